Context: an optimization exercise on an open-source flow, tuned for small area and a short achievable clock period. The choices shown serve that exercise and are no tape-out recipe.
At most, simulation tests tie the RTL to the original design; equivalence was not proved.
Order is by start time. A run may have started before the one above it ended, and the first run may already hold edits.
The series may have gaps, and a smaller design here may also do less where the tests do not look.
For run 2, only the layout was checked, not whether the RTL still works.
No activity file was given, so power comes from the tool's default toggle rates.

==> flow/design.v <==
package typedefs;
parameter NUM_OPS  = 32;
parameter WIDTH_OP = $clog2(NUM_OPS);
typedef enum logic[WIDTH_OP-1:0] {ALU_ADD , ALU_SUB , ALU_NOT , ALU_AND , ALU_OR , ALU_XOR , ALU_SLL , ALU_SRL , ALU_SLA , ALU_SRA , EQ , GRT , GTU , GTE , LTE , GEU , LEU, ALU_BSL} alu_opcode_t;
typedef enum logic[5:0] {
    ADD   = 6'b000000,
    SUB   = 6'b000001,
    NOT   = 6'b000010,
    AND   = 6'b000011,
    OR    = 6'b000100,
    XOR   = 6'b000101,
    SLL   = 6'b000110,
    SRL   = 6'b000111,
    SRA   = 6'b001000,
    ADDI  = 6'b001001,
    LUI   = 6'b001010,
    ANDI  = 6'b001011,
    ORI   = 6'b001100,
    XORI  = 6'b001101,
    BEQ   = 6'b001110,
    BNE   = 6'b001111,
    BLT   = 6'b010000,
    BGT   = 6'b010001,
    BGE   = 6'b010010,
    BLE   = 6'b010011,
    BLTU  = 6'b010100,
    BGTU  = 6'b010101,
    BGEU  = 6'b010110,
    BLEU  = 6'b010111,
    JAL   = 6'b011000,
    LW    = 6'b011001,
    SW    = 6'b011010,
    LAD   = 6'b011011,
    LOA   = 6'b011100
} opcode_t;
endpackage
module Mux2x1
( 
  input  [15:0] a   ,
  input  [15:0] b   ,
  input  sel ,
  output [15:0] out 
);
logic [15:0] aux;
assign out = aux;
always_comb begin
        aux = (sel == 1'b1) ? b : a;
end
endmodule
module Reg
#(
    parameter WIDTH = 16
)
(
    input  [WIDTH-1:0]  in,
    input               clk,
    input               rst,
    output [WIDTH-1:0]  out
);
logic [WIDTH-1:0] aux;
assign out = aux;
always_ff @(posedge clk or negedge rst) begin
    if (!rst) begin
        aux <= '0;
    end
    else begin
        aux <= in;
    end
end
endmodule
module RegFile
#(
    parameter WIDTH = 16,
    parameter DEPTH = 32,
    parameter ADDR_SIZE = $clog2(DEPTH)
)
(
    input  [ADDR_SIZE-1:0] a1,
    input  [ADDR_SIZE-1:0] a2,
    input  [WIDTH-1:0]     wdata,
    input                  we,
    input                  clk,
    input                  rst,
    output [WIDTH-1:0]     rd1,
    output [WIDTH-1:0]     rd2
);
logic [WIDTH-1:0] file [DEPTH-1:0];  
logic [WIDTH-1:0] out1, out2;
assign rd1 = out1;
assign rd2 = out2;
always_comb begin
	out1 = file[a1];
	out2 = file[a2];
end
always_ff @(negedge clk or negedge rst) begin
    if (!rst) begin
        integer i;
        for (i = 0; i < DEPTH; i = i + 1) begin
            file[i] <= '0;
        end
    end else if (we) begin
        file[a2] <= wdata;
    end
end
endmodule
import typedefs::*;
module ALU
#(
    parameter WIDTH    = 16
)
(
    input  [WIDTH-1:0]    a     ,
    input  [WIDTH-1:0]    b     ,
    input  typedefs::alu_opcode_t       opcode,
    output [WIDTH-1:0]    out   ,
    output                comp
);
logic [WIDTH-1:0] aux_out;
logic             aux_comp;
assign out = aux_out;
assign comp = aux_comp;
always_comb begin
    case (opcode)
        ALU_ADD : begin
            aux_out = (a + b);
            aux_comp = '0;
        end
        ALU_SUB : begin
            aux_out = (a - b);
            aux_comp = '0;
        end
        ALU_NOT : begin
            aux_out = ~a;
            aux_comp = '0;
        end
        ALU_AND : begin
            aux_out = (a & b);
            aux_comp = '0;
        end
        ALU_OR  : begin
            aux_out = (a | b);
            aux_comp = '0;
        end
        ALU_XOR : begin
            aux_out = (a ^ b);
            aux_comp = '0;
        end
        ALU_SLL : begin
            aux_out = (a << b);
            aux_comp = '0;
        end
        ALU_SRL : begin
            aux_out = (a >> b);
            aux_comp = '0;
        end
        ALU_SLA : begin
            aux_out = (a <<< b);
            aux_comp = '0;
        end
        ALU_SRA : begin
            aux_out = (a >>> b);
            aux_comp = '0;
        end
        EQ  : begin
            aux_out = '0;
            aux_comp = (signed'(a) == signed'(b)) ? '1 : '0;
        end
        GRT : begin
            aux_out = '0;
            aux_comp = (signed'(a) > signed'(b)) ? '1 : '0;
        end
        GTU : begin
            aux_out = '0;
            aux_comp = (a > b) ? '1 : '0;
        end
        GTE : begin
            aux_out = '0;
            aux_comp = (signed'(a) >= signed'(b)) ? '1 : '0;
        end
        LTE : begin
            aux_out = '0;
            aux_comp = (signed'(a) <= signed'(b)) ? '1 : '0;
        end
        GEU : begin
            aux_out = '0;
            aux_comp = (a >= b) ? '1 : '0;
        end
        LEU : begin
            aux_out = '0;
            aux_comp = (a <= b) ? '1 : '0;
        end
		  ALU_BSL : begin		 
            aux_out = (b << 8);
            aux_comp = '0;
        end
        default : begin
            aux_out = '0;
            aux_comp = '0;
        end
    endcase
end
endmodule
import typedefs::*;
module Controller
(
    input  logic        clk       ,
    input  typedefs::opcode_t     op        ,
    input  logic        comp      ,
    output logic        sel_PC    ,
    output logic        sum_imm   ,
    output logic        store_pc  ,
    output logic        reg_we    ,
    output logic        alu_imm   ,
    output typedefs::alu_opcode_t alu_ctrl  ,
    output logic        alu_bypass,
	 output logic			alu_feedback_in,
    output logic        mem_we    ,
    output logic        mem_bypass
);
always_comb begin
    case(op)
        ADD  : begin
            sel_PC     = '0;
            sum_imm    = '0;
            store_pc   = '0;
            reg_we     = '0;
            alu_imm    = '0;
            alu_ctrl   = ALU_ADD;
            alu_bypass = '0;
				alu_feedback_in = '0;
            mem_we     = '0;
            mem_bypass = '0;        
        end
        SUB  : begin
            sel_PC     = '0;
            sum_imm    = '0;
            store_pc   = '0;
            reg_we     = '0;
            alu_imm    = '0;
            alu_ctrl   = ALU_SUB;
            alu_bypass = '0;
				alu_feedback_in = '0;
            mem_we     = '0;
            mem_bypass = '0;        
        end
        NOT : begin
            sel_PC     = '0;
            sum_imm    = '0;
            store_pc   = '0;
            reg_we     = '0;
            alu_imm    = '0;
            alu_ctrl   = ALU_NOT;
            alu_bypass = '0;
				alu_feedback_in = '0;
            mem_we     = '0;
            mem_bypass = '0;        
        end
        AND  : begin
            sel_PC     = '0;
            sum_imm    = '0;
            store_pc   = '0;
            reg_we     = '0;
            alu_imm    = '0;
            alu_ctrl   = ALU_AND;
            alu_bypass = '0;
				alu_feedback_in = '0;
            mem_we     = '0;
            mem_bypass = '0;        
        end
        OR   : begin
            sel_PC     = '0;
            sum_imm    = '0;
            store_pc   = '0;
            reg_we     = '0;
            alu_imm    = '0;
            alu_ctrl   = ALU_OR;
            alu_bypass = '0;
				alu_feedback_in = '0;
            mem_we     = '0;
            mem_bypass = '0;        
        end
        XOR  : begin
            sel_PC     = '0;
            sum_imm    = '0;
            store_pc   = '0;
            reg_we     = '0;
            alu_imm    = '0;
            alu_ctrl   = ALU_XOR;
            alu_bypass = '0;
				alu_feedback_in = '0;
            mem_we     = '0;
            mem_bypass = '0;        
        end
        SLL  : begin
            sel_PC     = '0;
            sum_imm    = '0;
            store_pc   = '0;
            reg_we     = '0;
            alu_imm    = '0;
            alu_ctrl   = ALU_SLL;
            alu_bypass = '0;
				alu_feedback_in = '0;
            mem_we     = '0;
            mem_bypass = '0;        
        end
        SRL  : begin
            sel_PC     = '0;
            sum_imm    = '0;
            store_pc   = '0;
            reg_we     = '0;
            alu_imm    = '0;
            alu_ctrl   = ALU_SRL;
            alu_bypass = '0;
				alu_feedback_in = '0;
            mem_we     = '0;
            mem_bypass = '0;        
        end
        SRA  : begin
            sel_PC     = '0;
            sum_imm    = '0;
            store_pc   = '0;
            reg_we     = '0;
            alu_imm    = '0;
            alu_ctrl   = ALU_SRA;
            alu_bypass = '0;
				alu_feedback_in = '0;
            mem_we     = '0;
            mem_bypass = '0;        
        end
        ADDI : begin
            sel_PC     = '0;
            sum_imm    = '0;
            store_pc   = '0;
            reg_we     = '0;
            alu_imm    = '1;
            alu_ctrl   = ALU_ADD;
            alu_bypass = '0;
				alu_feedback_in = '1;
            mem_we     = '0;
            mem_bypass = '0;        
        end
        LUI  : begin
            sel_PC     = '0;
            sum_imm    = '0;
            store_pc   = '0;
            reg_we     = '0;
            alu_imm    = '1;
            alu_ctrl   = ALU_BSL;
            alu_bypass = '0;
				alu_feedback_in = '0;
            mem_we     = '0;
            mem_bypass = '0;        
        end
        ANDI : begin
            sel_PC     = '0;
            sum_imm    = '0;
            store_pc   = '0;
            reg_we     = '0;
            alu_imm    = '1;
            alu_ctrl   = ALU_AND;
            alu_bypass = '0;
				alu_feedback_in = '1;
            mem_we     = '0;
            mem_bypass = '0;        
        end
        ORI  : begin
            sel_PC     = '0;
            sum_imm    = '0;
            store_pc   = '0;
            reg_we     = '0;
            alu_imm    = '1;
            alu_ctrl   = ALU_OR;
            alu_bypass = '0;
				alu_feedback_in = '1;
            mem_we     = '0;
            mem_bypass = '0;        
        end
        XORI : begin
            sel_PC     = '0;
            sum_imm    = '0;
            store_pc   = '0;
            reg_we     = '0;
            alu_imm    = '1;
            alu_ctrl   = ALU_XOR;
            alu_bypass = '0;
				alu_feedback_in = '1;
            mem_we     = '0;
            mem_bypass = '0;        
        end
        BEQ  : begin
            sel_PC     = '0;
            if(comp == '1) 
                sum_imm = '1;
            else
                sum_imm = '0;
            store_pc   = '0;
            reg_we     = '0;
            alu_imm    = '0;
            alu_ctrl   = EQ;
				alu_feedback_in = '0;
            alu_bypass = '0;
            mem_we     = '0;
            mem_bypass = '0;
        end
        BNE  : begin
            sel_PC     = '0;
            if(comp == '0) 
                sum_imm = '1;
            else
                sum_imm = '0;
            store_pc   = '0;
            reg_we     = '0;
            alu_imm    = '0;
            alu_ctrl   = EQ;
				alu_feedback_in = '0;
            alu_bypass = '0;
            mem_we     = '0;
            mem_bypass = '0;
        end
        BGT  : begin
            sel_PC     = '0;
            if(comp == '1) 
                sum_imm = '1;
            else
                sum_imm = '0;
            store_pc   = '0;
            reg_we     = '0;
            alu_imm    = '0;
            alu_ctrl   = GRT;
				alu_feedback_in = '0;
            alu_bypass = '0;
            mem_we     = '0;
            mem_bypass = '0;
        end
        BLT  : begin
            sel_PC     = '0;
            if(comp == '0) 
                sum_imm = '1;
            else
                sum_imm = '0;
            store_pc   = '0;
            reg_we     = '0;
            alu_imm    = '0;
            alu_ctrl   = GRT;
				alu_feedback_in = '0;
            alu_bypass = '0;
            mem_we     = '0;
            mem_bypass = '0;
        end
        BGE  : begin
            sel_PC     = '0;
            if(comp == '1) 
                sum_imm = '1;
            else
                sum_imm = '0;
            store_pc   = '0;
            reg_we     = '0;
            alu_imm    = '0;
            alu_ctrl   = GTE;
				alu_feedback_in = '0;
            alu_bypass = '0;
            mem_we     = '0;
            mem_bypass = '0;
        end
        BLE : begin
            sel_PC     = '0;
            if(comp == '1) 
                sum_imm = '1;
            else
                sum_imm = '0;
            store_pc   = '0;
            reg_we     = '0;
            alu_imm    = '0;
            alu_ctrl   = LTE;
				alu_feedback_in = '0;
            alu_bypass = '0;
            mem_we     = '0;
            mem_bypass = '0;
        end
        BGTU : begin
            sel_PC     = '0;
            if(comp == '1) 
                sum_imm = '1;
            else
                sum_imm = '0;
            store_pc   = '0;
            reg_we     = '0;
            alu_imm    = '0;
            alu_ctrl   = GTU;
				alu_feedback_in = '0;
            alu_bypass = '0;
            mem_we     = '0;
            mem_bypass = '0;
        end
        BLTU : begin
            sel_PC     = '0;
            if(comp == '0) 
                sum_imm = '1;
            else
                sum_imm = '0;
            store_pc   = '0;
            reg_we     = '0;
            alu_imm    = '0;
            alu_ctrl   = GTU;
				alu_feedback_in = '0;
            alu_bypass = '0;
            mem_we     = '0;
            mem_bypass = '0;
        end
        BGEU : begin
            sel_PC     = '0;
            if(comp == '1) 
                sum_imm = '1;
            else
                sum_imm = '0;
            store_pc   = '0;
            reg_we     = '0;
            alu_imm    = '0;
            alu_ctrl   = GEU;
				alu_feedback_in = '0;
            alu_bypass = '0;
            mem_we     = '0;
            mem_bypass = '0;
        end
        BLEU : begin
            sel_PC     = '0;
            if(comp == '1) 
                sum_imm = '1;
            else
                sum_imm = '0;
            store_pc   = '0;
            reg_we     = '0;
            alu_imm    = '0;
            alu_ctrl   = LEU;
				alu_feedback_in = '0;
            alu_bypass = '0;
            mem_we     = '0;
            mem_bypass = '0;
        end
        JAL  : begin
            sel_PC     = '1;
            sum_imm    = '0;
            store_pc   = '1;
            reg_we     = '1;
            alu_imm    = '0;
            alu_ctrl   = ALU_ADD;
            alu_bypass = '0;
				alu_feedback_in = '0;
            mem_we     = '0;
            mem_bypass = '0;
        end
        LW   : begin
            sel_PC     = '0;
            sum_imm    = '0;
            store_pc   = '0;
            reg_we     = '1;
            alu_imm    = '0;
            alu_ctrl   = ALU_ADD;
            alu_bypass = '0;
				alu_feedback_in = '0;
            mem_we     = '0;
            mem_bypass = '0;
        end
        SW   : begin
            sel_PC     = '0;
            sum_imm    = '0;
            store_pc   = '0;
            reg_we     = '0;
            alu_imm    = '0;
            alu_ctrl   = ALU_ADD;
            alu_bypass = '0;
				alu_feedback_in = '0;
            mem_we     = '1;
            mem_bypass = '0;
        end
        LAD  : begin
            sel_PC     = '0;
            sum_imm    = '0;
            store_pc   = '0;
            reg_we     = '1;
            alu_imm    = '0;
            alu_ctrl   = ALU_ADD;
            alu_bypass = '0;
				alu_feedback_in = '0;
            mem_we     = '0;
            mem_bypass = '1;
        end
        LOA  : begin
            sel_PC     = '0;
            sum_imm    = '0;
            store_pc   = '0;
            reg_we     = '0;
            alu_imm    = '0;
            alu_ctrl   = ALU_ADD;
            alu_bypass = '1;
				alu_feedback_in = '0;
            mem_we     = '0;
            mem_bypass = '0;
        end
        default : begin
            sel_PC     = '0;
            sum_imm    = '0;
            store_pc   = '0;
            reg_we     = '0;
            alu_imm    = '0;
            alu_ctrl   = ALU_ADD;
            alu_bypass = '0;
				alu_feedback_in = '0;
            mem_we     = '0;
            mem_bypass = '0;
        end
    endcase
end
endmodule
import typedefs::*;
module SingleCycle_Top
(
	input				CLK	,
	input				RST	,
	output [9:0]	IMEM_ADDR	,
	input	 [15:0]	IMEM_RDATA	,
	output [9:0]	DMEM_ADDR	,
	output [15:0]	DMEM_WDATA	,
	output			DMEM_WE		,
	input	 [15:0]	DMEM_RDATA
);
	wire [15:0] sel_pc_out;
	wire [15:0] pc_out;
	wire [15:0] im_out;
	wire [15:0] alu_in;
	wire [15:0] rd1;
	wire [15:0] rd2;
	wire [15:0] alu_imm_out;
	wire [15:0] alu_out;
	wire [15:0] alu_bypass_out;
	wire [15:0] aux_out;
	wire [15:0] mem_out;
	wire [15:0] mem_bypass_out;
	wire [15:0] store_pc_out;
	wire [15:0] sum_imm_out;
	wire               comp;
	wire               sel_pc;    
	wire               sum_imm;   
	wire               store_pc;  
	wire               reg_we;    
	wire               alu_imm;   
	typedefs::alu_opcode_t alu_ctrl;  
	wire               alu_bypass;
	wire					 alu_feedback_in;
	wire               mem_we;    
	wire               mem_bypass;
	Controller control_block(
		.clk(CLK), 
		.op(typedefs::opcode_t'(im_out[15:10])), 
		.comp(comp), 
		.sel_PC(sel_pc), 
		.sum_imm(sum_imm), 
		.store_pc(store_pc), 
		.reg_we(reg_we), 
		.alu_imm(alu_imm), 
		.alu_ctrl(alu_ctrl), 
		.alu_bypass(alu_bypass),
		.alu_feedback_in(alu_feedback_in),
		.mem_we(mem_we), 
		.mem_bypass(mem_bypass)
	);
	Mux2x1 feedback_mux(
		.a(rd1), 
		.b(aux_out), 
		.sel(alu_feedback_in), 
		.out(alu_in)
	);
	Mux2x1 pc_mux(
		.a(pc_out + sum_imm_out), 
		.b(aux_out), 
		.sel(sel_pc), 
		.out(sel_pc_out)
	);
	Mux2x1 sum_imm_mux(
		.a(16'h1), 
		.b(aux_out), 
		.sel(sum_imm), 
		.out(sum_imm_out)
	);
	Reg pc(
		.in(sel_pc_out), 
		.clk(CLK),
		.rst(RST), 
		.out(pc_out)
	);
	assign IMEM_ADDR = pc_out[9:0];
	assign im_out    = IMEM_RDATA;
	RegFile reg_file(
		.a1(im_out[9:5]), 
		.a2(im_out[4:0]), 
		.wdata(store_pc_out), 
		.we(reg_we), 
		.clk(CLK),
		.rst(RST),
		.rd1(rd1), 
		.rd2(rd2)
	);
	Mux2x1 alu_imm_mux(
		.a(rd2), 
		.b({8'h0, im_out[7:0]}), 
		.sel(alu_imm), 
		.out(alu_imm_out)
	);
	ALU my_alu(
		.a(alu_in), 
		.b(alu_imm_out), 
		.opcode(alu_ctrl), 
		.out(alu_out), 
		.comp(comp)
	);
	Mux2x1 alu_bypass_mux(
		.a(alu_out), 
		.b(alu_imm_out), 
		.sel(alu_bypass), 
		.out(alu_bypass_out)
	);
	Reg aux(
		.in(alu_bypass_out), 
		.clk(CLK), 
		.rst(RST),
		.out(aux_out)
	);
	assign DMEM_ADDR  = aux_out[9:0];
	assign DMEM_WDATA = rd2;
	assign DMEM_WE    = mem_we;
	assign mem_out    = DMEM_RDATA;
	Mux2x1 mem_bypass_mux(
		.a(mem_out), 
		.b(aux_out), 
		.sel(mem_bypass), 
		.out(mem_bypass_out)
	);
	Mux2x1 store_pc_mux(
		.a(mem_bypass_out), 
		.b(pc_out), 
		.sel(store_pc), 
		.out(store_pc_out)
	);
endmodule
==> flow/run.sh <==
#!/bin/bash
# synth_recipe.tcl (not shown) runs the flow's synth.tcl, then flattens the netlist and writes it again
# the make line also repeats each setting of config.mk as NAME=value (left out here)
make -C /OpenROAD-flow-scripts/flow DESIGN_CONFIG=/design/flow/config.mk WORK_HOME=/design/flow/orfs CLKGATE_MAP_FILE= SYNTH_SCRIPT=/design/flow/synth_recipe.tcl finish
==> flow/config.mk <==
export PLATFORM = sky130hd
export DESIGN_NAME = SingleCycle_Top
export DESIGN_NICKNAME = SingleCycle_Top
export VERILOG_FILES = /design/flow/design.v
export SDC_FILE = /design/flow/constraint.sdc
export NUM_CORES = 4
export LEC_CHECK = 0
export CAP_MARGIN = 20
export CORE_MARGIN = 2
export CORE_UTILIZATION = 40
export SLEW_MARGIN = 20
==> flow/constraint.sdc <==
create_clock -name core_clock -period 16.0 [get_ports {CLK}]
set_input_delay 3.2000 -clock core_clock [delete_from_list [all_inputs] [get_ports {CLK}]]
set_output_delay 3.2000 -clock core_clock [all_outputs]
set_load 0.01 [all_outputs]
==> impl_results.html, run 1 <==
<table>
<tr><th>Metric</th><th>Value</th></tr>
<tr><th colspan="2">Logic synthesis</th></tr>
<tr><td>Cells after Synth</td><td>4095</td></tr>
<tr><td>EDFF count, synth</td><td>0</td></tr>
<tr><td>Top cells by area, synth</td><td>dfrtn_1 38%, o21ai_0 8.8%, nand2_1 7.2%, nand3_1 6.3%, and3_1 2.9%</td></tr>
<tr><td>Mean cell area of the mapped netlist</td><td>between 8 and 9 µm²</td></tr>
<tr><td>Post-synthesis instance area</td><td>around 0.034 mm²</td></tr>
<tr><td>Synth cell types</td><td>roughly 110</td></tr>
<tr><td>Cell type contributing the most total cell area after synthesis</td><td>dfrtn_1</td></tr>
<tr><td>Synth top area share</td><td>38.0%</td></tr>
<tr><td>Sequential element share of the synthesized area</td><td>40.4%</td></tr>
<tr><td>Net count after synthesis</td><td>4195</td></tr>
<tr><td>Predominant post-synthesis flop cell</td><td>dfrtn_1</td></tr>
<tr><td>Async S/R FF share, synth</td><td>100%</td></tr>
<tr><td>Number of synthesized register bits</td><td>approximately 540</td></tr>
<tr><td>Leading cell type by number of instances after synthesis</td><td>nand2_1</td></tr>
<tr><td>List of most frequent post-synthesis cells</td><td>643 x nand2_1, 592 x o21ai_0, 512 x dfrtn_1</td></tr>
<tr><td>Number of warning messages in the yosys log</td><td>6</td></tr>
<tr><th colspan="2">Global route</th></tr>
<tr><td>Global-route total usage across every layer</td><td>41.5%</td></tr>
<tr><td>Total grt overflow</td><td>0</td></tr>
<tr><td>Vias in the first global route</td><td>34000</td></tr>
<tr><td>Pin count of the biggest net entering global routing</td><td>about 110</td></tr>
<tr><td>First-pass GRT wire length</td><td>256000 µm</td></tr>
<tr><td>Antenna violations before repair</td><td>17</td></tr>
<tr><th colspan="2">Hold path</th></tr>
<tr><td>Worst Min Path Start</td><td>reg_file.file[31][13]</td></tr>
<tr><td>Worst Hold Endpoint</td><td>reg_file.file[31][13]</td></tr>
<tr><td>HP Class</td><td>reg -&gt; reg</td></tr>
<tr><td>Cells on Worst Hold Path</td><td>2</td></tr>
<tr><th colspan="2">Setup path</th></tr>
<tr><td>Crit-path max FO</td><td>4</td></tr>
<tr><td>Signal arrival time at the worst endpoint</td><td>15.99 ns</td></tr>
<tr><td>Worst Path Class, Setup</td><td>reg -&gt; reg</td></tr>
<tr><td>End of the worst register-to-register path</td><td>pc.aux[14]</td></tr>
<tr><td>Standard cell with the maximum stage delay on the critical path</td><td>fa_1</td></tr>
<tr><td>Number of cells traversed by the worst register-to-register path</td><td>36</td></tr>
<tr><td>Required @ worst endpoint</td><td>roughly 17 ns</td></tr>
<tr><td>Critical Path Max Stage Delay</td><td>0.47 ns</td></tr>
<tr><td>Crit path top cell by count</td><td>o21ai_1</td></tr>
<tr><td>RR Startpoint</td><td>reg_file.file[24][0]</td></tr>
<tr><td>Crit path capture type</td><td>register</td></tr>
<tr><td>Register-to-Register Setup Slack</td><td>0.52 ns</td></tr>
<tr><td>Sort of element at the start of the critical path</td><td>register</td></tr>
<tr><th colspan="2">STA</th></tr>
<tr><td>Worst hold slack after final layout</td><td>0.445 ns</td></tr>
<tr><td>Max-slew violation count</td><td>0</td></tr>
<tr><td>Actual transition at the worst max-transition pin</td><td>~1.3 ns</td></tr>
<tr><td>Endpoints failing setup</td><td>0</td></tr>
<tr><td>Hold violation total from the final report</td><td>0</td></tr>
<tr><td>Relative slew slack</td><td>11.8%</td></tr>
<tr><td>Post-Route Skew</td><td>0.0329 ns</td></tr>
<tr><td>Minimum setup slack in the final design</td><td>about 0.52 ns</td></tr>
<tr><th colspan="2">Place</th></tr>
<tr><td>Hpwl dp</td><td>123000 µm</td></tr>
<tr><td>Setup Slack @ Placement</td><td>0.0766 ns</td></tr>
<tr><td>Count of buffers inserted at the top-level ports</td><td>70</td></tr>
<tr><td>Gp weighted congestion</td><td>1.04</td></tr>
<tr><td>Post-Place Cells</td><td>around 5100</td></tr>
<tr><th colspan="2">Route</th></tr>
<tr><td>Number of DRC violations after detailed routing</td><td>0</td></tr>
<tr><td>Via count</td><td>around 36000</td></tr>
<tr><td>Wire length reported by the detailed router</td><td>183000 µm</td></tr>
<tr><td>Average wire length per cell after detail routing</td><td>35.0 µm</td></tr>
<tr><td>Antenna-violating nets left</td><td>0</td></tr>
<tr><td>Pre-antenna DRT Iters</td><td>9</td></tr>
<tr><td>First DRT Iteration DRCs</td><td>6308</td></tr>
<tr><td>Vias per Instance</td><td>between 6 and 7</td></tr>
<tr><th colspan="2">Floorplanning</th></tr>
<tr><td>Number of top-level pins</td><td>71</td></tr>
<tr><td>Effective utilization at floorplan</td><td>approximately two fifths</td></tr>
<tr><td>Core footprint</td><td>0.0836 mm²</td></tr>
<tr><td>Die width</td><td>just under 300 µm</td></tr>
<tr><td>DIE AREA</td><td>slightly below 0.09 mm²</td></tr>
<tr><td>Die height</td><td>294 µm</td></tr>
<tr><td>Row cnt</td><td>106</td></tr>
<tr><th colspan="2">Clocking</th></tr>
<tr><td>Hold buffer count at cts</td><td>0</td></tr>
<tr><td>Buffers inserted during post-CTS setup optimization</td><td>0</td></tr>
<tr><td>Register clock-pin slew on the reported worst setup and hold paths</td><td>0.06 ns</td></tr>
<tr><td>CTS root buf</td><td>clkbuf_16</td></tr>
<tr><td>Number of clock sinks</td><td>544</td></tr>
<tr><td>Maximum number of buffers from clock root to sink</td><td>3</td></tr>
<tr><td>Depth of the CTS H-tree</td><td>3</td></tr>
<tr><td>CTS tree</td><td>done</td></tr>
<tr><td>TritonCTS buffer count</td><td>66</td></tr>
<tr><td>Clk Latency, worst-skew pair</td><td>around 0.62 ns</td></tr>
<tr><th colspan="2">Layout</th></tr>
<tr><td>Fraction of final layout cells sized beyond drive strength 1</td><td>12.0%</td></tr>
<tr><td>Non-filler cells in the finished layout</td><td>5211</td></tr>
<tr><td>Number of fill cells</td><td>~8300</td></tr>
<tr><td>Storage cell area</td><td>0.0136 mm²</td></tr>
<tr><td>Area of the multi-input gates</td><td>approximately 0.018 mm²</td></tr>
<tr><td>Signed area change from the synthesized netlist to the final layout</td><td>13.6%</td></tr>
<tr><td>Final Net Count</td><td>4175</td></tr>
<tr><td>Final design utilization</td><td>roughly 46%</td></tr>
<tr><th colspan="2">Flow run</th></tr>
<tr><td>Max-capacitance violation count</td><td>0</td></tr>
<tr><th colspan="2">Power</th></tr>
<tr><td>PwrDens</td><td>97.1 mW/mm²</td></tr>
<tr><td>Leakage</td><td>approximately 17 nW</td></tr>
<tr><td>Total power after layout</td><td>3.72 mW</td></tr>
<tr><td>Worst-case vdd ir drop</td><td>0.0000722 V</td></tr>
<tr><th colspan="2">Outcome</th></tr>
<tr><td>Run status</td><td>finished clean</td></tr>
</table>
-- through the flow --
stage | TNS, ns | area (µm²)
CTS | 0 | 38200
global placement | 0 | 36100
floorplan | 0 | 33700
global route | -0.0566 | 38300
detailed placement | 0 | 36100
finish | 0 | 38300
-- logic make-up after synthesis --
| logic type | count (synthesis) | share of synthesized area, % |
|---|---|---|
| flops | 544 | 40.4 |
| mux | 82 | 2.61 |
| xor+xnor | 12 | 0.312 |
| compound gates | 1176 | 22.2 |
| simple gates | 1744 | 25.6 |
| buf+inv | 471 | 6.39 |
| fa+ha+maj | 66 | 2.52 |
-- registers in the layout (all words and copies together) (netlist names) --
name,flops
aux.aux,16
pc.aux,16
reg_file.file,512
-- worst max-delay path by stage --
stage / startpoint / slack (ns) / to / depth (start not counted)
2_1_floorplan: reg_file.file[12][1] / 0.57 / pc.aux[14] / 32
3_3_place_gp: reg_file.file[24][0] / 0.11 / pc.aux[14] / 36
3_5_place_dp: reg_file.file[24][0] / 0.08 / pc.aux[14] / 36
4_1_cts: reg_file.file[24][0] / 0.09 / pc.aux[14] / 36
5_1_grt: reg_file.file[24][0] / -0.06 / pc.aux[14] / 36
6_report: reg_file.file[24][0] / 0.52 / pc.aux[14] / 36
-- report_power, final --
part           switching, mW  leakage (nW)  internal [mW]
Clock                  0.652          1.07          0.884
Sequential            0.0929          7.50           1.46
Combinational          0.427          8.13          0.199
Total                   1.17          16.7           2.54
-- area by class of cell --
type | count | share of cell area (%)
diodes | 11 | 0.0719
repair buffers | 313 | 6.82
inverters | 70 | 0.693
clock buffers | 91 | 4.98
well taps | 1080 | 3.53
flip-flops and latches | 544 | 35.6
clock inverters | 22 | 0.634
multi-input cells | 3080 | 47.7
-- layout by cell type, fill, tap and decap left out, types with 28 or more instances in the layout --
cell             netlist  final
nand2_1              643    643
o21ai_0              592    589
dfrtn_1              512    512
nand3_1              427    416
buf_4                 37    233
and3_1               156    156
nor2_1               141    133
nand4_1              124    124
a21oi_1              101     84
a22oi_1               82     82
clkbuf_16              0     67
inv_1                 66     65
mux2i_1               63     63
ha_1                  63     63
clkdlybuf4s50_1        0     60
a2111oi_0             45     43
a32oi_1               38     38
dfrtp_1               32     32
o211ai_1              31     31
and2_1                30     30
nor3_1                30     28
nor4_1                32     28
-- critical path, delay by kind of cell (launching register included) --
| kind | cells | cell delay [ns] |
|---|---|---|
| buffers and inverters | 5 | 0.52 |
| multiplexers | 1 | 0.36 |
| AND/OR/NAND/NOR | 4 | 0.70 |
| AO/OA/AOI/OAI | 22 | 4.35 |
| flip-flops | 1 | 0.43 |
| adder cells (fa/ha/maj) | 4 | 1.04 |
-- metal layers --
| layer | global-route usage [%] | routed length, µm | vias to the layer above | share of wire [%] |
|---|---|---|---|---|
| met5 | 0.567 | 130 | - | 0.071 |
| met4 | 33.5 | 17900 | 8 | 9.8 |
| met3 | 15.0 | 24600 | 1006 | 13 |
| met2 | 59.0 | 74500 | 3032 | 41 |
| met1 | 50.3 | 65400 | 17300 | 36 |
| li1 | - | - | 15000 | - |
-- repair_timing --
item / CTS / global route
gates resized for setup: 1 / 16
hold endpoints to repair: 0 / 0
endpoints found under the setup margin: 1 / 3
pin swaps: 0 / 3
==> inputs of run 2 (changes only) <==
==> flow/design.v (replaced) <==
module rf_hold (input we, input wd, input nwe, input q, output y);
	assign y = (we & wd) | (nwe & q);
endmodule
module rf_rdbit (input [31:0] sel, input [31:0] d, output y);
	assign y = |(sel & d);
endmodule
module add16 (input [15:0] a, input [15:0] b, output [15:0] y);
	wire [16:0] c;
	assign c[0] = 1'b0;
	genvar i;
	generate
		for (i = 0; i < 16; i = i + 1) begin : rc
			assign y[i]   = a[i] ^ b[i] ^ c[i];
			assign c[i+1] = (a[i] & b[i]) | (c[i] & (a[i] ^ b[i]));
		end
	endgenerate
endmodule
module inc16 (input [15:0] a, output [15:0] y);
	wire [16:0] c;
	assign c[0] = 1'b1;
	genvar i;
	generate
		for (i = 0; i < 16; i = i + 1) begin : rc
			assign y[i]   = a[i] ^ c[i];
			assign c[i+1] = a[i] & c[i];
		end
	endgenerate
endmodule
module SingleCycle_Top
(
	input				CLK	,
	input				RST	,
	output [9:0]	IMEM_ADDR	,
	input	 [15:0]	IMEM_RDATA	,
	output [9:0]	DMEM_ADDR	,
	output [15:0]	DMEM_WDATA	,
	output			DMEM_WE		,
	input	 [15:0]	DMEM_RDATA
);
	reg  [15:0] pc;
	reg  [15:0] aux;
	reg  [31:0] vld;
	wire [15:0] I  = IMEM_RDATA;
	wire [5:0]  op = I[15:10];
	wire [4:0]  fa = I[9:5];
	wire [4:0]  fb = I[4:0];
	wire is_sub  = (op == 6'd1);
	wire is_not  = (op == 6'd2);
	wire is_and  = (op == 6'd3) | (op == 6'd11);
	wire is_or   = (op == 6'd4) | (op == 6'd12);
	wire is_xor  = (op == 6'd5) | (op == 6'd13);
	wire is_sll  = (op == 6'd6);
	wire is_srl  = (op == 6'd7) | (op == 6'd8);
	wire is_imm  = (op >= 6'd9) & (op <= 6'd13);
	wire is_lui  = (op == 6'd10);
	wire is_br   = (op >= 6'd14) & (op <= 6'd23);
	wire is_jal  = (op == 6'd24);
	wire is_lw   = (op == 6'd25);
	wire is_sw   = (op == 6'd26);
	wire is_loa  = (op == 6'd28);
	wire reg_we  = (op == 6'd24) | (op == 6'd25) | (op == 6'd27);
	wire [15:0] wdata = is_jal ? pc : (is_lw ? DMEM_RDATA : aux);
	wire [31:0] sel1, sel2;
	wire [31:0] col [0:15];    
	genvar g, b;
	generate
		for (g = 0; g < 32; g = g + 1) begin : regs
			wire        we  = reg_we & (fb == g);
			wire        nwe = ~we;
			wire [15:0] d;
			reg  [15:0] r;
			for (b = 0; b < 16; b = b + 1) begin : bits
				rf_hold h (.we(we), .wd(wdata[b]), .nwe(nwe), .q(r[b]), .y(d[b]));
				assign col[b][g] = r[b];
			end
			always @(posedge CLK) r <= d;
			always @(posedge CLK or negedge RST) begin
				if (!RST) vld[g] <= 1'b0;
				else if (we) vld[g] <= 1'b1;
			end
			assign sel1[g] = (fa == g) & vld[g];
			assign sel2[g] = (fb == g) & vld[g];
		end
	endgenerate
	wire [15:0] rd1, rd2;
	generate
		for (b = 0; b < 16; b = b + 1) begin : rdp
			rf_rdbit p1 (.sel(sel1), .d(col[b]), .y(rd1[b]));
			rf_rdbit p2 (.sel(sel2), .d(col[b]), .y(rd2[b]));
		end
	endgenerate
	wire [15:0] X = is_imm ? aux : ((reg_we & (fa == fb)) ? wdata : rd1);
	wire [15:0] Y = is_imm ? {8'h00, I[7:0]} : (reg_we ? wdata : rd2);
	wire        sub  = is_sub | is_br;
	wire [15:0] Yp   = Y ^ {16{sub}};
	wire [15:0] p    = X ^ Yp;           
	wire [15:0] gn   = X & Yp;           
	wire [16:0] sum  = {1'b0, X} + {1'b0, Yp} + {16'h0, sub};
	wire        eq   = &p;               
	wire        ge_u = sum[16];
	wire        ge_s = sum[16] ^ X[15] ^ Y[15];
	wire        gt_u = ge_u & ~eq;
	wire        gt_s = ge_s & ~eq;
	reg taken;
	always @* begin
		case (op[4:0])
			5'd14:   taken = eq;
			5'd15:   taken = ~eq;
			5'd16:   taken = ~gt_s;
			5'd17:   taken = gt_s;
			5'd18:   taken = ge_s;
			5'd19:   taken = ~gt_s;
			5'd20:   taken = ~gt_u;
			5'd21:   taken = gt_u;
			5'd22:   taken = ge_u;
			default: taken = ~gt_u;
		endcase
	end
	wire [15:0] Xr, T, Tr;
	genvar j;
	generate
		for (j = 0; j < 16; j = j + 1) begin : rev
			assign Xr[j] = X[15-j];
			assign Tr[j] = T[15-j];
		end
	endgenerate
	wire [15:0] Z   = is_sll ? X : Xr;
	assign      T   = Z << Y[3:0];
	wire        big = |Y[15:4];
	wire s_sum = ~(is_not | is_and | is_or | is_xor | is_sll | is_srl | is_lui | is_br | is_loa);
	wire [15:0] aux_n =
		  ({16{s_sum}}          & sum[15:0])
		| ({16{is_not}}         & ~X)
		| ({16{is_and}}         & gn)
		| ({16{is_or}}          & (p | gn))
		| ({16{is_xor}}         & p)
		| ({16{is_sll & ~big}}  & T)
		| ({16{is_srl & ~big}}  & Tr)
		| ({16{is_lui}}         & {I[7:0], 8'h00})
		| ({16{is_loa}}         & Y);
	wire [15:0] pc_br, pc_inc;
	add16 u_pcbr (.a(pc), .b(aux), .y(pc_br));
	inc16 u_pcinc (.a(pc), .y(pc_inc));
	wire [15:0] pc_n = is_jal ? aux : ((is_br & taken) ? pc_br : pc_inc);
	always @(posedge CLK or negedge RST) begin
		if (!RST) begin
			pc  <= 16'h0;
			aux <= 16'h0;
		end else begin
			pc  <= pc_n;
			aux <= aux_n;
		end
	end
	assign IMEM_ADDR  = pc[9:0];
	assign DMEM_ADDR  = aux[9:0];
	assign DMEM_WDATA = rd2;
	assign DMEM_WE    = is_sw;
endmodule
==> flow/flow/run.sh (new file) <==
#!/bin/bash
# Layout flow: the standard synthesis unchanged, then the standard ORFS
# layout steps with these changes:
#  - ports are buffered with buf_2 cells (the default picks a slow delay cell),
#  - timing repair may resize across cell footprints and aims for extra
#    setup slack, repairing only the worst paths.
set -euo pipefail
bash standard.sh synth > synth.log 2>&1
bash standard.sh \
  "BUFFER_PORTS_ARGS=-buffer_cell sky130_fd_sc_hd__buf_2" \
  MATCH_CELL_FOOTPRINT=0 \
  SETUP_SLACK_MARGIN=${MARGIN:-7.5} \
  TNS_END_PERCENT=5 \
  finish > layout.log 2>&1
==> flow/standard.sh (new file) <==
#!/bin/bash
# synth_recipe.tcl (not shown) runs the flow's synth.tcl, then flattens the netlist and writes it again
# the make line also repeats each setting of config.mk as NAME=value (left out here)
make -C /OpenROAD-flow-scripts/flow DESIGN_CONFIG=/design/flow/config.mk WORK_HOME=/design/flow/orfs CLKGATE_MAP_FILE= SYNTH_SCRIPT=/design/flow/synth_recipe.tcl "${@:-finish}"
--- a/flow/config.mk
+++ b/flow/config.mk
@@ -11 +11,2 @@
 export SLEW_MARGIN = 20
+export SYNTH_HIERARCHICAL = 1
removed: flow/run.sh
==> impl_results.html, run 2 <==
<table>
<tr><th>Metric</th><th>Value</th></tr>
<tr><th colspan="2">STA</th></tr>
<tr><td>Worst hold slack after final layout</td><td>0.496 ns (was 0.445 ns)</td></tr>
<tr><td>Max-slew violation count</td><td>0 (unchanged)</td></tr>
<tr><td>Actual transition at the worst max-transition pin</td><td>1.15 ns (was 1.32 ns)</td></tr>
<tr><td>Post-Route Skew</td><td>0.0326 ns (was 0.0329 ns)</td></tr>
<tr><td>Minimum setup slack in the final design</td><td>7.33 ns (was 0.524 ns)</td></tr>
<tr><td>Final critical path time including I/O delays and setup</td><td>8.67 ns</td></tr>
<tr><td>Max Clk Rate</td><td>115 MHz</td></tr>
<tr><td>Relative slew slack</td><td>22.7% (was 11.8%)</td></tr>
<tr><td>Setup repair after global routing missed its margin</td><td>true</td></tr>
<tr><td>Endpoints failing setup</td><td>0 (unchanged)</td></tr>
<tr><td>Setup TNS</td><td>0 ns (unchanged)</td></tr>
<tr><td>Hold violation total from the final report</td><td>0 (unchanged)</td></tr>
<tr><td>Part of the cycle the worst path needs</td><td>54.2%</td></tr>
<tr><th colspan="2">Logic synthesis</th></tr>
<tr><td>Synth top area share</td><td>36.1% (was 38.0%)</td></tr>
<tr><td>Top cells by area, synth</td><td>dfxtp_1 36%, a22o_1 16%, a22oi_1 13%, dfrtp_1 5.6%, nand4_1 3.0% (was dfrtn_1 38%, o21ai_0 8.8%, nand2_1 7.2%, nand3_1 6.3%, and3_1 2.9%)</td></tr>
<tr><td>Post-synthesis mux area share</td><td>1.42% (was 2.61%)</td></tr>
<tr><td>List of most frequent post-synthesis cells</td><td>515 x a22o_1, 512 x dfxtp_1, 490 x a22oi_1 (was 643 x nand2_1, 592 x o21ai_0, 512 x dfrtn_1)</td></tr>
<tr><td>Synthesized-area fraction occupied by ao, oa, aoi and oai cells</td><td>37.7% (was 22.2%)</td></tr>
<tr><td>Cells after Synth</td><td>2832 (was 4095)</td></tr>
<tr><td>Fraction of synthesized cell area in xor and xnor cells</td><td>1.22% (was 0.312%)</td></tr>
<tr><td>Area fraction in and, or, nand and nor cells after synthesis</td><td>12.0% (was 25.6%)</td></tr>
<tr><td>Synthesized-area fraction occupied by adder cells</td><td>3.13% (was 2.52%)</td></tr>
<tr><td>EDFF count, synth</td><td>0 (unchanged)</td></tr>
<tr><td>Cell type contributing the most total cell area after synthesis</td><td>dfxtp_1 (was dfrtn_1)</td></tr>
<tr><td>Post-synthesis instance area</td><td>0.0284 mm² (was 0.0337 mm²)</td></tr>
<tr><td>Dominant combinational cell family by area after synthesis</td><td>compound AO/OA/AOI/OAI gates (was simple AND/OR/NAND/NOR gates)</td></tr>
<tr><td>Number of synthesized register bits</td><td>576 (was 544)</td></tr>
<tr><td>Number of warning messages in the yosys log</td><td>7 (was 6)</td></tr>
<tr><td>Leading cell type by number of instances after synthesis</td><td>a22o_1 (was nand2_1)</td></tr>
<tr><td>Mean cell area of the mapped netlist</td><td>10.0 µm² (was 8.23 µm²)</td></tr>
<tr><td>Sequential element share of the synthesized area</td><td>41.7% (was 40.4%)</td></tr>
<tr><td>Net count after synthesis</td><td>2928 (was 4195)</td></tr>
<tr><td>Async S/R FF share, synth</td><td>11.1% (was 100%)</td></tr>
<tr><td>Synth cell types</td><td>89 (was 114)</td></tr>
<tr><td>Predominant post-synthesis flop cell</td><td>dfxtp_1 (was dfrtn_1)</td></tr>
<tr><th colspan="2">Layout</th></tr>
<tr><td>Ant. Diodes</td><td>0 (was 11)</td></tr>
<tr><td>Signed area change from the synthesized netlist to the final layout</td><td>18.1% (was 13.6%)</td></tr>
<tr><td>Largest registers</td><td>regs.r (512), vld (32) (was reg_file.file (512), aux.aux (16), pc.aux (16))</td></tr>
<tr><td>Most common cell after layout, fill and taps aside</td><td>a22o_1 (was nand2_1)</td></tr>
<tr><td>Fraction of final layout cells sized beyond drive strength 1</td><td>18.8% (was 12.0%)</td></tr>
<tr><td>Largest register FFs</td><td>512 (unchanged)</td></tr>
<tr><td>Most frequent cells in the layout</td><td>515 x a22o_1, 512 x dfxtp_1, 451 x a22oi_1, 135 x nand4_1, 101 x nand2_1 (was 643 x nand2_1, 589 x o21ai_0, 512 x dfrtn_1, 416 x nand3_1, 233 x buf_4)</td></tr>
<tr><td>Number of fill cells</td><td>6623 (was 8289)</td></tr>
<tr><td>Register name with the most flops</td><td>regs.r (was reg_file.file)</td></tr>
<tr><td>Non-filler cells in the finished layout</td><td>3988 (was 5211)</td></tr>
<tr><td>Final Net Count</td><td>3096 (was 4175)</td></tr>
<tr><td>Post-layout instance area</td><td>0.0336 mm² (was 0.0383 mm²)</td></tr>
<tr><th colspan="2">Place</th></tr>
<tr><td>Hpwl dp</td><td>93200 µm (was 123000 µm)</td></tr>
<tr><td>Setup Slack @ Placement</td><td>5.55 ns (was 0.0766 ns)</td></tr>
<tr><td>Gp weighted congestion</td><td>0.998 (was 1.04)</td></tr>
<tr><td>Post-Place Cells</td><td>3811 (was 5087)</td></tr>
<tr><td>Post-placement cell area</td><td>0.0301 mm² (was 0.0361 mm²)</td></tr>
<tr><td>Count of buffers inserted at the top-level ports</td><td>70 (unchanged)</td></tr>
<tr><th colspan="2">Setup path</th></tr>
<tr><td>Sort of element at the start of the critical path</td><td>primary input (was register)</td></tr>
<tr><td>Worst Path Class, Setup</td><td>in -&gt; out (was reg -&gt; reg)</td></tr>
<tr><td>Crit path capture type</td><td>output port (was register)</td></tr>
<tr><td>Crit-path max FO</td><td>9 (was 4)</td></tr>
<tr><td>Register-to-Register Setup Slack</td><td>8.81 ns (was 0.52 ns)</td></tr>
<tr><td>Signal arrival time at the worst endpoint</td><td>5.47 ns (was 15.99 ns)</td></tr>
<tr><td>Required @ worst endpoint</td><td>12.80 ns (was 16.51 ns)</td></tr>
<tr><th colspan="2">Route</th></tr>
<tr><td>Average wire length per cell after detail routing</td><td>34.1 µm (was 35.0 µm)</td></tr>
<tr><td>First DRT Iteration DRCs</td><td>3996 (was 6308)</td></tr>
<tr><td>Antenna-violating nets left</td><td>0 (unchanged)</td></tr>
<tr><td>Vias per Instance</td><td>7.14 (was 6.96)</td></tr>
<tr><td>Number of DRC violations after detailed routing</td><td>0 (unchanged)</td></tr>
<tr><td>Pre-antenna DRT Iters</td><td>7 (was 9)</td></tr>
<tr><td>Wire length reported by the detailed router</td><td>136000 µm (was 183000 µm)</td></tr>
<tr><td>Via count</td><td>28500 (was 36300)</td></tr>
<tr><th colspan="2">Global route</th></tr>
<tr><td>Met1 GRT Util</td><td>46.2% (was 50.3%)</td></tr>
<tr><td>First-pass GRT wire length</td><td>193000 µm (was 256000 µm)</td></tr>
<tr><td>Total grt overflow</td><td>0 (unchanged)</td></tr>
<tr><td>Met2 track demand over resource</td><td>54.5% (was 59.0%)</td></tr>
<tr><td>Met3 GRT Util</td><td>7.98% (was 15.0%)</td></tr>
<tr><td>Antenna violations before repair</td><td>5 (was 17)</td></tr>
<tr><td>Pin count of the biggest net entering global routing</td><td>65 (was 111)</td></tr>
<tr><td>Vias in the first global route</td><td>26600 (was 34000)</td></tr>
<tr><td>Most utilized layer in the global route result</td><td>met2 (unchanged)</td></tr>
<tr><td>Global-route total usage across every layer</td><td>35.4% (was 41.5%)</td></tr>
<tr><th colspan="2">Clocking</th></tr>
<tr><td>CTS root buf</td><td>clkbuf_16 (unchanged)</td></tr>
<tr><td>Maximum number of buffers from clock root to sink</td><td>3 (unchanged)</td></tr>
<tr><td>Clk Latency, worst-skew pair</td><td>0.63 ns (was 0.62 ns)</td></tr>
<tr><td>Depth of the CTS H-tree</td><td>3 (unchanged)</td></tr>
<tr><td>CTS tree</td><td>done (unchanged)</td></tr>
<tr><td>Register clock-pin slew on the reported worst setup and hold paths</td><td>0.06 ns (about the same)</td></tr>
<tr><td>Hold buffer count at cts</td><td>0 (unchanged)</td></tr>
<tr><td>Number of clock sinks</td><td>576 (was 544)</td></tr>
<tr><td>TritonCTS buffer count</td><td>66 (unchanged)</td></tr>
<tr><th colspan="2">Flow run</th></tr>
<tr><td>Max-capacitance violation count</td><td>0 (unchanged)</td></tr>
<tr><th colspan="2">Floorplanning</th></tr>
<tr><td>Die height</td><td>271 µm (was 294 µm)</td></tr>
<tr><td>DIE AREA</td><td>0.0732 mm² (was 0.0866 mm²)</td></tr>
<tr><td>Effective utilization at floorplan</td><td>40.5% (was 40.3%)</td></tr>
<tr><td>Core footprint</td><td>0.0701 mm² (was 0.0836 mm²)</td></tr>
<tr><td>Die width</td><td>271 µm (was 294 µm)</td></tr>
<tr><td>Row cnt</td><td>97 (was 106)</td></tr>
<tr><td>Number of top-level pins</td><td>71 (unchanged)</td></tr>
<tr><th colspan="2">Power</th></tr>
<tr><td>PwrDens</td><td>106 mW/mm² (was 97.1 mW/mm²)</td></tr>
<tr><td>Leakage</td><td>13.1 nW (was 16.7 nW)</td></tr>
<tr><td>Worst-case vdd ir drop</td><td>0.0000718 V (was 0.0000722 V)</td></tr>
<tr><th colspan="2">Outcome</th></tr>
<tr><td>Run status</td><td>finished clean (unchanged)</td></tr>
<tr><th colspan="2">Hold path</th></tr>
<tr><td>HP Class</td><td>reg -&gt; reg (unchanged)</td></tr>
</table>
## run 2: cell types whose count changed after synthesis, moves of 76 or more
cell,before,now
clkbuf_1,236,50
and3_1,156,74
o21ai_0,592,62
nand2_1,643,102
dfrtn_1,512,0
a22o_1,19,515
nand3_1,427,26
buf_2,88,12
a22oi_1,82,490
dfxtp_1,0,512
## run 2: per-module statistics from Yosys, one instance, submodules excluded
module | times used | flops+latches | cells | cell area [µm²]
SingleCycle_Top | 1 | 576 | 1616 | 18400
add16 | 1 | 0 | 16 | 317
inc16 | 1 | 0 | 16 | 188
rf_hold | 512 | 0 | 1 | 8.76
rf_rdbit | 32 | 0 | 21 | 158
## run 2: per-layer routing
metal	up-vias	routed length [µm]
li1	12000	-
met3	374	14500
met5	-	55
met4	8	8380
met1	14200	53400
met2	1964	59700
## run 2: path summary, 6_finish.rpt
kind | from | to | depth (start not counted)
setup reg to reg | aux[0] | pc[15] | 19
max in group asynchronous | RST | vld[24] | 2
hold / removal | vld[22] | vld[22] | 1
setup / recovery | IMEM_RDATA[2] | DMEM_WDATA[6] | 8
min in group asynchronous | RST | pc[3] | 2
hold reg to reg | vld[22] | vld[22] | 1
## run 2: cell families after synthesis
| family | Yosys count |
|---|---|
| buffers and inverters | 180 |
| DFF | 576 |
| AOI/OAI and AO/OA | 1327 |
| and+or+nand+nor | 611 |
| muxes | 39 |
| xor gates and xnor gates | 37 |
| adders and majority gates | 62 |
## run 2: area by class of cell
type	instances	area (µm²)	share of cell area, %
sequential	576	11900	35.3
clock buffer	91	1900	5.65
tap	940	1180	3.50
timing repair buffer	175	1340	3.98
multi-input combinational	2091	16700	49.7
clock inverter	25	273	0.813
inverter	90	342	1.02
## run 2: power by group
part	internal [mW]	switching (mW)	total, mW
Sequential	1.50	0.0899	1.59
Combinational	0.168	0.270	0.437
Clock	0.899	0.644	1.54
Total	2.56	1.00	3.57
## run 2: worst max-delay path: stages
cell	delay [ns]
buf_16	0.13
nor2b_2	0.18
and2_4	0.19
and3_2	0.27
a22oi_1	0.34
nand4_1	0.29
or4_4	0.66
buf_2	0.20
## run 2: repair_timing
action	4_1_cts	5_1_grt
endpoints found under the setup margin	37	33
pin swaps	62	47
resized for setup	155	62
buffers inserted	32	13
cloned	14	2
## run 2: metrics by stage
stage | util, % | total power, mW
global route | 47.9 | 3.68
global placement | 43.0 | 2.01
finish | 47.9 | 3.57
detailed placement | 43.0 | 2.02
floorplan | - | 1.86
CTS | 47.3 | 3.57
==> inputs of run 3 (changes only) <==
--- a/flow/design.v
+++ b/flow/design.v
@@ -3,4 +3,24 @@
 endmodule
-module rf_rdbit (input [31:0] sel, input [31:0] d, output y);
-	assign y = |(sel & d);
+module rf_oct (input [7:0] s, input [7:0] d, output y);
+	assign y = |(s & d);
+endmodule
+module rf_nor2 (input a, input b, output y);
+	assign y = ~(a | b);
+endmodule
+module rf_nand3 (input a, input b, input c, output y);
+	assign y = ~(a & b & c);
+endmodule
+module rf_rdbit (input [31:0] sel, input [31:0] d, input nx, output y);
+	wire [3:0] h;
+	wire [1:0] m;
+	genvar i;
+	generate
+		for (i = 0; i < 4; i = i + 1) begin : l2
+			rf_oct u (.s(sel[8*i+7:8*i]), .d(d[8*i+7:8*i]), .y(h[i]));
+		end
+		for (i = 0; i < 2; i = i + 1) begin : l3
+			rf_nor2 u (.a(h[2*i]), .b(h[2*i+1]), .y(m[i]));
+		end
+	endgenerate
+	rf_nand3 u4 (.a(m[0]), .b(m[1]), .c(nx), .y(y));
 endmodule
@@ -80,15 +100,18 @@
 			end
-			assign sel1[g] = (fa == g) & vld[g];
-			assign sel2[g] = (fb == g) & vld[g];
+			assign sel1[g] = (fa == g) & vld[g] & ~killX;
+			assign sel2[g] = (fb == g) & vld[g] & ~killY;
 		end
 	endgenerate
-	wire [15:0] rd1, rd2;
+	wire        fwdA  = reg_we & (fa == fb);
+	wire        killX = is_imm | fwdA;
+	wire        killY = is_imm | reg_we;
+	wire [15:0] xsrc  = is_imm ? aux : (fwdA ? wdata : 16'h0);
+	wire [15:0] ysrc  = is_imm ? {8'h00, I[7:0]} : (reg_we ? wdata : 16'h0);
+	wire [15:0] X, Y;
 	generate
 		for (b = 0; b < 16; b = b + 1) begin : rdp
-			rf_rdbit p1 (.sel(sel1), .d(col[b]), .y(rd1[b]));
-			rf_rdbit p2 (.sel(sel2), .d(col[b]), .y(rd2[b]));
+			rf_rdbit p1 (.sel(sel1), .d(col[b]), .nx(~xsrc[b]), .y(X[b]));
+			rf_rdbit p2 (.sel(sel2), .d(col[b]), .nx(~ysrc[b]), .y(Y[b]));
 		end
 	endgenerate
-	wire [15:0] X = is_imm ? aux : ((reg_we & (fa == fb)) ? wdata : rd1);
-	wire [15:0] Y = is_imm ? {8'h00, I[7:0]} : (reg_we ? wdata : rd2);
 	wire        sub  = is_sub | is_br;
@@ -155,3 +178,3 @@
 	assign DMEM_ADDR  = aux[9:0];
-	assign DMEM_WDATA = rd2;
+	assign DMEM_WDATA = Y;    
 	assign DMEM_WE    = is_sw;
==> impl_results.html, run 3 <==
<table>
<tr><th>Metric</th><th>Value</th></tr>
<tr><th colspan="2">Outcome</th></tr>
<tr><td>Run status</td><td>finished clean (unchanged)</td></tr>
<tr><th colspan="2">Logic synthesis</th></tr>
<tr><td>Cell type contributing the most total cell area after synthesis</td><td>dfxtp_1 (unchanged)</td></tr>
<tr><td>Net count after synthesis</td><td>2804 (was 2928)</td></tr>
<tr><td>Mean cell area of the mapped netlist</td><td>10.1 µm² (was 10.0 µm²)</td></tr>
<tr><td>Number of warning messages in the yosys log</td><td>7 (unchanged)</td></tr>
<tr><td>Number of synthesized register bits</td><td>576 (unchanged)</td></tr>
<tr><td>Cells after Synth</td><td>2708 (was 2832)</td></tr>
<tr><td>Top cells by area, synth</td><td>dfxtp_1 37%, a22o_1 16%, a22oi_1 15%, dfrtp_1 5.8%, nand4_1 3.1% (was dfxtp_1 36%, a22o_1 16%, a22oi_1 13%, dfrtp_1 5.6%, nand4_1 3.0%)</td></tr>
<tr><td>Async S/R FF share, synth</td><td>11.1% (unchanged)</td></tr>
<tr><td>Sequential element share of the synthesized area</td><td>43.2% (was 41.7%)</td></tr>
<tr><td>Post-synthesis instance area</td><td>0.0274 mm² (was 0.0284 mm²)</td></tr>
<tr><td>Synth cell types</td><td>82 (was 89)</td></tr>
<tr><td>EDFF count, synth</td><td>0 (unchanged)</td></tr>
<tr><td>Leading cell type by number of instances after synthesis</td><td>a22oi_1 (was a22o_1)</td></tr>
<tr><td>Synth top area share</td><td>37.4% (was 36.1%)</td></tr>
<tr><td>List of most frequent post-synthesis cells</td><td>541 x a22oi_1, 513 x a22o_1, 512 x dfxtp_1 (was 515 x a22o_1, 512 x dfxtp_1, 490 x a22oi_1)</td></tr>
<tr><td>Predominant post-synthesis flop cell</td><td>dfxtp_1 (unchanged)</td></tr>
<tr><th colspan="2">Setup path</th></tr>
<tr><td>Register-to-Register Setup Slack</td><td>9.00 ns (was 8.81 ns)</td></tr>
<tr><td>Standard cell with the maximum stage delay on the critical path</td><td>nand4_1 (was or4_4)</td></tr>
<tr><td>Required @ worst endpoint</td><td>12.80 ns (about the same)</td></tr>
<tr><td>Signal arrival time at the worst endpoint</td><td>5.85 ns (was 5.47 ns)</td></tr>
<tr><td>Crit path capture type</td><td>output port (unchanged)</td></tr>
<tr><td>Crit path top cell by count</td><td>buf_12</td></tr>
<tr><td>CP Cell Sequence</td><td>buf_12 &gt; nand2b_4 &gt; or2_4 &gt; nor2_4 &gt; buf_12 &gt; nor3_4 &gt; buf_12 &gt; and3_4 &gt; a22oi_1 &gt; nand4_1 &gt; nor2_2 &gt; nand3_2 &gt; buf_2 (was buf_16 &gt; nor2b_2 &gt; and2_4 &gt; and3_2 &gt; a22oi_1 &gt; nand4_1 &gt; or4_4 &gt; buf_2)</td></tr>
<tr><td>Cell family with most CP delay</td><td>simple AND/OR/NAND/NOR gates (unchanged)</td></tr>
<tr><td>Number of buffers and inverters on the critical path</td><td>4 (was 2)</td></tr>
<tr><td>Crit-path max FO</td><td>8 (was 9)</td></tr>
<tr><td>Critical Path Max Stage Delay</td><td>0.35 ns (was 0.66 ns)</td></tr>
<tr><td>Sort of element at the start of the critical path</td><td>primary input (unchanged)</td></tr>
<tr><td>Worst Path Class, Setup</td><td>in -&gt; out (unchanged)</td></tr>
<tr><th colspan="2">STA</th></tr>
<tr><td>Hold violation total from the final report</td><td>0 (unchanged)</td></tr>
<tr><td>Actual transition at the worst max-transition pin</td><td>1.08 ns (was 1.15 ns)</td></tr>
<tr><td>Endpoints failing setup</td><td>0 (unchanged)</td></tr>
<tr><td>Minimum setup slack in the final design</td><td>6.95 ns (was 7.33 ns)</td></tr>
<tr><td>Worst hold slack after final layout</td><td>0.492 ns (was 0.496 ns)</td></tr>
<tr><td>Part of the cycle the worst path needs</td><td>56.6% (was 54.2%)</td></tr>
<tr><td>Max Clk Rate</td><td>110 MHz (was 115 MHz)</td></tr>
<tr><td>Final critical path time including I/O delays and setup</td><td>9.05 ns (was 8.67 ns)</td></tr>
<tr><td>Setup TNS</td><td>0 ns (unchanged)</td></tr>
<tr><td>Setup repair after global routing missed its margin</td><td>true (unchanged)</td></tr>
<tr><td>Post-Route Skew</td><td>0.0459 ns (was 0.0326 ns)</td></tr>
<tr><td>Max-slew violation count</td><td>0 (unchanged)</td></tr>
<tr><td>Relative slew slack</td><td>27.6% (was 22.7%)</td></tr>
<tr><th colspan="2">Global route</th></tr>
<tr><td>First-pass GRT wire length</td><td>181000 µm (was 193000 µm)</td></tr>
<tr><td>Vias in the first global route</td><td>25900 (was 26600)</td></tr>
<tr><td>Pin count of the biggest net entering global routing</td><td>65 (unchanged)</td></tr>
<tr><td>Global-route total usage across every layer</td><td>34.4% (was 35.4%)</td></tr>
<tr><td>Total grt overflow</td><td>0 (unchanged)</td></tr>
<tr><td>Antenna violations before repair</td><td>7 (was 5)</td></tr>
<tr><th colspan="2">Floorplanning</th></tr>
<tr><td>DIE AREA</td><td>0.0706 mm² (was 0.0732 mm²)</td></tr>
<tr><td>Number of top-level pins</td><td>71 (unchanged)</td></tr>
<tr><td>Core footprint</td><td>0.0675 mm² (was 0.0701 mm²)</td></tr>
<tr><td>Die height</td><td>266 µm (was 271 µm)</td></tr>
<tr><td>Row cnt</td><td>95 (was 97)</td></tr>
<tr><td>Effective utilization at floorplan</td><td>40.6% (was 40.5%)</td></tr>
<tr><td>Die width</td><td>266 µm (was 271 µm)</td></tr>
<tr><th colspan="2">Clocking</th></tr>
<tr><td>Depth of the CTS H-tree</td><td>2 (was 3)</td></tr>
<tr><td>Register clock-pin slew on the reported worst setup and hold paths</td><td>0.06 ns (about the same)</td></tr>
<tr><td>Hold buffer count at cts</td><td>0 (unchanged)</td></tr>
<tr><td>CTS root buf</td><td>clkbuf_16 (unchanged)</td></tr>
<tr><td>CTS tree</td><td>done (unchanged)</td></tr>
<tr><td>Clk Latency, worst-skew pair</td><td>0.66 ns (was 0.63 ns)</td></tr>
<tr><td>Maximum number of buffers from clock root to sink</td><td>3 (unchanged)</td></tr>
<tr><td>TritonCTS buffer count</td><td>60 (was 66)</td></tr>
<tr><td>Number of clock sinks</td><td>576 (unchanged)</td></tr>
<tr><th colspan="2">Route</th></tr>
<tr><td>Average wire length per cell after detail routing</td><td>32.8 µm (was 34.1 µm)</td></tr>
<tr><td>Wire length reported by the detailed router</td><td>125000 µm (was 136000 µm)</td></tr>
<tr><td>Pre-antenna DRT Iters</td><td>8 (was 7)</td></tr>
<tr><td>Number of DRC violations after detailed routing</td><td>0 (unchanged)</td></tr>
<tr><td>Met2 layer wire length in the routed design</td><td>52400 µm (was 59700 µm)</td></tr>
<tr><td>Total routed wire length on the met1 layer</td><td>49700 µm (was 53400 µm)</td></tr>
<tr><td>First DRT Iteration DRCs</td><td>3797 (was 3996)</td></tr>
<tr><td>Via count</td><td>27200 (was 28500)</td></tr>
<tr><td>Wire length on met3</td><td>13900 µm (was 14500 µm)</td></tr>
<tr><td>Vias per Instance</td><td>7.16 (was 7.14)</td></tr>
<tr><td>Highest routed layer</td><td>met5 (unchanged)</td></tr>
<tr><td>Antenna-violating nets left</td><td>0 (unchanged)</td></tr>
<tr><th colspan="2">Layout</th></tr>
<tr><td>Largest registers</td><td>regs.r (512), vld (32) (unchanged)</td></tr>
<tr><td>Final Net Count</td><td>2970 (was 3096)</td></tr>
<tr><td>Signed area change from the synthesized netlist to the final layout</td><td>21.1% (was 18.1%)</td></tr>
<tr><td>Number of fill cells</td><td>6154 (was 6623)</td></tr>
<tr><td>Largest register FFs</td><td>512 (unchanged)</td></tr>
<tr><td>Final design utilization</td><td>49.2% (was 47.9%)</td></tr>
<tr><td>Most common cell after layout, fill and taps aside</td><td>a22o_1 (unchanged)</td></tr>
<tr><td>Fraction of final layout cells sized beyond drive strength 1</td><td>18.9% (was 18.8%)</td></tr>
<tr><td>Register name with the most flops</td><td>regs.r (unchanged)</td></tr>
<tr><td>Most frequent cells in the layout</td><td>513 x a22o_1, 512 x dfxtp_1, 480 x a22oi_1, 134 x nand4_1, 118 x nand2_1 (was 515 x a22o_1, 512 x dfxtp_1, 451 x a22oi_1, 135 x nand4_1, 101 x nand2_1)</td></tr>
<tr><th colspan="2">Power</th></tr>
<tr><td>Switching fraction of total power</td><td>27.1% (was 28.1%)</td></tr>
<tr><td>Fraction of power consumed by the clock network</td><td>43.7% (was 43.3%)</td></tr>
<tr><td>Internal power</td><td>2.49 mW (was 2.56 mW)</td></tr>
<tr><td>Net switching component of the power</td><td>0.927 mW (was 1.00 mW)</td></tr>
<tr><td>Sequential cell fraction of total power</td><td>45.8% (was 44.5%)</td></tr>
<tr><td>Leakage</td><td>13.0 nW (was 13.1 nW)</td></tr>
<tr><td>PwrDens</td><td>103 mW/mm² (was 106 mW/mm²)</td></tr>
<tr><td>Logic pwr share</td><td>10.5% (was 12.3%)</td></tr>
<tr><td>Worst-case vdd ir drop</td><td>0.0000893 V (was 0.0000718 V)</td></tr>
<tr><th colspan="2">Place</th></tr>
<tr><td>Hpwl dp</td><td>82200 µm (was 93200 µm)</td></tr>
<tr><td>Count of buffers inserted at the top-level ports</td><td>70 (unchanged)</td></tr>
<tr><td>Gp weighted congestion</td><td>1.08 (was 0.998)</td></tr>
<tr><td>Setup Slack @ Placement</td><td>5.53 ns (was 5.55 ns)</td></tr>
<tr><th colspan="2">Hold path</th></tr>
<tr><td>HP Class</td><td>reg -&gt; reg (unchanged)</td></tr>
<tr><th colspan="2">Flow run</th></tr>
<tr><td>Max-capacitance violation count</td><td>0 (unchanged)</td></tr>
</table>
run 3: cell types whose count changed after synthesis, sizes merged, moves of 11 or more:
cell / delta
nand2: +16
a22oi: +19
mux4: +11
o221ai: -15
a211oi: -18
a21oi: -20
mux2i: +27
nand3: +14
or2: -21
inv: -20
a221o: -11
or4: -34
run 3: kinds of logic after synthesis:
| logic type | count (synthesis) | synth area share [%] |
|---|---|---|
| compound gates | 1233 | 35.5 |
| mux | 73 | 3.26 |
| xor+xnor | 35 | 1.17 |
| fa+ha+maj | 62 | 3.24 |
| buf+inv | 148 | 2.45 |
| simple gates | 581 | 11.1 |
| flops | 576 | 43.2 |
run 3: metrics by stage:
| stage | std cells | cell area [µm²] | power (mW) |
|---|---|---|---|
| after global placement | 3624 | 29100 | 1.91 |
| after floorplan | 2708 | 27600 | 1.78 |
| final | 3800 | 33200 | 3.42 |
| after CTS | 3794 | 32800 | 3.41 |
| after global routing | 3796 | 33200 | 3.52 |
| after detailed placement | 3624 | 29100 | 1.92 |
run 3: area by class of cell:
class | instances | area [µm²] | share of cell area (%)
timing repair buffer | 165 | 1400 | 4.22
clock inverter | 22 | 304 | 0.916
clock buffer | 89 | 1790 | 5.40
sequential | 576 | 11900 | 35.7
tap | 873 | 1090 | 3.29
inverter | 71 | 267 | 0.803
antenna | 4 | 10.0 | 0.0302
multi-input combinational | 2000 | 16500 | 49.6
run 3: timing repair:
item,CTS,global route
endpoints found under the setup margin,44,47
endpoints found under the hold margin,0,0
gates resized for setup,253,96
gates cloned,23,0
pin swaps,101,13
setup buffers,36,2
run 3: power groups by stage:
stage	clock, mW	sequential [mW]	combinational (mW)
2_1_floorplan	0	1.57	0.213
3_3_place_gp	0	1.59	0.318
3_5_place_dp	0	1.59	0.326
4_1_cts	1.50	1.56	0.348
5_1_grt	1.57	1.57	0.382
6_report	1.49	1.57	0.360
run 3: path summary, 6_finish.rpt:
| check | start | endpoint | cells after the start |
|---|---|---|---|
| worst max-delay path | IMEM_RDATA[12] | DMEM_WDATA[11] | 13 |
| worst min-delay path | vld[12] | vld[12] | 1 |
| worst max register to register | aux[0] | pc[15] | 18 |
| worst min register to register | vld[12] | vld[12] | 1 |
| max in group asynchronous | RST | vld[19] | 2 |
| min in group asynchronous | RST | pc[6] | 2 |
run 3: layer usage:
layer / global-route usage [%] / vias up
met2: 50.0 / 1760
met1: 45.2 / 13600
li1: - / 11500
met5: 0 / -
met4: 20.1 / 10
met3: 9.89 / 433
run 3: modules after synthesis (local to each module, per instance), a selection:
module	cell area [µm²]	cells	copies in the design
inc16	188	16	1
rf_hold	8.76	1	512
add16	317	16	1
SingleCycle_Top	17400	1428	1
rf_nand3	5.00	1	32
rf_nor2	3.75	1	64
rf_oct	36.3	5	128
==> inputs of run 4 (changes only) <==
--- a/flow/design.v
+++ b/flow/design.v
@@ -6,4 +6,4 @@
 endmodule
-module rf_nor2 (input a, input b, output y);
-	assign y = ~(a | b);
+module rf_oai21 (input a, input b, input c, output y);
+	assign y = ~((a | b) & c);
 endmodule
@@ -12,3 +12,3 @@
 endmodule
-module rf_rdbit (input [31:0] sel, input [31:0] d, input nx, output y);
+module rf_rdbit (input [31:0] sel, input [31:0] d, input nkill, input nx, output y);
 	wire [3:0] h;
@@ -21,3 +21,3 @@
 		for (i = 0; i < 2; i = i + 1) begin : l3
-			rf_nor2 u (.a(h[2*i]), .b(h[2*i+1]), .y(m[i]));
+			rf_oai21 u (.a(h[2*i]), .b(h[2*i+1]), .c(nkill), .y(m[i]));
 		end
@@ -100,4 +100,4 @@
 			end
-			assign sel1[g] = (fa == g) & vld[g] & ~killX;
-			assign sel2[g] = (fb == g) & vld[g] & ~killY;
+			assign sel1[g] = (fa == g) & vld[g];
+			assign sel2[g] = (fb == g) & vld[g];
 		end
@@ -112,4 +112,4 @@
 		for (b = 0; b < 16; b = b + 1) begin : rdp
-			rf_rdbit p1 (.sel(sel1), .d(col[b]), .nx(~xsrc[b]), .y(X[b]));
-			rf_rdbit p2 (.sel(sel2), .d(col[b]), .nx(~ysrc[b]), .y(Y[b]));
+			rf_rdbit p1 (.sel(sel1), .d(col[b]), .nkill(~killX), .nx(~xsrc[b]), .y(X[b]));
+			rf_rdbit p2 (.sel(sel2), .d(col[b]), .nkill(~killY), .nx(~ysrc[b]), .y(Y[b]));
 		end
--- a/flow/flow/run.sh
+++ b/flow/flow/run.sh
@@ -5,3 +5,4 @@
 #  - timing repair may resize across cell footprints and aims for extra
-#    setup slack, repairing only the worst paths.
+#    setup slack, repairing only the worst paths,
+#  - the clock tree uses larger sink clusters of clkbuf_8 cells.
 set -euo pipefail
@@ -11,4 +12,7 @@
   MATCH_CELL_FOOTPRINT=0 \
-  SETUP_SLACK_MARGIN=${MARGIN:-7.5} \
+  SETUP_SLACK_MARGIN=8 \
   TNS_END_PERCENT=5 \
+  CTS_CLUSTER_SIZE=16 \
+  CTS_CLUSTER_DIAMETER=60 \
+  CTS_BUF_LIST=sky130_fd_sc_hd__clkbuf_8 \
   finish > layout.log 2>&1
==> impl_results.html, run 4 <==
<table>
<tr><th>Metric</th><th>Value</th></tr>
<tr><th colspan="2">Outcome</th></tr>
<tr><td>Run status</td><td>finished clean (unchanged)</td></tr>
<tr><th colspan="2">Route</th></tr>
<tr><td>Vias per Instance</td><td>7.33 (was 7.16)</td></tr>
<tr><td>Average wire length per cell after detail routing</td><td>35.8 µm (was 32.8 µm)</td></tr>
<tr><td>Pre-antenna DRT Iters</td><td>7 (was 8)</td></tr>
<tr><td>Via count</td><td>28700 (was 27200)</td></tr>
<tr><td>Number of DRC violations after detailed routing</td><td>0 (unchanged)</td></tr>
<tr><td>First DRT Iteration DRCs</td><td>4243 (was 3797)</td></tr>
<tr><td>Wire length reported by the detailed router</td><td>141000 µm (was 125000 µm)</td></tr>
<tr><td>Antenna-violating nets left</td><td>0 (unchanged)</td></tr>
<tr><th colspan="2">Layout</th></tr>
<tr><td>Final design utilization</td><td>48.5% (was 49.2%)</td></tr>
<tr><td>Most common cell after layout, fill and taps aside</td><td>a22o_1 (unchanged)</td></tr>
<tr><td>Signed area change from the synthesized netlist to the final layout</td><td>20.0% (was 21.1%)</td></tr>
<tr><td>Largest register FFs</td><td>512 (unchanged)</td></tr>
<tr><td>Register name with the most flops</td><td>regs.r (unchanged)</td></tr>
<tr><td>Most frequent cells in the layout</td><td>514 x a22o_1, 512 x dfxtp_1, 488 x a22oi_1, 132 x nand4_1, 110 x nand2_1 (was 513 x a22o_1, 512 x dfxtp_1, 480 x a22oi_1, 134 x nand4_1, 118 x nand2_1)</td></tr>
<tr><td>Fraction of final layout cells sized beyond drive strength 1</td><td>18.9% (about the same)</td></tr>
<tr><td>Largest registers</td><td>regs.r (512), vld (32) (unchanged)</td></tr>
<tr><td>Final Net Count</td><td>3056 (was 2970)</td></tr>
<tr><td>Post-layout instance area</td><td>0.0333 mm² (was 0.0332 mm²)</td></tr>
<tr><th colspan="2">Logic synthesis</th></tr>
<tr><td>Dominant combinational cell family by area after synthesis</td><td>compound AO/OA/AOI/OAI gates (unchanged)</td></tr>
<tr><td>Synthesized-area fraction occupied by ao, oa, aoi and oai cells</td><td>36.5% (was 35.5%)</td></tr>
<tr><td>Cell type contributing the most total cell area after synthesis</td><td>dfxtp_1 (unchanged)</td></tr>
<tr><td>Number of warning messages in the yosys log</td><td>7 (unchanged)</td></tr>
<tr><td>Mean cell area of the mapped netlist</td><td>10.1 µm² (about the same)</td></tr>
<tr><td>Number of synthesized register bits</td><td>576 (unchanged)</td></tr>
<tr><td>Synthesized-area fraction occupied by adder cells</td><td>3.20% (was 3.24%)</td></tr>
<tr><td>Synth cell types</td><td>87 (was 82)</td></tr>
<tr><td>Net count after synthesis</td><td>2839 (was 2804)</td></tr>
<tr><td>Post-synthesis instance area</td><td>0.0278 mm² (was 0.0274 mm²)</td></tr>
<tr><td>Synth top area share</td><td>36.9% (was 37.4%)</td></tr>
<tr><td>Post-synthesis mux area share</td><td>2.47% (was 3.26%)</td></tr>
<tr><td>Predominant post-synthesis flop cell</td><td>dfxtp_1 (unchanged)</td></tr>
<tr><td>Cells after Synth</td><td>2743 (was 2708)</td></tr>
<tr><td>List of most frequent post-synthesis cells</td><td>544 x a22oi_1, 514 x a22o_1, 512 x dfxtp_1 (was 541 x a22oi_1, 513 x a22o_1, 512 x dfxtp_1)</td></tr>
<tr><td>EDFF count, synth</td><td>0 (unchanged)</td></tr>
<tr><td>Async S/R FF share, synth</td><td>11.1% (unchanged)</td></tr>
<tr><td>Sequential element share of the synthesized area</td><td>42.7% (was 43.2%)</td></tr>
<tr><td>Leading cell type by number of instances after synthesis</td><td>a22oi_1 (unchanged)</td></tr>
<tr><td>Top cells by area, synth</td><td>dfxtp_1 37%, a22o_1 16%, a22oi_1 15%, dfrtp_1 5.8%, nand4_1 3.0% (was dfxtp_1 37%, a22o_1 16%, a22oi_1 15%, dfrtp_1 5.8%, nand4_1 3.1%)</td></tr>
<tr><td>Fraction of synthesized cell area in xor and xnor cells</td><td>1.10% (was 1.17%)</td></tr>
<tr><td>Area fraction in and, or, nand and nor cells after synthesis</td><td>11.6% (was 11.1%)</td></tr>
<tr><th colspan="2">Setup path</th></tr>
<tr><td>RR Startpoint</td><td>aux[0] (unchanged)</td></tr>
<tr><td>Required @ worst endpoint</td><td>12.80 ns (about the same)</td></tr>
<tr><td>Worst Path Class, Setup</td><td>in -&gt; out (unchanged)</td></tr>
<tr><td>Number of cells traversed by the worst register-to-register path</td><td>18 (unchanged)</td></tr>
<tr><td>End of the worst register-to-register path</td><td>pc[15] (unchanged)</td></tr>
<tr><td>Sort of element at the start of the critical path</td><td>primary input (unchanged)</td></tr>
<tr><td>Crit-path max FO</td><td>9 (was 8)</td></tr>
<tr><td>Crit path capture type</td><td>output port (unchanged)</td></tr>
<tr><td>Register-to-Register Setup Slack</td><td>8.97 ns (was 9.00 ns)</td></tr>
<tr><td>Signal arrival time at the worst endpoint</td><td>5.19 ns (was 5.85 ns)</td></tr>
<tr><th colspan="2">Global route</th></tr>
<tr><td>Vias in the first global route</td><td>27100 (was 25900)</td></tr>
<tr><td>Antenna violations before repair</td><td>8 (was 7)</td></tr>
<tr><td>Global-route total usage across every layer</td><td>37.8% (was 34.4%)</td></tr>
<tr><td>Pin count of the biggest net entering global routing</td><td>65 (unchanged)</td></tr>
<tr><td>First-pass GRT wire length</td><td>196000 µm (was 181000 µm)</td></tr>
<tr><td>Total grt overflow</td><td>0 (unchanged)</td></tr>
<tr><th colspan="2">Place</th></tr>
<tr><td>Hpwl dp</td><td>82300 µm (was 82200 µm)</td></tr>
<tr><td>Post-placement cell area</td><td>0.0297 mm² (was 0.0291 mm²)</td></tr>
<tr><td>Count of buffers inserted at the top-level ports</td><td>70 (unchanged)</td></tr>
<tr><td>Gp weighted congestion</td><td>1.02 (was 1.08)</td></tr>
<tr><th colspan="2">Power</th></tr>
<tr><td>Worst-case vdd ir drop</td><td>0.0000722 V (was 0.0000893 V)</td></tr>
<tr><td>Total power after layout</td><td>2.93 mW (was 3.42 mW)</td></tr>
<tr><td>PwrDens</td><td>88.0 mW/mm² (was 103 mW/mm²)</td></tr>
<tr><td>Leakage</td><td>13.0 nW (about the same)</td></tr>
<tr><th colspan="2">STA</th></tr>
<tr><td>Actual transition at the worst max-transition pin</td><td>0.965 ns (was 1.08 ns)</td></tr>
<tr><td>Part of the cycle the worst path needs</td><td>52.4% (was 56.6%)</td></tr>
<tr><td>Hold violation total from the final report</td><td>0 (unchanged)</td></tr>
<tr><td>Post-Route Skew</td><td>0.0799 ns (was 0.0459 ns)</td></tr>
<tr><td>Relative slew slack</td><td>35.4% (was 27.6%)</td></tr>
<tr><td>Max Clk Rate</td><td>119 MHz (was 110 MHz)</td></tr>
<tr><td>Worst hold slack after final layout</td><td>0.505 ns (was 0.492 ns)</td></tr>
<tr><td>Endpoints failing setup</td><td>0 (unchanged)</td></tr>
<tr><td>Setup repair after global routing missed its margin</td><td>true (unchanged)</td></tr>
<tr><td>Setup TNS</td><td>0 ns (unchanged)</td></tr>
<tr><td>Final critical path time including I/O delays and setup</td><td>8.39 ns (was 9.05 ns)</td></tr>
<tr><td>Max-slew violation count</td><td>0 (unchanged)</td></tr>
<tr><th colspan="2">Clocking</th></tr>
<tr><td>Depth of the CTS H-tree</td><td>2 (unchanged)</td></tr>
<tr><td>CTS root buf</td><td>clkbuf_8 (was clkbuf_16)</td></tr>
<tr><td>Hold buffer count at cts</td><td>0 (unchanged)</td></tr>
<tr><td>TritonCTS buffer count</td><td>47 (was 60)</td></tr>
<tr><td>Clk Latency, worst-skew pair</td><td>0.73 ns (was 0.66 ns)</td></tr>
<tr><td>Maximum number of buffers from clock root to sink</td><td>3 (unchanged)</td></tr>
<tr><td>CTS tree</td><td>done (unchanged)</td></tr>
<tr><td>Number of clock sinks</td><td>576 (unchanged)</td></tr>
<tr><td>Register clock-pin slew on the reported worst setup and hold paths</td><td>0.11 ns (was 0.06 ns)</td></tr>
<tr><th colspan="2">Floorplanning</th></tr>
<tr><td>Effective utilization at floorplan</td><td>40.4% (was 40.6%)</td></tr>
<tr><td>Die width</td><td>267 µm (was 266 µm)</td></tr>
<tr><td>Row cnt</td><td>96 (was 95)</td></tr>
<tr><td>Core footprint</td><td>0.0687 mm² (was 0.0675 mm²)</td></tr>
<tr><td>Number of top-level pins</td><td>71 (unchanged)</td></tr>
<tr><td>DIE AREA</td><td>0.0715 mm² (was 0.0706 mm²)</td></tr>
<tr><td>Die height</td><td>267 µm (was 266 µm)</td></tr>
<tr><th colspan="2">Hold path</th></tr>
<tr><td>Worst Hold Endpoint</td><td>vld[27] (was vld[12])</td></tr>
<tr><td>Cells on Worst Hold Path</td><td>1 (unchanged)</td></tr>
<tr><td>HP Class</td><td>reg -&gt; reg (unchanged)</td></tr>
<tr><td>Worst Min Path Start</td><td>vld[27] (was vld[12])</td></tr>
<tr><th colspan="2">Flow run</th></tr>
<tr><td>Max-capacitance violation count</td><td>0 (unchanged)</td></tr>
</table>
[run 4: critical path: stages]
cell     delay [ns]
buf_6          0.13
nor2b_4        0.16
buf_6          0.13
and3_4         0.23
a22oi_2        0.26
nand4_1        0.37
o21ai_2        0.38
nand3_4        0.15
buf_6          0.16
[run 4: modules after synthesis, one instance, submodules excluded, excerpt]
module           times used  cells inside  flops+latches  area (µm²)
SingleCycle_Top           1          1463            576       17600
rf_oai21                 64             1              0        5.00
inc16                     1            16              0         188
rf_hold                 512             1              0        8.76
rf_nand3                 32             1              0        5.00
add16                     1            16              0         317
rf_oct                  128             5              0        36.3
[run 4: how the worst max path moves through the flow]
stage          slack [ns]            from              to
2_1_floorplan        7.68  IMEM_RDATA[12]   DMEM_WDATA[2]
3_3_place_gp         6.47  IMEM_RDATA[14]          pc[13]
3_5_place_dp         6.32  IMEM_RDATA[14]           pc[5]
4_1_cts              7.78   IMEM_RDATA[4]   DMEM_WDATA[4]
5_1_grt              7.66   IMEM_RDATA[0]  DMEM_WDATA[12]
6_report             7.61   IMEM_RDATA[0]   DMEM_WDATA[6]
[run 4: metal layers]
metal | part of all wire, % | up-vias | track usage (%)
met5 | 0.027 | - | 0
met4 | 7.9 | 6 | 24.5
met3 | 12 | 543 | 11.9
met2 | 42 | 2133 | 55.5
met1 | 38 | 14300 | 47.9
li1 | - | 11800 | -
[run 4: logic make-up (layout without fill, tap and decap cells)]
| kind of cell | after synthesis | count (layout) |
|---|---|---|
| DFF | 576 | 576 |
| and+or+nand+nor | 569 | 593 |
| AOI/OAI and AO/OA | 1304 | 1304 |
| xor gates and xnor gates | 33 | 33 |
| buffers and inverters | 153 | 373 |
| adders and majority gates | 62 | 62 |
| muxes | 46 | 46 |
| other | 0 | 4 |
[run 4: cell type report]
type | count | area [µm²]
Tap cell | 931 | 1160
Multi-Input combinational cell | 2038 | 16700
Antenna cell | 4 | 10.0
Sequential cell | 576 | 11900
Inverter | 72 | 270
Timing Repair Buffer | 225 | 2380
Fill cell | 6345 | 35400
Clock inverter | 26 | 251
Clock buffer | 50 | 688
[run 4: what timing repair did]
item / in CTS / in global routing
hold endpoints to repair: 0 / 0
setup endpoints to repair: 35 / 32
buffers inserted: 75 / 0
pin swaps: 127 / 12
cloned: 46 / 0
resized for setup: 337 / 23
[run 4: metrics by stage]
stage	setup slack (ns)	instances
after floorplan	7.68	2743
after global placement	6.47	3721
after detailed placement	6.32	3721
after CTS	7.78	3918
after global routing	7.66	3919
final	7.61	3922
[run 4: report_power, final]
part	total, mW	internal (mW)	switching [mW]
combinational	0.468	0.180	0.288
clock	0.890	0.348	0.541
sequential	1.57	1.49	0.0814
==> inputs of run 5 (changes only) <==
--- a/flow/flow/run.sh
+++ b/flow/flow/run.sh
@@ -12,5 +12,5 @@
   MATCH_CELL_FOOTPRINT=0 \
-  SETUP_SLACK_MARGIN=8 \
+  SETUP_SLACK_MARGIN=7.4 \
   TNS_END_PERCENT=5 \
-  CTS_CLUSTER_SIZE=16 \
+  CTS_CLUSTER_SIZE=14 \
   CTS_CLUSTER_DIAMETER=60 \
==> impl_results.html, run 5 <==
<table>
<tr><th>Metric</th><th>Value</th></tr>
<tr><th colspan="2">Outcome</th></tr>
<tr><td>Run status</td><td>finished clean (unchanged)</td></tr>
<tr><th colspan="2">Layout</th></tr>
<tr><td>Final Net Count</td><td>2979 (was 3056)</td></tr>
<tr><td>Largest register FFs</td><td>512 (unchanged)</td></tr>
<tr><td>Most frequent cells in the layout</td><td>527 x a22oi_1, 514 x a22o_1, 512 x dfxtp_1, 132 x nand4_1, 119 x nand2_1 (was 514 x a22o_1, 512 x dfxtp_1, 488 x a22oi_1, 132 x nand4_1, 110 x nand2_1)</td></tr>
<tr><td>Most common cell after layout, fill and taps aside</td><td>a22oi_1 (was a22o_1)</td></tr>
<tr><td>Number of fill cells</td><td>6565 (was 6345)</td></tr>
<tr><td>Register name with the most flops</td><td>regs.r (unchanged)</td></tr>
<tr><td>Post-layout instance area</td><td>0.0317 mm² (was 0.0333 mm²)</td></tr>
<tr><td>Signed area change from the synthesized netlist to the final layout</td><td>14.3% (was 20.0%)</td></tr>
<tr><td>Fraction of final layout cells sized beyond drive strength 1</td><td>13.8% (was 18.9%)</td></tr>
<tr><td>Largest registers</td><td>regs.r (512), vld (32) (unchanged)</td></tr>
<tr><td>Area of the multi-input gates</td><td>0.0160 mm² (was 0.0167 mm²)</td></tr>
<tr><td>Storage cell area</td><td>0.0119 mm² (unchanged)</td></tr>
<tr><th colspan="2">Logic synthesis</th></tr>
<tr><td>Async S/R FF share, synth</td><td>11.1% (unchanged)</td></tr>
<tr><td>Cells after Synth</td><td>2743 (unchanged)</td></tr>
<tr><td>List of most frequent post-synthesis cells</td><td>544 x a22oi_1, 514 x a22o_1, 512 x dfxtp_1 (unchanged)</td></tr>
<tr><td>Synth top area share</td><td>36.9% (unchanged)</td></tr>
<tr><td>Predominant post-synthesis flop cell</td><td>dfxtp_1 (unchanged)</td></tr>
<tr><td>Cell type contributing the most total cell area after synthesis</td><td>dfxtp_1 (unchanged)</td></tr>
<tr><td>Post-synthesis instance area</td><td>0.0278 mm² (unchanged)</td></tr>
<tr><td>Number of synthesized register bits</td><td>576 (unchanged)</td></tr>
<tr><td>Mean cell area of the mapped netlist</td><td>10.1 µm² (unchanged)</td></tr>
<tr><td>Sequential element share of the synthesized area</td><td>42.7% (unchanged)</td></tr>
<tr><td>Number of warning messages in the yosys log</td><td>7 (unchanged)</td></tr>
<tr><td>Synth cell types</td><td>87 (unchanged)</td></tr>
<tr><td>Net count after synthesis</td><td>2839 (unchanged)</td></tr>
<tr><td>Leading cell type by number of instances after synthesis</td><td>a22oi_1 (unchanged)</td></tr>
<tr><td>EDFF count, synth</td><td>0 (unchanged)</td></tr>
<tr><td>Top cells by area, synth</td><td>dfxtp_1 37%, a22o_1 16%, a22oi_1 15%, dfrtp_1 5.8%, nand4_1 3.0% (unchanged)</td></tr>
<tr><th colspan="2">Clocking</th></tr>
<tr><td>Register clock-pin slew on the reported worst setup and hold paths</td><td>0.09 ns (was 0.11 ns)</td></tr>
<tr><td>Hold buffer count at cts</td><td>0 (unchanged)</td></tr>
<tr><td>Clk Latency, worst-skew pair</td><td>0.72 ns (was 0.73 ns)</td></tr>
<tr><td>Number of clock sinks</td><td>576 (unchanged)</td></tr>
<tr><td>Maximum number of buffers from clock root to sink</td><td>3 (unchanged)</td></tr>
<tr><td>CTS tree</td><td>done (unchanged)</td></tr>
<tr><td>Depth of the CTS H-tree</td><td>2 (unchanged)</td></tr>
<tr><td>CTS root buf</td><td>clkbuf_8 (unchanged)</td></tr>
<tr><td>TritonCTS buffer count</td><td>53 (was 47)</td></tr>
<tr><th colspan="2">Route</th></tr>
<tr><td>Antenna-violating nets left</td><td>0 (unchanged)</td></tr>
<tr><td>Via count</td><td>27400 (was 28700)</td></tr>
<tr><td>Wire length reported by the detailed router</td><td>122000 µm (was 141000 µm)</td></tr>
<tr><td>Average wire length per cell after detail routing</td><td>31.8 µm (was 35.8 µm)</td></tr>
<tr><td>Vias per Instance</td><td>7.12 (was 7.33)</td></tr>
<tr><td>Pre-antenna DRT Iters</td><td>6 (was 7)</td></tr>
<tr><td>Number of DRC violations after detailed routing</td><td>0 (unchanged)</td></tr>
<tr><td>First DRT Iteration DRCs</td><td>3585 (was 4243)</td></tr>
<tr><th colspan="2">STA</th></tr>
<tr><td>Hold violation total from the final report</td><td>0 (unchanged)</td></tr>
<tr><td>Setup repair after global routing missed its margin</td><td>true (unchanged)</td></tr>
<tr><td>Setup TNS</td><td>0 ns (unchanged)</td></tr>
<tr><td>Max Clk Rate</td><td>115 MHz (was 119 MHz)</td></tr>
<tr><td>Endpoints failing setup</td><td>0 (unchanged)</td></tr>
<tr><td>Final critical path time including I/O delays and setup</td><td>8.72 ns (was 8.39 ns)</td></tr>
<tr><td>Actual transition at the worst max-transition pin</td><td>1.04 ns (was 0.965 ns)</td></tr>
<tr><td>Post-Route Skew</td><td>0.0360 ns (was 0.0799 ns)</td></tr>
<tr><td>Minimum setup slack in the final design</td><td>7.28 ns (was 7.61 ns)</td></tr>
<tr><td>Worst hold slack after final layout</td><td>0.490 ns (was 0.505 ns)</td></tr>
<tr><td>Relative slew slack</td><td>30.8% (was 35.4%)</td></tr>
<tr><td>Part of the cycle the worst path needs</td><td>54.5% (was 52.4%)</td></tr>
<tr><td>Max-slew violation count</td><td>0 (unchanged)</td></tr>
<tr><th colspan="2">Setup path</th></tr>
<tr><td>Signal arrival time at the worst endpoint</td><td>5.52 ns (was 5.19 ns)</td></tr>
<tr><td>CP Cell Sequence</td><td>buf_2 &gt; nor2b_2 &gt; buf_4 &gt; and3_4 &gt; a22oi_1 &gt; nand4_1 &gt; o21ai_2 &gt; nand3_2 &gt; buf_2 (was buf_6 &gt; nor2b_4 &gt; buf_6 &gt; and3_4 &gt; a22oi_2 &gt; nand4_1 &gt; o21ai_2 &gt; nand3_4 &gt; buf_6)</td></tr>
<tr><td>Worst Path Class, Setup</td><td>in -&gt; out (unchanged)</td></tr>
<tr><td>Critical Path Max Stage Delay</td><td>0.37 ns (was 0.38 ns)</td></tr>
<tr><td>Standard cell with the maximum stage delay on the critical path</td><td>nand4_1 (was o21ai_2)</td></tr>
<tr><td>Cell family with most CP delay</td><td>simple AND/OR/NAND/NOR gates (unchanged)</td></tr>
<tr><td>Crit path capture type</td><td>output port (unchanged)</td></tr>
<tr><td>Number of buffers and inverters on the critical path</td><td>3 (unchanged)</td></tr>
<tr><td>Sort of element at the start of the critical path</td><td>primary input (unchanged)</td></tr>
<tr><td>Crit path top cell by count</td><td>buf_2 (was buf_6)</td></tr>
<tr><td>Crit-path max FO</td><td>16 (was 9)</td></tr>
<tr><td>Required @ worst endpoint</td><td>12.80 ns (about the same)</td></tr>
<tr><th colspan="2">Power</th></tr>
<tr><td>Fraction of power consumed by the clock network</td><td>31.3% (was 30.3%)</td></tr>
<tr><td>Sequential cell fraction of total power</td><td>54.9% (was 53.7%)</td></tr>
<tr><td>Net switching component of the power</td><td>0.860 mW (was 0.910 mW)</td></tr>
<tr><td>Switching fraction of total power</td><td>30.2% (was 31.0%)</td></tr>
<tr><td>Internal power</td><td>1.99 mW (was 2.02 mW)</td></tr>
<tr><td>Total power after layout</td><td>2.85 mW (was 2.93 mW)</td></tr>
<tr><td>Worst-case vdd ir drop</td><td>0.0000658 V (was 0.0000722 V)</td></tr>
<tr><td>PwrDens</td><td>89.8 mW/mm² (was 88.0 mW/mm²)</td></tr>
<tr><td>Leakage</td><td>12.4 nW (was 13.0 nW)</td></tr>
<tr><td>Logic pwr share</td><td>13.8% (was 16.0%)</td></tr>
<tr><th colspan="2">Floorplanning</th></tr>
<tr><td>Row cnt</td><td>96 (unchanged)</td></tr>
<tr><td>DIE AREA</td><td>0.0715 mm² (unchanged)</td></tr>
<tr><td>Core footprint</td><td>0.0687 mm² (unchanged)</td></tr>
<tr><td>Effective utilization at floorplan</td><td>40.4% (unchanged)</td></tr>
<tr><td>Die height</td><td>267 µm (unchanged)</td></tr>
<tr><td>Die width</td><td>267 µm (unchanged)</td></tr>
<tr><td>Number of top-level pins</td><td>71 (unchanged)</td></tr>
<tr><th colspan="2">Global route</th></tr>
<tr><td>Total grt overflow</td><td>0 (unchanged)</td></tr>
<tr><td>First-pass GRT wire length</td><td>173000 µm (was 196000 µm)</td></tr>
<tr><td>Vias in the first global route</td><td>25600 (was 27100)</td></tr>
<tr><td>Global-route total usage across every layer</td><td>32.2% (was 37.8%)</td></tr>
<tr><td>Antenna violations before repair</td><td>11 (was 8)</td></tr>
<tr><td>Pin count of the biggest net entering global routing</td><td>65 (unchanged)</td></tr>
<tr><th colspan="2">Flow run</th></tr>
<tr><td>Max-capacitance violation count</td><td>0 (unchanged)</td></tr>
<tr><th colspan="2">Place</th></tr>
<tr><td>Hpwl dp</td><td>80700 µm (was 82300 µm)</td></tr>
<tr><td>Setup Slack @ Placement</td><td>5.86 ns (was 6.32 ns)</td></tr>
<tr><td>Gp weighted congestion</td><td>1.03 (was 1.02)</td></tr>
<tr><td>Count of buffers inserted at the top-level ports</td><td>70 (unchanged)</td></tr>
<tr><td>Post-placement cell area</td><td>0.0295 mm² (was 0.0297 mm²)</td></tr>
<tr><th colspan="2">Hold path</th></tr>
<tr><td>HP Class</td><td>reg -&gt; reg (unchanged)</td></tr>
</table>
==> run 5: cell counts after synthesis <==
No cell type changed its count.
==> run 5: kinds of logic after synthesis <==
group	share of synthesized area (%)
compound gates	36.5
flops	42.7
simple gates	11.6
buf+inv	2.43
fa+ha+maj	3.20
mux	2.47
xor+xnor	1.10
==> run 5: through the flow <==
step	util, %	cells
floorplan	-	2743
global placement	42.9	3717
detailed placement	42.9	3717
CTS	45.3	3817
global route	46.2	3843
finish	46.2	3845
==> run 5: cell type report <==
cell class	instances	area share (%)
Clock inverter	28	0.647
Multi-Input combinational cell	2015	50.4
Clock buffer	55	2.39
Inverter	72	0.852
Sequential cell	576	37.4
Tap cell	931	3.67
Timing Repair Buffer	165	4.65
Antenna cell	3	0.0237
==> run 5: worst register-to-register path, cell delays in order, from the launching register on <==
cell     delay, ns
dfrtp_1       0.50
ha_1          0.24
fa_1          0.39
fa_1          0.39
fa_1          0.41
fa_1          0.40
fa_1          0.42
fa_1          0.41
fa_1          0.39
fa_1          0.42
fa_1          0.40
fa_1          0.39
fa_1          0.38
fa_1          0.39
fa_1          0.39
fa_1          0.39
xor3_1        0.36
o21ai_0       0.08
nand3_1       0.09
==> run 5: path summary, 6_finish.rpt <==
kind,from,end,slack [ns],cells after the start
setup reg to reg,aux[0],pc[15],9.03,18
max in group asynchronous,RST,pc[5],12.69,1
min in group asynchronous,RST,vld[20],2.64,1
hold reg to reg,vld[16],vld[16],0.49,1
setup / recovery,IMEM_RDATA[0],DMEM_WDATA[6],7.28,9
hold / removal,vld[16],vld[16],0.49,1
==> run 5: Yosys stat by module (local to each module, per instance), excerpt <==
module	cells inside	copies in the design	flops+latches	area, µm²
SingleCycle_Top	1463	1	576	17600
rf_oai21	1	64	0	5.00
rf_oct	5	128	0	36.3
add16	16	1	0	317
rf_hold	1	512	0	8.76
inc16	16	1	0	188
rf_nand3	1	32	0	5.00
==> run 5: what timing repair did <==
| action | 4_1_cts | 5_1_grt |
|---|---|---|
| setup endpoints to repair | 32 | 32 |
| gates cloned | 4 | 5 |
| setup buffers | 13 | 20 |
| pin swaps | 8 | 18 |
| resized for setup | 140 | 71 |
==> run 5: routing by layer <==
layer	GRT usage, %	routed length [µm]	up-vias
met4	17.0	7390	16
met2	49.9	54200	1813
li1	-	-	11600
met3	8.50	13500	371
met5	0.208	165	-
met1	41.1	47000	13600
==> run 5: power by group through the flow <==
| stage | Sequential [mW] | Clock (mW) | Combinational, mW |
|---|---|---|---|
| 3_5_place_dp | 1.59 | 0 | 0.330 |
| 6_report | 1.56 | 0.891 | 0.394 |
| 2_1_floorplan | 1.57 | 0 | 0.221 |
| 4_1_cts | 1.56 | 0.899 | 0.353 |
| 3_3_place_gp | 1.59 | 0 | 0.322 |
| 5_1_grt | 1.57 | 0.952 | 0.417 |
==> inputs of run 6 (changes only) <==
--- a/flow/design.v
+++ b/flow/design.v
@@ -8,2 +8,8 @@
 	assign y = ~((a | b) & c);
+endmodule
+module rf_nor2 (input a, input b, output y);
+	assign y = ~(a | b);
+endmodule
+module rf_nand2 (input a, input b, output y);
+	assign y = ~(a & b);
 endmodule
@@ -25,2 +31,19 @@
 	rf_nand3 u4 (.a(m[0]), .b(m[1]), .c(nx), .y(y));
+endmodule
+module rf_rdbit2 (input [31:0] sel, input [31:0] d, input nkill, input nx, output r, output y);
+	wire [3:0] h;
+	wire [1:0] m;
+	wire       t;
+	genvar i;
+	generate
+		for (i = 0; i < 4; i = i + 1) begin : l2
+			rf_oct u (.s(sel[8*i+7:8*i]), .d(d[8*i+7:8*i]), .y(h[i]));
+		end
+		for (i = 0; i < 2; i = i + 1) begin : l3
+			rf_nor2 u (.a(h[2*i]), .b(h[2*i+1]), .y(m[i]));
+		end
+	endgenerate
+	rf_nand2 u4 (.a(m[0]), .b(m[1]), .y(r));
+	rf_nand2 u5 (.a(r), .b(nkill), .y(t));
+	rf_nand2 u6 (.a(t), .b(nx), .y(y));
 endmodule
@@ -109,3 +132,3 @@
 	wire [15:0] ysrc  = is_imm ? {8'h00, I[7:0]} : (reg_we ? wdata : 16'h0);
-	wire [15:0] X, Y;
+	wire [15:0] X, Y, rd2;
 	generate
@@ -113,3 +136,3 @@
 			rf_rdbit p1 (.sel(sel1), .d(col[b]), .nkill(~killX), .nx(~xsrc[b]), .y(X[b]));
-			rf_rdbit p2 (.sel(sel2), .d(col[b]), .nkill(~killY), .nx(~ysrc[b]), .y(Y[b]));
+			rf_rdbit2 p2 (.sel(sel2), .d(col[b]), .nkill(~killY), .nx(~ysrc[b]), .r(rd2[b]), .y(Y[b]));
 		end
@@ -178,3 +201,3 @@
 	assign DMEM_ADDR  = aux[9:0];
-	assign DMEM_WDATA = Y;    
+	assign DMEM_WDATA = rd2;
 	assign DMEM_WE    = is_sw;
==> impl_results.html, run 6 <==
<table>
<tr><th>Metric</th><th>Value</th></tr>
<tr><th colspan="2">Outcome</th></tr>
<tr><td>Run status</td><td>finished clean (unchanged)</td></tr>
<tr><th colspan="2">Clocking</th></tr>
<tr><td>Number of clock sinks</td><td>576 (unchanged)</td></tr>
<tr><td>Depth of the CTS H-tree</td><td>2 (unchanged)</td></tr>
<tr><td>CTS tree</td><td>done (unchanged)</td></tr>
<tr><td>TritonCTS buffer count</td><td>51 (was 53)</td></tr>
<tr><td>Register clock-pin slew on the reported worst setup and hold paths</td><td>0.08 ns (was 0.09 ns)</td></tr>
<tr><td>Clk Latency, worst-skew pair</td><td>0.74 ns (was 0.72 ns)</td></tr>
<tr><td>CTS root buf</td><td>clkbuf_8 (unchanged)</td></tr>
<tr><td>Maximum number of buffers from clock root to sink</td><td>3 (unchanged)</td></tr>
<tr><th colspan="2">STA</th></tr>
<tr><td>Max-slew violation count</td><td>0 (unchanged)</td></tr>
<tr><td>Endpoints failing setup</td><td>0 (unchanged)</td></tr>
<tr><td>Minimum setup slack in the final design</td><td>7.29 ns (was 7.28 ns)</td></tr>
<tr><td>Hold violation total from the final report</td><td>0 (unchanged)</td></tr>
<tr><td>Final critical path time including I/O delays and setup</td><td>8.71 ns (was 8.72 ns)</td></tr>
<tr><td>Part of the cycle the worst path needs</td><td>54.4% (was 54.5%)</td></tr>
<tr><td>Actual transition at the worst max-transition pin</td><td>0.999 ns (was 1.04 ns)</td></tr>
<tr><td>Post-Route Skew</td><td>0.0519 ns (was 0.0360 ns)</td></tr>
<tr><td>Worst hold slack after final layout</td><td>0.483 ns (was 0.490 ns)</td></tr>
<tr><td>Relative slew slack</td><td>33.4% (was 30.8%)</td></tr>
<tr><td>Max Clk Rate</td><td>115 MHz (about the same)</td></tr>
<tr><td>Setup TNS</td><td>0 ns (unchanged)</td></tr>
<tr><td>Setup repair after global routing missed its margin</td><td>true (unchanged)</td></tr>
<tr><th colspan="2">Layout</th></tr>
<tr><td>Final design utilization</td><td>44.8% (was 46.2%)</td></tr>
<tr><td>Most common cell after layout, fill and taps aside</td><td>a22oi_1 (unchanged)</td></tr>
<tr><td>Largest registers</td><td>regs.r (512), vld (32) (unchanged)</td></tr>
<tr><td>Number of fill cells</td><td>6537 (was 6565)</td></tr>
<tr><td>Most frequent cells in the layout</td><td>535 x a22oi_1, 514 x a22o_1, 512 x dfxtp_1, 172 x nand2_1, 132 x nand4_1 (was 527 x a22oi_1, 514 x a22o_1, 512 x dfxtp_1, 132 x nand4_1, 119 x nand2_1)</td></tr>
<tr><td>Largest register FFs</td><td>512 (unchanged)</td></tr>
<tr><td>Signed area change from the synthesized netlist to the final layout</td><td>11.1% (was 14.3%)</td></tr>
<tr><td>Fraction of final layout cells sized beyond drive strength 1</td><td>10.9% (was 13.8%)</td></tr>
<tr><td>Post-layout instance area</td><td>0.0306 mm² (was 0.0317 mm²)</td></tr>
<tr><td>Non-filler cells in the finished layout</td><td>3778 (was 3845)</td></tr>
<tr><td>Final Net Count</td><td>2965 (was 2979)</td></tr>
<tr><td>Register name with the most flops</td><td>regs.r (unchanged)</td></tr>
<tr><th colspan="2">Setup path</th></tr>
<tr><td>Sort of element at the start of the critical path</td><td>primary input (unchanged)</td></tr>
<tr><td>Crit path capture type</td><td>output port (unchanged)</td></tr>
<tr><td>Required @ worst endpoint</td><td>12.80 ns (about the same)</td></tr>
<tr><td>Worst Path Class, Setup</td><td>in -&gt; out (unchanged)</td></tr>
<tr><td>Crit-path max FO</td><td>16 (unchanged)</td></tr>
<tr><td>Signal arrival time at the worst endpoint</td><td>5.51 ns (was 5.52 ns)</td></tr>
<tr><th colspan="2">Logic synthesis</th></tr>
<tr><td>EDFF count, synth</td><td>0 (unchanged)</td></tr>
<tr><td>Cells after Synth</td><td>2754 (was 2743)</td></tr>
<tr><td>List of most frequent post-synthesis cells</td><td>543 x a22oi_1, 514 x a22o_1, 512 x dfxtp_1 (was 544 x a22oi_1, 514 x a22o_1, 512 x dfxtp_1)</td></tr>
<tr><td>Number of synthesized register bits</td><td>576 (unchanged)</td></tr>
<tr><td>Synth top area share</td><td>37.2% (was 36.9%)</td></tr>
<tr><td>Cell type contributing the most total cell area after synthesis</td><td>dfxtp_1 (unchanged)</td></tr>
<tr><td>Mean cell area of the mapped netlist</td><td>9.99 µm² (was 10.1 µm²)</td></tr>
<tr><td>Sequential element share of the synthesized area</td><td>43.1% (was 42.7%)</td></tr>
<tr><td>Post-synthesis instance area</td><td>0.0275 mm² (was 0.0278 mm²)</td></tr>
<tr><td>Number of warning messages in the yosys log</td><td>7 (unchanged)</td></tr>
<tr><td>Synth cell types</td><td>69 (was 87)</td></tr>
<tr><td>Leading cell type by number of instances after synthesis</td><td>a22oi_1 (unchanged)</td></tr>
<tr><td>Predominant post-synthesis flop cell</td><td>dfxtp_1 (unchanged)</td></tr>
<tr><td>Top cells by area, synth</td><td>dfxtp_1 37%, a22o_1 16%, a22oi_1 15%, dfrtp_1 5.8%, nand4_1 3.0% (unchanged)</td></tr>
<tr><td>Async S/R FF share, synth</td><td>11.1% (unchanged)</td></tr>
<tr><td>Net count after synthesis</td><td>2850 (was 2839)</td></tr>
<tr><th colspan="2">Power</th></tr>
<tr><td>Worst-case vdd ir drop</td><td>0.0000642 V (was 0.0000658 V)</td></tr>
<tr><td>PwrDens</td><td>89.4 mW/mm² (was 89.8 mW/mm²)</td></tr>
<tr><td>Leakage</td><td>12.1 nW (was 12.4 nW)</td></tr>
<tr><td>Total power after layout</td><td>2.73 mW (was 2.85 mW)</td></tr>
<tr><th colspan="2">Route</th></tr>
<tr><td>Average wire length per cell after detail routing</td><td>31.5 µm (was 31.8 µm)</td></tr>
<tr><td>Vias per Instance</td><td>7.10 (was 7.12)</td></tr>
<tr><td>Antenna-violating nets left</td><td>0 (unchanged)</td></tr>
<tr><td>Pre-antenna DRT Iters</td><td>6 (unchanged)</td></tr>
<tr><td>First DRT Iteration DRCs</td><td>3908 (was 3585)</td></tr>
<tr><td>Via count</td><td>26800 (was 27400)</td></tr>
<tr><td>Wire length reported by the detailed router</td><td>119000 µm (was 122000 µm)</td></tr>
<tr><td>Number of DRC violations after detailed routing</td><td>0 (unchanged)</td></tr>
<tr><th colspan="2">Place</th></tr>
<tr><td>Setup Slack @ Placement</td><td>6.54 ns (was 5.86 ns)</td></tr>
<tr><td>Count of buffers inserted at the top-level ports</td><td>70 (unchanged)</td></tr>
<tr><td>Hpwl dp</td><td>79800 µm (was 80700 µm)</td></tr>
<tr><td>Gp weighted congestion</td><td>0.994 (was 1.03)</td></tr>
<tr><td>Post-placement cell area</td><td>0.0293 mm² (was 0.0295 mm²)</td></tr>
<tr><td>Post-Place Cells</td><td>3688 (was 3717)</td></tr>
<tr><th colspan="2">Floorplanning</th></tr>
<tr><td>Die width</td><td>266 µm (was 267 µm)</td></tr>
<tr><td>Number of top-level pins</td><td>71 (unchanged)</td></tr>
<tr><td>Row cnt</td><td>96 (unchanged)</td></tr>
<tr><td>Core footprint</td><td>0.0683 mm² (was 0.0687 mm²)</td></tr>
<tr><td>Die height</td><td>266 µm (was 267 µm)</td></tr>
<tr><td>DIE AREA</td><td>0.0709 mm² (was 0.0715 mm²)</td></tr>
<tr><td>Effective utilization at floorplan</td><td>40.3% (was 40.4%)</td></tr>
<tr><th colspan="2">Global route</th></tr>
<tr><td>Vias in the first global route</td><td>25400 (was 25600)</td></tr>
<tr><td>Total grt overflow</td><td>0 (unchanged)</td></tr>
<tr><td>Pin count of the biggest net entering global routing</td><td>65 (unchanged)</td></tr>
<tr><td>First-pass GRT wire length</td><td>173000 µm (about the same)</td></tr>
<tr><td>Antenna violations before repair</td><td>9 (was 11)</td></tr>
<tr><td>Global-route total usage across every layer</td><td>32.5% (was 32.2%)</td></tr>
<tr><th colspan="2">Flow run</th></tr>
<tr><td>Max-capacitance violation count</td><td>0 (unchanged)</td></tr>
<tr><th colspan="2">Hold path</th></tr>
<tr><td>HP Class</td><td>reg -&gt; reg (unchanged)</td></tr>
</table>
run 6: changes by cell type after synthesis, moves of 15 or more:
cell      delta
and3_1      -15
nand3_1     -29
nand4b_1    -15
nor2_1      +33
o21ai_1     -37
mux2i_1     +41
nand2_1     +53
run 6: critical path: stages:
cell and delay (ns):
clkbuf_4 0.25, nand2b_1 0.24, nor2_1 0.12, and3_2 0.38
a22oi_1 0.23, nand4_1 0.31, nor2_2 0.33, nand2_1 0.23
buf_2 0.20
run 6: where the power goes:
part	internal, mW	switching (mW)	total [mW]
logic	0.120	0.209	0.329
registers	1.49	0.0655	1.56
clock network	0.313	0.535	0.848
total	1.93	0.809	2.73
run 6: final timing paths:
kind                       cells after the start  slack, ns        endpoint          start
setup / recovery                               9       7.29  DMEM_WDATA[10]  IMEM_RDATA[3]
hold / removal                                 1       0.48         vld[18]        vld[18]
setup reg to reg                              18       8.99          pc[15]          pc[0]
hold reg to reg                                1       0.48         vld[18]        vld[18]
max in group asynchronous                      2      12.62         vld[29]            RST
min in group asynchronous                      2       2.69           pc[9]            RST
run 6: area by class of cell:
| cell class | count | area [µm²] | area share (%) |
|---|---|---|---|
| clock buffer | 53 | 729 | 2.38 |
| antenna | 4 | 10.0 | 0.0327 |
| multi-input combinational | 2023 | 15500 | 50.5 |
| sequential | 576 | 11900 | 38.7 |
| inverter | 74 | 282 | 0.920 |
| clock inverter | 23 | 145 | 0.475 |
| timing repair buffer | 143 | 1010 | 3.29 |
| tap | 882 | 1100 | 3.61 |
run 6: Yosys stat by module (local to each module, per instance), excerpt:
module / cells inside / flip-flops and latches / cell area [µm²] / times used
inc16: 16 / 0 / 188 / 1
rf_hold: 1 / 0 / 8.76 / 512
rf_nand2: 1 / 0 / 3.75 / 48
SingleCycle_Top: 1442 / 576 / 17300 / 1
rf_nor2: 1 / 0 / 3.75 / 32
rf_nand3: 1 / 0 / 5.00 / 16
rf_oai21: 1 / 0 / 5.00 / 32
rf_oct: 5 / 0 / 36.3 / 128
add16: 16 / 0 / 317 / 1
run 6: repair_timing:
| action | CTS | global route |
|---|---|---|
| endpoints found under the setup margin | 32 | 37 |
| setup buffers | 2 | 6 |
| resized for setup | 50 | 38 |
| pin swaps | 4 | 8 |
| hold buffers | 0 | 0 |
| gates cloned | 0 | 0 |
run 6: kinds of logic (layout without fill, tap and decap cells):
| family | count (synthesis) | after routing | synth area share [%] |
|---|---|---|---|
| AOI/OAI and AO/OA | 1259 | 1259 | 35.9 |
| and+or+nand+nor | 592 | 592 | 11.1 |
| muxes | 75 | 75 | 3.01 |
| xor gates and xnor gates | 35 | 35 | 1.17 |
| buffers and inverters | 155 | 293 | 2.52 |
| other | 0 | 4 | 0 |
| DFF | 576 | 576 | 43.1 |
| adders and majority gates | 62 | 62 | 3.23 |
run 6: routing by layer:
metal	global-route usage (%)	vias up	share of wire, %
met5	0	-	0.035
met4	20.4	8	7.5
met3	7.07	397	11
met2	47.9	1807	42
met1	43.3	13200	39
li1	-	11400	-
==> inputs of run 7 (changes only) <==
--- a/flow/design.v
+++ b/flow/design.v
@@ -48,2 +48,9 @@
 	rf_nand2 u6 (.a(t), .b(nx), .y(y));
+endmodule
+module rf_aoi222 (input s0, input d0, input s1, input d1, input s2, input d2, output y);
+	assign y = ~((s0 & d0) | (s1 & d1) | (s2 & d2));
+endmodule
+module rf_aoi2222 (input s0, input d0, input s1, input d1, input s2, input d2,
+                   input s3, input d3, output y);
+	assign y = ~((s0 & d0) | (s1 & d1) | (s2 & d2) | (s3 & d3));
 endmodule
@@ -130,4 +137,9 @@
 	wire        killY = is_imm | reg_we;
-	wire [15:0] xsrc  = is_imm ? aux : (fwdA ? wdata : 16'h0);
-	wire [15:0] ysrc  = is_imm ? {8'h00, I[7:0]} : (reg_we ? wdata : 16'h0);
+	wire        is_lad = (op == 6'd27);
+	wire        same   = (fa == fb);
+	wire        cxa    = is_imm | (same & is_lad);
+	wire        cxp    = same & is_jal;
+	wire        cxd    = same & is_lw;
+	wire [15:0] imm16  = {8'h00, I[7:0]};
+	wire [15:0] nxsrc, nysrc;
 	wire [15:0] X, Y, rd2;
@@ -135,4 +147,12 @@
 		for (b = 0; b < 16; b = b + 1) begin : rdp
-			rf_rdbit p1 (.sel(sel1), .d(col[b]), .nkill(~killX), .nx(~xsrc[b]), .y(X[b]));
-			rf_rdbit2 p2 (.sel(sel2), .d(col[b]), .nkill(~killY), .nx(~ysrc[b]), .r(rd2[b]), .y(Y[b]));
+			rf_aoi222 sx (.s0(cxa), .d0(aux[b]), .s1(cxp), .d1(pc[b]), .s2(cxd), .d2(DMEM_RDATA[b]), .y(nxsrc[b]));
+			if (b < 8) begin : ylo
+				rf_aoi2222 sy (.s0(is_imm), .d0(imm16[b]), .s1(is_jal), .d1(pc[b]), .s2(is_lw), .d2(DMEM_RDATA[b]),
+				               .s3(is_lad), .d3(aux[b]), .y(nysrc[b]));
+			end else begin : yhi
+				rf_aoi222 sy (.s0(is_jal), .d0(pc[b]), .s1(is_lw), .d1(DMEM_RDATA[b]), .s2(is_lad), .d2(aux[b]),
+				              .y(nysrc[b]));
+			end
+			rf_rdbit p1 (.sel(sel1), .d(col[b]), .nkill(~killX), .nx(nxsrc[b]), .y(X[b]));
+			rf_rdbit2 p2 (.sel(sel2), .d(col[b]), .nkill(~killY), .nx(nysrc[b]), .r(rd2[b]), .y(Y[b]));
 		end
==> impl_results.html, run 7 <==
<table>
<tr><th>Metric</th><th>Value</th></tr>
<tr><th colspan="2">Place</th></tr>
<tr><td>Gp weighted congestion</td><td>1.03 (was 0.994)</td></tr>
<tr><td>Setup Slack @ Placement</td><td>6.07 ns (was 6.54 ns)</td></tr>
<tr><td>Count of buffers inserted at the top-level ports</td><td>70 (unchanged)</td></tr>
<tr><td>Hpwl dp</td><td>87800 µm (was 79800 µm)</td></tr>
<tr><th colspan="2">Layout</th></tr>
<tr><td>Most common cell after layout, fill and taps aside</td><td>a22o_1 (was a22oi_1)</td></tr>
<tr><td>Signed area change from the synthesized netlist to the final layout</td><td>12.0% (was 11.1%)</td></tr>
<tr><td>Storage cell area</td><td>0.0119 mm² (unchanged)</td></tr>
<tr><td>Final Net Count</td><td>2965 (unchanged)</td></tr>
<tr><td>Number of fill cells</td><td>6526 (was 6537)</td></tr>
<tr><td>Final design utilization</td><td>45.3% (was 44.8%)</td></tr>
<tr><td>Largest register FFs</td><td>512 (unchanged)</td></tr>
<tr><td>Largest registers</td><td>regs.r (512), vld (32) (unchanged)</td></tr>
<tr><td>Most frequent cells in the layout</td><td>520 x a22o_1, 512 x dfxtp_1, 501 x a22oi_1, 156 x nand2_1, 133 x nand4_1 (was 535 x a22oi_1, 514 x a22o_1, 512 x dfxtp_1, 172 x nand2_1, 132 x nand4_1)</td></tr>
<tr><td>Area of the multi-input gates</td><td>0.0158 mm² (was 0.0155 mm²)</td></tr>
<tr><td>Fraction of final layout cells sized beyond drive strength 1</td><td>12.3% (was 10.9%)</td></tr>
<tr><td>Register name with the most flops</td><td>regs.r (unchanged)</td></tr>
<tr><th colspan="2">Clocking</th></tr>
<tr><td>Hold buffer count at cts</td><td>0 (unchanged)</td></tr>
<tr><td>TritonCTS buffer count</td><td>52 (was 51)</td></tr>
<tr><td>Number of clock sinks</td><td>576 (unchanged)</td></tr>
<tr><td>Clk Latency, worst-skew pair</td><td>0.76 ns (was 0.74 ns)</td></tr>
<tr><td>CTS tree</td><td>done (unchanged)</td></tr>
<tr><td>Maximum number of buffers from clock root to sink</td><td>3 (unchanged)</td></tr>
<tr><td>Register clock-pin slew on the reported worst setup and hold paths</td><td>0.08 ns (about the same)</td></tr>
<tr><td>CTS root buf</td><td>clkbuf_8 (unchanged)</td></tr>
<tr><td>Depth of the CTS H-tree</td><td>2 (unchanged)</td></tr>
<tr><th colspan="2">Floorplanning</th></tr>
<tr><td>Row cnt</td><td>96 (unchanged)</td></tr>
<tr><td>Number of top-level pins</td><td>71 (unchanged)</td></tr>
<tr><td>Effective utilization at floorplan</td><td>40.5% (was 40.3%)</td></tr>
<tr><td>Core footprint</td><td>0.0686 mm² (was 0.0683 mm²)</td></tr>
<tr><td>Die width</td><td>267 µm (was 266 µm)</td></tr>
<tr><td>DIE AREA</td><td>0.0715 mm² (was 0.0709 mm²)</td></tr>
<tr><td>Die height</td><td>267 µm (was 266 µm)</td></tr>
<tr><th colspan="2">STA</th></tr>
<tr><td>Minimum setup slack in the final design</td><td>7.19 ns (was 7.29 ns)</td></tr>
<tr><td>Setup TNS</td><td>0 ns (unchanged)</td></tr>
<tr><td>Part of the cycle the worst path needs</td><td>55.1% (was 54.4%)</td></tr>
<tr><td>Final critical path time including I/O delays and setup</td><td>8.81 ns (was 8.71 ns)</td></tr>
<tr><td>Max Clk Rate</td><td>113 MHz (was 115 MHz)</td></tr>
<tr><td>Max-slew violation count</td><td>0 (unchanged)</td></tr>
<tr><td>Post-Route Skew</td><td>0.0763 ns (was 0.0519 ns)</td></tr>
<tr><td>Actual transition at the worst max-transition pin</td><td>1.14 ns (was 0.999 ns)</td></tr>
<tr><td>Endpoints failing setup</td><td>0 (unchanged)</td></tr>
<tr><td>Relative slew slack</td><td>24.0% (was 33.4%)</td></tr>
<tr><td>Hold violation total from the final report</td><td>0 (unchanged)</td></tr>
<tr><td>Setup repair after global routing missed its margin</td><td>true (unchanged)</td></tr>
<tr><th colspan="2">Route</th></tr>
<tr><td>Average wire length per cell after detail routing</td><td>32.6 µm (was 31.5 µm)</td></tr>
<tr><td>Pre-antenna DRT Iters</td><td>8 (was 6)</td></tr>
<tr><td>Wire length reported by the detailed router</td><td>125000 µm (was 119000 µm)</td></tr>
<tr><td>Vias per Instance</td><td>7.08 (was 7.10)</td></tr>
<tr><td>Via count</td><td>27100 (was 26800)</td></tr>
<tr><td>Antenna-violating nets left</td><td>0 (unchanged)</td></tr>
<tr><td>Number of DRC violations after detailed routing</td><td>0 (unchanged)</td></tr>
<tr><td>First DRT Iteration DRCs</td><td>4020 (was 3908)</td></tr>
<tr><th colspan="2">Power</th></tr>
<tr><td>PwrDens</td><td>91.9 mW/mm² (was 89.4 mW/mm²)</td></tr>
<tr><td>Leakage</td><td>12.2 nW (was 12.1 nW)</td></tr>
<tr><td>Worst-case vdd ir drop</td><td>0.0000686 V (was 0.0000642 V)</td></tr>
<tr><td>Total power after layout</td><td>2.86 mW (was 2.73 mW)</td></tr>
<tr><th colspan="2">Logic synthesis</th></tr>
<tr><td>Cells after Synth</td><td>2750 (was 2754)</td></tr>
<tr><td>Sequential element share of the synthesized area</td><td>42.7% (was 43.1%)</td></tr>
<tr><td>Cell type contributing the most total cell area after synthesis</td><td>dfxtp_1 (unchanged)</td></tr>
<tr><td>Synth top area share</td><td>36.9% (was 37.2%)</td></tr>
<tr><td>Leading cell type by number of instances after synthesis</td><td>a22o_1 (was a22oi_1)</td></tr>
<tr><td>Number of warning messages in the yosys log</td><td>7 (unchanged)</td></tr>
<tr><td>Top cells by area, synth</td><td>dfxtp_1 37%, a22o_1 16%, a22oi_1 14%, dfrtp_1 5.8%, nand4_1 3.0% (was dfxtp_1 37%, a22o_1 16%, a22oi_1 15%, dfrtp_1 5.8%, nand4_1 3.0%)</td></tr>
<tr><td>Number of synthesized register bits</td><td>576 (unchanged)</td></tr>
<tr><td>Net count after synthesis</td><td>2846 (was 2850)</td></tr>
<tr><td>EDFF count, synth</td><td>0 (unchanged)</td></tr>
<tr><td>Async S/R FF share, synth</td><td>11.1% (unchanged)</td></tr>
<tr><td>Mean cell area of the mapped netlist</td><td>10.1 µm² (was 9.99 µm²)</td></tr>
<tr><td>Synth cell types</td><td>71 (was 69)</td></tr>
<tr><td>Predominant post-synthesis flop cell</td><td>dfxtp_1 (unchanged)</td></tr>
<tr><td>Post-synthesis instance area</td><td>0.0277 mm² (was 0.0275 mm²)</td></tr>
<tr><td>List of most frequent post-synthesis cells</td><td>520 x a22o_1, 517 x a22oi_1, 512 x dfxtp_1 (was 543 x a22oi_1, 514 x a22o_1, 512 x dfxtp_1)</td></tr>
<tr><th colspan="2">Setup path</th></tr>
<tr><td>Sort of element at the start of the critical path</td><td>primary input (unchanged)</td></tr>
<tr><td>Signal arrival time at the worst endpoint</td><td>5.61 ns (was 5.51 ns)</td></tr>
<tr><td>Worst Path Class, Setup</td><td>in -&gt; out (unchanged)</td></tr>
<tr><td>Number of cells traversed by the worst register-to-register path</td><td>18 (unchanged)</td></tr>
<tr><td>Required @ worst endpoint</td><td>12.80 ns (about the same)</td></tr>
<tr><td>Crit path capture type</td><td>output port (unchanged)</td></tr>
<tr><td>End of the worst register-to-register path</td><td>pc[15] (unchanged)</td></tr>
<tr><td>Register-to-Register Setup Slack</td><td>8.89 ns (was 8.99 ns)</td></tr>
<tr><td>Crit-path max FO</td><td>16 (unchanged)</td></tr>
<tr><td>RR Startpoint</td><td>pc[0] (unchanged)</td></tr>
<tr><th colspan="2">Hold path</th></tr>
<tr><td>HP Class</td><td>reg -&gt; reg (unchanged)</td></tr>
<tr><td>Worst Min Path Start</td><td>vld[17] (was vld[18])</td></tr>
<tr><td>Cells on Worst Hold Path</td><td>1 (unchanged)</td></tr>
<tr><td>Worst Hold Endpoint</td><td>vld[17] (was vld[18])</td></tr>
<tr><th colspan="2">Global route</th></tr>
<tr><td>Global-route total usage across every layer</td><td>33.7% (was 32.5%)</td></tr>
<tr><td>Antenna violations before repair</td><td>5 (was 9)</td></tr>
<tr><td>Vias in the first global route</td><td>25800 (was 25400)</td></tr>
<tr><td>Pin count of the biggest net entering global routing</td><td>81 (was 65)</td></tr>
<tr><td>Total grt overflow</td><td>0 (unchanged)</td></tr>
<tr><td>First-pass GRT wire length</td><td>179000 µm (was 173000 µm)</td></tr>
<tr><th colspan="2">Flow run</th></tr>
<tr><td>Max-capacitance violation count</td><td>0 (unchanged)</td></tr>
<tr><th colspan="2">Outcome</th></tr>
<tr><td>Run status</td><td>finished clean (unchanged)</td></tr>
</table>
==> run 7: modules after synthesis, one instance, submodules excluded, a selection <==
module	cell area (µm²)	cells inside
SingleCycle_Top	17100	1398
add16	317	16
inc16	188	16
rf_aoi222	10.0	1
rf_aoi2222	23.8	2
rf_hold	8.76	1
rf_nand2	3.75	1
rf_nand3	5.00	1
rf_nor2	3.75	1
rf_oai21	5.00	1
rf_oct	36.3	5
==> run 7: per-stage QoR <==
step / cell area [µm²] / hold WS, ns / std cells
3_3_place_gp: 29500 / 0.456 / 3728
4_1_cts: 30900 / 0.485 / 3820
6_report: 31100 / 0.488 / 3829
5_1_grt: 31100 / 0.511 / 3829
3_5_place_dp: 29500 / 0.462 / 3728
2_1_floorplan: 27800 / 0.440 / 2750
==> run 7: worst max-delay path, stage by stage <==
cell and delay, ns:
clkbuf_4 0.23, nor2b_1 0.18, and2_1 0.20, and3_2 0.39, a22oi_1 0.38, nand4_1 0.29, nor2_2 0.31, nand2_1 0.22
buf_2 0.20
==> run 7: worst max path at each step <==
stage	start	end
6_report	IMEM_RDATA[3]	DMEM_WDATA[13]
5_1_grt	IMEM_RDATA[3]	DMEM_WDATA[14]
4_1_cts	IMEM_RDATA[3]	DMEM_WDATA[11]
3_5_place_dp	IMEM_RDATA[12]	aux[14]
3_3_place_gp	IMEM_RDATA[12]	aux[14]
2_1_floorplan	IMEM_RDATA[15]	pc[10]
==> run 7: area by class of cell <==
class                   count  area share [%]
diodes                      1         0.00805
clock inverters            25           0.680
inverters                  76           0.954
well taps                 931            3.75
flip-flops and latches    576            38.1
repair buffers            140            3.12
multi-input cells        2023            50.8
clock buffers              57            2.52
==> run 7: where the power goes <==
part	switching (mW)	internal (mW)	total, mW
Combinational	0.231	0.126	0.356
Sequential	0.0891	1.49	1.58
Clock	0.548	0.368	0.916
==> run 7: cell families after synthesis <==
family / count (synthesis) / synth area share (%)
buffers and inverters: 151 / 2.37
adders and majority gates: 62 / 3.20
DFF: 576 / 42.7
and+or+nand+nor: 577 / 10.9
xor gates and xnor gates: 37 / 1.22
AOI/OAI and AO/OA: 1275 / 36.6
muxes: 72 / 3.06
==> run 7: repair_timing <==
item | in CTS | in global routing
endpoints found under the setup margin | 47 | 38
buffers inserted | 10 | 8
hold endpoints to repair | 0 | 0
pin swaps | 11 | 6
resized for setup | 65 | 37
==> run 7: metal layers <==
metal | GRT usage [%] | vias to the layer above | wire, µm | share of wire, %
li1 | - | 11500 | - | -
met1 | 44.5 | 13600 | 50500 | 40
met2 | 51.4 | 1705 | 55300 | 44
met3 | 8.86 | 304 | 12900 | 10
met4 | 15.3 | 6 | 6280 | 5.0
met5 | 0 | - | 47 | 0.038
==> inputs of run 8 (changes only) <==
--- a/flow/design.v
+++ b/flow/design.v
@@ -48,9 +48,2 @@
 	rf_nand2 u6 (.a(t), .b(nx), .y(y));
-endmodule
-module rf_aoi222 (input s0, input d0, input s1, input d1, input s2, input d2, output y);
-	assign y = ~((s0 & d0) | (s1 & d1) | (s2 & d2));
-endmodule
-module rf_aoi2222 (input s0, input d0, input s1, input d1, input s2, input d2,
-                   input s3, input d3, output y);
-	assign y = ~((s0 & d0) | (s1 & d1) | (s2 & d2) | (s3 & d3));
 endmodule
@@ -137,9 +130,4 @@
 	wire        killY = is_imm | reg_we;
-	wire        is_lad = (op == 6'd27);
-	wire        same   = (fa == fb);
-	wire        cxa    = is_imm | (same & is_lad);
-	wire        cxp    = same & is_jal;
-	wire        cxd    = same & is_lw;
-	wire [15:0] imm16  = {8'h00, I[7:0]};
-	wire [15:0] nxsrc, nysrc;
+	wire [15:0] xsrc  = is_imm ? aux : (fwdA ? wdata : 16'h0);
+	wire [15:0] ysrc  = is_imm ? {8'h00, I[7:0]} : (reg_we ? wdata : 16'h0);
 	wire [15:0] X, Y, rd2;
@@ -147,12 +135,4 @@
 		for (b = 0; b < 16; b = b + 1) begin : rdp
-			rf_aoi222 sx (.s0(cxa), .d0(aux[b]), .s1(cxp), .d1(pc[b]), .s2(cxd), .d2(DMEM_RDATA[b]), .y(nxsrc[b]));
-			if (b < 8) begin : ylo
-				rf_aoi2222 sy (.s0(is_imm), .d0(imm16[b]), .s1(is_jal), .d1(pc[b]), .s2(is_lw), .d2(DMEM_RDATA[b]),
-				               .s3(is_lad), .d3(aux[b]), .y(nysrc[b]));
-			end else begin : yhi
-				rf_aoi222 sy (.s0(is_jal), .d0(pc[b]), .s1(is_lw), .d1(DMEM_RDATA[b]), .s2(is_lad), .d2(aux[b]),
-				              .y(nysrc[b]));
-			end
-			rf_rdbit p1 (.sel(sel1), .d(col[b]), .nkill(~killX), .nx(nxsrc[b]), .y(X[b]));
-			rf_rdbit2 p2 (.sel(sel2), .d(col[b]), .nkill(~killY), .nx(nysrc[b]), .r(rd2[b]), .y(Y[b]));
+			rf_rdbit p1 (.sel(sel1), .d(col[b]), .nkill(~killX), .nx(~xsrc[b]), .y(X[b]));
+			rf_rdbit2 p2 (.sel(sel2), .d(col[b]), .nkill(~killY), .nx(~ysrc[b]), .r(rd2[b]), .y(Y[b]));
 		end
--- a/flow/flow/run.sh
+++ b/flow/flow/run.sh
@@ -12,3 +12,3 @@
   MATCH_CELL_FOOTPRINT=0 \
-  SETUP_SLACK_MARGIN=7.4 \
+  SETUP_SLACK_MARGIN=7.8 \
   TNS_END_PERCENT=5 \
==> impl_results.html, run 8 <==
<table>
<tr><th>Metric</th><th>Value</th></tr>
<tr><th colspan="2">Setup path</th></tr>
<tr><td>Crit-path max FO</td><td>16 (unchanged)</td></tr>
<tr><td>CP Cell Sequence</td><td>buf_6 &gt; nand2_1 &gt; nor2_1 &gt; and3_4 &gt; a22oi_1 &gt; nand4_1 &gt; nor2_4 &gt; nand2_2 &gt; buf_2 (was clkbuf_4 &gt; nor2b_1 &gt; and2_1 &gt; and3_2 &gt; a22oi_1 &gt; nand4_1 &gt; nor2_2 &gt; nand2_1 &gt; buf_2)</td></tr>
<tr><td>Critical Path Max Stage Delay</td><td>0.45 ns (was 0.39 ns)</td></tr>
<tr><td>Standard cell with the maximum stage delay on the critical path</td><td>nand4_1 (was and3_2)</td></tr>
<tr><td>Signal arrival time at the worst endpoint</td><td>5.18 ns (was 5.61 ns)</td></tr>
<tr><td>Crit path capture type</td><td>output port (unchanged)</td></tr>
<tr><td>Cell family with most CP delay</td><td>simple AND/OR/NAND/NOR gates (unchanged)</td></tr>
<tr><td>Sort of element at the start of the critical path</td><td>primary input (unchanged)</td></tr>
<tr><td>Required @ worst endpoint</td><td>12.80 ns (about the same)</td></tr>
<tr><td>Worst Path Class, Setup</td><td>in -&gt; out (unchanged)</td></tr>
<tr><td>Number of buffers and inverters on the critical path</td><td>2 (unchanged)</td></tr>
<tr><th colspan="2">Logic synthesis</th></tr>
<tr><td>Synth cell types</td><td>69 (was 71)</td></tr>
<tr><td>EDFF count, synth</td><td>0 (unchanged)</td></tr>
<tr><td>Async S/R FF share, synth</td><td>11.1% (unchanged)</td></tr>
<tr><td>Leading cell type by number of instances after synthesis</td><td>a22oi_1 (was a22o_1)</td></tr>
<tr><td>Synth top area share</td><td>37.2% (was 36.9%)</td></tr>
<tr><td>Net count after synthesis</td><td>2850 (was 2846)</td></tr>
<tr><td>Number of synthesized register bits</td><td>576 (unchanged)</td></tr>
<tr><td>Top cells by area, synth</td><td>dfxtp_1 37%, a22o_1 16%, a22oi_1 15%, dfrtp_1 5.8%, nand4_1 3.0% (was dfxtp_1 37%, a22o_1 16%, a22oi_1 14%, dfrtp_1 5.8%, nand4_1 3.0%)</td></tr>
<tr><td>Cells after Synth</td><td>2754 (was 2750)</td></tr>
<tr><td>Number of warning messages in the yosys log</td><td>7 (unchanged)</td></tr>
<tr><td>List of most frequent post-synthesis cells</td><td>543 x a22oi_1, 514 x a22o_1, 512 x dfxtp_1 (was 520 x a22o_1, 517 x a22oi_1, 512 x dfxtp_1)</td></tr>
<tr><td>Predominant post-synthesis flop cell</td><td>dfxtp_1 (unchanged)</td></tr>
<tr><td>Sequential element share of the synthesized area</td><td>43.1% (was 42.7%)</td></tr>
<tr><td>Post-synthesis instance area</td><td>0.0275 mm² (was 0.0277 mm²)</td></tr>
<tr><td>Mean cell area of the mapped netlist</td><td>9.99 µm² (was 10.1 µm²)</td></tr>
<tr><td>Cell type contributing the most total cell area after synthesis</td><td>dfxtp_1 (unchanged)</td></tr>
<tr><th colspan="2">Power</th></tr>
<tr><td>Worst-case vdd ir drop</td><td>0.0000733 V (was 0.0000686 V)</td></tr>
<tr><td>Leakage</td><td>12.4 nW (was 12.2 nW)</td></tr>
<tr><td>PwrDens</td><td>88.9 mW/mm² (was 91.9 mW/mm²)</td></tr>
<tr><th colspan="2">STA</th></tr>
<tr><td>Part of the cycle the worst path needs</td><td>52.4% (was 55.1%)</td></tr>
<tr><td>Hold violation total from the final report</td><td>0 (unchanged)</td></tr>
<tr><td>Max-slew violation count</td><td>0 (unchanged)</td></tr>
<tr><td>Actual transition at the worst max-transition pin</td><td>1.05 ns (was 1.14 ns)</td></tr>
<tr><td>Max Clk Rate</td><td>119 MHz (was 113 MHz)</td></tr>
<tr><td>Endpoints failing setup</td><td>0 (unchanged)</td></tr>
<tr><td>Relative slew slack</td><td>29.6% (was 24.0%)</td></tr>
<tr><td>Setup TNS</td><td>0 ns (unchanged)</td></tr>
<tr><td>Setup repair after global routing missed its margin</td><td>true (unchanged)</td></tr>
<tr><td>Post-Route Skew</td><td>0.0432 ns (was 0.0763 ns)</td></tr>
<tr><td>Worst hold slack after final layout</td><td>0.490 ns (was 0.488 ns)</td></tr>
<tr><td>Final critical path time including I/O delays and setup</td><td>8.38 ns (was 8.81 ns)</td></tr>
<tr><th colspan="2">Route</th></tr>
<tr><td>First DRT Iteration DRCs</td><td>3891 (was 4020)</td></tr>
<tr><td>Antenna-violating nets left</td><td>0 (unchanged)</td></tr>
<tr><td>Average wire length per cell after detail routing</td><td>32.2 µm (was 32.6 µm)</td></tr>
<tr><td>Vias per Instance</td><td>7.17 (was 7.08)</td></tr>
<tr><td>Via count</td><td>27300 (was 27100)</td></tr>
<tr><td>Number of DRC violations after detailed routing</td><td>0 (unchanged)</td></tr>
<tr><td>Wire length reported by the detailed router</td><td>123000 µm (was 125000 µm)</td></tr>
<tr><td>Pre-antenna DRT Iters</td><td>6 (was 8)</td></tr>
<tr><th colspan="2">Clocking</th></tr>
<tr><td>CTS tree</td><td>done (unchanged)</td></tr>
<tr><td>Register clock-pin slew on the reported worst setup and hold paths</td><td>0.09 ns (was 0.08 ns)</td></tr>
<tr><td>CTS root buf</td><td>clkbuf_8 (unchanged)</td></tr>
<tr><td>Maximum number of buffers from clock root to sink</td><td>3 (unchanged)</td></tr>
<tr><td>Number of clock sinks</td><td>576 (unchanged)</td></tr>
<tr><td>Depth of the CTS H-tree</td><td>2 (unchanged)</td></tr>
<tr><td>Clk Latency, worst-skew pair</td><td>0.70 ns (was 0.76 ns)</td></tr>
<tr><td>TritonCTS buffer count</td><td>51 (was 52)</td></tr>
<tr><th colspan="2">Global route</th></tr>
<tr><td>Antenna violations before repair</td><td>7 (was 5)</td></tr>
<tr><td>Global-route total usage across every layer</td><td>32.7% (was 33.7%)</td></tr>
<tr><td>Pin count of the biggest net entering global routing</td><td>66 (was 81)</td></tr>
<tr><td>Total grt overflow</td><td>0 (unchanged)</td></tr>
<tr><td>Vias in the first global route</td><td>25300 (was 25800)</td></tr>
<tr><td>First-pass GRT wire length</td><td>174000 µm (was 179000 µm)</td></tr>
<tr><th colspan="2">Place</th></tr>
<tr><td>Gp weighted congestion</td><td>0.953 (was 1.03)</td></tr>
<tr><td>Hpwl dp</td><td>77500 µm (was 87800 µm)</td></tr>
<tr><td>Post-placement cell area</td><td>0.0293 mm² (was 0.0295 mm²)</td></tr>
<tr><td>Count of buffers inserted at the top-level ports</td><td>70 (unchanged)</td></tr>
<tr><th colspan="2">Floorplanning</th></tr>
<tr><td>Effective utilization at floorplan</td><td>40.3% (was 40.5%)</td></tr>
<tr><td>DIE AREA</td><td>0.0709 mm² (was 0.0715 mm²)</td></tr>
<tr><td>Die height</td><td>266 µm (was 267 µm)</td></tr>
<tr><td>Row cnt</td><td>96 (unchanged)</td></tr>
<tr><td>Number of top-level pins</td><td>71 (unchanged)</td></tr>
<tr><td>Core footprint</td><td>0.0683 mm² (was 0.0686 mm²)</td></tr>
<tr><td>Die width</td><td>266 µm (was 267 µm)</td></tr>
<tr><th colspan="2">Layout</th></tr>
<tr><td>Most common cell after layout, fill and taps aside</td><td>a22oi_1 (was a22o_1)</td></tr>
<tr><td>Largest registers</td><td>regs.r (512), vld (32) (unchanged)</td></tr>
<tr><td>Fraction of final layout cells sized beyond drive strength 1</td><td>13.5% (was 12.3%)</td></tr>
<tr><td>Largest register FFs</td><td>512 (unchanged)</td></tr>
<tr><td>Post-layout instance area</td><td>0.0313 mm² (was 0.0311 mm²)</td></tr>
<tr><td>Most frequent cells in the layout</td><td>534 x a22oi_1, 514 x a22o_1, 512 x dfxtp_1, 166 x nand2_1, 132 x nand4_1 (was 520 x a22o_1, 512 x dfxtp_1, 501 x a22oi_1, 156 x nand2_1, 133 x nand4_1)</td></tr>
<tr><td>Register name with the most flops</td><td>regs.r (unchanged)</td></tr>
<tr><td>Signed area change from the synthesized netlist to the final layout</td><td>13.8% (was 12.0%)</td></tr>
<tr><td>Final Net Count</td><td>2998 (was 2965)</td></tr>
<tr><th colspan="2">Hold path</th></tr>
<tr><td>HP Class</td><td>reg -&gt; reg (unchanged)</td></tr>
<tr><th colspan="2">Flow run</th></tr>
<tr><td>Max-capacitance violation count</td><td>0 (unchanged)</td></tr>
<tr><th colspan="2">Outcome</th></tr>
<tr><td>Run status</td><td>finished clean (unchanged)</td></tr>
</table>
[run 8: cell types whose count changed after synthesis, sizes merged, moves of 7 or more]
cell	before	now
or2	19	11
nand2b	31	39
a221oi	27	14
a222oi	25	0
a21oi	34	25
nand2	160	173
mux2i	60	67
a22oi	517	543
[run 8: worst paths after layout]
| kind | cells after the start | slack [ns] | startpoint | endpoint |
|---|---|---|---|---|
| setup / recovery | 9 | 7.62 | IMEM_RDATA[2] | DMEM_WDATA[7] |
| hold / removal | 1 | 0.49 | vld[0] | vld[0] |
| setup reg to reg | 18 | 9.03 | aux[0] | pc[15] |
| hold reg to reg | 1 | 0.49 | vld[0] | vld[0] |
| max in group asynchronous | 2 | 12.64 | RST | vld[16] |
| min in group asynchronous | 2 | 2.72 | RST | pc[5] |
[run 8: layout make-up]
| class | count | area, µm² |
|---|---|---|
| fill | 6422 | 37000 |
| multi-input combinational | 2032 | 15800 |
| sequential | 576 | 11900 |
| timing repair buffer | 167 | 1330 |
| tap | 882 | 1100 |
| clock buffer | 56 | 771 |
| inverter | 74 | 278 |
| clock inverter | 18 | 171 |
| antenna | 4 | 10.0 |
[run 8: logic make-up after synthesis]
| family | Yosys count | share of synthesized area, % |
|---|---|---|
| adder cells (fa/ha/maj) | 62 | 3.23 |
| XOR/XNOR | 35 | 1.17 |
| AND/OR/NAND/NOR | 592 | 11.1 |
| multiplexers | 75 | 3.01 |
| AO/OA/AOI/OAI | 1259 | 35.9 |
| flip-flops | 576 | 43.1 |
| buffers and inverters | 155 | 2.52 |
[run 8: layer usage]
layer	vias up	wire [µm]	GRT usage [%]
li1	11500	-	-
met1	13600	48800	43.8
met2	1901	51400	48.1
met3	343	14800	8.41
met4	4	7540	17.2
met5	-	23	0
[run 8: timing repair]
action	CTS	global route
resized for setup	112	62
endpoints found under the setup margin	37	37
hold buffers	0	0
pin swaps	34	25
gates cloned	4	9
buffers inserted	11	18
[run 8: through the flow]
stage                     worst slack, ns  total power, mW  util, %  std cells
final                                7.62             2.78     45.8       3809
after global routing                 7.67             2.88     45.8       3807
after CTS                            7.67             2.77     45.0       3776
after detailed placement             6.61             1.90     42.9       3687
after global placement               6.70             1.88     42.8       3685
after floorplan                      7.81             1.78        -       2754
[run 8: modules after synthesis (local to each module, per instance), a selection]
module,area [µm²],times used,flops+latches
rf_oct,36.3,128,0
rf_nand3,5.00,16,0
add16,317,1,0
rf_hold,8.76,512,0
rf_nor2,3.75,32,0
inc16,188,1,0
rf_oai21,5.00,32,0
rf_nand2,3.75,48,0
SingleCycle_Top,17300,1,576
[run 8: worst reg2reg max path, stage by stage (launching register included)]
cell	delay, ns
dfrtp_1	0.47
ha_1	0.23
fa_1	0.39
fa_1	0.41
fa_1	0.41
fa_1	0.41
fa_1	0.41
fa_1	0.40
fa_1	0.39
fa_1	0.39
fa_1	0.40
fa_1	0.39
fa_1	0.39
fa_1	0.39
fa_1	0.41
fa_1	0.38
xor3_1	0.37
mux2i_1	0.12
o21ai_0	0.09
[run 8: report_power, final]
group	internal (mW)	total [mW]	switching, mW
Clock	0.356	0.885	0.530
Combinational	0.127	0.341	0.214
Sequential	1.49	1.56	0.0667
Total	1.97	2.78	0.810
==> inputs of run 9 (changes only) <==
--- a/flow/flow/run.sh
+++ b/flow/flow/run.sh
@@ -12,3 +12,3 @@
   MATCH_CELL_FOOTPRINT=0 \
-  SETUP_SLACK_MARGIN=7.8 \
+  SETUP_SLACK_MARGIN=7.4 \
   TNS_END_PERCENT=5 \
--- a/flow/config.mk
+++ b/flow/config.mk
@@ -9,3 +9,4 @@
 export CORE_MARGIN = 2
-export CORE_UTILIZATION = 40
+export CORE_UTILIZATION = 46
+export PLACE_DENSITY = 0.7
 export SLEW_MARGIN = 20
==> impl_results.html, run 9 <==
<table>
<tr><th>Metric</th><th>Value</th></tr>
<tr><th colspan="2">Layout</th></tr>
<tr><td>Register name with the most flops</td><td>regs.r (unchanged)</td></tr>
<tr><td>Most common cell after layout, fill and taps aside</td><td>a22oi_1 (unchanged)</td></tr>
<tr><td>Post-layout instance area</td><td>0.0305 mm² (was 0.0313 mm²)</td></tr>
<tr><td>Fraction of final layout cells sized beyond drive strength 1</td><td>11.1% (was 13.5%)</td></tr>
<tr><td>Most frequent cells in the layout</td><td>531 x a22oi_1, 514 x a22o_1, 512 x dfxtp_1, 172 x nand2_1, 132 x nand4_1 (was 534 x a22oi_1, 514 x a22o_1, 512 x dfxtp_1, 166 x nand2_1, 132 x nand4_1)</td></tr>
<tr><td>Largest registers</td><td>regs.r (512), vld (32) (unchanged)</td></tr>
<tr><td>Signed area change from the synthesized netlist to the final layout</td><td>10.8% (was 13.8%)</td></tr>
<tr><td>Largest register FFs</td><td>512 (unchanged)</td></tr>
<tr><td>Final Net Count</td><td>2960 (was 2998)</td></tr>
<tr><th colspan="2">STA</th></tr>
<tr><td>Final critical path time including I/O delays and setup</td><td>8.74 ns (was 8.38 ns)</td></tr>
<tr><td>Minimum setup slack in the final design</td><td>7.26 ns (was 7.62 ns)</td></tr>
<tr><td>Max-slew violation count</td><td>0 (unchanged)</td></tr>
<tr><td>Setup TNS</td><td>0 ns (unchanged)</td></tr>
<tr><td>Part of the cycle the worst path needs</td><td>54.6% (was 52.4%)</td></tr>
<tr><td>Hold violation total from the final report</td><td>0 (unchanged)</td></tr>
<tr><td>Setup repair after global routing missed its margin</td><td>true (unchanged)</td></tr>
<tr><td>Actual transition at the worst max-transition pin</td><td>1.10 ns (was 1.05 ns)</td></tr>
<tr><td>Endpoints failing setup</td><td>0 (unchanged)</td></tr>
<tr><td>Relative slew slack</td><td>26.7% (was 29.6%)</td></tr>
<tr><td>Max Clk Rate</td><td>114 MHz (was 119 MHz)</td></tr>
<tr><td>Post-Route Skew</td><td>0.0312 ns (was 0.0432 ns)</td></tr>
<tr><th colspan="2">Route</th></tr>
<tr><td>Wire length reported by the detailed router</td><td>115000 µm (was 123000 µm)</td></tr>
<tr><td>Vias per Instance</td><td>7.40 (was 7.17)</td></tr>
<tr><td>Number of DRC violations after detailed routing</td><td>0 (unchanged)</td></tr>
<tr><td>Average wire length per cell after detail routing</td><td>31.5 µm (was 32.2 µm)</td></tr>
<tr><td>Via count</td><td>27100 (was 27300)</td></tr>
<tr><td>First DRT Iteration DRCs</td><td>4050 (was 3891)</td></tr>
<tr><td>Antenna-violating nets left</td><td>0 (unchanged)</td></tr>
<tr><td>Pre-antenna DRT Iters</td><td>21 (was 6)</td></tr>
<tr><th colspan="2">Logic synthesis</th></tr>
<tr><td>Mean cell area of the mapped netlist</td><td>9.99 µm² (unchanged)</td></tr>
<tr><td>List of most frequent post-synthesis cells</td><td>543 x a22oi_1, 514 x a22o_1, 512 x dfxtp_1 (unchanged)</td></tr>
<tr><td>Net count after synthesis</td><td>2850 (unchanged)</td></tr>
<tr><td>Cells after Synth</td><td>2754 (unchanged)</td></tr>
<tr><td>Synth cell types</td><td>69 (unchanged)</td></tr>
<tr><td>Number of warning messages in the yosys log</td><td>7 (unchanged)</td></tr>
<tr><td>Cell type contributing the most total cell area after synthesis</td><td>dfxtp_1 (unchanged)</td></tr>
<tr><td>Predominant post-synthesis flop cell</td><td>dfxtp_1 (unchanged)</td></tr>
<tr><td>Synth top area share</td><td>37.2% (unchanged)</td></tr>
<tr><td>Top cells by area, synth</td><td>dfxtp_1 37%, a22o_1 16%, a22oi_1 15%, dfrtp_1 5.8%, nand4_1 3.0% (unchanged)</td></tr>
<tr><td>Post-synthesis instance area</td><td>0.0275 mm² (unchanged)</td></tr>
<tr><td>EDFF count, synth</td><td>0 (unchanged)</td></tr>
<tr><td>Async S/R FF share, synth</td><td>11.1% (unchanged)</td></tr>
<tr><td>Sequential element share of the synthesized area</td><td>43.1% (unchanged)</td></tr>
<tr><td>Number of synthesized register bits</td><td>576 (unchanged)</td></tr>
<tr><td>Leading cell type by number of instances after synthesis</td><td>a22oi_1 (unchanged)</td></tr>
<tr><th colspan="2">Setup path</th></tr>
<tr><td>Required @ worst endpoint</td><td>12.80 ns (about the same)</td></tr>
<tr><td>CP Cell Sequence</td><td>clkbuf_4 &gt; nand2b_1 &gt; nor2_1 &gt; and3_2 &gt; a22oi_1 &gt; nand4_1 &gt; nor2_2 &gt; nand2_1 &gt; buf_2 (was buf_6 &gt; nand2_1 &gt; nor2_1 &gt; and3_4 &gt; a22oi_1 &gt; nand4_1 &gt; nor2_4 &gt; nand2_2 &gt; buf_2)</td></tr>
<tr><td>Crit path capture type</td><td>output port (unchanged)</td></tr>
<tr><td>Cell family with most CP delay</td><td>simple AND/OR/NAND/NOR gates (unchanged)</td></tr>
<tr><td>Crit-path max FO</td><td>16 (unchanged)</td></tr>
<tr><td>Standard cell with the maximum stage delay on the critical path</td><td>and3_2 (was nand4_1)</td></tr>
<tr><td>Critical Path Max Stage Delay</td><td>0.36 ns (was 0.45 ns)</td></tr>
<tr><td>Worst Path Class, Setup</td><td>in -&gt; out (unchanged)</td></tr>
<tr><td>RR Startpoint</td><td>aux[0] (unchanged)</td></tr>
<tr><td>Sort of element at the start of the critical path</td><td>primary input (unchanged)</td></tr>
<tr><td>Signal arrival time at the worst endpoint</td><td>5.54 ns (was 5.18 ns)</td></tr>
<tr><td>Number of buffers and inverters on the critical path</td><td>2 (unchanged)</td></tr>
<tr><td>Launching element of the worst setup path</td><td>IMEM_RDATA[3] (was IMEM_RDATA[2])</td></tr>
<tr><th colspan="2">Global route</th></tr>
<tr><td>Pin count of the biggest net entering global routing</td><td>65 (was 66)</td></tr>
<tr><td>Global-route total usage across every layer</td><td>35.8% (was 32.7%)</td></tr>
<tr><td>First-pass GRT wire length</td><td>170000 µm (was 174000 µm)</td></tr>
<tr><td>Total grt overflow</td><td>0 (unchanged)</td></tr>
<tr><td>Vias in the first global route</td><td>25200 (was 25300)</td></tr>
<tr><td>Antenna violations before repair</td><td>6 (was 7)</td></tr>
<tr><th colspan="2">Power</th></tr>
<tr><td>Worst-case vdd ir drop</td><td>0.0000679 V (was 0.0000733 V)</td></tr>
<tr><td>Leakage</td><td>12.1 nW (was 12.4 nW)</td></tr>
<tr><td>PwrDens</td><td>91.9 mW/mm² (was 88.9 mW/mm²)</td></tr>
<tr><th colspan="2">Clocking</th></tr>
<tr><td>Maximum number of buffers from clock root to sink</td><td>3 (unchanged)</td></tr>
<tr><td>CTS root buf</td><td>clkbuf_8 (unchanged)</td></tr>
<tr><td>Depth of the CTS H-tree</td><td>2 (unchanged)</td></tr>
<tr><td>Clk Latency, worst-skew pair</td><td>0.70 ns (about the same)</td></tr>
<tr><td>CTS tree</td><td>done (unchanged)</td></tr>
<tr><td>TritonCTS buffer count</td><td>52 (was 51)</td></tr>
<tr><td>Number of clock sinks</td><td>576 (unchanged)</td></tr>
<tr><td>Register clock-pin slew on the reported worst setup and hold paths</td><td>0.07 ns (was 0.09 ns)</td></tr>
<tr><th colspan="2">Floorplanning</th></tr>
<tr><td>Number of top-level pins</td><td>71 (unchanged)</td></tr>
<tr><td>Core footprint</td><td>0.0591 mm² (was 0.0683 mm²)</td></tr>
<tr><td>DIE AREA</td><td>0.0618 mm² (was 0.0709 mm²)</td></tr>
<tr><td>Row cnt</td><td>89 (was 96)</td></tr>
<tr><td>Die height</td><td>249 µm (was 266 µm)</td></tr>
<tr><td>Effective utilization at floorplan</td><td>46.5% (was 40.3%)</td></tr>
<tr><td>Die width</td><td>249 µm (was 266 µm)</td></tr>
<tr><th colspan="2">Outcome</th></tr>
<tr><td>Run status</td><td>finished clean (unchanged)</td></tr>
<tr><th colspan="2">Place</th></tr>
<tr><td>Gp weighted congestion</td><td>0.983 (was 0.953)</td></tr>
<tr><td>Count of buffers inserted at the top-level ports</td><td>70 (unchanged)</td></tr>
<tr><td>Setup Slack @ Placement</td><td>6.52 ns (was 6.61 ns)</td></tr>
<tr><td>Post-placement cell area</td><td>0.0291 mm² (was 0.0293 mm²)</td></tr>
<tr><td>Hpwl dp</td><td>75900 µm (was 77500 µm)</td></tr>
<tr><th colspan="2">Hold path</th></tr>
<tr><td>Worst Min Path Start</td><td>vld[21] (was vld[0])</td></tr>
<tr><td>HP Class</td><td>reg -&gt; reg (unchanged)</td></tr>
<tr><th colspan="2">Flow run</th></tr>
<tr><td>Max-capacitance violation count</td><td>0 (unchanged)</td></tr>
</table>
-- run 9: Yosys stat by module, one instance, submodules excluded, excerpt --
| module | times used | cells inside |
|---|---|---|
| rf_oct | 128 | 5 |
| inc16 | 1 | 16 |
| rf_hold | 512 | 1 |
| rf_nor2 | 32 | 1 |
| rf_oai21 | 32 | 1 |
| SingleCycle_Top | 1 | 1442 |
| rf_nand2 | 48 | 1 |
| add16 | 1 | 16 |
| rf_nand3 | 16 | 1 |
-- run 9: final cells by class --
cell class                      instances  area (µm²)
Fill cell                            5396       28600
Multi-Input combinational cell       2024       15500
Sequential cell                       576       11900
Tap cell                              773         967
Timing Repair Buffer                  136         903
Clock buffer                           59         812
Inverter                               74         282
Clock inverter                         19         204
Antenna cell                            2        5.00
-- run 9: logic make-up (layout without fill, tap and decap cells) --
| family | Yosys count | in the layout | share of synthesized area, % |
|---|---|---|---|
| AO/OA/AOI/OAI | 1259 | 1260 | 35.9 |
| AND/OR/NAND/NOR | 592 | 592 | 11.1 |
| flip-flops | 576 | 576 | 43.1 |
| buffers and inverters | 155 | 288 | 2.52 |
| multiplexers | 75 | 75 | 3.01 |
| adder cells (fa/ha/maj) | 62 | 62 | 3.23 |
| XOR/XNOR | 35 | 35 | 1.17 |
| other | 0 | 2 | 0 |
-- run 9: through the flow --
step / power (mW) / instances / utilization [%] / hold slack [ns]
3_5_place_dp: 1.90 / 3577 / 49.3 / 0.462
6_report: 2.80 / 3663 / 51.6 / 0.484
3_3_place_gp: 1.89 / 3577 / 49.3 / 0.455
4_1_cts: 2.80 / 3657 / 51.2 / 0.484
2_1_floorplan: 1.78 / 2754 / - / 0.439
5_1_grt: 2.89 / 3661 / 51.5 / 0.501
-- run 9: final timing paths --
check | slack [ns] | end | depth (start not counted)
min | 0.48 | vld[21] | 1
max in group asynchronous | 12.65 | vld[15] | 2
max reg2reg | 9.02 | pc[15] | 18
max | 7.26 | DMEM_WDATA[10] | 9
min in group asynchronous | 2.71 | pc[3] | 2
min reg2reg | 0.48 | vld[21] | 1
-- run 9: power by group --
group / internal (mW) / total [mW] / switching (mW)
combinational: 0.118 / 0.329 / 0.211
sequential: 1.49 / 1.56 / 0.0694
clock: 0.388 / 0.912 / 0.524
-- run 9: layer usage --
metal	GRT usage, %	up-vias	share of wire (%)
met5	0	-	0.017
met2	52.5	2057	42
li1	-	11400	-
met1	48.4	13300	39
met4	19.1	4	6.4
met3	8.99	396	13
-- run 9: what timing repair did --
item / CTS / global route
pin swaps: 3 / 4
endpoints found under the setup margin: 32 / 30
gates resized for setup: 49 / 32
hold buffers: 0 / 0
buffers inserted: 1 / 2
gates cloned: 1 / 0
==> inputs of run 10 (changes only) <==
--- a/flow/flow/run.sh
+++ b/flow/flow/run.sh
@@ -12,3 +12,3 @@
   MATCH_CELL_FOOTPRINT=0 \
-  SETUP_SLACK_MARGIN=7.4 \
+  SETUP_SLACK_MARGIN=8.2 \
   TNS_END_PERCENT=5 \
--- a/flow/config.mk
+++ b/flow/config.mk
@@ -9,4 +9,3 @@
 export CORE_MARGIN = 2
-export CORE_UTILIZATION = 46
-export PLACE_DENSITY = 0.7
+export CORE_UTILIZATION = 40
 export SLEW_MARGIN = 20
==> impl_results.html, run 10 <==
<table>
<tr><th>Metric</th><th>Value</th></tr>
<tr><th colspan="2">Outcome</th></tr>
<tr><td>Run status</td><td>finished clean (unchanged)</td></tr>
<tr><th colspan="2">STA</th></tr>
<tr><td>Max Clk Rate</td><td>121 MHz (was 114 MHz)</td></tr>
<tr><td>Worst hold slack after final layout</td><td>0.498 ns (was 0.484 ns)</td></tr>
<tr><td>Post-Route Skew</td><td>0.0421 ns (was 0.0312 ns)</td></tr>
<tr><td>Endpoints failing setup</td><td>0 (unchanged)</td></tr>
<tr><td>Setup repair after global routing missed its margin</td><td>true (unchanged)</td></tr>
<tr><td>Actual transition at the worst max-transition pin</td><td>1.05 ns (was 1.10 ns)</td></tr>
<tr><td>Hold violation total from the final report</td><td>0 (unchanged)</td></tr>
<tr><td>Setup TNS</td><td>0 ns (unchanged)</td></tr>
<tr><td>Max-slew violation count</td><td>0 (unchanged)</td></tr>
<tr><td>Part of the cycle the worst path needs</td><td>51.8% (was 54.6%)</td></tr>
<tr><td>Relative slew slack</td><td>30.2% (was 26.7%)</td></tr>
<tr><td>Final critical path time including I/O delays and setup</td><td>8.29 ns (was 8.74 ns)</td></tr>
<tr><th colspan="2">Layout</th></tr>
<tr><td>Largest register FFs</td><td>512 (unchanged)</td></tr>
<tr><td>Fraction of final layout cells sized beyond drive strength 1</td><td>17.3% (was 11.1%)</td></tr>
<tr><td>Signed area change from the synthesized netlist to the final layout</td><td>17.5% (was 10.8%)</td></tr>
<tr><td>Most common cell after layout, fill and taps aside</td><td>a22o_1 (was a22oi_1)</td></tr>
<tr><td>Final design utilization</td><td>47.3% (was 51.6%)</td></tr>
<tr><td>Final Net Count</td><td>3040 (was 2960)</td></tr>
<tr><td>Storage cell area</td><td>0.0119 mm² (unchanged)</td></tr>
<tr><td>Largest registers</td><td>regs.r (512), vld (32) (unchanged)</td></tr>
<tr><td>Register name with the most flops</td><td>regs.r (unchanged)</td></tr>
<tr><td>Most frequent cells in the layout</td><td>514 x a22o_1, 512 x dfxtp_1, 511 x a22oi_1, 152 x nand2_1, 132 x nand4_1 (was 531 x a22oi_1, 514 x a22o_1, 512 x dfxtp_1, 172 x nand2_1, 132 x nand4_1)</td></tr>
<tr><td>Area of the multi-input gates</td><td>0.0162 mm² (was 0.0155 mm²)</td></tr>
<tr><td>Non-filler cells in the finished layout</td><td>3853 (was 3663)</td></tr>
<tr><td>Number of fill cells</td><td>6314 (was 5396)</td></tr>
<tr><th colspan="2">Floorplanning</th></tr>
<tr><td>DIE AREA</td><td>0.0709 mm² (was 0.0618 mm²)</td></tr>
<tr><td>Effective utilization at floorplan</td><td>40.3% (was 46.5%)</td></tr>
<tr><td>Die height</td><td>266 µm (was 249 µm)</td></tr>
<tr><td>Number of top-level pins</td><td>71 (unchanged)</td></tr>
<tr><td>Die width</td><td>266 µm (was 249 µm)</td></tr>
<tr><td>Core footprint</td><td>0.0683 mm² (was 0.0591 mm²)</td></tr>
<tr><td>Row cnt</td><td>96 (was 89)</td></tr>
<tr><th colspan="2">Clocking</th></tr>
<tr><td>TritonCTS buffer count</td><td>53 (was 52)</td></tr>
<tr><td>Clk Latency, worst-skew pair</td><td>0.73 ns (was 0.70 ns)</td></tr>
<tr><td>Number of clock sinks</td><td>576 (unchanged)</td></tr>
<tr><td>CTS root buf</td><td>clkbuf_8 (unchanged)</td></tr>
<tr><td>Maximum number of buffers from clock root to sink</td><td>3 (unchanged)</td></tr>
<tr><td>Register clock-pin slew on the reported worst setup and hold paths</td><td>0.09 ns (was 0.07 ns)</td></tr>
<tr><td>Depth of the CTS H-tree</td><td>2 (unchanged)</td></tr>
<tr><td>CTS tree</td><td>done (unchanged)</td></tr>
<tr><td>Hold buffer count at cts</td><td>0 (unchanged)</td></tr>
<tr><th colspan="2">Global route</th></tr>
<tr><td>Vias in the first global route</td><td>25800 (was 25200)</td></tr>
<tr><td>Most utilized layer in the global route result</td><td>met2 (unchanged)</td></tr>
<tr><td>Total grt overflow</td><td>0 (unchanged)</td></tr>
<tr><td>Antenna violations before repair</td><td>9 (was 6)</td></tr>
<tr><td>Global-route total usage across every layer</td><td>33.9% (was 35.8%)</td></tr>
<tr><td>First-pass GRT wire length</td><td>179000 µm (was 170000 µm)</td></tr>
<tr><td>Met3 GRT Util</td><td>8.03% (was 8.99%)</td></tr>
<tr><td>Met2 track demand over resource</td><td>50.9% (was 52.5%)</td></tr>
<tr><td>Pin count of the biggest net entering global routing</td><td>65 (unchanged)</td></tr>
<tr><td>Met1 GRT Util</td><td>45.5% (was 48.4%)</td></tr>
<tr><th colspan="2">Power</th></tr>
<tr><td>PwrDens</td><td>88.2 mW/mm² (was 91.9 mW/mm²)</td></tr>
<tr><td>Worst-case vdd ir drop</td><td>0.0000946 V (was 0.0000679 V)</td></tr>
<tr><td>Leakage</td><td>12.9 nW (was 12.1 nW)</td></tr>
<tr><th colspan="2">Logic synthesis</th></tr>
<tr><td>Top cells by area, synth</td><td>dfxtp_1 37%, a22o_1 16%, a22oi_1 15%, dfrtp_1 5.8%, nand4_1 3.0% (unchanged)</td></tr>
<tr><td>Mean cell area of the mapped netlist</td><td>9.99 µm² (unchanged)</td></tr>
<tr><td>Synth top area share</td><td>37.2% (unchanged)</td></tr>
<tr><td>Synth cell types</td><td>69 (unchanged)</td></tr>
<tr><td>Leading cell type by number of instances after synthesis</td><td>a22oi_1 (unchanged)</td></tr>
<tr><td>EDFF count, synth</td><td>0 (unchanged)</td></tr>
<tr><td>Predominant post-synthesis flop cell</td><td>dfxtp_1 (unchanged)</td></tr>
<tr><td>Number of synthesized register bits</td><td>576 (unchanged)</td></tr>
<tr><td>List of most frequent post-synthesis cells</td><td>543 x a22oi_1, 514 x a22o_1, 512 x dfxtp_1 (unchanged)</td></tr>
<tr><td>Sequential element share of the synthesized area</td><td>43.1% (unchanged)</td></tr>
<tr><td>Number of warning messages in the yosys log</td><td>7 (unchanged)</td></tr>
<tr><td>Cells after Synth</td><td>2754 (unchanged)</td></tr>
<tr><td>Async S/R FF share, synth</td><td>11.1% (unchanged)</td></tr>
<tr><td>Cell type contributing the most total cell area after synthesis</td><td>dfxtp_1 (unchanged)</td></tr>
<tr><td>Post-synthesis instance area</td><td>0.0275 mm² (unchanged)</td></tr>
<tr><td>Net count after synthesis</td><td>2850 (unchanged)</td></tr>
<tr><th colspan="2">Route</th></tr>
<tr><td>Via count</td><td>27300 (was 27100)</td></tr>
<tr><td>Pre-antenna DRT Iters</td><td>6 (was 21)</td></tr>
<tr><td>Vias per Instance</td><td>7.09 (was 7.40)</td></tr>
<tr><td>First DRT Iteration DRCs</td><td>3792 (was 4050)</td></tr>
<tr><td>Number of DRC violations after detailed routing</td><td>0 (unchanged)</td></tr>
<tr><td>Antenna-violating nets left</td><td>0 (unchanged)</td></tr>
<tr><td>Average wire length per cell after detail routing</td><td>32.5 µm (was 31.5 µm)</td></tr>
<tr><td>Wire length reported by the detailed router</td><td>125000 µm (was 115000 µm)</td></tr>
<tr><th colspan="2">Place</th></tr>
<tr><td>Post-Place Cells</td><td>3687 (was 3577)</td></tr>
<tr><td>Count of buffers inserted at the top-level ports</td><td>70 (unchanged)</td></tr>
<tr><td>Hpwl dp</td><td>80800 µm (was 75900 µm)</td></tr>
<tr><td>Gp weighted congestion</td><td>0.962 (was 0.983)</td></tr>
<tr><th colspan="2">Flow run</th></tr>
<tr><td>Max-capacitance violation count</td><td>0 (unchanged)</td></tr>
<tr><th colspan="2">Setup path</th></tr>
<tr><td>Sort of element at the start of the critical path</td><td>primary input (unchanged)</td></tr>
<tr><td>Crit-path max FO</td><td>14 (was 16)</td></tr>
<tr><td>Worst Path Class, Setup</td><td>in -&gt; out (unchanged)</td></tr>
<tr><td>Signal arrival time at the worst endpoint</td><td>5.09 ns (was 5.54 ns)</td></tr>
<tr><td>Crit path capture type</td><td>output port (unchanged)</td></tr>
<tr><td>Register-to-Register Setup Slack</td><td>8.90 ns (was 9.02 ns)</td></tr>
<tr><td>Required @ worst endpoint</td><td>12.80 ns (about the same)</td></tr>
<tr><th colspan="2">Hold path</th></tr>
<tr><td>HP Class</td><td>reg -&gt; reg (unchanged)</td></tr>
</table>
run 10: worst paths after layout:
kind,cells past startpoint,startpoint,to
max,10,IMEM_RDATA[0],DMEM_WDATA[12]
max in group asynchronous,2,RST,vld[22]
max reg2reg,18,pc[0],pc[15]
min,1,vld[4],vld[4]
min in group asynchronous,2,RST,pc[7]
min reg2reg,1,vld[4],vld[4]
run 10: critical path, stage by stage:
cell	delay [ns]
buf_16	0.12
buf_12	0.14
nand2b_4	0.08
nor2_1	0.08
and3_4	0.25
a22oi_1	0.26
nand4_1	0.30
nor2_4	0.36
nand2_4	0.12
buf_2	0.17
run 10: modules after synthesis (local to each module, per instance), excerpt:
| module | cell area [µm²] | flip-flops and latches | copies in the design | cells inside |
|---|---|---|---|---|
| SingleCycle_Top | 17300 | 576 | 1 | 1442 |
| add16 | 317 | 0 | 1 | 16 |
| inc16 | 188 | 0 | 1 | 16 |
| rf_oct | 36.3 | 0 | 128 | 5 |
| rf_hold | 8.76 | 0 | 512 | 1 |
| rf_nand3 | 5.00 | 0 | 16 | 1 |
| rf_oai21 | 5.00 | 0 | 32 | 1 |
| rf_nand2 | 3.75 | 0 | 48 | 1 |
| rf_nor2 | 3.75 | 0 | 32 | 1 |
run 10: repair_timing:
action                     4_1_cts  5_1_grt
gates resized for setup        182      104
setup endpoints to repair       46       41
buffers inserted                41       24
pin swaps                       67       29
gates cloned                    16        2
run 10: kinds of logic (layout without fill, tap and decap cells):
group                    count (synthesis)  in the layout  synth area share, %
AO/OA/AOI/OAI                         1259           1259                 35.9
XOR/XNOR                                35             35                 1.17
buffers and inverters                  155            356                 2.52
flip-flops                             576            576                 43.1
other                                    0              1                    0
AND/OR/NAND/NOR                        592            607                 11.1
adder cells (fa/ha/maj)                 62             62                 3.23
multiplexers                            75             75                 3.01
run 10: stage by stage:
step	worst slack [ns]	instance area (µm²)	power [mW]
final	7.71	32300	2.85
after global routing	7.75	32300	2.95
after CTS	7.81	31700	2.84
after detailed placement	6.34	29400	1.91
after global placement	6.52	29400	1.90
after floorplan	8.12	27900	1.79
run 10: power breakdown:
part	internal (mW)	switching [mW]
sequential	1.49	0.0724
clock	0.384	0.550
combinational	0.136	0.219
total	2.01	0.841
run 10: layout make-up:
cell class | instances | area share (%)
Timing Repair Buffer | 201 | 5.71
Multi-Input combinational cell | 2038 | 50.2
Clock buffer | 57 | 2.43
Clock inverter | 24 | 0.732
Tap cell | 882 | 3.41
Sequential cell | 576 | 36.7
Antenna cell | 1 | 0.00774
Inverter | 74 | 0.867
run 10: routing by layer:
metal / wire length (µm) / share of wire (%)
met3: 14300 / 11
met5: 52 / 0.041
met1: 49800 / 40
met4: 7780 / 6.2
met2: 53500 / 43
==> inputs of run 11 (changes only) <==
--- a/flow/flow/run.sh
+++ b/flow/flow/run.sh
@@ -12,3 +12,3 @@
   MATCH_CELL_FOOTPRINT=0 \
-  SETUP_SLACK_MARGIN=8.2 \
+  SETUP_SLACK_MARGIN=8.0 \
   TNS_END_PERCENT=5 \
==> impl_results.html, run 11 <==
<table>
<tr><th>Metric</th><th>Value</th></tr>
<tr><th colspan="2">Logic synthesis</th></tr>
<tr><td>Cell type contributing the most total cell area after synthesis</td><td>dfxtp_1 (unchanged)</td></tr>
<tr><td>Synth cell types</td><td>69 (unchanged)</td></tr>
<tr><td>Mean cell area of the mapped netlist</td><td>9.99 µm² (unchanged)</td></tr>
<tr><td>Async S/R FF share, synth</td><td>11.1% (unchanged)</td></tr>
<tr><td>Top cells by area, synth</td><td>dfxtp_1 37%, a22o_1 16%, a22oi_1 15%, dfrtp_1 5.8%, nand4_1 3.0% (unchanged)</td></tr>
<tr><td>Synth top area share</td><td>37.2% (unchanged)</td></tr>
<tr><td>Cells after Synth</td><td>2754 (unchanged)</td></tr>
<tr><td>Net count after synthesis</td><td>2850 (unchanged)</td></tr>
<tr><td>Leading cell type by number of instances after synthesis</td><td>a22oi_1 (unchanged)</td></tr>
<tr><td>EDFF count, synth</td><td>0 (unchanged)</td></tr>
<tr><td>Number of warning messages in the yosys log</td><td>7 (unchanged)</td></tr>
<tr><td>List of most frequent post-synthesis cells</td><td>543 x a22oi_1, 514 x a22o_1, 512 x dfxtp_1 (unchanged)</td></tr>
<tr><td>Post-synthesis instance area</td><td>0.0275 mm² (unchanged)</td></tr>
<tr><td>Predominant post-synthesis flop cell</td><td>dfxtp_1 (unchanged)</td></tr>
<tr><td>Number of synthesized register bits</td><td>576 (unchanged)</td></tr>
<tr><td>Sequential element share of the synthesized area</td><td>43.1% (unchanged)</td></tr>
<tr><th colspan="2">Setup path</th></tr>
<tr><td>Launching element of the worst setup path</td><td>IMEM_RDATA[1] (was IMEM_RDATA[0])</td></tr>
<tr><td>Register-to-Register Setup Slack</td><td>8.89 ns (was 8.90 ns)</td></tr>
<tr><td>Worst Path Class, Setup</td><td>in -&gt; out (unchanged)</td></tr>
<tr><td>CP Cell Sequence</td><td>buf_6 &gt; nor2b_4 &gt; buf_12 &gt; and3_4 &gt; a22oi_2 &gt; nand4_1 &gt; nor2_4 &gt; nand2_2 &gt; buf_6 (was buf_16 &gt; buf_12 &gt; nand2b_4 &gt; nor2_1 &gt; and3_4 &gt; a22oi_1 &gt; nand4_1 &gt; nor2_4 &gt; nand2_4 &gt; buf_2)</td></tr>
<tr><td>Critical path destination</td><td>DMEM_WDATA[13] (was DMEM_WDATA[12])</td></tr>
<tr><td>RR Startpoint</td><td>aux[0] (was pc[0])</td></tr>
<tr><td>Required @ worst endpoint</td><td>12.80 ns (about the same)</td></tr>
<tr><td>Crit-path max FO</td><td>16 (was 14)</td></tr>
<tr><td>End of the worst register-to-register path</td><td>pc[15] (unchanged)</td></tr>
<tr><td>Sort of element at the start of the critical path</td><td>primary input (unchanged)</td></tr>
<tr><td>Standard cell with the maximum stage delay on the critical path</td><td>nand4_1 (was nor2_4)</td></tr>
<tr><td>Number of cells traversed by the worst register-to-register path</td><td>18 (unchanged)</td></tr>
<tr><td>Critical Path Max Stage Delay</td><td>0.39 ns (was 0.36 ns)</td></tr>
<tr><td>Crit path top cell by count</td><td>buf_6</td></tr>
<tr><td>Crit path capture type</td><td>output port (unchanged)</td></tr>
<tr><td>Signal arrival time at the worst endpoint</td><td>5.08 ns (was 5.09 ns)</td></tr>
<tr><th colspan="2">Route</th></tr>
<tr><td>Pre-antenna DRT Iters</td><td>7 (was 6)</td></tr>
<tr><td>Via count</td><td>27300 (about the same)</td></tr>
<tr><td>First DRT Iteration DRCs</td><td>4038 (was 3792)</td></tr>
<tr><td>Average wire length per cell after detail routing</td><td>32.3 µm (was 32.5 µm)</td></tr>
<tr><td>Antenna-violating nets left</td><td>0 (unchanged)</td></tr>
<tr><td>Number of DRC violations after detailed routing</td><td>0 (unchanged)</td></tr>
<tr><td>Vias per Instance</td><td>7.12 (was 7.09)</td></tr>
<tr><td>Wire length reported by the detailed router</td><td>124000 µm (was 125000 µm)</td></tr>
<tr><th colspan="2">Floorplanning</th></tr>
<tr><td>Number of top-level pins</td><td>71 (unchanged)</td></tr>
<tr><td>Die width</td><td>266 µm (unchanged)</td></tr>
<tr><td>Core footprint</td><td>0.0683 mm² (unchanged)</td></tr>
<tr><td>Effective utilization at floorplan</td><td>40.3% (unchanged)</td></tr>
<tr><td>DIE AREA</td><td>0.0709 mm² (unchanged)</td></tr>
<tr><td>Die height</td><td>266 µm (unchanged)</td></tr>
<tr><td>Row cnt</td><td>96 (unchanged)</td></tr>
<tr><th colspan="2">Place</th></tr>
<tr><td>Setup Slack @ Placement</td><td>6.69 ns (was 6.34 ns)</td></tr>
<tr><td>Count of buffers inserted at the top-level ports</td><td>70 (unchanged)</td></tr>
<tr><td>Hpwl dp</td><td>81100 µm (was 80800 µm)</td></tr>
<tr><td>Post-placement cell area</td><td>0.0294 mm² (about the same)</td></tr>
<tr><td>Gp weighted congestion</td><td>1.04 (was 0.962)</td></tr>
<tr><th colspan="2">Layout</th></tr>
<tr><td>Most common cell after layout, fill and taps aside</td><td>a22o_1 (unchanged)</td></tr>
<tr><td>Final Net Count</td><td>3019 (was 3040)</td></tr>
<tr><td>Post-layout instance area</td><td>0.0321 mm² (was 0.0323 mm²)</td></tr>
<tr><td>Largest register FFs</td><td>512 (unchanged)</td></tr>
<tr><td>Final design utilization</td><td>46.9% (was 47.3%)</td></tr>
<tr><td>Number of fill cells</td><td>6385 (was 6314)</td></tr>
<tr><td>Fraction of final layout cells sized beyond drive strength 1</td><td>16.0% (was 17.3%)</td></tr>
<tr><td>Largest registers</td><td>regs.r (512), vld (32) (unchanged)</td></tr>
<tr><td>Most frequent cells in the layout</td><td>514 x a22o_1, 512 x dfxtp_1, 498 x a22oi_1, 156 x nand2_1, 132 x nand4_1 (was 514 x a22o_1, 512 x dfxtp_1, 511 x a22oi_1, 152 x nand2_1, 132 x nand4_1)</td></tr>
<tr><td>Register name with the most flops</td><td>regs.r (unchanged)</td></tr>
<tr><td>Signed area change from the synthesized netlist to the final layout</td><td>16.5% (was 17.5%)</td></tr>
<tr><th colspan="2">Clocking</th></tr>
<tr><td>Clk Latency, worst-skew pair</td><td>0.72 ns (was 0.73 ns)</td></tr>
<tr><td>Hold buffer count at cts</td><td>0 (unchanged)</td></tr>
<tr><td>Number of clock sinks</td><td>576 (unchanged)</td></tr>
<tr><td>CTS root buf</td><td>clkbuf_8 (unchanged)</td></tr>
<tr><td>CTS tree</td><td>done (unchanged)</td></tr>
<tr><td>Maximum number of buffers from clock root to sink</td><td>3 (unchanged)</td></tr>
<tr><td>TritonCTS buffer count</td><td>54 (was 53)</td></tr>
<tr><td>Depth of the CTS H-tree</td><td>2 (unchanged)</td></tr>
<tr><td>Register clock-pin slew on the reported worst setup and hold paths</td><td>0.08 ns (was 0.09 ns)</td></tr>
<tr><th colspan="2">Flow run</th></tr>
<tr><td>Max-capacitance violation count</td><td>0 (unchanged)</td></tr>
<tr><th colspan="2">Outcome</th></tr>
<tr><td>Run status</td><td>finished clean (unchanged)</td></tr>
<tr><th colspan="2">STA</th></tr>
<tr><td>Max-slew violation count</td><td>0 (unchanged)</td></tr>
<tr><td>Setup repair after global routing missed its margin</td><td>true (unchanged)</td></tr>
<tr><td>Endpoints failing setup</td><td>0 (unchanged)</td></tr>
<tr><td>Minimum setup slack in the final design</td><td>7.72 ns (was 7.71 ns)</td></tr>
<tr><td>Part of the cycle the worst path needs</td><td>51.8% (about the same)</td></tr>
<tr><td>Actual transition at the worst max-transition pin</td><td>1.19 ns (was 1.05 ns)</td></tr>
<tr><td>Post-Route Skew</td><td>0.0638 ns (was 0.0421 ns)</td></tr>
<tr><td>Final critical path time including I/O delays and setup</td><td>8.28 ns (was 8.29 ns)</td></tr>
<tr><td>Max Clk Rate</td><td>121 MHz (about the same)</td></tr>
<tr><td>Hold violation total from the final report</td><td>0 (unchanged)</td></tr>
<tr><td>Setup TNS</td><td>0 ns (unchanged)</td></tr>
<tr><td>Relative slew slack</td><td>20.9% (was 30.2%)</td></tr>
<tr><th colspan="2">Global route</th></tr>
<tr><td>Vias in the first global route</td><td>25900 (was 25800)</td></tr>
<tr><td>First-pass GRT wire length</td><td>179000 µm (about the same)</td></tr>
<tr><td>Global-route total usage across every layer</td><td>33.8% (was 33.9%)</td></tr>
<tr><td>Antenna violations before repair</td><td>8 (was 9)</td></tr>
<tr><td>Pin count of the biggest net entering global routing</td><td>66 (was 65)</td></tr>
<tr><td>Total grt overflow</td><td>0 (unchanged)</td></tr>
<tr><th colspan="2">Power</th></tr>
<tr><td>Worst-case vdd ir drop</td><td>0.0000702 V (was 0.0000946 V)</td></tr>
<tr><td>Leakage</td><td>12.7 nW (was 12.9 nW)</td></tr>
<tr><td>PwrDens</td><td>88.6 mW/mm² (was 88.2 mW/mm²)</td></tr>
<tr><th colspan="2">Hold path</th></tr>
<tr><td>HP Class</td><td>reg -&gt; reg (unchanged)</td></tr>
</table>
## run 11: cell counts after synthesis
Identical to the previous run, type by type.
## run 11: repair_timing
item | 4_1_cts | 5_1_grt
setup buffers | 44 | 2
setup endpoints to repair | 39 | 37
cloned | 15 | 2
gates resized for setup | 206 | 30
pin swaps | 87 | 1
## run 11: worst min path at each step
stage,start,to,slack (ns),depth (start not counted)
6_report,regs[1].r[10],regs[1].r[10],0.50,1
5_1_grt,regs[22].r[15],regs[22].r[15],0.52,1
4_1_cts,vld[19],vld[19],0.50,1
3_5_place_dp,vld[23],vld[23],0.46,1
3_3_place_gp,vld[19],vld[19],0.46,1
2_1_floorplan,vld[10],vld[10],0.44,1
## run 11: final cells by class
type	instances	area, µm²	share of cell area (%)
multi-input cells	2034	16100	50.2
clock inverters	25	230	0.718
inverters	74	278	0.866
diodes	2	5.00	0.0156
clock buffers	59	812	2.53
flip-flops and latches	576	11900	37.0
repair buffers	183	1690	5.26
well taps	882	1100	3.44
## run 11: through the flow
step / hold slack (ns) / std cells / total power [mW]
6_report: 0.503 / 3835 / 2.84
5_1_grt: 0.518 / 3835 / 2.94
4_1_cts: 0.498 / 3828 / 2.84
3_5_place_dp: 0.463 / 3685 / 1.91
3_3_place_gp: 0.461 / 3683 / 1.90
2_1_floorplan: 0.440 / 2754 / 1.78
## run 11: cells by family (layout without fill, tap and decap cells)
family | count (synthesis) | count (layout) | share of synthesized area (%)
DFF | 576 | 576 | 43.1
AOI/OAI and AO/OA | 1259 | 1260 | 35.9
xor gates and xnor gates | 35 | 35 | 1.17
adders and majority gates | 62 | 62 | 3.23
muxes | 75 | 75 | 3.01
buffers and inverters | 155 | 341 | 2.52
and+or+nand+nor | 592 | 602 | 11.1
other | 0 | 2 | 0
## run 11: Yosys stat by module, one instance, submodules excluded, a selection
module,times used,cell area [µm²],flip-flops and latches,cells
add16,1,317,0,16
rf_nor2,32,3.75,0,1
inc16,1,188,0,16
rf_nand2,48,3.75,0,1
SingleCycle_Top,1,17300,576,1442
rf_oai21,32,5.00,0,1
rf_oct,128,36.3,0,5
rf_hold,512,8.76,0,1
## run 11: critical path, delay by kind of cell
kind	cells	cell delay (ns)
AOI/OAI and AO/OA	1	0.18
buffers and inverters	3	0.40
and+or+nand+nor	5	1.28
## run 11: routing by layer
metal	part of all wire, %	global-route usage, %
met5	0.034	0
met1	39	44.2
met2	43	51.2
met4	6.2	17.8
met3	11	8.74
## run 11: report_power, final
part	switching (mW)	internal, mW	total, mW	leakage (nW)
Clock	0.544	0.380	0.924	0.560
Combinational	0.223	0.131	0.354	7.17
Sequential	0.0720	1.49	1.56	4.98
==> inputs of run 12 (changes only) <==
--- a/flow/design.v
+++ b/flow/design.v
@@ -70,2 +70,35 @@
 	endgenerate
+endmodule
+module ctl (
+	input  [15:0] I,
+	output        is_sub, is_not, is_and, is_or, is_xor, is_sll, is_srl,
+	output        is_imm, is_lui, is_br, is_jal, is_lw, is_sw, is_lad, is_loa,
+	output        reg_we, sub,
+	output        nkillX, nkillY,
+	output        xs_aux, xs_pc, xs_dm
+);
+	wire [5:0] op = I[15:10];
+	assign is_sub = (op == 6'd1);
+	assign is_not = (op == 6'd2);
+	assign is_and = (op == 6'd3) | (op == 6'd11);
+	assign is_or  = (op == 6'd4) | (op == 6'd12);
+	assign is_xor = (op == 6'd5) | (op == 6'd13);
+	assign is_sll = (op == 6'd6);
+	assign is_srl = (op == 6'd7) | (op == 6'd8);
+	assign is_imm = (op >= 6'd9) & (op <= 6'd13);
+	assign is_lui = (op == 6'd10);
+	assign is_br  = (op >= 6'd14) & (op <= 6'd23);
+	assign is_jal = (op == 6'd24);
+	assign is_lw  = (op == 6'd25);
+	assign is_sw  = (op == 6'd26);
+	assign is_lad = (op == 6'd27);
+	assign is_loa = (op == 6'd28);
+	assign reg_we = is_jal | is_lw | is_lad;
+	assign sub    = is_sub | is_br;
+	wire   fwdA   = reg_we & (I[9:5] == I[4:0]);
+	assign nkillX = ~(is_imm | fwdA);
+	assign nkillY = ~(is_imm | reg_we);
+	assign xs_aux = is_imm | (fwdA & is_lad);
+	assign xs_pc  = fwdA & is_jal;
+	assign xs_dm  = fwdA & is_lw;
 endmodule
@@ -89,17 +122,11 @@
 	wire [4:0]  fb = I[4:0];
-	wire is_sub  = (op == 6'd1);
-	wire is_not  = (op == 6'd2);
-	wire is_and  = (op == 6'd3) | (op == 6'd11);
-	wire is_or   = (op == 6'd4) | (op == 6'd12);
-	wire is_xor  = (op == 6'd5) | (op == 6'd13);
-	wire is_sll  = (op == 6'd6);
-	wire is_srl  = (op == 6'd7) | (op == 6'd8);
-	wire is_imm  = (op >= 6'd9) & (op <= 6'd13);
-	wire is_lui  = (op == 6'd10);
-	wire is_br   = (op >= 6'd14) & (op <= 6'd23);
-	wire is_jal  = (op == 6'd24);
-	wire is_lw   = (op == 6'd25);
-	wire is_sw   = (op == 6'd26);
-	wire is_loa  = (op == 6'd28);
-	wire reg_we  = (op == 6'd24) | (op == 6'd25) | (op == 6'd27);
+	wire is_sub, is_not, is_and, is_or, is_xor, is_sll, is_srl;
+	wire is_imm, is_lui, is_br, is_jal, is_lw, is_sw, is_lad, is_loa;
+	wire reg_we, sub, nkillX, nkillY, xs_aux, xs_pc, xs_dm;
+	ctl u_ctl (.I(I),
+		.is_sub(is_sub), .is_not(is_not), .is_and(is_and), .is_or(is_or), .is_xor(is_xor),
+		.is_sll(is_sll), .is_srl(is_srl), .is_imm(is_imm), .is_lui(is_lui), .is_br(is_br),
+		.is_jal(is_jal), .is_lw(is_lw), .is_sw(is_sw), .is_lad(is_lad), .is_loa(is_loa),
+		.reg_we(reg_we), .sub(sub), .nkillX(nkillX), .nkillY(nkillY),
+		.xs_aux(xs_aux), .xs_pc(xs_pc), .xs_dm(xs_dm));
 	wire [15:0] wdata = is_jal ? pc : (is_lw ? DMEM_RDATA : aux);
@@ -127,7 +154,5 @@
 	endgenerate
-	wire        fwdA  = reg_we & (fa == fb);
-	wire        killX = is_imm | fwdA;
-	wire        killY = is_imm | reg_we;
-	wire [15:0] xsrc  = is_imm ? aux : (fwdA ? wdata : 16'h0);
-	wire [15:0] ysrc  = is_imm ? {8'h00, I[7:0]} : (reg_we ? wdata : 16'h0);
+	wire [15:0] xsrc  = ({16{xs_aux}} & aux) | ({16{xs_pc}} & pc) | ({16{xs_dm}} & DMEM_RDATA);
+	wire [15:0] ysrc  = ({16{is_imm}} & {8'h00, I[7:0]}) | ({16{is_jal}} & pc)
+	                  | ({16{is_lw}} & DMEM_RDATA) | ({16{is_lad}} & aux);
 	wire [15:0] X, Y, rd2;
@@ -135,7 +160,6 @@
 		for (b = 0; b < 16; b = b + 1) begin : rdp
-			rf_rdbit p1 (.sel(sel1), .d(col[b]), .nkill(~killX), .nx(~xsrc[b]), .y(X[b]));
-			rf_rdbit2 p2 (.sel(sel2), .d(col[b]), .nkill(~killY), .nx(~ysrc[b]), .r(rd2[b]), .y(Y[b]));
-		end
-	endgenerate
-	wire        sub  = is_sub | is_br;
+			rf_rdbit p1 (.sel(sel1), .d(col[b]), .nkill(nkillX), .nx(~xsrc[b]), .y(X[b]));
+			rf_rdbit2 p2 (.sel(sel2), .d(col[b]), .nkill(nkillY), .nx(~ysrc[b]), .r(rd2[b]), .y(Y[b]));
+		end
+	endgenerate
 	wire [15:0] Yp   = Y ^ {16{sub}};
--- a/flow/flow/run.sh
+++ b/flow/flow/run.sh
@@ -12,3 +12,3 @@
   MATCH_CELL_FOOTPRINT=0 \
-  SETUP_SLACK_MARGIN=8.0 \
+  SETUP_SLACK_MARGIN=7.8 \
   TNS_END_PERCENT=5 \
==> impl_results.html, run 12 <==
<table>
<tr><th>Metric</th><th>Value</th></tr>
<tr><th colspan="2">Setup path</th></tr>
<tr><td>Cell family with most CP delay</td><td>simple AND/OR/NAND/NOR gates (unchanged)</td></tr>
<tr><td>Number of buffers and inverters on the critical path</td><td>3 (unchanged)</td></tr>
<tr><td>Number of cells traversed by the worst register-to-register path</td><td>19 (was 18)</td></tr>
<tr><td>Crit path capture type</td><td>output port (unchanged)</td></tr>
<tr><td>End of the worst register-to-register path</td><td>pc[15] (unchanged)</td></tr>
<tr><td>Critical Path Max Stage Delay</td><td>0.36 ns (was 0.39 ns)</td></tr>
<tr><td>Register-to-Register Setup Slack</td><td>8.97 ns (was 8.89 ns)</td></tr>
<tr><td>RR Startpoint</td><td>pc[0] (was aux[0])</td></tr>
<tr><td>Levels on crit path</td><td>9 (unchanged)</td></tr>
<tr><td>Launching element of the worst setup path</td><td>IMEM_RDATA[2] (was IMEM_RDATA[1])</td></tr>
<tr><td>Worst Path Class, Setup</td><td>in -&gt; out (unchanged)</td></tr>
<tr><td>Sort of element at the start of the critical path</td><td>primary input (unchanged)</td></tr>
<tr><td>Signal arrival time at the worst endpoint</td><td>5.11 ns (was 5.08 ns)</td></tr>
<tr><td>Required @ worst endpoint</td><td>12.80 ns (about the same)</td></tr>
<tr><td>Critical path destination</td><td>DMEM_WDATA[6] (was DMEM_WDATA[13])</td></tr>
<tr><td>Crit-path max FO</td><td>11 (was 16)</td></tr>
<tr><td>Standard cell with the maximum stage delay on the critical path</td><td>nand4_1 (unchanged)</td></tr>
<tr><td>CP Cell Sequence</td><td>buf_8 &gt; and2_4 &gt; buf_12 &gt; and3_2 &gt; a22oi_2 &gt; nand4_1 &gt; nor2_4 &gt; nand2_2 &gt; buf_2 (was buf_6 &gt; nor2b_4 &gt; buf_12 &gt; and3_4 &gt; a22oi_2 &gt; nand4_1 &gt; nor2_4 &gt; nand2_2 &gt; buf_6)</td></tr>
<tr><th colspan="2">STA</th></tr>
<tr><td>Endpoints failing setup</td><td>0 (unchanged)</td></tr>
<tr><td>Max Clk Rate</td><td>120 MHz (was 121 MHz)</td></tr>
<tr><td>Hold violation total from the final report</td><td>0 (unchanged)</td></tr>
<tr><td>Setup TNS</td><td>0 ns (unchanged)</td></tr>
<tr><td>Worst hold slack after final layout</td><td>0.481 ns (was 0.503 ns)</td></tr>
<tr><td>Part of the cycle the worst path needs</td><td>52.0% (was 51.8%)</td></tr>
<tr><td>Setup repair after global routing missed its margin</td><td>true (unchanged)</td></tr>
<tr><td>Actual transition at the worst max-transition pin</td><td>1.18 ns (was 1.19 ns)</td></tr>
<tr><td>Final critical path time including I/O delays and setup</td><td>8.31 ns (was 8.28 ns)</td></tr>
<tr><td>Max-slew violation count</td><td>0 (unchanged)</td></tr>
<tr><td>Minimum setup slack in the final design</td><td>7.69 ns (was 7.72 ns)</td></tr>
<tr><td>Post-Route Skew</td><td>0.0457 ns (was 0.0638 ns)</td></tr>
<tr><td>Relative slew slack</td><td>20.8% (was 20.9%)</td></tr>
<tr><th colspan="2">Layout</th></tr>
<tr><td>Largest registers</td><td>regs.r (512), vld (32) (unchanged)</td></tr>
<tr><td>Final design utilization</td><td>46.3% (was 46.9%)</td></tr>
<tr><td>Largest register FFs</td><td>512 (unchanged)</td></tr>
<tr><td>Signed area change from the synthesized netlist to the final layout</td><td>15.1% (was 16.5%)</td></tr>
<tr><td>Most frequent cells in the layout</td><td>512 x a22o_1, 512 x dfxtp_1, 511 x a22oi_1, 151 x nand2_1, 132 x nand4_1 (was 514 x a22o_1, 512 x dfxtp_1, 498 x a22oi_1, 156 x nand2_1, 132 x nand4_1)</td></tr>
<tr><td>Number of fill cells</td><td>6548 (was 6385)</td></tr>
<tr><td>Storage cell area</td><td>0.0119 mm² (unchanged)</td></tr>
<tr><td>Final Net Count</td><td>3102 (was 3019)</td></tr>
<tr><td>Post-layout instance area</td><td>0.0323 mm² (was 0.0321 mm²)</td></tr>
<tr><td>Fraction of final layout cells sized beyond drive strength 1</td><td>15.3% (was 16.0%)</td></tr>
<tr><td>Non-filler cells in the finished layout</td><td>3972 (was 3835)</td></tr>
<tr><td>Area of the multi-input gates</td><td>0.0166 mm² (was 0.0161 mm²)</td></tr>
<tr><td>Register name with the most flops</td><td>regs.r (unchanged)</td></tr>
<tr><th colspan="2">Route</th></tr>
<tr><td>First DRT Iteration DRCs</td><td>4370 (was 4038)</td></tr>
<tr><td>Vias per Instance</td><td>7.26 (was 7.12)</td></tr>
<tr><td>Number of DRC violations after detailed routing</td><td>0 (unchanged)</td></tr>
<tr><td>Pre-antenna DRT Iters</td><td>10 (was 7)</td></tr>
<tr><td>Average wire length per cell after detail routing</td><td>33.5 µm (was 32.3 µm)</td></tr>
<tr><td>Antenna-violating nets left</td><td>0 (unchanged)</td></tr>
<tr><td>Via count</td><td>28800 (was 27300)</td></tr>
<tr><td>Wire length reported by the detailed router</td><td>133000 µm (was 124000 µm)</td></tr>
<tr><th colspan="2">Global route</th></tr>
<tr><td>Global-route total usage across every layer</td><td>34.7% (was 33.8%)</td></tr>
<tr><td>Total grt overflow</td><td>0 (unchanged)</td></tr>
<tr><td>Pin count of the biggest net entering global routing</td><td>65 (was 66)</td></tr>
<tr><td>Vias in the first global route</td><td>26300 (was 25900)</td></tr>
<tr><td>First-pass GRT wire length</td><td>186000 µm (was 179000 µm)</td></tr>
<tr><td>Antenna violations before repair</td><td>4 (was 8)</td></tr>
<tr><th colspan="2">Power</th></tr>
<tr><td>Switching fraction of total power</td><td>31.7% (was 29.5%)</td></tr>
<tr><td>Leakage</td><td>12.5 nW (was 12.7 nW)</td></tr>
<tr><td>Net switching component of the power</td><td>0.950 mW (was 0.839 mW)</td></tr>
<tr><td>Fraction of power consumed by the clock network</td><td>30.9% (was 32.5%)</td></tr>
<tr><td>Worst-case vdd ir drop</td><td>0.0000698 V (was 0.0000702 V)</td></tr>
<tr><td>Internal power</td><td>2.05 mW (was 2.00 mW)</td></tr>
<tr><td>Total power after layout</td><td>3.00 mW (was 2.84 mW)</td></tr>
<tr><td>PwrDens</td><td>92.8 mW/mm² (was 88.6 mW/mm²)</td></tr>
<tr><td>Sequential cell fraction of total power</td><td>53.8% (was 55.0%)</td></tr>
<tr><td>Logic pwr share</td><td>15.3% (was 12.5%)</td></tr>
<tr><th colspan="2">Floorplanning</th></tr>
<tr><td>Core footprint</td><td>0.0698 mm² (was 0.0683 mm²)</td></tr>
<tr><td>Die width</td><td>269 µm (was 266 µm)</td></tr>
<tr><td>DIE AREA</td><td>0.0723 mm² (was 0.0709 mm²)</td></tr>
<tr><td>Die height</td><td>269 µm (was 266 µm)</td></tr>
<tr><td>Number of top-level pins</td><td>71 (unchanged)</td></tr>
<tr><td>Row cnt</td><td>97 (was 96)</td></tr>
<tr><td>Effective utilization at floorplan</td><td>40.2% (was 40.3%)</td></tr>
<tr><th colspan="2">Place</th></tr>
<tr><td>Setup Slack @ Placement</td><td>6.49 ns (was 6.69 ns)</td></tr>
<tr><td>Post-placement cell area</td><td>0.0300 mm² (was 0.0294 mm²)</td></tr>
<tr><td>Post-Place Cells</td><td>3835 (was 3685)</td></tr>
<tr><td>Count of buffers inserted at the top-level ports</td><td>70 (unchanged)</td></tr>
<tr><td>Hpwl dp</td><td>86000 µm (was 81100 µm)</td></tr>
<tr><td>Gp weighted congestion</td><td>1.02 (was 1.04)</td></tr>
<tr><th colspan="2">Logic synthesis</th></tr>
<tr><td>Cells after Synth</td><td>2848 (was 2754)</td></tr>
<tr><td>Mean cell area of the mapped netlist</td><td>9.85 µm² (was 9.99 µm²)</td></tr>
<tr><td>Number of warning messages in the yosys log</td><td>7 (unchanged)</td></tr>
<tr><td>Post-synthesis instance area</td><td>0.0281 mm² (was 0.0275 mm²)</td></tr>
<tr><td>Net count after synthesis</td><td>2944 (was 2850)</td></tr>
<tr><th colspan="2">Clocking</th></tr>
<tr><td>Clk Latency, worst-skew pair</td><td>0.74 ns (was 0.72 ns)</td></tr>
<tr><td>Register clock-pin slew on the reported worst setup and hold paths</td><td>0.08 ns (about the same)</td></tr>
<tr><td>Hold buffer count at cts</td><td>0 (unchanged)</td></tr>
<tr><td>CTS root buf</td><td>clkbuf_8 (unchanged)</td></tr>
<tr><td>Depth of the CTS H-tree</td><td>2 (unchanged)</td></tr>
<tr><td>TritonCTS buffer count</td><td>53 (was 54)</td></tr>
<tr><td>Maximum number of buffers from clock root to sink</td><td>3 (unchanged)</td></tr>
<tr><td>CTS tree</td><td>done (unchanged)</td></tr>
<tr><td>Number of clock sinks</td><td>576 (unchanged)</td></tr>
<tr><th colspan="2">Flow run</th></tr>
<tr><td>Max-capacitance violation count</td><td>0 (unchanged)</td></tr>
<tr><th colspan="2">Hold path</th></tr>
<tr><td>HP Class</td><td>reg -&gt; reg (unchanged)</td></tr>
<tr><th colspan="2">Outcome</th></tr>
<tr><td>Run status</td><td>finished clean (unchanged)</td></tr>
</table>
run 12: worst min-delay path by stage:
stage	startpoint	endpoint	slack, ns	cells past startpoint
after floorplan	vld[10]	vld[10]	0.44	1
after global placement	vld[15]	vld[15]	0.46	1
after detailed placement	vld[5]	vld[5]	0.46	1
after CTS	vld[2]	vld[2]	0.48	1
after global routing	vld[5]	vld[5]	0.51	1
final	vld[2]	vld[2]	0.48	1
run 12: power by group through the flow:
stage                     clock (mW)  sequential (mW)  combinational [mW]
final                          0.927             1.61               0.459
after global routing           0.988             1.62               0.491
after CTS                      0.935             1.60               0.438
after detailed placement           0             1.64               0.432
after global placement             0             1.63               0.419
after floorplan                    0             1.59               0.287
run 12: layer usage:
layer  global-route usage [%]  share of wire [%]  vias up
li1                         -                  -    11900
met1                     47.7                 39    14300
met2                     50.6                 42     2192
met3                     8.44                 13      432
met4                     17.6                6.2        6
met5                        0              0.026        -
run 12: timing repair:
item	4_1_cts	5_1_grt
pin swaps	28	64
cloned	4	9
setup buffers	18	25
setup endpoints to repair	34	33
gates resized for setup	125	126
run 12: area by class of cell:
type,count,area share (%)
Tap cell,940,3.64
Antenna cell,2,0.0155
Sequential cell,576,36.7
Clock buffer,54,2.30
Timing Repair Buffer,180,4.37
Inverter,83,0.965
Multi-Input combinational cell,2112,51.2
Clock inverter,25,0.771
==> inputs of run 13 (changes only) <==
--- a/flow/design.v
+++ b/flow/design.v
@@ -49,2 +49,24 @@
 endmodule
+module rf_mux4 (input [3:0] d, input [1:0] s, output y);
+	assign y = d[s];
+endmodule
+module rf_rdbit3 (input [31:0] sel, input [31:0] d, input [1:0] lo, input nkill, input nx,
+                  output r, output y);
+	wire [3:0] t;
+	wire       u;
+	genvar i, j;
+	generate
+		for (i = 0; i < 4; i = i + 1) begin : grp
+			wire [7:0] s8, d8;
+			for (j = 0; j < 8; j = j + 1) begin : m
+				assign s8[j] = sel[4*j+i];
+				assign d8[j] = d[4*j+i];
+			end
+			rf_oct u (.s(s8), .d(d8), .y(t[i]));
+		end
+	endgenerate
+	rf_mux4  um (.d(t), .s(lo), .y(r));
+	rf_nand2 u5 (.a(r), .b(nkill), .y(u));
+	rf_nand2 u6 (.a(u), .b(nx), .y(y));
+endmodule
 module add16 (input [15:0] a, input [15:0] b, output [15:0] y);
@@ -70,35 +92,2 @@
 	endgenerate
-endmodule
-module ctl (
-	input  [15:0] I,
-	output        is_sub, is_not, is_and, is_or, is_xor, is_sll, is_srl,
-	output        is_imm, is_lui, is_br, is_jal, is_lw, is_sw, is_lad, is_loa,
-	output        reg_we, sub,
-	output        nkillX, nkillY,
-	output        xs_aux, xs_pc, xs_dm
-);
-	wire [5:0] op = I[15:10];
-	assign is_sub = (op == 6'd1);
-	assign is_not = (op == 6'd2);
-	assign is_and = (op == 6'd3) | (op == 6'd11);
-	assign is_or  = (op == 6'd4) | (op == 6'd12);
-	assign is_xor = (op == 6'd5) | (op == 6'd13);
-	assign is_sll = (op == 6'd6);
-	assign is_srl = (op == 6'd7) | (op == 6'd8);
-	assign is_imm = (op >= 6'd9) & (op <= 6'd13);
-	assign is_lui = (op == 6'd10);
-	assign is_br  = (op >= 6'd14) & (op <= 6'd23);
-	assign is_jal = (op == 6'd24);
-	assign is_lw  = (op == 6'd25);
-	assign is_sw  = (op == 6'd26);
-	assign is_lad = (op == 6'd27);
-	assign is_loa = (op == 6'd28);
-	assign reg_we = is_jal | is_lw | is_lad;
-	assign sub    = is_sub | is_br;
-	wire   fwdA   = reg_we & (I[9:5] == I[4:0]);
-	assign nkillX = ~(is_imm | fwdA);
-	assign nkillY = ~(is_imm | reg_we);
-	assign xs_aux = is_imm | (fwdA & is_lad);
-	assign xs_pc  = fwdA & is_jal;
-	assign xs_dm  = fwdA & is_lw;
 endmodule
@@ -122,11 +111,17 @@
 	wire [4:0]  fb = I[4:0];
-	wire is_sub, is_not, is_and, is_or, is_xor, is_sll, is_srl;
-	wire is_imm, is_lui, is_br, is_jal, is_lw, is_sw, is_lad, is_loa;
-	wire reg_we, sub, nkillX, nkillY, xs_aux, xs_pc, xs_dm;
-	ctl u_ctl (.I(I),
-		.is_sub(is_sub), .is_not(is_not), .is_and(is_and), .is_or(is_or), .is_xor(is_xor),
-		.is_sll(is_sll), .is_srl(is_srl), .is_imm(is_imm), .is_lui(is_lui), .is_br(is_br),
-		.is_jal(is_jal), .is_lw(is_lw), .is_sw(is_sw), .is_lad(is_lad), .is_loa(is_loa),
-		.reg_we(reg_we), .sub(sub), .nkillX(nkillX), .nkillY(nkillY),
-		.xs_aux(xs_aux), .xs_pc(xs_pc), .xs_dm(xs_dm));
+	wire is_sub  = (op == 6'd1);
+	wire is_not  = (op == 6'd2);
+	wire is_and  = (op == 6'd3) | (op == 6'd11);
+	wire is_or   = (op == 6'd4) | (op == 6'd12);
+	wire is_xor  = (op == 6'd5) | (op == 6'd13);
+	wire is_sll  = (op == 6'd6);
+	wire is_srl  = (op == 6'd7) | (op == 6'd8);
+	wire is_imm  = (op >= 6'd9) & (op <= 6'd13);
+	wire is_lui  = (op == 6'd10);
+	wire is_br   = (op >= 6'd14) & (op <= 6'd23);
+	wire is_jal  = (op == 6'd24);
+	wire is_lw   = (op == 6'd25);
+	wire is_sw   = (op == 6'd26);
+	wire is_loa  = (op == 6'd28);
+	wire reg_we  = (op == 6'd24) | (op == 6'd25) | (op == 6'd27);
 	wire [15:0] wdata = is_jal ? pc : (is_lw ? DMEM_RDATA : aux);
@@ -150,9 +145,11 @@
 			end
-			assign sel1[g] = (fa == g) & vld[g];
-			assign sel2[g] = (fb == g) & vld[g];
-		end
-	endgenerate
-	wire [15:0] xsrc  = ({16{xs_aux}} & aux) | ({16{xs_pc}} & pc) | ({16{xs_dm}} & DMEM_RDATA);
-	wire [15:0] ysrc  = ({16{is_imm}} & {8'h00, I[7:0]}) | ({16{is_jal}} & pc)
-	                  | ({16{is_lw}} & DMEM_RDATA) | ({16{is_lad}} & aux);
+			assign sel1[g] = (fa[4:2] == (g >> 2)) & vld[g];
+			assign sel2[g] = (fb[4:2] == (g >> 2)) & vld[g];
+		end
+	endgenerate
+	wire        fwdA  = reg_we & (fa == fb);
+	wire        killX = is_imm | fwdA;
+	wire        killY = is_imm | reg_we;
+	wire [15:0] xsrc  = is_imm ? aux : (fwdA ? wdata : 16'h0);
+	wire [15:0] ysrc  = is_imm ? {8'h00, I[7:0]} : (reg_we ? wdata : 16'h0);
 	wire [15:0] X, Y, rd2;
@@ -160,6 +157,7 @@
 		for (b = 0; b < 16; b = b + 1) begin : rdp
-			rf_rdbit p1 (.sel(sel1), .d(col[b]), .nkill(nkillX), .nx(~xsrc[b]), .y(X[b]));
-			rf_rdbit2 p2 (.sel(sel2), .d(col[b]), .nkill(nkillY), .nx(~ysrc[b]), .r(rd2[b]), .y(Y[b]));
-		end
-	endgenerate
+			rf_rdbit3 p1 (.sel(sel1), .d(col[b]), .lo(fa[1:0]), .nkill(~killX), .nx(~xsrc[b]), .r(), .y(X[b]));
+			rf_rdbit3 p2 (.sel(sel2), .d(col[b]), .lo(fb[1:0]), .nkill(~killY), .nx(~ysrc[b]), .r(rd2[b]), .y(Y[b]));
+		end
+	endgenerate
+	wire        sub  = is_sub | is_br;
 	wire [15:0] Yp   = Y ^ {16{sub}};
==> impl_results.html, run 13 <==
<table>
<tr><th>Metric</th><th>Value</th></tr>
<tr><th colspan="2">Outcome</th></tr>
<tr><td>Run status</td><td>finished clean (unchanged)</td></tr>
<tr><th colspan="2">Logic synthesis</th></tr>
<tr><td>Number of warning messages in the yosys log</td><td>7 (unchanged)</td></tr>
<tr><td>Predominant post-synthesis flop cell</td><td>dfxtp_1</td></tr>
<tr><td>Synth cell types</td><td>82</td></tr>
<tr><td>Top cells by area, synth</td><td>dfxtp_1 37%, a22o_1 16%, a22oi_1 15%, dfrtp_1 5.7%, mux4_2 3.7%</td></tr>
<tr><td>Cell type contributing the most total cell area after synthesis</td><td>dfxtp_1</td></tr>
<tr><td>Cells after Synth</td><td>2657 (was 2848)</td></tr>
<tr><td>Number of synthesized register bits</td><td>576</td></tr>
<tr><td>Net count after synthesis</td><td>2753 (was 2944)</td></tr>
<tr><td>Synth top area share</td><td>36.7%</td></tr>
<tr><td>Mean cell area of the mapped netlist</td><td>10.5 µm² (was 9.85 µm²)</td></tr>
<tr><td>Leading cell type by number of instances after synthesis</td><td>a22oi_1</td></tr>
<tr><td>Sequential element share of the synthesized area</td><td>42.5%</td></tr>
<tr><td>Async S/R FF share, synth</td><td>between 10% and 20%</td></tr>
<tr><td>EDFF count, synth</td><td>0</td></tr>
<tr><td>Post-synthesis instance area</td><td>0.0279 mm² (was 0.0281 mm²)</td></tr>
<tr><td>List of most frequent post-synthesis cells</td><td>543 x a22oi_1, 513 x a22o_1, 512 x dfxtp_1</td></tr>
<tr><th colspan="2">Setup path</th></tr>
<tr><td>Launching element of the worst setup path</td><td>IMEM_RDATA[3] (was IMEM_RDATA[2])</td></tr>
<tr><td>Signal arrival time at the worst endpoint</td><td>5.38 ns (was 5.11 ns)</td></tr>
<tr><td>Crit path capture type</td><td>output port (unchanged)</td></tr>
<tr><td>Crit-path max FO</td><td>7 (was 11)</td></tr>
<tr><td>Number of cells traversed by the worst register-to-register path</td><td>17 (was 19)</td></tr>
<tr><td>Sort of element at the start of the critical path</td><td>primary input (unchanged)</td></tr>
<tr><td>Required @ worst endpoint</td><td>12.80 ns (about the same)</td></tr>
<tr><td>Register-to-Register Setup Slack</td><td>9.01 ns (was 8.97 ns)</td></tr>
<tr><td>Worst Path Class, Setup</td><td>in -&gt; out (unchanged)</td></tr>
<tr><td>RR Startpoint</td><td>aux[0] (was pc[0])</td></tr>
<tr><td>Critical path destination</td><td>DMEM_WDATA[11] (was DMEM_WDATA[6])</td></tr>
<tr><td>End of the worst register-to-register path</td><td>pc[15] (unchanged)</td></tr>
<tr><th colspan="2">STA</th></tr>
<tr><td>Relative slew slack</td><td>30.9% (was 20.8%)</td></tr>
<tr><td>Minimum setup slack in the final design</td><td>7.42 ns (was 7.69 ns)</td></tr>
<tr><td>Max-slew violation count</td><td>0 (unchanged)</td></tr>
<tr><td>Setup repair after global routing missed its margin</td><td>true (unchanged)</td></tr>
<tr><td>Actual transition at the worst max-transition pin</td><td>1.03 ns (was 1.18 ns)</td></tr>
<tr><td>Part of the cycle the worst path needs</td><td>53.6% (was 52.0%)</td></tr>
<tr><td>Setup TNS</td><td>0 ns (unchanged)</td></tr>
<tr><td>Worst hold slack after final layout</td><td>0.490 ns (was 0.481 ns)</td></tr>
<tr><td>Post-Route Skew</td><td>0.0520 ns (was 0.0457 ns)</td></tr>
<tr><td>Endpoints failing setup</td><td>0 (unchanged)</td></tr>
<tr><td>Final critical path time including I/O delays and setup</td><td>8.58 ns (was 8.31 ns)</td></tr>
<tr><td>Hold violation total from the final report</td><td>0 (unchanged)</td></tr>
<tr><td>Max Clk Rate</td><td>117 MHz (was 120 MHz)</td></tr>
<tr><th colspan="2">Power</th></tr>
<tr><td>Sequential cell fraction of total power</td><td>54.8% (was 53.8%)</td></tr>
<tr><td>PwrDens</td><td>89.7 mW/mm² (was 92.8 mW/mm²)</td></tr>
<tr><td>Leakage</td><td>12.2 nW (was 12.5 nW)</td></tr>
<tr><td>Fraction of power consumed by the clock network</td><td>32.7% (was 30.9%)</td></tr>
<tr><td>Internal power</td><td>2.03 mW (was 2.05 mW)</td></tr>
<tr><td>Net switching component of the power</td><td>0.819 mW (was 0.950 mW)</td></tr>
<tr><td>Total power after layout</td><td>2.85 mW (was 3.00 mW)</td></tr>
<tr><td>Logic pwr share</td><td>12.6% (was 15.3%)</td></tr>
<tr><td>Switching fraction of total power</td><td>28.8% (was 31.7%)</td></tr>
<tr><td>Worst-case vdd ir drop</td><td>0.0000647 V (was 0.0000698 V)</td></tr>
<tr><th colspan="2">Clocking</th></tr>
<tr><td>CTS root buf</td><td>clkbuf_8 (unchanged)</td></tr>
<tr><td>Register clock-pin slew on the reported worst setup and hold paths</td><td>0.09 ns (was 0.08 ns)</td></tr>
<tr><td>Maximum number of buffers from clock root to sink</td><td>3 (unchanged)</td></tr>
<tr><td>Depth of the CTS H-tree</td><td>2 (unchanged)</td></tr>
<tr><td>Hold buffer count at cts</td><td>0 (unchanged)</td></tr>
<tr><td>Clk Latency, worst-skew pair</td><td>0.73 ns (was 0.74 ns)</td></tr>
<tr><td>CTS tree</td><td>done (unchanged)</td></tr>
<tr><td>TritonCTS buffer count</td><td>51 (was 53)</td></tr>
<tr><td>Number of clock sinks</td><td>576 (unchanged)</td></tr>
<tr><th colspan="2">Route</th></tr>
<tr><td>Vias per Instance</td><td>7.03 (was 7.26)</td></tr>
<tr><td>Antenna-violating nets left</td><td>0 (unchanged)</td></tr>
<tr><td>Pre-antenna DRT Iters</td><td>6 (was 10)</td></tr>
<tr><td>Via count</td><td>26600 (was 28800)</td></tr>
<tr><td>Wire length reported by the detailed router</td><td>124000 µm (was 133000 µm)</td></tr>
<tr><td>Average wire length per cell after detail routing</td><td>32.6 µm (was 33.5 µm)</td></tr>
<tr><td>Number of DRC violations after detailed routing</td><td>0 (unchanged)</td></tr>
<tr><td>First DRT Iteration DRCs</td><td>3649 (was 4370)</td></tr>
<tr><th colspan="2">Floorplanning</th></tr>
<tr><td>Die height</td><td>268 µm (was 269 µm)</td></tr>
<tr><td>Number of top-level pins</td><td>71 (unchanged)</td></tr>
<tr><td>Die width</td><td>268 µm (was 269 µm)</td></tr>
<tr><td>Core footprint</td><td>0.0688 mm² (was 0.0698 mm²)</td></tr>
<tr><td>Effective utilization at floorplan</td><td>40.6% (was 40.2%)</td></tr>
<tr><td>Row cnt</td><td>96 (was 97)</td></tr>
<tr><td>DIE AREA</td><td>0.0719 mm² (was 0.0723 mm²)</td></tr>
<tr><th colspan="2">Global route</th></tr>
<tr><td>Global-route total usage across every layer</td><td>33.5% (was 34.7%)</td></tr>
<tr><td>Vias in the first global route</td><td>24900 (was 26300)</td></tr>
<tr><td>First-pass GRT wire length</td><td>178000 µm (was 186000 µm)</td></tr>
<tr><td>Antenna violations before repair</td><td>9 (was 4)</td></tr>
<tr><td>Total grt overflow</td><td>0 (unchanged)</td></tr>
<tr><td>Pin count of the biggest net entering global routing</td><td>65 (unchanged)</td></tr>
<tr><th colspan="2">Place</th></tr>
<tr><td>Hpwl dp</td><td>84500 µm (was 86000 µm)</td></tr>
<tr><td>Setup Slack @ Placement</td><td>5.97 ns (was 6.49 ns)</td></tr>
<tr><td>Count of buffers inserted at the top-level ports</td><td>70 (unchanged)</td></tr>
<tr><td>Gp weighted congestion</td><td>1.03 (was 1.02)</td></tr>
<tr><th colspan="2">Layout</th></tr>
<tr><td>Final design utilization</td><td>46.1% (was 46.3%)</td></tr>
<tr><td>Most frequent cells in the layout</td><td>513 x a22o_1, 512 x dfxtp_1, 493 x a22oi_1, 160 x nand2_1, 132 x nand4_1 (was 512 x a22o_1, 512 x dfxtp_1, 511 x a22oi_1, 151 x nand2_1, 132 x nand4_1)</td></tr>
<tr><td>Largest registers</td><td>regs.r (512), vld (32) (unchanged)</td></tr>
<tr><td>Final Net Count</td><td>2920 (was 3102)</td></tr>
<tr><td>Register name with the most flops</td><td>regs.r (unchanged)</td></tr>
<tr><td>Number of fill cells</td><td>6435 (was 6548)</td></tr>
<tr><td>Most common cell after layout, fill and taps aside</td><td>a22o_1</td></tr>
<tr><td>Signed area change from the synthesized netlist to the final layout</td><td>13.6% (was 15.1%)</td></tr>
<tr><td>Largest register FFs</td><td>512 (unchanged)</td></tr>
<tr><td>Fraction of final layout cells sized beyond drive strength 1</td><td>15.8% (was 15.3%)</td></tr>
<tr><th colspan="2">Hold path</th></tr>
<tr><td>HP Class</td><td>reg -&gt; reg (unchanged)</td></tr>
<tr><td>Worst Min Path Start</td><td>vld[0] (was vld[2])</td></tr>
<tr><th colspan="2">Flow run</th></tr>
<tr><td>Max-capacitance violation count</td><td>0 (unchanged)</td></tr>
</table>
==> run 13: cell count changes in the layout (fill, tap and decap cells not counted), sizes merged, moves of 40 or more <==
cell,previous run,this run
nor2,91,30
and3,80,19
o21ai,94,45
and2,7,73
nand3,51,7
mux4,6,46
==> run 13: layer usage <==
metal | vias to the layer above | track usage, % | part of all wire (%)
met3 | 336 | 8.16 | 11
met5 | - | 0 | 0.040
met1 | 13300 | 45.1 | 40
li1 | 11300 | - | -
met4 | 8 | 17.3 | 6.0
met2 | 1689 | 49.6 | 43
==> run 13: timing repair <==
action / in CTS / in global routing
setup endpoints to repair: 45 / 35
gates resized for setup: 158 / 21
setup buffers: 28 / 7
pin swaps: 57 / 15
cloned: 10 / 0
==> run 13: modules after synthesis, one instance, submodules excluded, a selection <==
module / area (µm²) / cells inside / flip-flops and latches
add16: 317 / 16 / 0
rf_mux4: 22.5 / 1 / 0
rf_oct: 36.3 / 5 / 0
SingleCycle_Top: 17300 / 1377 / 576
rf_hold: 8.76 / 1 / 0
inc16: 188 / 16 / 0
rf_nand2: 3.75 / 1 / 0
==> run 13: kinds of logic (layout without fill, tap and decap cells) <==
logic type	after synthesis	in the layout	share of synthesized area (%)
AO/OA/AOI/OAI	1233	1233	35.3
XOR/XNOR	33	33	1.09
adder cells (fa/ha/maj)	62	62	3.18
buffers and inverters	141	326	2.43
flip-flops	576	576	42.5
multiplexers	83	83	5.18
other	0	4	0
AND/OR/NAND/NOR	529	537	10.4
==> run 13: cell type report <==
type                    count  area, µm²  share of cell area [%]
clock inverters            21        220                   0.694
clock buffers              58        798                    2.52
diodes                      4       10.0                  0.0316
multi-input cells        1948      16100                    50.6
repair buffers            178       1360                    4.27
inverters                  69        259                   0.816
well taps                 931       1160                    3.67
flip-flops and latches    576      11900                    37.4
==> run 13: worst max-delay path: stages <==
cell and delay (ns):
buf_12 0.11, nor3b_2 0.15, buf_6 0.15, and2_4 0.21, buf_6 0.15, a22oi_2 0.17, nand4_1 0.39, mux4_2 0.64
buf_4 0.18
==> run 13: stage by stage <==
stage | cell area, µm² | cells
after CTS | 31600 | 3774
after global routing | 31700 | 3782
after floorplan | 28000 | 2657
after detailed placement | 29800 | 3657
after global placement | 29700 | 3656
final | 31700 | 3785
==> run 13: worst min-delay path by stage <==
stage / to / slack (ns) / cells past startpoint
floorplan: vld[0] / 0.44 / 1
global placement: vld[11] / 0.45 / 1
detailed placement: vld[20] / 0.46 / 1
CTS: vld[10] / 0.49 / 1
finish: vld[0] / 0.49 / 1
global route: regs[29].r[12] / 0.52 / 1
==> run 13: power groups by stage <==
stage | sequential, mW | combinational [mW] | clock, mW
final | 1.56 | 0.357 | 0.929
after floorplan | 1.57 | 0.226 | 0
after CTS | 1.56 | 0.352 | 0.942
after global placement | 1.59 | 0.329 | 0
after detailed placement | 1.59 | 0.342 | 0
after global routing | 1.57 | 0.382 | 0.994

==> re-timing with driven ports <==
The results above use ideal ports. As a check the final layouts listed here were re-extracted and re-timed, cells and wires unchanged.
Step 1: set_driving_cell puts a clkbuf_16 on CLK and a buf_2 on each other input, an assumption about the parent block.
Step 2 adds t to the input delays and takes it off the output delays; t is the mean of the earliest and latest rising clock arrival at the registers after step 1. Input paths then give back, and output paths get back, about the clock's delay inside the block.
a / b / c = ideal / step 1 / step 2; a / b = the first two.
run | shift t [ns] | setup WS [ns] | hold WS [ns] | pins driven straight from the clock port
run 2 | 0.681 | 7.329 / 7.205 / 6.760 | 0.496 / 0.496 / 0.496 | 1
run 3 | 0.702 | 6.946 / 6.894 / 6.894 | 0.492 / 0.492 / 0.492 | 1
run 4 | 0.742 | 7.610 / 7.453 / 7.005 | 0.505 / 0.505 / 0.505 | 1
run 5 | 0.771 | 7.283 / 7.205 / 6.688 | 0.490 / 0.490 / 0.490 | 1
run 6 | 0.771 | 7.290 / 7.164 / 6.929 | 0.483 / 0.483 / 0.483 | 1
run 7 | 0.778 | 7.186 / 7.162 / 6.695 | 0.488 / 0.488 / 0.488 | 1
run 8 | 0.742 | 7.621 / 7.486 / 7.192 | 0.490 / 0.490 / 0.490 | 1
run 9 | 0.742 | 7.263 / 7.185 / 6.961 | 0.484 / 0.484 / 0.484 | 1
run 10 | 0.765 | 7.710 / 7.495 / 7.488 | 0.498 / 0.498 / 0.498 | 1
run 11 | 0.748 | 7.717 / 7.558 / 7.099 | 0.503 / 0.503 / 0.503 | 1
run 12 | 0.775 | 7.685 / 7.564 / 7.126 | 0.481 / 0.481 / 0.481 | 1
run 13 | 0.765 | 7.417 / 7.218 / 6.836 | 0.490 / 0.490 / 0.490 | 1
After both steps every run listed still meets setup and hold. The setup slack of run 11, which loses most, moves by -0.159 ns with the drivers and by -0.618 ns with both steps.
